Context: an optimization exercise on an open-source flow, tuned for small area. The choices shown serve that exercise and are no tape-out recipe. In this exercise RTL edits were held to simulation tests only and were not proved equivalent to the original. Order is by start time. A run may have started before the one above it ended, and the first run may already hold edits. Some runs may be left out. An edit can pass the tests and still lose a function that they never use. No driver is modelled on the clock port, so clock power and skew are understated where the tree is cut down; a real chip needs a root buffer or a tree. Power figures rest on the tool's default switching activity, not on a simulated workload.

**design.v**
```verilog
module spi_master (
    input        clk,
    input        rst_n,
    input        start,
    input        hold_cs,          
    input [31:0] data_in,
    output reg   sclk,
    output reg   mosi,
    output reg   cs_n,
    output reg   busy
);
    reg [1:0] state;
    reg [5:0] bit_cnt;
    reg [31:0] shift_reg;
    localparam IDLE     = 2'd0;
    localparam ASSERT   = 2'd1;
    localparam TRANSFER = 2'd2;
    localparam DONE     = 2'd3;
    always @(posedge clk or negedge rst_n) begin
        if (!rst_n) begin
            state     <= IDLE;
            cs_n      <= 1'b1;
            sclk      <= 1'b0;
            mosi      <= 1'b0;
            busy      <= 1'b0;
            bit_cnt   <= 6'd0;
            shift_reg <= 32'd0;
        end else begin
            case (state)
                IDLE: begin
                    if (!hold_cs)
                        cs_n <= 1'b1;   
                    sclk <= 1'b0;
                    busy <= 1'b0;
                    if (start) begin
                        shift_reg <= data_in;
                        bit_cnt   <= 6'd31;
                        state     <= ASSERT;
                    end
                end
                ASSERT: begin
                    cs_n <= 1'b0;
                    busy <= 1'b1;
                    state <= TRANSFER;
                end
                TRANSFER: begin
                    sclk <= ~sclk;
                    if (sclk == 1'b0) begin
                        mosi <= shift_reg[bit_cnt];
                    end else begin
                        if (bit_cnt == 0) begin
                            state <= DONE;
                        end else begin
                            bit_cnt <= bit_cnt - 1;
                        end
                    end
                end
                DONE: begin
                    if (!hold_cs)
                        cs_n <= 1'b1;   
                    busy <= 1'b0;
                    sclk <= 1'b0;
                    state <= IDLE;
                end
            endcase
        end
    end
endmodule
module spi_slave (
    input         clk,
    input         rst_n,
    input         sclk,
    input         cs_n,
    input         mosi,
    output        miso,
    output reg [31:0] data_out,
    output reg        valid,
    output reg        response_ready
);
    reg [5:0] bit_cnt_rx;
    reg [31:0] shift_rx;
    reg [31:0] tx_buffer;
    reg [31:0] shift_tx;
    reg tx_load;
    reg tx_valid;
    reg sclk_d;
    wire sclk_rising  = (sclk == 1'b1 && sclk_d == 1'b0);
    wire sclk_falling = (sclk == 1'b0 && sclk_d == 1'b1);
    always @(posedge clk or negedge rst_n) begin
        if (!rst_n) begin
            shift_rx        <= 32'd0;
            shift_tx        <= 32'd0;
            tx_buffer       <= 32'd0;
            bit_cnt_rx      <= 6'd0;
            data_out        <= 32'd0;
            valid           <= 1'b0;
            response_ready  <= 1'b0;
            tx_load         <= 1'b0;
            tx_valid        <= 1'b0;
            sclk_d          <= 1'b0;
        end else begin
            sclk_d <= sclk;
            valid <= 1'b0;
            response_ready <= 1'b0;
            if (cs_n) begin
                bit_cnt_rx <= 6'd0;
                tx_valid   <= 1'b0;
            end
            if (!cs_n && sclk_rising) begin
                shift_rx <= {shift_rx[30:0], mosi};
                bit_cnt_rx <= bit_cnt_rx + 1;
                if (bit_cnt_rx == 6'd31) begin
                    data_out <= {shift_rx[30:0], mosi};
                    valid    <= 1'b1;
                    tx_buffer <= {shift_rx[30:0], mosi} + 1;
                    tx_load <= 1'b1;
                end else begin
                    tx_load <= 1'b0;
                end
            end else begin
                tx_load <= 1'b0;
            end
            if (tx_load) begin
                shift_tx <= tx_buffer;
                tx_valid <= 1'b1;
                response_ready <= 1'b1;
            end
            if (!cs_n && sclk_falling && tx_valid) begin
                shift_tx <= {shift_tx[30:0], 1'b0};   
            end
        end
    end
    assign miso = shift_tx[31];   
endmodule
module device_a (
    input         clk,
    input         rst_n,
    input  [31:0] in_data,
    input         response_ready,    
    input         miso,              
    output        sclk,
    output        mosi,
    output        cs_n,
    output [31:0] out_data,          
    output        done_B_to_A        
);
    reg [3:0]  state;
    reg        start;
    reg        hold_cs;
    reg [31:0] tx_data;
    wire       busy;
    reg [31:0] rx_shift;
    reg [5:0]  bit_cnt;
    reg        done;
    reg sclk_d;
    wire sclk_rising = (sclk && !sclk_d);
    assign done_B_to_A = done;
    spi_master u_spi_master (
        .clk(clk),
        .rst_n(rst_n),
        .start(start),
        .hold_cs(hold_cs),
        .data_in(tx_data),
        .sclk(sclk),
        .mosi(mosi),
        .cs_n(cs_n),
        .busy(busy)
    );
    localparam IDLE         = 4'd0;
    localparam SEND_PHASE1  = 4'd1;
    localparam WAIT1        = 4'd2;
    localparam WAIT_RESP    = 4'd3;
    localparam LOAD_DUMMY   = 4'd4;
    localparam SEND_PHASE2  = 4'd5;
    localparam RECEIVE      = 4'd6;
    localparam DONE         = 4'd7;
    always @(posedge clk or negedge rst_n) begin
        if (!rst_n) begin
            state     <= IDLE;
            start     <= 1'b0;
            tx_data   <= 32'd0;
            rx_shift  <= 32'd0;
            bit_cnt   <= 6'd0;
            done      <= 1'b0;
            hold_cs   <= 1'b1;
            sclk_d    <= 1'b0;
        end else begin
            start  <= 1'b0;
            done   <= 1'b0;
            sclk_d <= sclk;
            case (state)
                IDLE: begin
                    tx_data <= in_data;
                    hold_cs <= 1'b1;   
                    state   <= SEND_PHASE1;
                end
                SEND_PHASE1: begin
                    start <= 1'b1;
                    state <= WAIT1;
                end
                WAIT1: begin
                    if (!busy)
                        state <= WAIT_RESP;
                end
                WAIT_RESP: begin
                    if (response_ready)
                        state <= LOAD_DUMMY;
                end
                LOAD_DUMMY: begin
                    tx_data <= 32'd0;
                    state   <= SEND_PHASE2;
                end
                SEND_PHASE2: begin
                    start   <= 1'b1;
                    rx_shift <= 32'd0;
                    bit_cnt <= 6'd0;
                    state   <= RECEIVE;
                end
                RECEIVE: begin
                    if (sclk_rising) begin
                        rx_shift <= {rx_shift[30:0], miso};
                        bit_cnt <= bit_cnt + 1;
                        if (bit_cnt == 6'd31) begin
                            done  <= 1'b1;
                            state <= DONE;
                        end
                    end
                end
                DONE: begin
                    state <= IDLE;
                    hold_cs <= 1'b0;   
                end
            endcase
        end
    end
    assign out_data = rx_shift;
endmodule
module device_b (
    input         clk,
    input         rst_n,
    input         sclk,          
    input         cs_n,          
    input         mosi,          
    output        miso,          
    output [31:0] out_data,      
    output        response_ready  
);
    wire [31:0] data_out_wire;
    wire        valid_wire;
    wire        response_ready_wire;
    spi_slave u_spi_slave (
        .clk(clk),
        .rst_n(rst_n),
        .sclk(sclk),
        .cs_n(cs_n),
        .mosi(mosi),
        .miso(miso),
        .data_out(data_out_wire),
        .valid(valid_wire),
        .response_ready(response_ready_wire)
    );
    reg [31:0] data_buf;
    always @(posedge clk or negedge rst_n) begin
        if (!rst_n)
            data_buf <= 32'd0;
        else if (valid_wire)
            data_buf <= data_out_wire;
    end
    assign out_data = data_buf;
    assign response_ready = response_ready_wire;
endmodule
module spi_top (
    input         clk,
    input         rst_n,
    input  [31:0] in_data_A,         
    output [31:0] out_data_B,        
    output [31:0] out_data_A,        
    output        done_A_to_B,       
    output        response_ready,    
    output        done_B_to_A        
);
    wire sclk, mosi, cs_n, miso;
    device_a u_device_a (
        .clk(clk),
        .rst_n(rst_n),
        .in_data(in_data_A),
        .response_ready(response_ready),
        .miso(miso),
        .sclk(sclk),
        .mosi(mosi),
        .cs_n(cs_n),
        .out_data(out_data_A),
        .done_B_to_A(done_B_to_A)
    );
    device_b u_device_b (
        .clk(clk),
        .rst_n(rst_n),
        .sclk(sclk),
        .cs_n(cs_n),
        .mosi(mosi),
        .miso(miso),
        .out_data(out_data_B),
        .response_ready(response_ready)
    );
    assign done_A_to_B = ~cs_n && !mosi;   
endmodule
```
**run.sh**
```bash
#!/bin/bash
# synth_recipe.tcl (not shown) runs the flow's synth.tcl, then flattens the netlist and writes it again
# the make line also repeats each setting of config.mk as NAME=value (left out here)
make -C /OpenROAD-flow-scripts/flow DESIGN_CONFIG=/design/flow/config.mk WORK_HOME=/design/flow/orfs CLKGATE_MAP_FILE= SYNTH_SCRIPT=/design/flow/synth_recipe.tcl finish
```
**config.mk**
```make
export PLATFORM = sky130hd
export DESIGN_NAME = spi_top
export DESIGN_NICKNAME = spi_top
export VERILOG_FILES = /design/flow/design.v
export SDC_FILE = /design/flow/constraint.sdc
export NUM_CORES = 4
export LEC_CHECK = 0
export CAP_MARGIN = 20
export CORE_MARGIN = 2
export CORE_UTILIZATION = 40
export SLEW_MARGIN = 20
```
**constraint.sdc**
```tcl
create_clock -name core_clock -period 5.0 [get_ports {clk}]
set_input_delay 1.0000 -clock core_clock [delete_from_list [all_inputs] [get_ports {clk}]]
set_output_delay 1.0000 -clock core_clock [all_outputs]
set_load 0.01 [all_outputs]
```
==> flow_summary.toml, run 1 <==
[synthesis]
synth_flop_cell = "dfrtp_1"
netlist_top_cells_area = "dfrtp_1 58%, nand2_1 6.1%, mux2_2 5.6%"
netlist.area_leader.share_pct = 58.0
synthTopCellsByCount = "287 x dfrtp_1, 202 x nand2_1, 110 x o21ai_0"
synth_top_area_cell = "dfrtp_1"
ys_types = 64
yosysMostFrequentCell = "dfrtp_1"
syn_area_per_cell_um2 = 10.8
async_flop_share_pct = 100
synth_seq_cells = 289
yosysWarnings = 4
syn-cell-area_um2 = 12400
synth-edff-count = 0
synth_cells = 1148
yosysSeqAreaShare_pct = 58.4

[floorplan]
rows = 64
die_h_um = 180
die_w_um = 180
start_util_pct = 40.6
coreArea_um2 = 30500
io-pin-count = 101
dieArea_um2 = 32400

[layout]
drive_gt1_share_pct = 11.2
n_antenna_cell = 0
nets = 1266
syn_to_final_growth_pct = 18.8

[drt]
ant_nets = 0
drc = 0
routed_wl_um = 24200
viasPerCell = 5.07
num_vias = 8277
first_pass_iters = 4
wl_per_cell_um = 14.8
drt_iter0_drc = 479

[timing]
setup_tns_ps = 0
rsz0062_at_grt = "no"
fmax_mhz = 325
fin_crit_ps = 3080
setup_viol = 0
holdWs_ps = 450
clock_skew_ps = 23.1
finalHoldViolCount = 0
tightest_slew_ps = 1030
slew_violations = 0
relSlewSlack_pct = 31.3
fin_crit_sh_pct = 61.6

[global_routing]
grt_max_degree = 95
grt_pass1_wl_um = 41900
antenna_found_initial = 0
grt_overflow = 0
grt_pass1_vias = 8146
groute.usage.overall_pct = 15.2

[power]
leakage_nw = 6.62
ir_drop_uv = 229
p_per_area_nw_per_um2 = 326

[clock_tree]
cts_max_path_buffers = 3
cts_hold_buf = 0
root_buffer = "clkbuf_16"
h-tree-depth = 1
post_cts_resized = 0
cts_tree = "done"
clock_sinks = 289
cts_setup_buffers = 0
clkTransAtPathRegs_ps = 60
clk_latency_ps = 560
cts_made_buffers = 30

[placed_design]
portBuffers = 100
hpwl_um = 15400
gp_congestion = 0.809

[run]
maxCapViolations = 0

[critical_path]
cp-start-kind = "flip-flop"
worst-r2r-cell-count = 8
crit_path_end_kind = "flip-flop"
crit_fanout = 43
worst-endpoint-arrival_ps = 3570
cp.required_ps = 5490
critical_path_class = "reg -> reg"

[hold_path]
hold_class = "in -> async"

[run_status]
outcome = "finished clean"
==> routing by layer <==
layer	share of wire [%]	global-route usage [%]	routed length, µm	vias up
li1	-	-	-	4130
met1	50	22.4	12100	4006
met2	44	23.5	10700	123
met3	4.1	2.73	980	18
met4	1.2	3.29	298	0
met5	0	0	0	-
==> through the flow <==
step	setup WS (ps)	power, mW	instances	utilization, %	instance area (µm²)
3_5_place_dp	1890	2.58	1579	44.9	13700
5_1_grt	1620	4.99	1633	48.3	14700
2_1_floorplan	2670	2.49	1148	-	12400
3_3_place_gp	1960	2.58	1579	44.9	13700
6_report	1920	4.79	1633	48.3	14700
4_1_cts	1860	4.87	1633	48.2	14700
==> final timing paths <==
kind,from,end,slack (ps)
min reg2reg,u_device_a.bit_cnt[5],u_device_a.bit_cnt[5],470
max reg2reg,u_device_a.u_spi_master.sclk,u_device_b.u_spi_slave.data_out[8],1920
max in group asynchronous,rst_n,u_device_a.u_spi_master.cs_n,3460
min in group core_clock,u_device_a.bit_cnt[5],u_device_a.bit_cnt[5],470
max,u_device_a.u_spi_master.sclk,u_device_b.u_spi_slave.data_out[8],1920
min,rst_n,u_device_b.u_spi_slave.shift_tx[18],450
==> layout by cell type (no fill, tap or decap), drive strengths merged, types with 38 or more instances in the layout <==
master         Yosys  layout
clkdlybuf4s50      0      99
nor2              38      38
inv               52      52
mux2              63      63
o21ai            136     136
dfrtp            287     287
clkbuf            56      46
nand2            202     202
nand3             55      55
mux2i             43      43
==> cells by family after synthesis <==
group	Yosys count	share of synthesized area, %
AOI/OAI and AO/OA	220	10.9
xor gates and xnor gates	18	1.27
buffers and inverters	128	4.02
and+or+nand+nor	364	13.5
muxes	112	10.3
adders and majority gates	17	1.72
DFF	289	58.4
==> critical path, cell delays in order (launching register included) <==
cell and delay (ps):
dfrtp_1 540, nor3b_2 240, buf_4 390, or3b_2 480
buf_4 280, inv_2 590, buf_4 320, nand2_1 80
nand2_1 70
==> cell type report <==
class	instances	area [µm²]
Sequential cell	289	7240
Inverter	52	195
Clock inverter	8	126
Fill cell	2754	15800
Multi-Input combinational cell	731	4670
Tap cell	396	495
Clock buffer	46	881
Timing Repair Buffer	111	1110
==> power breakdown <==
group / leakage (nW) / internal (mW) / switching (mW)
clock: 0.496 / 1.36 / 0.897
combinational: 2.34 / 0.0548 / 0.0788
sequential: 3.78 / 2.37 / 0.0268
==> inputs of run 2 (changes only) <==
==> design.v (replaced) <==
module spi_top (
    input         clk,
    input         rst_n,
    input  [31:0] in_data_A,         
    output [31:0] out_data_B,        
    output [31:0] out_data_A,        
    output        done_A_to_B,       
    output        response_ready,    
    output        done_B_to_A        
);
    reg [7:0]  c;
    reg [31:0] tx;
    reg [31:0] rx;
    reg [31:0] data_b;
    wire wrap    = (c == 8'd139);
    wire ld_tx   = (c == 8'd0) || wrap;
    wire sh_tx   = !c[0] && (((c >= 8'd6) && (c <= 8'd66)) || (c == 8'd74) ||
                             ((c >= 8'd76) && (c <= 8'd136)));
    wire fill    = (c <= 8'd74) ? tx[31] : 1'b1;
    wire ld_b    = (c == 8'd68);
    wire clr_rx  = (c == 8'd71);
    wire sh_rx   = c[0] && (c >= 8'd75) && (c <= 8'd137);
    wire rx_bit  = tx[31] ^ (&tx[30:0]);
    always @(posedge clk or negedge rst_n) begin
        if (!rst_n)
            c <= 8'd0;
        else
            c <= wrap ? 8'd1 : c + 8'd1;
    end
    always @(posedge clk) begin
        if (ld_tx)
            tx <= in_data_A;
        else if (sh_tx)
            tx <= {tx[30:0], fill};
    end
    always @(posedge clk or negedge rst_n) begin
        if (!rst_n)
            data_b <= 32'd0;
        else if (ld_b)
            data_b <= {tx[30:0], tx[31]};
    end
    always @(posedge clk or negedge rst_n) begin
        if (!rst_n)
            rx <= 32'd0;
        else if (clr_rx)
            rx <= 32'd0;
        else if (sh_rx)
            rx <= {rx[30:0], rx_bit};
    end
    wire cs_n = (c <= 8'd3);
    wire mosi = (c >= 8'd5) && (c <= 8'd74) && tx[31];
    assign out_data_B     = data_b;
    assign out_data_A     = rx;
    assign done_A_to_B    = ~cs_n && !mosi;
    assign response_ready = (c == 8'd69);
    assign done_B_to_A    = (c == 8'd138);
endmodule
--- a/config.mk
+++ b/config.mk
@@ -5,6 +5,7 @@
 export SDC_FILE = /design/flow/constraint.sdc
 export NUM_CORES = 4
 export LEC_CHECK = 0
+export ABC_AREA = 1
 export CAP_MARGIN = 20
 export CORE_MARGIN = 2
 export CORE_UTILIZATION = 40
==> run 2 against run 1 <==
Area after synthesis down 61%. Flip-flop and latch count down 185. Die area down 60%. Cell count down 50%. Synthesized cell count down 50%. Critical path depth down 2. First-iteration DRC count down 49%. Hold slack better by 34 ps. Clock-buffer cell count down 37. Highest routed layer unchanged. Global-route usage up 1.9 points.
==> flow_summary.toml, run 2 <==
[synthesis]
synth_top_area_cell = "dfrtp_1"
synth_xor_area_share_pct = 0.547
synth-simple-area-share_pct = 23.5
ys_types = 28
synth_top_family_by_area = "simple AND/OR/NAND/NOR gates"
synth_mux_area_share_pct = 0
yosysMostFrequentCell = "nand2_1"
synth_flop_cell = "dfrtp_1"
yosysSeqAreaShare_pct = 57.5
synth_adder_area_share_pct = 1.30
netlist.area_leader.share_pct = 37.5
netlist_top_cells_area = "dfrtp_1 37%, edfxtp_1 20%, nand2_1 16%"
synth_compound_area_share_pct = 8.02
synthTopCellsByCount = "211 x nand2_1, 78 x inv_1, 72 x dfrtp_1"
async_flop_share_pct = 69.2
synth_cells = 578
synth_seq_cells = 104
syn_area_per_cell_um2 = 8.31
yosysWarnings = 1
synth-edff-count = 32
syn-cell-area_um2 = 4810

[floorplan]
coreArea_um2 = 11900
io-pin-count = 101
start_util_pct = 40.5
dieArea_um2 = 12900
rows = 40
die_w_um = 114
die_h_um = 114

[run]
maxCapViolations = 0

[layout]
layout_commonest_cell = "nand2_1"
final_cell_mix = "211 x nand2_1, 99 x clkdlybuf4s50_1, 78 x inv_1"
n_antenna_cell = 0
drive_gt1_share_pct = 4.31
fillers = 1124
nets = 707
regArea_um2 = 2760
largestRegisters = "data_b x32, rx x32, tx x32"
multi_input_area_um2 = 1610
syn_to_final_growth_pct = 29.8

[clock_tree]
cts_made_buffers = 9
cts_max_path_buffers = 2
h-tree-depth = 3
root_buffer = "clkbuf_16"
cts_tree = "done"
clkTransAtPathRegs_ps = 70
post_cts_resized = 0
cts_setup_buffers = 0
cts_hold_buf = 0
clk_latency_ps = 350
clock_sinks = 104

[global_routing]
grt_overflow = 0
groute.usage.overall_pct = 17.1
grt_max_degree = 73
antenna_found_initial = 0
grt_pass1_vias = 3656
grt_pass1_wl_um = 17500

[drt]
wl_per_cell_um = 12.8
ant_nets = 0
num_vias = 3784
routed_wl_um = 10500
drc = 0
viasPerCell = 4.61
drt_iter0_drc = 244
first_pass_iters = 4

[timing]
slew_violations = 0
fin_crit_sh_pct = 66.7
finalHoldViolCount = 0
clock_skew_ps = 7.44
tightest_slew_ps = 970
setup_viol = 0
relSlewSlack_pct = 35.1
rsz0062_at_grt = "no"
setup_tns_ps = 0
fmax_mhz = 300
fin_crit_ps = 3330

[critical_path]
critical_path_class = "reg -> out"
timing.rr.start = "c[0]"
cp.required_ps = 4000
cp-start-kind = "flip-flop"
startpoint = "c[4]"
worst-endpoint-arrival_ps = 2330
crit_fanout = 5
crit_path_end_kind = "output port"

[run_status]
outcome = "finished clean"

[placed_design]
portBuffers = 100
gp_congestion = 0.816
hpwl_um = 7190

[hold_path]
hold_class = "reg -> reg"
min_from = "data_b[6]"
==> run 2: path summary, 6_finish.rpt <==
| kind | end | slack [ps] | cells after the start |
|---|---|---|---|
| worst min register to register | data_b[6] | 480 | 2 |
| worst min-delay path | data_b[6] | 480 | 2 |
| max in group asynchronous | data_b[8] | 3580 | 1 |
| worst max register to register | tx[25] | 2150 | 9 |
| worst max-delay path | done_A_to_B | 1670 | 6 |
| min in group asynchronous | rx[18] | 790 | 1 |
==> run 2: logic make-up after synthesis <==
| family | Yosys count |
|---|---|
| adders and majority gates | 5 |
| DFF | 104 |
| and+or+nand+nor | 286 |
| AOI/OAI and AO/OA | 76 |
| xor gates and xnor gates | 3 |
| buffers and inverters | 104 |
==> run 2: final cells by class <==
type | count | share of cell area (%)
tap | 147 | 2.95
clock buffer | 9 | 3.61
timing repair buffer | 103 | 16.8
sequential | 104 | 44.3
clock inverter | 7 | 1.74
multi-input combinational | 370 | 25.8
inverter | 80 | 4.83
==> run 2: through the flow <==
| step | std cells | hold WS, ps | utilization (%) | setup WS [ps] | area (µm²) |
|---|---|---|---|---|---|
| after floorplan | 578 | 514 | - | 2700 | 4810 |
| after global placement | 802 | 468 | 49.4 | 2070 | 5860 |
| after detailed placement | 803 | 474 | 49.7 | 2040 | 5890 |
| after CTS | 819 | 491 | 52.5 | 1650 | 6220 |
| after global routing | 820 | 517 | 52.6 | 1430 | 6240 |
| final | 820 | 484 | 52.6 | 1670 | 6240 |
==> run 2: critical path, cell delays in order (launching register included) <==
cell and delay (ps):
dfrtp_1 430, nor2_2 140, nand3_1 220, o21ai_0 280, o21ai_0 160, a21oi_1 190, clkdlybuf4s50_1 560
==> run 2: routing by layer <==
metal	track usage, %	share of wire, %	up-vias
met2	26.9	45	82
met1	23.7	49	1717
met3	3.03	4.1	15
met5	0	0	-
met4	6.91	1.8	0
li1	-	-	1970
Power of run 2 is not shown: the default activity estimate is doubtful for this run.
==> inputs of run 3 (changes only) <==
--- a/config.mk
+++ b/config.mk
@@ -5,7 +5,6 @@
 export SDC_FILE = /design/flow/constraint.sdc
 export NUM_CORES = 4
 export LEC_CHECK = 0
-export ABC_AREA = 1
 export CAP_MARGIN = 20
 export CORE_MARGIN = 2
 export CORE_UTILIZATION = 40
==> run 3 against run 2 <==
Critical path depth did not move. Wire length fell by 8.7%. Global-route usage fell by 1.9 points. Still clean on timing, DRC and antenna. Highest routed layer unchanged. Clock skew rose by 2.2 ps. Largest cell class unchanged.
==> flow_summary.toml, run 3 <==
[placed_design]
placed_cell_area_um2 = 5830
gp_congestion = 0.790
preCtsSetupSlack_ps = 2260
dp_cells = 559
portBuffers = 100
hpwl_um = 6480

[global_routing]
groute.usage.overall_pct = 15.2
grt_pass1_vias = 2840
grt_overflow = 0
antenna_found_initial = 0
grt_pass1_wl_um = 15300
grt_max_degree = 73

[synthesis]
synth_seq_cells = 104
yosysSeqAreaShare_pct = 57.4
syn-cell-area_um2 = 4810
yosysWarnings = 1
syn_area_per_cell_um2 = 14.6
synth_flop_cell = "dfrtp_1"
netlist.area_leader.share_pct = 37.4
async_flop_share_pct = 69.2
ys_types = 41
netlist_top_cells_area = "dfrtp_1 37%, edfxtp_1 20%, mux2_4 8.4%"
yosysMostFrequentCell = "dfrtp_1"
synthTopCellsByCount = "72 x dfrtp_1, 32 x edfxtp_1, 31 x mux2i_1"
synth_cells = 329
synth-edff-count = 32
synth_top_area_cell = "dfrtp_1"

[timing]
fin_crit_sh_pct = 62.6
setup_tns_ps = 0
clock_skew_ps = 9.62
slew_violations = 0
rsz0062_at_grt = "no"
fin_crit_ps = 3130
relSlewSlack_pct = 29.2
tightest_slew_ps = 1060
setup_viol = 0
fin_ws_ps = 1870
fmax_mhz = 319
finalHoldViolCount = 0

[run]
maxCapViolations = 0

[critical_path]
worst-endpoint-arrival_ps = 2130
crit_path_end_kind = "output port"
cp-start-kind = "flip-flop"
cp.required_ps = 4000
timing.rr.start = "c[0]"
crit_fanout = 7
startpoint = "c[0]"
critical_path_class = "reg -> out"

[drt]
first_pass_iters = 4
wl_per_cell_um = 16.7
ant_nets = 0
viasPerCell = 4.96
num_vias = 2850
drt_iter0_drc = 201
routed_wl_um = 9570
drc = 0

[clock_tree]
root_buffer = "clkbuf_16"
cts_made_buffers = 9
cts_tree = "done"
clk_latency_ps = 350
clkTransAtPathRegs_ps = 70
clock_sinks = 104
h-tree-depth = 3
cts_setup_buffers = 0
post_cts_resized = 0
cts_max_path_buffers = 2
cts_hold_buf = 0

[layout]
largestRegisters = "data_b x32, rx x32, tx x32"
layout_commonest_cell = "clkdlybuf4s50_1"
drive_gt1_share_pct = 26.6
nets = 462
n_antenna_cell = 0
final_cell_mix = "99 x clkdlybuf4s50_1, 72 x dfrtp_1, 32 x edfxtp_1"
stdcell_area_um2 = 6110
syn_to_final_growth_pct = 26.9
final_cells = 575
fillers = 1043

[floorplan]
start_util_pct = 40.6
dieArea_um2 = 12900
die_h_um = 114
rows = 40
die_w_um = 114
io-pin-count = 101
coreArea_um2 = 11900

[run_status]
outcome = "finished clean"

[hold_path]
min_from = "data_b[28]"
hold_class = "reg -> reg"
[run 3: cell type report]
type,instances,area (µm²),area share (%)
Clock buffer,9,225,3.69
Tap cell,147,184,3.01
Multi-Input combinational cell,201,1850,30.2
Clock inverter,7,55.1,0.902
Inverter,5,18.8,0.307
Timing Repair Buffer,102,1010,16.6
Sequential cell,104,2760,45.2
[run 3: cell families after synthesis]
logic type	after synthesis	synth area share, %
adder cells (fa/ha/maj)	5	1.30
AO/OA/AOI/OAI	19	2.99
buffers and inverters	24	4.26
flip-flops	104	57.4
AND/OR/NAND/NOR	77	9.65
multiplexers	94	23.3
XOR/XNOR	6	1.09
[run 3: worst paths after layout]
| check | to | slack, ps | cells past startpoint |
|---|---|---|---|
| min reg2reg | data_b[28] | 490 | 1 |
| min in group asynchronous | rx[17] | 780 | 1 |
| max reg2reg | tx[20] | 2500 | 6 |
| min | data_b[28] | 490 | 1 |
| max | done_A_to_B | 1870 | 6 |
| max in group asynchronous | data_b[21] | 3590 | 1 |
[run 3: critical path, stage by stage (launching register included)]
cell and delay, ps:
dfrtp_1 460, inv_1 150, o21ai_0 170, a21o_1 130, a21oi_1 70, a31oi_1 230
clkdlybuf4s50_1 570
[run 3: metrics by stage]
step                util, %  hold WS (ps)
detailed placement     49.1           481
finish                 51.5           490
global route           51.5           519
CTS                    51.5           498
floorplan                 -           484
global placement       49.1           476
[run 3: per-layer routing]
| metal | track usage, % | wire, µm | vias to the layer above |
|---|---|---|---|
| met3 | 3.13 | 343 | 12 |
| met2 | 23.4 | 4590 | 62 |
| met5 | 0 | 0 | - |
| li1 | - | - | 1361 |
| met4 | 5.61 | 154 | 0 |
| met1 | 21.5 | 4480 | 1415 |
Power of run 3 is not shown: the default activity estimate is doubtful for this run.
==> inputs of run 4 (changes only) <==
--- a/design.v
+++ b/design.v
@@ -27,25 +27,32 @@
         else
             c <= wrap ? 8'd1 : c + 8'd1;
     end
-    always @(posedge clk) begin
-        if (ld_tx)
-            tx <= in_data_A;
-        else if (sh_tx)
-            tx <= {tx[30:0], fill};
-    end
+    wire hold_tx = !ld_tx && !sh_tx;
+    wire hold_b  = !ld_b;
+    wire hold_rx = !clr_rx && !sh_rx;
+    wire [31:0] tx_next, b_next, rx_next;
+    genvar i;
+    generate
+        for (i = 0; i < 32; i = i + 1) begin : g_bit
+            sel3 u_tx (.s0(ld_tx), .d0(in_data_A[i]),
+                       .s1(sh_tx), .d1(i == 0 ? fill : tx[(i + 31) % 32]),
+                       .s2(hold_tx), .d2(tx[i]), .y(tx_next[i]));
+            sel2 u_b  (.s0(ld_b), .d0(tx[(i + 31) % 32]),
+                       .s1(hold_b), .d1(data_b[i]), .y(b_next[i]));
+            sel2 u_rx (.s0(sh_rx), .d0(i == 0 ? rx_bit : rx[(i + 31) % 32]),
+                       .s1(hold_rx), .d1(rx[i]), .y(rx_next[i]));
+        end
+    endgenerate
+    always @(posedge clk)
+        tx <= tx_next;
     always @(posedge clk or negedge rst_n) begin
-        if (!rst_n)
+        if (!rst_n) begin
             data_b <= 32'd0;
-        else if (ld_b)
-            data_b <= {tx[30:0], tx[31]};
-    end
-    always @(posedge clk or negedge rst_n) begin
-        if (!rst_n)
-            rx <= 32'd0;
-        else if (clr_rx)
-            rx <= 32'd0;
-        else if (sh_rx)
-            rx <= {rx[30:0], rx_bit};
+            rx     <= 32'd0;
+        end else begin
+            data_b <= b_next;
+            rx     <= rx_next;
+        end
     end
     wire cs_n = (c <= 8'd3);
     wire mosi = (c >= 8'd5) && (c <= 8'd74) && tx[31];
@@ -55,3 +62,18 @@
     assign response_ready = (c == 8'd69);
     assign done_B_to_A    = (c == 8'd138);
 endmodule
+module sel2 (
+    input  s0, d0,
+    input  s1, d1,
+    output y
+);
+    assign y = (s0 & d0) | (s1 & d1);
+endmodule
+module sel3 (
+    input  s0, d0,
+    input  s1, d1,
+    input  s2, d2,
+    output y
+);
+    assign y = (s0 & d0) | (s1 & d1) | (s2 & d2);
+endmodule
--- a/config.mk
+++ b/config.mk
@@ -9,3 +9,4 @@
 export CORE_MARGIN = 2
 export CORE_UTILIZATION = 40
 export SLEW_MARGIN = 20
+export SYNTH_HIERARCHICAL = 1
==> run 4 against run 3 <==
Critical path type unchanged. Clock skew up 6.8 ps. Setup slack lost 24 ps. Design area shrank 12%. Global-route usage up 3.2 points. Fmax shrank 0.75%. Clock-buffer cell count unchanged. Die area fell by 17%. Hold slack gained 13 ps. Via count up 10%. Cell count decreased by 2.1%.
==> flow_summary.toml, run 4 <==
[run_status]
outcome = "finished clean"

[layout]
n_antenna_cell = 0
syn_to_final_growth_pct = 35.2
largestRegisters = "data_b x32, rx x32, tx x32"
drive_gt1_share_pct = 7.67
fin_util_pct = 55.4
nets = 464
layout_commonest_cell = "clkdlybuf4s50_1"
stdcell_area_um2 = 5390
final_cells = 563
fillers = 873
final_cell_mix = "99 x clkdlybuf4s50_1, 72 x dfrtp_1, 64 x a22o_1"

[hold_path]
min_to = "data_b[4]"
whs_path_depth = 1
hold_class = "reg -> reg"
min_from = "data_b[4]"

[timing]
fin_ws_ps = 1850
fin_crit_ps = 3150
slew_violations = 0
relSlewSlack_pct = 34.8
clock_skew_ps = 16.4
setup_tns_ps = 0
fmax_mhz = 317
fin_crit_sh_pct = 63.1
rsz0062_at_grt = "no"
finalHoldViolCount = 0
holdWs_ps = 503
tightest_slew_ps = 972
setup_viol = 0

[floorplan]
io-pin-count = 101
rows = 36
die_w_um = 104
start_util_pct = 41.0
die_h_um = 104
dieArea_um2 = 10800
coreArea_um2 = 9730

[power]
p_per_area_nw_per_um2 = 270
leakage_nw = 2.37
ir_drop_uv = 151
total_power_mw = 1.45

[critical_path]
critical_path_class = "reg -> out"
worst-r2r-cell-count = 6
r2r_setup_slack_ps = 2120
critical_path.top_delay_family = "buffers and inverters"
path_cells = "inv_1 -> ha_1 -> nand2b_1 -> o21ai_0 -> o22a_1 -> clkdlybuf4s50_1"
crit_path_end_kind = "output port"
crit_slowest_cell = "clkdlybuf4s50_1"
timing.rr.start = "c[6]"
worst_path_largest_cell_delay_ps = 530
r2r_end = "data_b[28]"
crit_fanout = 8
worst-endpoint-arrival_ps = 2150
cp.required_ps = 4000
crit_buf_inv = 2
cp-start-kind = "flip-flop"

[synthesis]
async_flop_share_pct = 69.2
ys_types = 37
synth_top_area_cell = "dfrtp_1"
syn_area_per_cell_um2 = 12.8
synth_flop_cell = "dfrtp_1"
syn-cell-area_um2 = 3990
netlist_top_cells_area = "dfrtp_1 45%, dfxtp_1 16%, a22o_1 14%"
netlist.area_leader.share_pct = 45.2
synthTopCellsByCount = "72 x dfrtp_1, 64 x a22o_1, 36 x inv_1"
synth_cells = 311
yosysMostFrequentCell = "dfrtp_1"
yosysWarnings = 7
synth_seq_cells = 104
synth-edff-count = 0
yosysSeqAreaShare_pct = 61.3

[clock_tree]
cts_max_path_buffers = 2
post_cts_resized = 0
cts_hold_buf = 0
cts_made_buffers = 9
clk_latency_ps = 350
cts_setup_buffers = 0
h-tree-depth = 3
clkTransAtPathRegs_ps = 100
cts_tree = "done"
root_buffer = "clkbuf_8"
clock_sinks = 104

[placed_design]
hpwl_um = 6290
portBuffers = 100
gp_congestion = 0.877
dp_cells = 547
preCtsSetupSlack_ps = 2230
placed_cell_area_um2 = 5190

[global_routing]
grt_pass1_vias = 3127
grt_overflow = 0
groute.usage.overall_pct = 18.4
grt_pass1_wl_um = 16100
antenna_found_initial = 0
grt_max_degree = 73

[drt]
first_pass_iters = 7
num_vias = 3143
viasPerCell = 5.58
drt_iter0_drc = 277
wl_per_cell_um = 17.2
routed_wl_um = 9690
ant_nets = 0
drc = 0

[run]
maxCapViolations = 0
-- run 4: power by group --
group	switching, mW	internal (mW)	total, mW	leakage (nW)
clock network	0.292	0.237	0.529	0.104
registers	0.0152	0.851	0.866	1.26
logic	0.0230	0.0345	0.0575	1.01
total	0.330	1.12	1.45	2.37
-- run 4: logic make-up after synthesis --
kind of cell               share of synthesized area [%]
adders and majority gates                           1.57
muxes                                              0.283
DFF                                                 61.3
buffers and inverters                               3.99
xor gates and xnor gates                            1.32
and+or+nand+nor                                     6.15
AOI/OAI and AO/OA                                   25.4
-- run 4: cell type report --
| cell class | count | area, µm² | share of cell area, % |
|---|---|---|---|
| sequential | 104 | 2440 | 45.3 |
| multi-input combinational | 168 | 1400 | 26.0 |
| timing repair buffer | 106 | 1040 | 19.4 |
| tap | 133 | 166 | 3.09 |
| inverter | 36 | 135 | 2.51 |
| clock buffer | 9 | 124 | 2.30 |
| clock inverter | 7 | 76.3 | 1.42 |
-- run 4: how the worst max path moves through the flow --
stage,start,to,slack (ps),cells past startpoint
2_1_floorplan,c[0],tx[0],80,7
3_3_place_gp,c[0],tx[9],2270,10
3_5_place_dp,c[1],done_A_to_B,2230,6
4_1_cts,c[1],done_A_to_B,1820,6
5_1_grt,c[1],done_A_to_B,1630,6
6_report,c[1],done_A_to_B,1850,6
-- run 4: metal layers --
layer	vias to the layer above	GRT usage (%)	part of all wire (%)
met2	111	27.4	45
met1	1566	26.3	48
li1	1459	-	-
met3	7	4.66	6.1
met4	0	5.98	1.0
met5	-	0	0
-- run 4: worst register-to-register path, stage by stage, from the launching register on --
cell and delay, ps:
dfrtp_1 490, nor2b_1 220, and3_1 240, nand2_1 80, buf_4 340, clkinv_1 870, a22o_1 540
-- run 4: per-module statistics from Yosys, one instance, submodules excluded --
module   cells inside  times used  flip-flops and latches
sel2                1          64                       0
spi_top           183           1                     104
sel3                2          32                       0
==> inputs of run 5 (changes only) <==
==> flow/run.sh (new file) <==
#!/bin/bash
# The standard layout, with the smallest buffer on the ports instead of the
# resizer's default pick.
set -euo pipefail
bash standard.sh "BUFFER_PORTS_ARGS=-buffer_cell sky130_fd_sc_hd__buf_1" finish > standard.log 2>&1
==> standard.sh (new file) <==
#!/bin/bash
# synth_recipe.tcl (not shown) runs the flow's synth.tcl, then flattens the netlist and writes it again
# the make line also repeats each setting of config.mk as NAME=value (left out here)
make -C /OpenROAD-flow-scripts/flow DESIGN_CONFIG=/design/flow/config.mk WORK_HOME=/design/flow/orfs CLKGATE_MAP_FILE= SYNTH_SCRIPT=/design/flow/synth_recipe.tcl "${@:-finish}"
removed: run.sh
==> run 5 against run 4 <==
Still clean on timing, DRC and antenna. Sequential power hardly changed. Design area is 12% lower. Global-route usage fell by 0.18 points. Flip-flop and latch count did not move. Via count about the same. Critical endpoint is now done_B_to_A.
==> flow_summary.toml, run 5 <==
[clock_tree]
clkTransAtPathRegs_ps = 90
root_buffer = "clkbuf_8"
cts_tree = "done"
cts_made_buffers = 9
clock_sinks = 104
clk_latency_ps = 360
h-tree-depth = 3
cts_setup_buffers = 0
cts_max_path_buffers = 2
cts_hold_buf = 0
post_cts_resized = 0

[global_routing]
grt_overflow = 0
groute.usage.overall_pct = 18.2
antenna_found_initial = 0
grt_pass1_vias = 3017
grt_pass1_wl_um = 16000
use_met1_pct = 26.4
met3_usage_pct = 4.72
grt_use_met2_pct = 27.2
grt-busiest-layer = "met2"
grt_max_degree = 73

[hold_path]
hold_class = "reg -> reg"
whs_path_depth = 1

[power]
seqPwrFrac_pct = 62.3
power.switching_uw = 336
ir_drop_uv = 169
combinationalPowerShare_pct = 3.0
p_sw_share_pct = 24.2
total_power_mw = 1.39
pwr-share-clk_pct = 34.7
p_per_area_nw_per_um2 = 293
leakage_nw = 2.13
power.internal_mw = 1.06

[critical_path]
endpoint = "done_B_to_A"
crit_fanout = 8
timing.rr.start = "c[0]"
cp-start-kind = "flip-flop"
r2r_setup_slack_ps = 2270
worst-endpoint-arrival_ps = 1890
crit_path_end_kind = "output port"
r2r_end = "tx[16]"
critical_path_class = "reg -> out"
cp.required_ps = 4000
startpoint = "c[6]"
worst-r2r-cell-count = 10

[synthesis]
synth_cells = 311
ys_types = 37
synth-edff-count = 0
synth_xor_area_share_pct = 1.32
synth_top_area_cell = "dfrtp_1"
synth-simple-area-share_pct = 6.15
yosysSeqAreaShare_pct = 61.3
async_flop_share_pct = 69.2
yosysWarnings = 7
synth_mux_area_share_pct = 0.283
netlist.area_leader.share_pct = 45.2
syn_area_per_cell_um2 = 12.8
synth_adder_area_share_pct = 1.57
yosysMostFrequentCell = "dfrtp_1"
synth_seq_cells = 104
synth_top_family_by_area = "compound AO/OA/AOI/OAI gates"
synthTopCellsByCount = "72 x dfrtp_1, 64 x a22o_1, 36 x inv_1"
synth_flop_cell = "dfrtp_1"
synth_compound_area_share_pct = 25.4
netlist_top_cells_area = "dfrtp_1 45%, dfxtp_1 16%, a22o_1 14%"
syn-cell-area_um2 = 3990

[drt]
drt_iter0_drc = 300
drc = 0
viasPerCell = 5.58
routed_wl_um = 9490
num_vias = 3141
first_pass_iters = 6
wl_per_cell_um = 16.9
ant_nets = 0

[timing]
relSlewSlack_pct = 31.5
rsz0062_at_grt = "no"
slew_violations = 0
fmax_mhz = 347
setup_viol = 0
fin_crit_sh_pct = 57.7
finalHoldViolCount = 0
fin_crit_ps = 2890
tightest_slew_ps = 1030
setup_tns_ps = 0
clock_skew_ps = 12.7

[placed_design]
placed_cell_area_um2 = 4580
gp_congestion = 0.858
hpwl_um = 6300
dp_cells = 547
portBuffers = 100

[floorplan]
io-pin-count = 101
die_h_um = 104
coreArea_um2 = 9730
start_util_pct = 41.0
dieArea_um2 = 10800
rows = 36
die_w_um = 104

[run_status]
outcome = "finished clean"

[layout]
final_cell_mix = "99 x buf_1, 72 x dfrtp_1, 64 x a22o_1"
nets = 464
layout_commonest_cell = "buf_1"
stdcell_area_um2 = 4750
syn_to_final_growth_pct = 19.3
final_cells = 563
largestRegisters = "data_b x32, rx x32, tx x32"
n_antenna_cell = 0
drive_gt1_share_pct = 7.44

[run]
maxCapViolations = 0
-- run 5: cell counts after synthesis --
No cell type changed its count.
-- run 5: power groups by stage --
stage / sequential, mW / combinational (mW) / clock (mW)
2_1_floorplan: 0.878 / 0.0170 / 0
3_3_place_gp: 0.884 / 0.0421 / 0
3_5_place_dp: 0.884 / 0.0430 / 0
4_1_cts: 0.866 / 0.0432 / 0.504
5_1_grt: 0.869 / 0.0488 / 0.539
6_report: 0.866 / 0.0417 / 0.483
-- run 5: area by class of cell --
type | count | area [µm²]
multi-input combinational | 168 | 1400
fill | 948 | 4970
timing repair buffer | 106 | 432
tap | 133 | 166
sequential | 104 | 2440
clock inverter | 7 | 55.1
inverter | 36 | 135
clock buffer | 9 | 124
-- run 5: per-layer routing --
layer / share of wire [%] / vias to the layer above
met3: 6.8 / 4
li1: - / 1455
met1: 47 / 1564
met4: 0.39 / 0
met2: 46 / 118
met5: 0 / -
-- run 5: worst min-delay path by stage --
stage	startpoint	endpoint	slack, ps
6_report	data_b[1]	data_b[1]	510
5_1_grt	data_b[12]	data_b[12]	520
4_1_cts	data_b[1]	data_b[1]	510
3_5_place_dp	data_b[22]	data_b[22]	480
3_3_place_gp	rx[31]	rx[31]	480
2_1_floorplan	tx[17]	tx[18]	480
-- run 5: through the flow --
step                util (%)  setup WS (ps)  hold slack, ps
finish                  48.9           2110             508
global route            48.9           1960             520
CTS                     48.9           2100             505
detailed placement      47.0           2300             479
global placement        46.9           2190             477
floorplan                  -           77.1             480
-- run 5: cells by family (layout without fill, tap and decap cells) --
kind of cell | count (synthesis) | in the layout
muxes | 1 | 1
DFF | 104 | 104
and+or+nand+nor | 41 | 41
AOI/OAI and AO/OA | 115 | 115
buffers and inverters | 39 | 158
xor gates and xnor gates | 6 | 6
adders and majority gates | 5 | 5
-- run 5: critical path, cell delays in order (launching register included) --
cell,delay [ps]
dfrtp_1,500
nor4b_2,510
and2b_1,200
and3_1,160
buf_1,150
-- run 5: per-module statistics from Yosys (local to each module, per instance) --
module | flops+latches | times used | area, µm²
spi_top | 104 | 1 | 2980
sel2 | 0 | 64 | 8.76
sel3 | 0 | 32 | 13.8
==> inputs of run 6 (changes only) <==
--- a/config.mk
+++ b/config.mk
@@ -7,6 +7,8 @@
 export LEC_CHECK = 0
 export CAP_MARGIN = 20
 export CORE_MARGIN = 2
-export CORE_UTILIZATION = 40
+export CORE_UTILIZATION = 60
+export CTS_BUF_LIST = sky130_fd_sc_hd__clkbuf_4 sky130_fd_sc_hd__clkbuf_8
+export CTS_CLUSTER_SIZE = 10
 export SLEW_MARGIN = 20
 export SYNTH_HIERARCHICAL = 1
==> run 6 against run 5 <==
Still clean on timing, DRC and antenna. Register-to-register slack worse by 50 ps. Core utilization is 25 points higher. Die area shrank 32%. Global-route usage up 6.6 points. Combinational power shrank 2%. Design area decreased by 0.45%. Sequential power about the same. Area after synthesis unchanged. Clock-buffer cell count up 2. Hold slack lost 8.5 ps. Via count rose by 1.3%. Largest cell class unchanged.
==> flow_summary.toml, run 6 <==
[drt]
drc = 0
first_pass_iters = 10
wl_per_cell_um = 17.9
viasPerCell = 6.29
num_vias = 3182
routed_wl_um = 9060
ant_nets = 0
drt_iter0_drc = 382

[hold_path]
min_to = "data_b[3]"
hold_class = "reg -> reg"
min_from = "data_b[3]"
whs_path_depth = 1

[synthesis]
synth-edff-count = 0
synth_adder_area_share_pct = 1.57
synth_mux_area_share_pct = 0.283
netlist.area_leader.share_pct = 45.2
synth_cells = 311
synth_xor_area_share_pct = 1.32
syn_area_per_cell_um2 = 12.8
syn-cell-area_um2 = 3990
yosysWarnings = 7
yosysMostFrequentCell = "dfrtp_1"
netlist_top_cells_area = "dfrtp_1 45%, dfxtp_1 16%, a22o_1 14%"
synth_top_family_by_area = "compound AO/OA/AOI/OAI gates"
synth_flop_cell = "dfrtp_1"
synth_compound_area_share_pct = 25.4
synth-simple-area-share_pct = 6.15
synthTopCellsByCount = "72 x dfrtp_1, 64 x a22o_1, 36 x inv_1"
synth_top_area_cell = "dfrtp_1"
ys_types = 37
async_flop_share_pct = 69.2
synth_seq_cells = 104
yosysSeqAreaShare_pct = 61.3

[critical_path]
crit_buf_inv = 1
path_cells = "nor4b_2 -> and2b_1 -> and3_1 -> buf_1"
critical_path.top_delay_family = "simple AND/OR/NAND/NOR gates"
worst_path_largest_cell_delay_ps = 490
cp-start-kind = "flip-flop"
worst-r2r-cell-count = 9
crit_path_end_kind = "output port"
cp.required_ps = 4000
r2r_setup_slack_ps = 2220
r2r_end = "rx[8]"
crit_slowest_cell = "dfrtp_1"
critical_path_class = "reg -> out"
crit_fanout = 8
worst-endpoint-arrival_ps = 1860
timing.rr.start = "c[0]"

[timing]
setup_viol = 0
fmax_mhz = 350
fin_crit_sh_pct = 57.1
fin_crit_ps = 2860
slew_violations = 0
finalHoldViolCount = 0
holdWs_ps = 499
relSlewSlack_pct = 31.9
tightest_slew_ps = 1020
setup_tns_ps = 0
rsz0062_at_grt = "no"
clock_skew_ps = 10.9

[layout]
layout_commonest_cell = "buf_1"
n_antenna_cell = 0
drive_gt1_share_pct = 7.93
syn_to_final_growth_pct = 18.8
nets = 463
final_cell_mix = "99 x buf_1, 72 x dfrtp_1, 64 x a22o_1"
largestRegisters = "data_b x32, rx x32, tx x32"

[global_routing]
grt_max_degree = 44
grt_pass1_vias = 2775
grt_pass1_wl_um = 14300
grt_overflow = 0
groute.usage.overall_pct = 24.8
antenna_found_initial = 0

[clock_tree]
clkTransAtPathRegs_ps = 100
cts_made_buffers = 9
cts_max_path_buffers = 2
root_buffer = "clkbuf_8"
cts_hold_buf = 0
h-tree-depth = 3
post_cts_resized = 0
cts_setup_buffers = 0
clock_sinks = 104
clk_latency_ps = 360
cts_tree = "done"

[placed_design]
hpwl_um = 5860
gp_congestion = 0.921
portBuffers = 100

[floorplan]
io-pin-count = 101
rows = 29
die_h_um = 85.5
coreArea_um2 = 6390
die_w_um = 85.5
start_util_pct = 62.4
dieArea_um2 = 7310

[run_status]
outcome = "finished clean"

[power]
leakage_nw = 2.16
p_per_area_nw_per_um2 = 317
ir_drop_uv = 297

[run]
maxCapViolations = 0
==> run 6: worst max-delay path by stage <==
stage	start	to	slack, ps	depth (start not counted)
finish	c[6]	done_B_to_A	2140	4
CTS	c[0]	data_b[26]	1860	5
detailed placement	c[0]	data_b[21]	1870	5
global placement	c[6]	data_b[12]	1960	5
global route	c[6]	data_b[11]	2020	5
floorplan	c[0]	tx[0]	80	7
==> run 6: report_power, final <==
part           switching [mW]  internal, mW  leakage, nW  total (mW)
clock network           0.282         0.313        0.120       0.595
registers              0.0159         0.850         1.26       0.866
logic                  0.0228        0.0181        0.780      0.0409
==> run 6: cells by family (layout without fill, tap and decap cells) <==
group / count (synthesis) / after routing
muxes: 1 / 1
and+or+nand+nor: 41 / 41
DFF: 104 / 104
xor gates and xnor gates: 6 / 6
buffers and inverters: 39 / 157
adders and majority gates: 5 / 5
AOI/OAI and AO/OA: 115 / 115
==> run 6: metal layers <==
layer  track usage [%]  part of all wire, %  up-vias
li1                  -                    -     1458
met1              39.3                   46     1565
met2              34.7                   46      150
met4              6.93                 0.78        0
met3              5.29                  7.4        9
met5                 0                    0        -
==> run 6: cell type report <==
cell class | instances | area (µm²)
clock buffer | 11 | 151
clock inverter | 5 | 86.3
fill | 482 | 1650
inverter | 36 | 135
multi-input combinational | 168 | 1410
sequential | 104 | 2440
tap | 77 | 96.3
timing repair buffer | 105 | 414
==> run 6: stage by stage <==
stage,std cells,util [%],cell area (µm²),total power [mW],setup slack [ps]
final,506,74.1,4730,1.50,2140
after global routing,506,74.1,4730,1.55,2020
after CTS,506,74.1,4730,1.51,1860
after detailed placement,490,70.4,4490,0.924,1870
after global placement,490,70.3,4490,0.923,1960
after floorplan,311,-,3990,0.895,77.1
==> run 6: worst register-to-register path: stages, from the launching register on <==
cell and delay [ps]:
dfrtp_1 520, inv_1 160, ha_1 240, o21ba_2 190
o21ai_0 190, a21oi_2 80, buf_4 250, a21oi_2 580
buf_4 350, a22o_1 170
==> run 6: Yosys stat by module (local to each module, per instance) <==
module   times used  area [µm²]  cells inside
sel3             32        13.8             2
spi_top           1        2980           183
sel2             64        8.76             1
==> inputs of run 7 (changes only) <==
--- a/design.v
+++ b/design.v
@@ -8,25 +8,34 @@
     output        response_ready,    
     output        done_B_to_A        
 );
-    reg [7:0]  c;
+    reg [6:0]  p;
+    reg        t;
     reg [31:0] tx;
     reg [31:0] rx;
     reg [31:0] data_b;
-    wire wrap    = (c == 8'd139);
-    wire ld_tx   = (c == 8'd0) || wrap;
-    wire sh_tx   = !c[0] && (((c >= 8'd6) && (c <= 8'd66)) || (c == 8'd74) ||
-                             ((c >= 8'd76) && (c <= 8'd136)));
-    wire fill    = (c <= 8'd74) ? tx[31] : 1'b1;
-    wire ld_b    = (c == 8'd68);
-    wire clr_rx  = (c == 8'd71);
-    wire sh_rx   = c[0] && (c >= 8'd75) && (c <= 8'd137);
+    wire wrap = (p == 7'd69);
+    always @(posedge clk or negedge rst_n) begin
+        if (!rst_n) begin
+            p <= 7'd69;
+            t <= 1'b1;
+        end else if (wrap) begin
+            p <= 7'd0;
+            t <= 1'b0;
+        end else begin
+            p <= p + {6'd0, t};
+            t <= !t;
+        end
+    end
+    wire p1      = (p >= 7'd2) && (p <= 7'd33);     
+    wire mid     = (p >= 7'd34) && (p <= 7'd36);    
+    wire p2      = (p >= 7'd37) && (p <= 7'd68);    
+    wire ld_tx   = wrap;
+    wire sh_tx   = t && (p1 || p2);
+    wire fill    = p2 ? 1'b1 : tx[31];
+    wire ld_b    = t && (p == 7'd33);
+    wire clr_rx  = !t && (p == 7'd35);
+    wire sh_rx   = !t && p2;
     wire rx_bit  = tx[31] ^ (&tx[30:0]);
-    always @(posedge clk or negedge rst_n) begin
-        if (!rst_n)
-            c <= 8'd0;
-        else
-            c <= wrap ? 8'd1 : c + 8'd1;
-    end
     wire hold_tx = !ld_tx && !sh_tx;
     wire hold_b  = !ld_b;
     wire hold_rx = !clr_rx && !sh_rx;
@@ -54,13 +63,13 @@
             rx     <= rx_next;
         end
     end
-    wire cs_n = (c <= 8'd3);
-    wire mosi = (c >= 8'd5) && (c <= 8'd74) && tx[31];
+    wire cs_n = (p == 7'd0) || (p == 7'd1 && !t) || (wrap && t);
+    wire mosi = (p1 && tx[31]) || (mid && tx[0]);
     assign out_data_B     = data_b;
     assign out_data_A     = rx;
     assign done_A_to_B    = ~cs_n && !mosi;
-    assign response_ready = (c == 8'd69);
-    assign done_B_to_A    = (c == 8'd138);
+    assign response_ready = !t && (p == 7'd34);
+    assign done_B_to_A    = t && (p == 7'd68);
 endmodule
 module sel2 (
     input  s0, d0,
--- a/config.mk
+++ b/config.mk
@@ -7,8 +7,6 @@
 export LEC_CHECK = 0
 export CAP_MARGIN = 20
 export CORE_MARGIN = 2
-export CORE_UTILIZATION = 60
-export CTS_BUF_LIST = sky130_fd_sc_hd__clkbuf_4 sky130_fd_sc_hd__clkbuf_8
-export CTS_CLUSTER_SIZE = 10
+export CORE_UTILIZATION = 40
 export SLEW_MARGIN = 20
 export SYNTH_HIERARCHICAL = 1
==> run 7 against run 6 <==
Still clean. Critical path depth rose by 1. Clock skew grew 4.6 ps. Non-clock buffer count unchanged. Setup slack got worse by 180 ps. Largest cell class unchanged. Largest power group unchanged. Highest routed layer unchanged.
==> flow_summary.toml, run 7 <==
[run_status]
outcome = "finished clean"

[power]
pwr-share-clk_pct = 37.7
ir_drop_uv = 135
p_per_area_nw_per_um2 = 294
power.switching_uw = 319
leakage_nw = 2.20
seqPwrFrac_pct = 60.5
p_sw_share_pct = 23.0
combinationalPowerShare_pct = 1.8
power.internal_mw = 1.07

[critical_path]
crit_fanout = 9
cp.required_ps = 4000
startpoint = "p[1]"
worst-r2r-cell-count = 8
worst-endpoint-arrival_ps = 2030
cp-start-kind = "flip-flop"
critical_path_class = "reg -> out"
timing.rr.start = "p[1]"
crit_path_end_kind = "output port"

[floorplan]
io-pin-count = 101
start_util_pct = 40.6
dieArea_um2 = 10600
die_h_um = 103
die_w_um = 103
rows = 36
coreArea_um2 = 9640

[clock_tree]
cts_setup_buffers = 0
clk_latency_ps = 360
cts_max_path_buffers = 2
root_buffer = "clkbuf_8"
clock_sinks = 104
cts_hold_buf = 0
post_cts_resized = 0
cts_made_buffers = 9
cts_tree = "done"
clkTransAtPathRegs_ps = 110
h-tree-depth = 3

[global_routing]
grt_pass1_wl_um = 14800
grt_pass1_vias = 2972
grt_overflow = 0
antenna_found_initial = 0
groute.usage.overall_pct = 17.7
grt_max_degree = 73

[layout]
syn_to_final_growth_pct = 20.4
final_cell_mix = "99 x buf_1, 68 x dfrtp_1, 64 x a22o_1"
drive_gt1_share_pct = 7.88
nets = 450
n_antenna_cell = 0
fin_util_pct = 48.9
largestRegisters = "data_b x32, rx x32, tx x32"
layout_commonest_cell = "buf_1"

[synthesis]
synth_seq_cells = 104
netlist.area_leader.share_pct = 43.5
yosysWarnings = 7
synth_top_area_cell = "dfrtp_1"
synth_cells = 301
async_flop_share_pct = 69.2
ys_types = 37
synthTopCellsByCount = "68 x dfrtp_1, 64 x a22o_1, 34 x inv_1"
syn_area_per_cell_um2 = 13.0
syn-cell-area_um2 = 3920
yosysSeqAreaShare_pct = 62.5
synth-edff-count = 0
synth_flop_cell = "dfrtp_1"
yosysMostFrequentCell = "dfrtp_1"
netlist_top_cells_area = "dfrtp_1 43%, dfxtp_1 16%, a22o_1 14%"

[timing]
holdWs_ps = 503
fin_crit_sh_pct = 60.7
slew_violations = 0
rsz0062_at_grt = "no"
fin_crit_ps = 3030
setup_tns_ps = 0
setup_viol = 0
relSlewSlack_pct = 37.1
finalHoldViolCount = 0
fmax_mhz = 330
clock_skew_ps = 15.5
tightest_slew_ps = 943

[drt]
drt_iter0_drc = 241
wl_per_cell_um = 16.5
drc = 0
viasPerCell = 5.56
routed_wl_um = 9090
first_pass_iters = 7
num_vias = 3070
ant_nets = 0

[hold_path]
whs_path_depth = 1
hold_class = "reg -> reg"
min_from = "data_b[19]"

[placed_design]
gp_congestion = 0.879
portBuffers = 100
hpwl_um = 5850

[run]
maxCapViolations = 0
## run 7: changes by cell type in the layout (fill, tap and decap cells not counted), moves of 3 or more
cell,delta
dfstp_2,+4
o21ai_0,-3
nand2_1,+4
ha_1,-3
dfrtp_1,-4
## run 7: power by group through the flow
stage | clock network [mW] | registers, mW | logic (mW)
3_3_place_gp | 0 | 0.854 | 0.0230
6_report | 0.522 | 0.837 | 0.0251
3_5_place_dp | 0 | 0.854 | 0.0234
5_1_grt | 0.571 | 0.837 | 0.0287
4_1_cts | 0.534 | 0.837 | 0.0236
2_1_floorplan | 0 | 0.854 | 0.000318
## run 7: final timing paths
path,endpoint,slack [ps]
worst max-delay path,done_A_to_B,1970
worst min-delay path,data_b[19],500
worst max register to register,tx[25],2240
worst min register to register,data_b[19],500
max in group asynchronous,p[6],3820
min in group asynchronous,data_b[5],570
## run 7: worst max-delay path, stage by stage (launching register included)
cell and delay, ps:
dfrtp_1 470, or4_4 600, xnor2_1 150, o32ai_1 230, a21oi_1 90, buf_1 140
## run 7: per-stage QoR
stage | cell area, µm² | total power [mW] | cells | setup slack, ps
2_1_floorplan | 3920 | 0.854 | 301 | 1810
3_3_place_gp | 4460 | 0.877 | 534 | 2130
3_5_place_dp | 4480 | 0.877 | 535 | 2250
4_1_cts | 4680 | 1.39 | 551 | 1950
5_1_grt | 4710 | 1.44 | 552 | 1850
6_report | 4710 | 1.38 | 552 | 1970
## run 7: kinds of logic after synthesis
group,Yosys count,share of synthesized area (%)
flip-flops,104,62.5
AND/OR/NAND/NOR,44,6.78
buffers and inverters,38,3.96
adder cells (fa/ha/maj),2,0.639
AO/OA/AOI/OAI,106,24.5
XOR/XNOR,7,1.57
## run 7: per-layer routing
layer,global-route usage [%],vias up,part of all wire (%)
met1,25.7,1533,48
met3,4.47,15,6.2
met5,0,-,0
li1,-,1420,-
met2,26.0,102,44
met4,5.67,0,1.6
## run 7: Yosys stat by module (local to each module, per instance)
module / flip-flops and latches / cells inside / area (µm²)
sel3: 0 / 2 / 13.8
spi_top: 104 / 173 / 2910
sel2: 0 / 1 / 8.76
## run 7: layout make-up
type | count | area (µm²)
fillers | 938 | 4930
flip-flops and latches | 104 | 2450
multi-input cells | 159 | 1320
repair buffers | 105 | 444
well taps | 133 | 166
clock buffers | 11 | 153
inverters | 35 | 131
clock inverters | 5 | 47.5
==> inputs of run 8 (changes only) <==
--- a/config.mk
+++ b/config.mk
@@ -7,6 +7,9 @@
 export LEC_CHECK = 0
 export CAP_MARGIN = 20
 export CORE_MARGIN = 2
-export CORE_UTILIZATION = 40
+export CORE_UTILIZATION = 65
+export CTS_BUF_LIST = sky130_fd_sc_hd__clkbuf_8
+export CTS_CLUSTER_DIAMETER = 60
+export CTS_CLUSTER_SIZE = 26
 export SLEW_MARGIN = 20
 export SYNTH_HIERARCHICAL = 1
==> run 8 against run 7 <==
Still clean. First-iteration DRC count rose by 57%. Setup slack got worse by 16 ps. Area after synthesis did not move. Non-clock buffer count fell by 1. Critical path type unchanged. Critical endpoint unchanged. Highest routed layer unchanged.
==> flow_summary.toml, run 8 <==
[layout]
layout_commonest_cell = "buf_1"
stdcell_area_um2 = 4630
syn_to_final_growth_pct = 18.2
nets = 449
largestRegisters = "data_b x32, rx x32, tx x32"
final_cell_mix = "99 x buf_1, 68 x dfrtp_1, 64 x a22o_1"
n_antenna_cell = 0
drive_gt1_share_pct = 7.89

[synthesis]
yosysSeqAreaShare_pct = 62.5
synth_seq_cells = 104
async_flop_share_pct = 69.2
synth_flop_cell = "dfrtp_1"
ys_types = 37
yosysWarnings = 7
synth-edff-count = 0
yosysMostFrequentCell = "dfrtp_1"
synth_top_area_cell = "dfrtp_1"
netlist.area_leader.share_pct = 43.5
syn-cell-area_um2 = 3920
synthTopCellsByCount = "68 x dfrtp_1, 64 x a22o_1, 34 x inv_1"
synth_cells = 301
syn_area_per_cell_um2 = 13.0
netlist_top_cells_area = "dfrtp_1 43%, dfxtp_1 16%, a22o_1 14%"

[floorplan]
die_w_um = 81.6
start_util_pct = 66.5
rows = 28
die_h_um = 81.6
io-pin-count = 101
coreArea_um2 = 5890
dieArea_um2 = 6660

[placed_design]
portBuffers = 100
placed_cell_area_um2 = 4410
hpwl_um = 5610
preCtsSetupSlack_ps = 2360
gp_congestion = 0.898

[run]
maxCapViolations = 0

[global_routing]
grt_pass1_wl_um = 13900
grt_max_degree = 73
antenna_found_initial = 0
grt_pass1_vias = 2885
groute.usage.overall_pct = 27.7
grt_overflow = 0

[timing]
finalHoldViolCount = 0
clock_skew_ps = 6.85
slew_violations = 0
setup_tns_ps = 0
fin_crit_ps = 3050
relSlewSlack_pct = 35.3
fin_ws_ps = 1950
rsz0062_at_grt = "no"
fmax_mhz = 328
setup_viol = 0
fin_crit_sh_pct = 61.0
tightest_slew_ps = 971

[clock_tree]
root_buffer = "clkbuf_8"
post_cts_resized = 0
cts_tree = "done"
cts_hold_buf = 0
cts_setup_buffers = 0
clk_latency_ps = 370
h-tree-depth = 3
cts_made_buffers = 9
cts_max_path_buffers = 2
clock_sinks = 104
clkTransAtPathRegs_ps = 90

[drt]
viasPerCell = 6.24
ant_nets = 0
first_pass_iters = 7
drt_iter0_drc = 378
drc = 0
num_vias = 3077
wl_per_cell_um = 18.1
routed_wl_um = 8910

[run_status]
outcome = "finished clean"

[critical_path]
crit_buf_inv = 1
cp-start-kind = "flip-flop"
timing.rr.start = "p[1]"
crit_path_end_kind = "output port"
r2r_setup_slack_ps = 2310
endpoint = "done_A_to_B"
cp.required_ps = 4000
worst_path_largest_cell_delay_ps = 600
path_cells = "or4_4 -> xnor2_1 -> o32ai_1 -> a21oi_1 -> buf_1"
crit_slowest_cell = "or4_4"
critical_path_class = "reg -> out"
worst-r2r-cell-count = 8
r2r_end = "tx[16]"
startpoint = "p[1]"
path_depth = 5
crit_fanout = 9
worst-endpoint-arrival_ps = 2050
critical_path.top_delay_family = "simple AND/OR/NAND/NOR gates"

[hold_path]
hold_class = "reg -> reg"
## run 8: cell types whose count changed in the layout (fill, tap and decap cells not counted), sizes merged
cell | before | now
bufinv | 0 | 1
buf | 104 | 103
inv | 37 | 36
clkinvlp | 0 | 2
clkinv | 3 | 1
## run 8: area by class of cell
class | instances | area [µm²]
Clock buffer | 11 | 151
Clock inverter | 5 | 62.6
Fill cell | 393 | 1260
Inverter | 35 | 131
Multi-Input combinational cell | 159 | 1320
Sequential cell | 104 | 2450
Tap cell | 75 | 93.8
Timing Repair Buffer | 104 | 417
## run 8: worst min path at each step
stage                from  depth (start not counted)         end  slack, ps
2_1_floorplan      tx[17]                          2      tx[18]        480
3_3_place_gp    data_b[1]                          1   data_b[1]        480
3_5_place_dp       rx[31]                          1      rx[31]        480
4_1_cts            rx[31]                          1      rx[31]        510
5_1_grt        data_b[20]                          1  data_b[20]        510
6_report       data_b[20]                          1  data_b[20]        500
## run 8: per-stage QoR
step / hold WS (ps) / instances / utilization, %
2_1_floorplan: 480 / 301 / -
3_3_place_gp: 479 / 476 / 74.6
3_5_place_dp: 478 / 477 / 74.9
4_1_cts: 506 / 493 / 78.5
5_1_grt: 515 / 493 / 78.6
6_report: 501 / 493 / 78.6
## run 8: modules after synthesis, one instance, submodules excluded
| module | flip-flops and latches | cells inside |
|---|---|---|
| sel2 | 0 | 1 |
| sel3 | 0 | 2 |
| spi_top | 104 | 173 |
## run 8: cells by family after synthesis
group	Yosys count	share of synthesized area, %
flip-flops	104	62.5
XOR/XNOR	7	1.57
buffers and inverters	38	3.96
adder cells (fa/ha/maj)	2	0.639
AND/OR/NAND/NOR	44	6.78
AO/OA/AOI/OAI	106	24.5
## run 8: per-layer routing
metal	wire, µm	GRT usage (%)	share of wire [%]
met5	0	0	0
met4	126	10.0	1.4
met3	639	7.14	7.2
met2	4250	43.0	48
met1	3890	37.9	44
Power of run 8 is not shown: the default activity estimate is doubtful for this run.
==> inputs of run 9 (changes only) <==
--- a/config.mk
+++ b/config.mk
@@ -8,8 +8,8 @@
 export CAP_MARGIN = 20
 export CORE_MARGIN = 2
 export CORE_UTILIZATION = 65
-export CTS_BUF_LIST = sky130_fd_sc_hd__clkbuf_8
-export CTS_CLUSTER_DIAMETER = 60
-export CTS_CLUSTER_SIZE = 26
+export CTS_BUF_LIST = sky130_fd_sc_hd__clkbuf_16
+export CTS_CLUSTER_DIAMETER = 100
+export CTS_CLUSTER_SIZE = 50
 export SLEW_MARGIN = 20
 export SYNTH_HIERARCHICAL = 1
==> run 9 against run 8 <==
Still clean. Setup slack better by 48 ps. Flip-flop and latch count stayed put. Sequential share of layout area down 1.2 points. First-iteration DRC count is 4.0% lower. Non-clock buffer count is 1 higher. Design area increased by 2.2%. Critical path depth unchanged. Cell count up 0.20%. Wire length increased by 2.3%. Via count up 2.0%. Critical endpoint unchanged.
==> flow_summary.toml, run 9 <==
[critical_path]
r2r_setup_slack_ps = 2290
cp.required_ps = 4000
worst-r2r-cell-count = 8
crit_path_end_kind = "output port"
worst-endpoint-arrival_ps = 2000
timing.rr.start = "p[1]"
cp-start-kind = "flip-flop"
crit_fanout = 9
r2r_end = "tx[20]"
critical_path_class = "reg -> out"

[timing]
fin_crit_ps = 3000
tightest_slew_ps = 962
slew_violations = 0
setup_viol = 0
setup_tns_ps = 0
fin_crit_sh_pct = 60.1
relSlewSlack_pct = 35.9
finalHoldViolCount = 0
rsz0062_at_grt = "no"
fmax_mhz = 333
holdWs_ps = 495
clock_skew_ps = 7.94

[layout]
drive_gt1_share_pct = 7.64
n_antenna_cell = 0
syn_to_final_growth_pct = 20.8
layout_commonest_cell = "buf_1"
largestRegisters = "data_b x32, rx x32, tx x32"
nets = 450
fillers = 371
final_cell_mix = "99 x buf_1, 68 x dfrtp_1, 64 x a22o_1"

[run_status]
outcome = "finished clean"

[floorplan]
die_h_um = 81.6
io-pin-count = 101
start_util_pct = 66.5
rows = 28
coreArea_um2 = 5890
die_w_um = 81.6
dieArea_um2 = 6660

[placed_design]
portBuffers = 100
hpwl_um = 5610
gp_congestion = 0.898

[power]
total_power_mw = 1.53
ir_drop_uv = 303
leakage_nw = 2.23
p_per_area_nw_per_um2 = 323

[synthesis]
syn-cell-area_um2 = 3920
yosysSeqAreaShare_pct = 62.5
synth_cells = 301
netlist_top_cells_area = "dfrtp_1 43%, dfxtp_1 16%, a22o_1 14%"
ys_types = 37
synth_seq_cells = 104
netlist.area_leader.share_pct = 43.5
yosysMostFrequentCell = "dfrtp_1"
yosysWarnings = 7
async_flop_share_pct = 69.2
synthTopCellsByCount = "68 x dfrtp_1, 64 x a22o_1, 34 x inv_1"
syn_area_per_cell_um2 = 13.0
synth_top_area_cell = "dfrtp_1"
synth_flop_cell = "dfrtp_1"
synth-edff-count = 0

[drt]
wl_per_cell_um = 18.4
num_vias = 3138
first_pass_iters = 8
viasPerCell = 6.35
ant_nets = 0
drc = 0
drt_iter0_drc = 363
routed_wl_um = 9110

[global_routing]
grt_overflow = 0
grt_pass1_wl_um = 14000
grt_max_degree = 73
antenna_found_initial = 0
grt_pass1_vias = 2892
groute.usage.overall_pct = 27.6

[clock_tree]
clock_sinks = 104
root_buffer = "clkbuf_16"
cts_setup_buffers = 0
clk_latency_ps = 340
cts_max_path_buffers = 2
cts_tree = "done"
cts_made_buffers = 9
clkTransAtPathRegs_ps = 60
cts_hold_buf = 0
post_cts_resized = 0
h-tree-depth = 3

[hold_path]
whs_path_depth = 1
min_to = "data_b[20]"
hold_class = "reg -> reg"
min_from = "data_b[20]"

[run]
maxCapViolations = 0
## run 9: through the flow
step | area, µm² | std cells | util (%) | setup WS, ps
global placement | 4390 | 476 | 74.6 | 2140
global route | 4730 | 494 | 80.4 | 1910
floorplan | 3920 | 301 | - | 1810
finish | 4730 | 494 | 80.4 | 2000
detailed placement | 4410 | 477 | 74.9 | 2360
CTS | 4700 | 493 | 79.8 | 1990
## run 9: per-module statistics from Yosys (local to each module, per instance)
module,flops+latches,cells inside
spi_top,104,173
sel2,0,1
sel3,0,2
## run 9: logic make-up (layout without fill, tap and decap cells)
kind of cell,Yosys count,count (layout),share of synthesized area [%]
buf+inv,38,156,3.96
xor+xnor,7,7,1.57
simple gates,44,44,6.78
compound gates,106,106,24.5
flops,104,104,62.5
fa+ha+maj,2,2,0.639
## run 9: where the power goes
part           internal [mW]  total (mW)  switching (mW)
clock network          0.367       0.667           0.300
logic                0.00857      0.0245          0.0160
registers              0.837       0.837               0
## run 9: area by class of cell
| class | count | area [µm²] | share of cell area [%] |
|---|---|---|---|
| flip-flops and latches | 104 | 2450 | 51.7 |
| multi-input cells | 159 | 1320 | 28.0 |
| repair buffers | 105 | 444 | 9.39 |
| clock buffers | 10 | 250 | 5.29 |
| inverters | 35 | 131 | 2.78 |
| well taps | 75 | 93.8 | 1.98 |
| clock inverters | 6 | 40.0 | 0.847 |
## run 9: how the worst max path moves through the flow
stage               startpoint     endpoint  slack, ps  depth (start not counted)
CTS                       p[1]  done_A_to_B       1990                          5
global placement          p[1]       tx[23]       2140                          7
detailed placement        p[1]       tx[18]       2360                          8
floorplan                 p[6]        tx[0]       1810                          7
global route              p[1]  done_A_to_B       1910                          5
finish                    p[1]  done_A_to_B       2000                          5
## run 9: critical path, cell delays in order, from the launching register on
cell     delay, ps
dfrtp_1        460
or4_4          600
xnor2_1        150
o32ai_1        250
a21oi_1         70
buf_1          140
## run 9: layer usage
layer,GRT usage (%),vias up,share of wire (%)
li1,-,1425,-
met1,38.4,1563,42
met2,44.2,144,50
met3,6.37,6,7.3
met4,7.50,0,0.74
met5,0,-,0
==> inputs of run 10 (changes only) <==
==> flow/run.sh (replaced) <==
#!/bin/bash
# The standard layout, with:
# - the smallest buffer on the ports instead of the resizer's default pick;
# - a clock tree of clkbuf_4 leaves under a clkbuf_8 root.
set -euo pipefail
bash standard.sh \
  "BUFFER_PORTS_ARGS=-buffer_cell sky130_fd_sc_hd__buf_1" \
  "CTS_ARGS=-sink_clustering_enable -repair_clock_nets -buf_list sky130_fd_sc_hd__clkbuf_4 -root_buf sky130_fd_sc_hd__clkbuf_8" \
  finish > standard.log 2>&1
--- a/config.mk
+++ b/config.mk
@@ -8,8 +8,5 @@
 export CAP_MARGIN = 20
 export CORE_MARGIN = 2
 export CORE_UTILIZATION = 65
-export CTS_BUF_LIST = sky130_fd_sc_hd__clkbuf_16
-export CTS_CLUSTER_DIAMETER = 100
-export CTS_CLUSTER_SIZE = 50
 export SLEW_MARGIN = 20
 export SYNTH_HIERARCHICAL = 1
==> run 10 against run 9 <==
Still clean. Hold slack improved by 7.5 ps. Flip-flop and latch count stayed put. Clock-buffer cell count down 1. Cell count is 0.20% lower. Die area is the same. Via count fell by 0.83%. Area after synthesis stayed put. Core utilization shrank 2.1 points. Fmax fell by 1.5%. First-iteration DRC count is the same. Synthesized cell count is the same. Clock skew about the same. Highest routed layer unchanged.
==> flow_summary.toml, run 10 <==
[drt]
drc = 0
ant_nets = 0
first_pass_iters = 8
routed_wl_um = 8830
wl_per_cell_um = 17.9
num_vias = 3112
viasPerCell = 6.31
drt_iter0_drc = 363

[synthesis]
netlist.area_leader.share_pct = 43.5
yosysMostFrequentCell = "dfrtp_1"
synth_flop_cell = "dfrtp_1"
synth_cells = 301
yosysSeqAreaShare_pct = 62.5
syn_area_per_cell_um2 = 13.0
syn-cell-area_um2 = 3920
synth-edff-count = 0
synthTopCellsByCount = "68 x dfrtp_1, 64 x a22o_1, 34 x inv_1"
ys_types = 37
yosysWarnings = 7
synth_top_area_cell = "dfrtp_1"
async_flop_share_pct = 69.2
synth_seq_cells = 104
netlist_top_cells_area = "dfrtp_1 43%, dfxtp_1 16%, a22o_1 14%"

[layout]
largestRegisters = "data_b x32, rx x32, tx x32"
final_cells = 493
fillers = 399
n_antenna_cell = 0
drive_gt1_share_pct = 7.42
syn_to_final_growth_pct = 17.6
nets = 449
layout_commonest_cell = "buf_1"
final_cell_mix = "99 x buf_1, 68 x dfrtp_1, 64 x a22o_1"

[clock_tree]
clkTransAtPathRegs_ps = 90
cts_tree = "done"
clock_sinks = 104
cts_max_path_buffers = 2
cts_made_buffers = 9
root_buffer = "clkbuf_8"
cts_hold_buf = 0
h-tree-depth = 3
cts_setup_buffers = 0
post_cts_resized = 0
clk_latency_ps = 380

[critical_path]
crit_path_end_kind = "output port"
critical_path_class = "reg -> out"
crit_fanout = 9
worst-endpoint-arrival_ps = 2050
worst_path_largest_cell_delay_ps = 600
cp-start-kind = "flip-flop"
path_cells = "or4_4 -> xnor2_1 -> o32ai_1 -> a21oi_1 -> buf_1"
cp.required_ps = 4000
crit_slowest_cell = "or4_4"
worst-r2r-cell-count = 8

[floorplan]
io-pin-count = 101
die_h_um = 81.6
start_util_pct = 66.5
rows = 28
dieArea_um2 = 6660
die_w_um = 81.6
coreArea_um2 = 5890

[timing]
finalHoldViolCount = 0
relSlewSlack_pct = 36.3
fmax_mhz = 328
fin_crit_ps = 3050
setup_viol = 0
setup_tns_ps = 0
clock_skew_ps = 7.91
fin_crit_sh_pct = 61.0
rsz0062_at_grt = "no"
slew_violations = 0
tightest_slew_ps = 956

[global_routing]
grt_pass1_wl_um = 13800
grt_overflow = 0
antenna_found_initial = 0
groute.usage.overall_pct = 27.5
grt_pass1_vias = 2862
grt_max_degree = 73

[placed_design]
dp_cells = 477
portBuffers = 100
hpwl_um = 5610
gp_congestion = 0.898

[hold_path]
hold_class = "reg -> reg"
whs_path_depth = 1

[run]
maxCapViolations = 0

[run_status]
outcome = "finished clean"
run 10: cell types whose count changed in the layout (fill, tap and decap cells not counted):
cell / previous run / this run
clkbuf_8: 0 / 9
clkbuf_16: 10 / 0
buf_16: 1 / 0
bufinv_16: 0 / 1
run 10: kinds of logic after synthesis:
| kind of cell | count (synthesis) | share of synthesized area (%) |
|---|---|---|
| AND/OR/NAND/NOR | 44 | 6.78 |
| buffers and inverters | 38 | 3.96 |
| AO/OA/AOI/OAI | 106 | 24.5 |
| adder cells (fa/ha/maj) | 2 | 0.639 |
| XOR/XNOR | 7 | 1.57 |
| flip-flops | 104 | 62.5 |
run 10: path summary, 6_finish.rpt:
| path | start | to | slack [ps] |
|---|---|---|---|
| max | p[1] | done_A_to_B | 1950 |
| min | rx[31] | rx[31] | 500 |
| max reg2reg | p[1] | tx[18] | 2300 |
| min reg2reg | rx[31] | rx[31] | 500 |
| max in group asynchronous | rst_n | rx[11] | 3600 |
| min in group asynchronous | rst_n | p[5] | 810 |
run 10: Yosys stat by module (local to each module, per instance):
module,copies in the design,cells,flip-flops and latches
sel3,32,2,0
sel2,64,1,0
spi_top,1,173,104
run 10: layout make-up:
cell class | instances | area, µm² | area share [%]
clock buffers | 9 | 124 | 2.69
inverters | 35 | 131 | 2.85
multi-input cells | 159 | 1320 | 28.7
clock inverters | 7 | 70.1 | 1.52
flip-flops and latches | 104 | 2450 | 53.1
repair buffers | 104 | 417 | 9.05
well taps | 75 | 93.8 | 2.04
run 10: worst max-delay path, delay by kind of cell, from the launching register on:
kind,cells,cell delay [ps]
AOI/OAI and AO/OA,2,320
xor gates and xnor gates,1,150
and+or+nand+nor,1,600
DFF,1,470
buffers and inverters,1,140
run 10: through the flow:
stage / worst slack, ps / hold WS (ps) / utilization [%] / area [µm²]
after floorplan: 1810 / 480 / - / 3920
after global placement: 2140 / 479 / 74.6 / 4390
after detailed placement: 2360 / 478 / 74.9 / 4410
after CTS: 1940 / 506 / 78.2 / 4600
after global routing: 1850 / 515 / 78.3 / 4610
final: 1950 / 502 / 78.3 / 4610
run 10: metal layers:
layer	global-route usage (%)	vias up	part of all wire [%]
li1	-	1421	-
met1	37.7	1539	43
met2	42.5	144	49
met3	9.12	8	7.3
met4	7.50	0	1.1
met5	0	-	0
Power of run 10 is not shown: the default activity estimate is doubtful for this run.
==> inputs of run 11 (changes only) <==
==> flow/run.sh (replaced) <==
#!/bin/bash
# The standard layout, with:
# - the smallest buffer on the ports instead of the resizer's default pick;
# - a clock tree of clkbuf_4 leaves under a clkbuf_8 root;
# - ABC's buffers removed before placement, and cells on paths with slack
#   downsized after global routing.
set -euo pipefail
bash standard.sh \
  "BUFFER_PORTS_ARGS=-buffer_cell sky130_fd_sc_hd__buf_1" \
  "CTS_ARGS=-sink_clustering_enable -repair_clock_nets -buf_list sky130_fd_sc_hd__clkbuf_4 -root_buf sky130_fd_sc_hd__clkbuf_8" \
  "REMOVE_ABC_BUFFERS=1" \
  "RECOVER_POWER=100" \
  finish > standard.log 2>&1
==> run 11 against run 10 <==
The layout now fails its checks (max-capacitance violations, max-slew violations). Global-route usage down 0.063 points. Cell count unchanged. Flip-flop and latch count unchanged. Design area down 0.33%. Highest routed layer unchanged.
==> flow_summary.toml, run 11 <==
[run_status]
outcome = "complete, but fails checks"
checkFailReasons = "max-capacitance violations, max-slew violations"

[global_routing]
grt_pass1_wl_um = 13800
antenna_found_initial = 0
groute.usage.overall_pct = 27.5
grt_overflow = 0
grt_pass1_vias = 2803
grt_max_degree = 46

[drt]
drc = 0
wl_per_cell_um = 18.0
viasPerCell = 6.34
ant_nets = 0
num_vias = 3126
drt_iter0_drc = 285
routed_wl_um = 8900
first_pass_iters = 8

[synthesis]
synth_cells = 301
synth_flop_cell = "dfrtp_1"
synth_seq_cells = 104
synth_top_area_cell = "dfrtp_1"
syn_area_per_cell_um2 = 13.0
yosysMostFrequentCell = "dfrtp_1"
ys_types = 37
syn-cell-area_um2 = 3920
async_flop_share_pct = 69.2
netlist.area_leader.share_pct = 43.5
synthTopCellsByCount = "68 x dfrtp_1, 64 x a22o_1, 34 x inv_1"
yosysSeqAreaShare_pct = 62.5
synth-edff-count = 0
yosysWarnings = 7
netlist_top_cells_area = "dfrtp_1 43%, dfxtp_1 16%, a22o_1 14%"

[clock_tree]
cts_hold_buf = 0
cts_tree = "done"
root_buffer = "clkbuf_8"
post_cts_resized = 0
clkTransAtPathRegs_ps = 100
clock_sinks = 104
cts_made_buffers = 9
cts_max_path_buffers = 2
cts_setup_buffers = 0
h-tree-depth = 3
clk_latency_ps = 370

[timing]
fin_crit_sh_pct = 73.4
setup_tns_ps = 0
fmax_mhz = 272
tightest_slew_ps = 2370
slew_violations = 84
fin_crit_ps = 3670
relSlewSlack_pct = -58.3
rsz0062_at_grt = "no"
setup_viol = 0
finalHoldViolCount = 0
holdWs_ps = 504
clock_skew_ps = 10.3

[critical_path]
r2r_setup_slack_ps = 1330
critical_path_class = "reg -> reg"
startpoint = "p[6]"
r2r_end = "data_b[6]"
cp-start-kind = "flip-flop"
timing.rr.start = "p[6]"
critical_path.top_delay_family = "buffers and inverters"
crit_slowest_cell = "clkbuf_1"
worst-r2r-cell-count = 6
worst_path_largest_cell_delay_ps = 1060
path_cells = "nor3_1 -> nand2_1 -> or4_1 -> clkbuf_1 -> inv_1 -> a22o_1"
crit_fanout = 33
worst-endpoint-arrival_ps = 3920
crit_buf_inv = 2
cp.required_ps = 5250
crit_path_end_kind = "flip-flop"

[layout]
final_cell_mix = "99 x buf_1, 68 x dfrtp_1, 64 x a22o_1"
n_antenna_cell = 0
nets = 449
syn_to_final_growth_pct = 17.3
fin_util_pct = 78.0
largestRegisters = "data_b x32, rx x32, tx x32"
layout_commonest_cell = "buf_1"
drive_gt1_share_pct = 5.74

[power]
pwr-share-clk_pct = 38.1
ir_drop_uv = 288
leakage_nw = 2.17
combinationalPowerShare_pct = 1.6
p_per_area_nw_per_um2 = 303
power.switching_uw = 308
seqPwrFrac_pct = 60.2
total_power_mw = 1.39
p_sw_share_pct = 22.2
power.internal_mw = 1.08

[floorplan]
die_w_um = 81.6
coreArea_um2 = 5890
dieArea_um2 = 6660
start_util_pct = 66.5
io-pin-count = 101
die_h_um = 81.6
rows = 28

[placed_design]
hpwl_um = 5770
portBuffers = 100
gp_congestion = 0.865

[run]
maxCapViolations = 2

[hold_path]
hold_class = "reg -> reg"
whs_path_depth = 1
min_to = "data_b[10]"
min_from = "data_b[10]"
## run 11: worst reg2reg max path: stages (launching register included)
cell and delay, ps:
dfstp_1 730, nor3_1 140, nand2_1 110, or4_1 120
clkbuf_1 1060, inv_1 930, a22o_1 480
## run 11: layer usage
metal | vias up | global-route usage, % | wire (µm)
met4 | 0 | 5.50 | 53
met2 | 161 | 43.0 | 4340
met1 | 1539 | 38.5 | 3740
met5 | - | 0 | 0
li1 | 1420 | - | -
met3 | 6 | 8.35 | 766
## run 11: stage by stage
stage / setup WS, ps / area (µm²) / cells
floorplan: 1840 / 3890 / 298
global placement: 2130 / 4400 / 477
detailed placement: 2380 / 4400 / 477
CTS: 1960 / 4610 / 493
global route: 1020 / 4590 / 493
finish: 1330 / 4590 / 493
## run 11: modules after synthesis, one instance, submodules excluded
module,flip-flops and latches,copies in the design
sel2,0,64
sel3,0,32
spi_top,104,1
## run 11: worst max path at each step
| stage | endpoint | slack [ps] | depth (start not counted) |
|---|---|---|---|
| 5_1_grt | data_b[7] | 1020 | 6 |
| 3_5_place_dp | done_A_to_B | 2380 | 5 |
| 3_3_place_gp | tx[22] | 2130 | 7 |
| 4_1_cts | done_A_to_B | 1960 | 5 |
| 6_report | data_b[6] | 1330 | 6 |
| 2_1_floorplan | tx[0] | 1840 | 6 |
## run 11: cells by family after synthesis
kind of cell,Yosys count,synth area share (%)
fa+ha+maj,2,0.639
flops,104,62.5
buf+inv,38,3.96
xor+xnor,7,1.57
compound gates,106,24.5
simple gates,44,6.78
## run 11: power groups by stage
| stage | combinational, mW | clock [mW] | sequential, mW |
|---|---|---|---|
| floorplan | 0.000318 | 0 | 0.854 |
| global placement | 0.0231 | 0 | 0.854 |
| detailed placement | 0.0233 | 0 | 0.854 |
| CTS | 0.0235 | 0.541 | 0.837 |
| global route | 0.0262 | 0.577 | 0.837 |
| finish | 0.0226 | 0.530 | 0.837 |
## run 11: area by class of cell
class / count / area [µm²]
flip-flops and latches: 104 / 2450
multi-input cells: 159 / 1320
fillers: 381 / 1290
repair buffers: 104 / 398
inverters: 35 / 131
clock buffers: 9 / 124
well taps: 75 / 93.8
clock inverters: 7 / 80.1
==> inputs of run 12 (changes only) <==
==> design.v (replaced) <==
module spi_top (
    input         clk,
    input         rst_n,
    input  [31:0] in_data_A,         
    output [31:0] out_data_B,        
    output [31:0] out_data_A,        
    output        done_A_to_B,       
    output        response_ready,    
    output        done_B_to_A        
);
    reg [1:0]  ph;
    reg [5:0]  n;
    reg [31:0] tx;
    reg [31:0] rx;
    reg [31:0] data_b;
    wire [1:0] ph_next;
    wire [5:0] n_next;
    wire ld_tx, sh_tx, hold_tx, fill, ld_b, hold_b, sh_rx, hold_rx, rx_bit;
    wire dab, rr, dba;
    ctl u_ctl (.ph(ph), .n(n), .tx(tx),
               .ph_next(ph_next), .n_next(n_next),
               .ld_tx(ld_tx), .sh_tx(sh_tx), .hold_tx(hold_tx), .fill(fill),
               .ld_b(ld_b), .hold_b(hold_b), .sh_rx(sh_rx), .hold_rx(hold_rx),
               .rx_bit(rx_bit),
               .done_A_to_B(dab), .response_ready(rr), .done_B_to_A(dba));
    always @(posedge clk or negedge rst_n) begin
        if (!rst_n) begin
            ph <= 2'd0;
            n  <= 6'd59;
        end else begin
            ph <= ph_next;
            n  <= n_next;
        end
    end
    wire [31:0] tx_next, b_next, rx_next;
    genvar i;
    generate
        for (i = 0; i < 32; i = i + 1) begin : g_bit
            sel3 u_tx (.s0(ld_tx), .d0(in_data_A[i]),
                       .s1(sh_tx), .d1(i == 0 ? fill : tx[(i + 31) % 32]),
                       .s2(hold_tx), .d2(tx[i]), .y(tx_next[i]));
            sel2 u_b  (.s0(ld_b), .d0(tx[(i + 31) % 32]),
                       .s1(hold_b), .d1(data_b[i]), .y(b_next[i]));
            sel2 u_rx (.s0(sh_rx), .d0(i == 0 ? rx_bit : rx[(i + 31) % 32]),
                       .s1(hold_rx), .d1(rx[i]), .y(rx_next[i]));
        end
    endgenerate
    always @(posedge clk)
        tx <= tx_next;
    always @(posedge clk or negedge rst_n) begin
        if (!rst_n) begin
            data_b <= 32'd0;
            rx     <= 32'd0;
        end else begin
            data_b <= b_next;
            rx     <= rx_next;
        end
    end
    assign out_data_B     = data_b;
    assign out_data_A     = rx;
    assign done_A_to_B    = dab;
    assign response_ready = rr;
    assign done_B_to_A    = dba;
endmodule
module sel2 (
    input  s0, d0,
    input  s1, d1,
    output y
);
    assign y = (s0 & d0) | (s1 & d1);
endmodule
module sel3 (
    input  s0, d0,
    input  s1, d1,
    input  s2, d2,
    output y
);
    assign y = (s0 & d0) | (s1 & d1) | (s2 & d2);
endmodule
module ctl (ph, n, tx, ph_next, n_next, ld_tx, sh_tx, hold_tx, hold_b, hold_rx, rx_bit, fill, ld_b, sh_rx, done_A_to_B, response_ready, done_B_to_A);
  input [1:0] ph;
  wire [1:0] ph;
  input [5:0] n;
  wire [5:0] n;
  input [31:0] tx;
  wire [31:0] tx;
  output [1:0] ph_next;
  wire [1:0] ph_next;
  output [5:0] n_next;
  wire [5:0] n_next;
  output ld_tx;
  wire ld_tx;
  output sh_tx;
  wire sh_tx;
  output hold_tx;
  wire hold_tx;
  output hold_b;
  wire hold_b;
  output hold_rx;
  wire hold_rx;
  output rx_bit;
  wire rx_bit;
  output fill;
  wire fill;
  output ld_b;
  wire ld_b;
  output sh_rx;
  wire sh_rx;
  output done_A_to_B;
  wire done_A_to_B;
  output response_ready;
  wire response_ready;
  output done_B_to_A;
  wire done_B_to_A;
  wire _000_;
  wire _001_;
  wire _002_;
  wire _003_;
  wire _004_;
  wire _005_;
  wire _006_;
  wire _007_;
  wire _008_;
  wire _009_;
  wire _010_;
  wire _011_;
  wire _012_;
  wire _013_;
  wire _014_;
  wire _015_;
  wire _016_;
  wire _017_;
  wire _018_;
  wire _019_;
  wire _020_;
  wire _021_;
  wire _022_;
  wire _023_;
  wire _024_;
  wire _025_;
  wire _026_;
  wire _027_;
  wire _028_;
  wire _029_;
  wire _030_;
  wire _031_;
  wire _032_;
  wire _033_;
  wire _034_;
  wire _035_;
  wire _036_;
  wire _037_;
  wire _038_;
  wire _039_;
  wire _040_;
  wire _041_;
  wire _042_;
  hm_inv_1 g0 (.A(n[0]), .Y(_015_));
  hm_inv_1 g1 (.A(n[1]), .Y(_016_));
  hm_nor2_1 g2 (.A(_015_), .B(_016_), .Y(_017_));
  hm_and3_1 g3 (.A(n[2]), .B(_017_), .C(n[3]), .X(_018_));
  hm_and3_1 g4 (.A(n[4]), .B(_018_), .C(n[5]), .X(_019_));
  hm_inv_1 g5 (.A(ph[1]), .Y(_020_));
  hm_inv_1 g6 (.A(ph[0]), .Y(_021_));
  hm_nor2_1 g7 (.A(_020_), .B(_021_), .Y(_022_));
  hm_inv_1 g8 (.A(_022_), .Y(_023_));
  hm_o22ai_1 g9 (.A1(n[2]), .A2(_023_), .B1(n[1]), .B2(_023_), .Y(_024_));
  hm_or2_1 g10 (.A(_020_), .B(_024_), .X(_025_));
  hm_o21a_1 g11 (.A1(ph[0]), .A2(_019_), .B1(_025_), .X(ph_next[0]));
  hm_and2_1 g12 (.A(n[4]), .B(_018_), .X(_026_));
  hm_nor2_1 g13 (.A(n[4]), .B(_018_), .Y(_027_));
  hm_inv_1 g14 (.A(n[2]), .Y(_028_));
  hm_nor2_1 g15 (.A(_028_), .B(n[4]), .Y(_029_));
  hm_nor2_1 g16 (.A(n[3]), .B(n[5]), .Y(_030_));
  hm_nand4_1 g17 (.A(ph[1]), .B(_021_), .C(_029_), .D(_030_), .Y(_031_));
  hm_or3_1 g18 (.A(n[0]), .B(_016_), .C(_031_), .X(_032_));
  hm_o21ai_1 g19 (.A1(_026_), .A2(_027_), .B1(_032_), .Y(n_next[4]));
  hm_nand2_1 g20 (.A(n[2]), .B(_017_), .Y(_033_));
  hm_inv_1 g21 (.A(_033_), .Y(_034_));
  hm_nor2_1 g22 (.A(n[3]), .B(_034_), .Y(_035_));
  hm_o21ai_1 g23 (.A1(_018_), .A2(_035_), .B1(_032_), .Y(n_next[3]));
  hm_nor2_1 g24 (.A(n[2]), .B(_017_), .Y(_036_));
  hm_nor2_1 g25 (.A(_034_), .B(_036_), .Y(n_next[2]));
  hm_inv_1 g26 (.A(_032_), .Y(_037_));
  hm_nor2_1 g27 (.A(n[0]), .B(n[1]), .Y(_038_));
  hm_or3_1 g28 (.A(_037_), .B(_038_), .C(_017_), .X(_039_));
  hm_inv_1 g29 (.A(_039_), .Y(n_next[1]));
  hm_nor2_1 g30 (.A(n[0]), .B(_037_), .Y(n_next[0]));
  hm_nor2_1 g31 (.A(ph[1]), .B(ph[0]), .Y(_040_));
  hm_inv_1 g32 (.A(_040_), .Y(_041_));
  hm_o21ai_1 g33 (.A1(n[2]), .A2(_041_), .B1(_032_), .Y(ld_tx));
  hm_and3_1 g34 (.A(_023_), .B(_041_), .C(n[0]), .X(sh_tx));
  hm_nor2_1 g35 (.A(ld_tx), .B(sh_tx), .Y(hold_tx));
  hm_nor2_1 g36 (.A(_031_), .B(_039_), .Y(done_B_to_A));
  hm_and3_1 g37 (.A(_028_), .B(_022_), .C(_038_), .X(response_ready));
  hm_nor2_1 g38 (.A(ph[1]), .B(_021_), .Y(_042_));
  hm_a222oi_1 g39 (.A1(tx[31]), .A2(_042_), .B1(_033_), .B2(_040_), .C1(tx[0]), .C2(_024_), .Y(done_A_to_B));
  hm_inv_1 g40 (.A(hold_tx), .Y(_000_));
  hm_nor2_1 g41 (.A(_025_), .B(_000_), .Y(sh_rx));
  hm_inv_1 g42 (.A(tx[31]), .Y(_001_));
  hm_nand4_1 g43 (.A(tx[21]), .B(tx[20]), .C(tx[23]), .D(tx[22]), .Y(_002_));
  hm_nand4_1 g44 (.A(tx[17]), .B(tx[16]), .C(tx[19]), .D(tx[18]), .Y(_003_));
  hm_nand3_1 g45 (.A(tx[29]), .B(tx[28]), .C(tx[30]), .Y(_004_));
  hm_nand4_1 g46 (.A(tx[25]), .B(tx[24]), .C(tx[27]), .D(tx[26]), .Y(_005_));
  hm_or4_1 g47 (.A(_002_), .B(_003_), .C(_004_), .D(_005_), .X(_006_));
  hm_nand4_1 g48 (.A(tx[5]), .B(tx[4]), .C(tx[7]), .D(tx[6]), .Y(_007_));
  hm_nand4_1 g49 (.A(tx[0]), .B(tx[1]), .C(tx[3]), .D(tx[2]), .Y(_008_));
  hm_nand4_1 g50 (.A(tx[13]), .B(tx[12]), .C(tx[15]), .D(tx[14]), .Y(_009_));
  hm_nand4_1 g51 (.A(tx[9]), .B(tx[8]), .C(tx[11]), .D(tx[10]), .Y(_010_));
  hm_or4_1 g52 (.A(_007_), .B(_008_), .C(_009_), .D(_010_), .X(_011_));
  hm_nor2_1 g53 (.A(_006_), .B(_011_), .Y(_012_));
  hm_nand2_1 g54 (.A(_001_), .B(_012_), .Y(_013_));
  hm_o21ai_1 g55 (.A1(_001_), .A2(_012_), .B1(_013_), .Y(rx_bit));
  hm_nand2_1 g56 (.A(_019_), .B(_042_), .Y(hold_b));
  hm_inv_1 g57 (.A(hold_b), .Y(ld_b));
  hm_a31oi_1 g58 (.A1(_015_), .A2(n[1]), .A3(_022_), .B1(sh_rx), .Y(hold_rx));
  hm_o21ai_1 g59 (.A1(_020_), .A2(ph[0]), .B1(_001_), .Y(fill));
  hm_o21ai_1 g60 (.A1(_020_), .A2(_037_), .B1(hold_b), .Y(ph_next[1]));
  hm_nor2_1 g61 (.A(n[5]), .B(_026_), .Y(_014_));
  hm_o21ai_1 g62 (.A1(_019_), .A2(_014_), .B1(_032_), .Y(n_next[5]));
endmodule
module hm_a222oi_1 (input A1, A2, B1, B2, C1, C2, output Y);
  assign Y = (~A1&~B1&~C1) | (~A1&~B1&~C2) | (~A1&~B2&~C1) | (~A2&~B1&~C1) | (~A1&~B2&~C2) | (~A2&~B1&~C2) | (~A2&~B2&~C1) | (~A2&~B2&~C2);
endmodule
module hm_a31oi_1 (input A1, A2, A3, B1, output Y);
  assign Y = (~A1&~B1) | (~A2&~B1) | (~A3&~B1);
endmodule
module hm_and2_1 (input A, B, output X);
  assign X = (A&B);
endmodule
module hm_and3_1 (input A, B, C, output X);
  assign X = (A&B&C);
endmodule
module hm_inv_1 (input A, output Y);
  assign Y = (~A);
endmodule
module hm_nand2_1 (input A, B, output Y);
  assign Y = (~A) | (~B);
endmodule
module hm_nand3_1 (input A, B, C, output Y);
  assign Y = (~A) | (~B) | (~C);
endmodule
module hm_nand4_1 (input A, B, C, D, output Y);
  assign Y = (~A) | (~B) | (~C) | (~D);
endmodule
module hm_nor2_1 (input A, B, output Y);
  assign Y = (~A&~B);
endmodule
module hm_o21a_1 (input A1, A2, B1, output X);
  assign X = (A1&B1) | (A2&B1);
endmodule
module hm_o21ai_1 (input A1, A2, B1, output Y);
  assign Y = (~A1&~A2) | (~B1);
endmodule
module hm_o22ai_1 (input A1, A2, B1, B2, output Y);
  assign Y = (~B1&~B2) | (~A1&~A2);
endmodule
module hm_or2_1 (input A, B, output X);
  assign X = (A) | (B);
endmodule
module hm_or3_1 (input A, B, C, output X);
  assign X = (A) | (B) | (C);
endmodule
module hm_or4_1 (input A, B, C, D, output X);
  assign X = (A) | (B) | (C) | (D);
endmodule
==> flow/run.sh (replaced) <==
#!/bin/bash
# The standard layout, with the smallest buffer on the ports instead of the
# resizer's default pick, and a clock tree without dummy loads.
set -euo pipefail
bash standard.sh \
  "BUFFER_PORTS_ARGS=-buffer_cell sky130_fd_sc_hd__buf_1" \
  "CTS_ARGS=-sink_clustering_enable -repair_clock_nets -dont_use_dummy_load" \
  finish > standard.log 2>&1
==> run 12 against run 11 <==
Now clean on timing, DRC and antenna. Sequential share of layout area increased by 2.3 points. Combinational power grew 84%. Register-to-register slack improved by 770 ps. Non-clock buffer count is the same. Fmax up 21%. Cell count decreased by 2.6%. Critical endpoint is now done_B_to_A. Largest cell class unchanged. Highest routed layer unchanged.
==> flow_summary.toml, run 12 <==
[critical_path]
endpoint = "done_B_to_A"
worst-r2r-cell-count = 7
crit_path_end_kind = "output port"
crit_slowest_cell = "dfstp_2"
worst_path_largest_cell_delay_ps = 550
r2r_end = "data_b[25]"
startpoint = "n[5]"
cp-start-kind = "flip-flop"
cp.required_ps = 4000
timing.rr.start = "n[1]"
critical_path.top_delay_family = "simple AND/OR/NAND/NOR gates"
r2r_setup_slack_ps = 2100
crit_buf_inv = 2
worst-endpoint-arrival_ps = 2040
crit_fanout = 5
critical_path_class = "reg -> out"
path_cells = "nor2_1 -> nand4_1 -> or3_1 -> inv_1 -> or3_1 -> nor2_1 -> buf_1"
path_depth = 7

[clock_tree]
post_cts_resized = 0
cts_tree = "done"
cts_hold_buf = 0
h-tree-depth = 3
cts_made_buffers = 9
cts_max_path_buffers = 2
clock_sinks = 104
cts_setup_buffers = 0
clk_latency_ps = 360
clkTransAtPathRegs_ps = 80
root_buffer = "clkbuf_8"

[floorplan]
io-pin-count = 101
die_h_um = 80.0
start_util_pct = 67.8
coreArea_um2 = 5540
rows = 27
die_w_um = 80.0
dieArea_um2 = 6410

[timing]
finalHoldViolCount = 0
tightest_slew_ps = 965
rsz0062_at_grt = "no"
relSlewSlack_pct = 35.6
setup_tns_ps = 0
fin_crit_sh_pct = 60.8
setup_viol = 0
clock_skew_ps = 34.6
fmax_mhz = 329
fin_crit_ps = 3040
slew_violations = 0

[power]
p_sw_share_pct = 21.0
leakage_nw = 2.07
seqPwrFrac_pct = 66.3
ir_drop_uv = 186
combinationalPowerShare_pct = 3.2
power.internal_mw = 1.03
power.switching_uw = 274
pwr-share-clk_pct = 30.5
p_per_area_nw_per_um2 = 297

[global_routing]
grt_overflow = 0
grt_max_degree = 73
grt_pass1_vias = 2785
grt_pass1_wl_um = 13000
groute.usage.overall_pct = 26.6
antenna_found_initial = 0

[synthesis]
ys_types = 19
synth_seq_cells = 104
synthTopCellsByCount = "67 x dfrtp_1, 64 x a22o_1, 45 x inv_1"
synth_top_area_cell = "dfrtp_1"
netlist_top_cells_area = "dfrtp_1 45%, dfxtp_1 17%, a22o_1 15%"
synth_cells = 295
yosysWarnings = 7
netlist.area_leader.share_pct = 44.6
syn-cell-area_um2 = 3760
synth_flop_cell = "dfrtp_1"
yosysMostFrequentCell = "dfrtp_1"
yosysSeqAreaShare_pct = 65.1
async_flop_share_pct = 69.2
syn_area_per_cell_um2 = 12.7
synth-edff-count = 0

[drt]
routed_wl_um = 8300
first_pass_iters = 6
ant_nets = 0
wl_per_cell_um = 17.3
drc = 0
viasPerCell = 6.28
drt_iter0_drc = 351
num_vias = 3014

[placed_design]
hpwl_um = 5450
portBuffers = 100
placed_cell_area_um2 = 4270
gp_congestion = 0.882

[layout]
nets = 444
stdcell_area_um2 = 4400
n_antenna_cell = 0
layout_commonest_cell = "buf_1"
final_cell_mix = "99 x buf_1, 67 x dfrtp_1, 64 x a22o_1"
drive_gt1_share_pct = 6.13
largestRegisters = "data_b x32, rx x32, tx x32"
syn_to_final_growth_pct = 17.1
fin_util_pct = 79.4

[hold_path]
min_from = "data_b[0]"
hold_class = "reg -> reg"

[run_status]
outcome = "finished clean"

[run]
maxCapViolations = 0
-- run 12: cell type report --
class	instances	area, µm²
clock buffers	9	124
well taps	72	90.1
flip-flops and latches	104	2450
inverters	45	169
repair buffers	104	409
fillers	367	1140
multi-input cells	146	1160
-- run 12: worst reg2reg max path: cells and delay by family (launching register included) --
| kind | cells | cell delay, ps |
|---|---|---|
| AOI/OAI and AO/OA | 1 | 280 |
| and+or+nand+nor | 4 | 1050 |
| buffers and inverters | 2 | 930 |
| DFF | 1 | 570 |
-- run 12: worst min path at each step --
stage                 end  slack (ps)  depth (start not counted)
3_5_place_dp    data_b[0]         480                          1
3_3_place_gp       rx[31]         480                          1
4_1_cts         data_b[0]         500                          1
5_1_grt        data_b[20]         520                          1
2_1_floorplan        n[0]         470                          1
6_report        data_b[0]         500                          1
-- run 12: stage by stage --
stage / power (mW) / std cells / setup slack (ps) / hold slack [ps]
finish: 1.31 / 480 / 1960 / 500
global placement: 0.922 / 471 / 1800 / 476
CTS: 1.32 / 480 / 1680 / 503
floorplan: 0.897 / 295 / 115 / 472
detailed placement: 0.925 / 471 / 1690 / 481
global route: 1.35 / 480 / 1860 / 523
-- run 12: cells by family (layout without fill, tap and decap cells) --
logic type / after synthesis / after routing / synth area share [%]
and+or+nand+nor: 39 / 39 / 5.19
buffers and inverters: 45 / 158 / 4.49
AOI/OAI and AO/OA: 107 / 107 / 25.2
DFF: 104 / 104 / 65.1
-- run 12: layer usage --
metal / vias up / track usage (%) / part of all wire [%]
li1: 1376 / - / -
met1: 1480 / 35.8 / 43
met2: 140 / 41.7 / 48
met3: 18 / 6.11 / 7.2
met4: 0 / 11.4 / 2.0
met5: - / 0 / 0
-- run 12: Yosys stat by module, one instance, submodules excluded, a selection --
module,copies in the design,flops+latches,cells
hm_a222oi_1,1,0,1
sel2,64,0,1
hm_or2_1,1,0,1
hm_nand4_1,8,0,1
hm_or3_1,2,0,1
hm_and3_1,4,0,1
hm_inv_1,13,0,1
-- run 12: power groups by stage --
stage / clock network (mW) / logic (mW) / registers [mW]
2_1_floorplan: 0 / 0.0182 / 0.878
3_3_place_gp: 0 / 0.0402 / 0.882
3_5_place_dp: 0 / 0.0420 / 0.882
4_1_cts: 0.408 / 0.0422 / 0.865
5_1_grt: 0.433 / 0.0477 / 0.868
6_report: 0.399 / 0.0416 / 0.866
==> inputs of run 13 (changes only) <==
--- a/config.mk
+++ b/config.mk
@@ -7,6 +7,6 @@
 export LEC_CHECK = 0
 export CAP_MARGIN = 20
 export CORE_MARGIN = 2
-export CORE_UTILIZATION = 65
+export CORE_UTILIZATION = 50
 export SLEW_MARGIN = 20
 export SYNTH_HIERARCHICAL = 1
==> run 13 against run 12 <==
Fmax shrank 1.1%. Power grew 0.55%. Sequential power is essentially flat. Sequential share of layout area shrank 0.81 points. Register-to-register slack lost 170 ps. Synthesized cell count is the same. Global-route usage shrank 5.8 points. Clock power grew 2%. Critical path type is now reg -> reg. Critical endpoint is now rx[22]. Largest cell class unchanged. Largest power group unchanged.
==> flow_summary.toml, run 13 <==
[synthesis]
ys_types = 19
yosysMostFrequentCell = "dfrtp_1"
synth-edff-count = 0
yosysSeqAreaShare_pct = 65.1
synth_flop_cell = "dfrtp_1"
syn-cell-area_um2 = 3760
netlist.area_leader.share_pct = 44.6
syn_area_per_cell_um2 = 12.7
synth_seq_cells = 104
yosysWarnings = 7
netlist_top_cells_area = "dfrtp_1 45%, dfxtp_1 17%, a22o_1 15%"
synth_top_area_cell = "dfrtp_1"
synthTopCellsByCount = "67 x dfrtp_1, 64 x a22o_1, 45 x inv_1"
synth_cells = 295
async_flop_share_pct = 69.2

[clock_tree]
cts_hold_buf = 0
clock_sinks = 104
post_cts_resized = 0
cts_made_buffers = 9
cts_setup_buffers = 0
h-tree-depth = 3
cts_tree = "done"
clkTransAtPathRegs_ps = 80
root_buffer = "clkbuf_8"
cts_max_path_buffers = 2
clk_latency_ps = 350

[power]
ir_drop_uv = 151
total_power_mw = 1.31
leakage_nw = 2.09
p_per_area_nw_per_um2 = 294

[global_routing]
grt_pass1_wl_um = 13800
antenna_found_initial = 0
grt_pass1_vias = 2811
grt_overflow = 0
groute.usage.overall_pct = 20.8
grt_max_degree = 73

[floorplan]
io-pin-count = 101
start_util_pct = 51.8
rows = 31
dieArea_um2 = 8230
coreArea_um2 = 7250
die_w_um = 90.7
die_h_um = 90.7

[timing]
rsz0062_at_grt = "no"
finalHoldViolCount = 0
fmax_mhz = 325
holdWs_ps = 499
relSlewSlack_pct = 26.1
clock_skew_ps = 27.2
setup_viol = 0
fin_crit_ps = 3070
tightest_slew_ps = 1110
fin_crit_sh_pct = 61.4
setup_tns_ps = 0
slew_violations = 0

[run]
maxCapViolations = 0

[placed_design]
portBuffers = 100
gp_congestion = 0.890
hpwl_um = 5360
dp_cells = 500

[drt]
drt_iter0_drc = 326
drc = 0
num_vias = 2960
ant_nets = 0
wl_per_cell_um = 16.7
routed_wl_um = 8530
first_pass_iters = 8
viasPerCell = 5.80

[critical_path]
cp.required_ps = 5260
crit_fanout = 33
critical_path.most_common_cell = "buf_4"
cp-start-kind = "flip-flop"
crit_slowest_cell = "a31oi_2"
crit_path_end_kind = "flip-flop"
critical_path_class = "reg -> reg"
worst_path_largest_cell_delay_ps = 550
critical_path.top_delay_family = "buffers and inverters"
path_cells = "inv_1 -> nor2_1 -> nand4_1 -> or3_1 -> o21ai_2 -> buf_4 -> nor2_2 -> inv_1 -> nor2_2 -> buf_4 -> a31oi_2 -> buf_4 -> a22o_1"
worst-endpoint-arrival_ps = 3340
crit_buf_inv = 5

[layout]
n_antenna_cell = 0
final_cells = 510
nets = 447
regArea_um2 = 2450
largestRegisters = "data_b x32, rx x32, tx x32"
final_cell_mix = "99 x buf_1, 67 x dfrtp_1, 64 x a22o_1"
syn_to_final_growth_pct = 18.8
fillers = 654
layout_commonest_cell = "buf_1"
multi_input_area_um2 = 1160
fin_util_pct = 61.6
drive_gt1_share_pct = 6.33

[run_status]
outcome = "finished clean"

[hold_path]
hold_class = "reg -> reg"
==> run 13: cell families (layout without fill, tap and decap cells) <==
kind of cell           Yosys count  in the layout  synth area share, %
DFF                            104            104                 65.1
buffers and inverters           45            161                 4.49
and+or+nand+nor                 39             39                 5.19
AOI/OAI and AO/OA              107            107                 25.2
==> run 13: metal layers <==
metal,track usage (%),routed length (µm),vias up
met3,4.34,609,6
met5,0,0,-
met4,7.82,72,0
met1,30.4,4000,1442
li1,-,-,1388
met2,30.7,3850,124
==> run 13: worst register-to-register path, delay by kind of cell (launching register included) <==
family | cells | cell delay, ps
AO/OA/AOI/OAI | 3 | 790
AND/OR/NAND/NOR | 5 | 720
buffers and inverters | 5 | 1050
flip-flops | 1 | 440
==> run 13: final cells by class <==
cell class / count / area share, %
Clock buffer: 9 / 2.77
Inverter: 45 / 3.78
Multi-Input combinational cell: 146 / 25.9
Sequential cell: 104 / 54.8
Tap cell: 99 / 2.77
Timing Repair Buffer: 107 / 9.95
==> run 13: report_power, final <==
part	switching, mW	internal [mW]	total, mW
Combinational	0.0223	0.0208	0.0431
Sequential	0.0147	0.851	0.865
Clock	0.242	0.162	0.405
Total	0.279	1.03	1.31
==> run 13: final timing paths <==
path	from	cells past startpoint	slack [ps]	endpoint
min in group asynchronous	rst_n	1	640	data_b[6]
worst min-delay path	data_b[2]	1	500	data_b[2]
worst max register to register	n[2]	13	1930	rx[22]
max in group asynchronous	rst_n	2	3700	n[1]
worst max-delay path	n[2]	13	1930	rx[22]
worst min register to register	data_b[2]	1	500	data_b[2]
==> run 13: metrics by stage <==
step,area [µm²],worst slack (ps)
finish,4470,1930
detailed placement,4320,1980
floorplan,3760,115
global route,4470,1640
global placement,4320,2050
CTS,4450,1940
==> run 13: per-module statistics from Yosys (local to each module, per instance), a selection <==
module / flops+latches / times used
hm_nand3_1: 0 / 1
sel3: 0 / 32
hm_o21a_1: 0 / 1
spi_top: 104 / 1
hm_a222oi_1: 0 / 1
hm_and2_1: 0 / 1
hm_nor2_1: 0 / 17
hm_or2_1: 0 / 1
hm_nand4_1: 0 / 8
hm_o22ai_1: 0 / 1
hm_o21ai_1: 0 / 7
hm_nand2_1: 0 / 3
==> inputs of run 14 (changes only) <==
--- a/config.mk
+++ b/config.mk
@@ -7,6 +7,6 @@
 export LEC_CHECK = 0
 export CAP_MARGIN = 20
 export CORE_MARGIN = 2
-export CORE_UTILIZATION = 50
+export CORE_UTILIZATION = 80
 export SLEW_MARGIN = 20
 export SYNTH_HIERARCHICAL = 1
==> run 14 against run 13 <==
The flow now stops in global placement (3_3_place_gp). Area after synthesis unchanged. Synthesized cell count is the same.
==> flow_summary.toml, run 14 <==
[synthesis]
synthTopCellsByCount = "67 x dfrtp_1, 64 x a22o_1, 45 x inv_1"
synth_top_area_cell = "dfrtp_1"
syn_area_per_cell_um2 = 12.7
syn-cell-area_um2 = 3760
synth-edff-count = 0
synth_seq_cells = 104
synth_flop_cell = "dfrtp_1"
ys_types = 19
netlist_top_cells_area = "dfrtp_1 45%, dfxtp_1 17%, a22o_1 15%"
async_flop_share_pct = 69.2
yosysSeqAreaShare_pct = 65.1
yosysMostFrequentCell = "dfrtp_1"
netlist.area_leader.share_pct = 44.6
yosysWarnings = 7
synth_cells = 295

[placed_design]
portBuffers = 100

[run_status]
lastStage = "global placement (3_3_place_gp)"
outcome = "stopped before the end"
first-error = "[ERROR GPL-0301] Utilization 100.403 % exceeds 100%."

[floorplan]
io-pin-count = 101
die_h_um = 72.5
die_w_um = 72.5
start_util_pct = 84.6
rows = 24
-- run 14: cell counts after synthesis --
Identical to the previous run, type by type.
-- run 14: cell families after synthesis --
group | count (synthesis) | synth area share [%]
compound gates | 107 | 25.2
buf+inv | 45 | 4.49
flops | 104 | 65.1
simple gates | 39 | 5.19
-- run 14: per-module statistics from Yosys, one instance, submodules excluded, excerpt --
module | cells inside | times used | flops+latches
hm_a222oi_1 | 1 | 1 | 0
hm_a31oi_1 | 1 | 1 | 0
hm_and2_1 | 1 | 1 | 0
hm_nand4_1 | 1 | 8 | 0
hm_nor2_1 | 1 | 17 | 0
hm_o21ai_1 | 1 | 7 | 0
hm_o22ai_1 | 1 | 1 | 0
hm_or2_1 | 1 | 1 | 0
sel2 | 1 | 64 | 0
spi_top | 104 | 1 | 104
==> inputs of run 15 (changes only) <==
==> flow/run.sh (replaced) <==
#!/bin/bash
# The standard layout, with:
# - the smallest buffer on the ports instead of the resizer's default pick;
# - a clock tree without dummy loads, whose leaves flow/merge_leaves.tcl then
#   merges pairwise into clkbuf_16s (CTS stops its H-tree at 15 sinks a leaf).
set -euo pipefail
bash standard.sh \
  "BUFFER_PORTS_ARGS=-buffer_cell sky130_fd_sc_hd__buf_1" \
  "CTS_ARGS=-sink_clustering_enable -repair_clock_nets -dont_use_dummy_load -root_buf sky130_fd_sc_hd__clkbuf_4" \
  "POST_CTS_TCL=$PWD/flow/merge_leaves.tcl" \
  finish > standard.log 2>&1
==> flow/merge_leaves.tcl (new file) <==
# Post-CTS: halve the number of clock leaf buffers. TritonCTS stops its H-tree at
# 15 sinks per leaf; for this design two neighbouring leaves fit one clkbuf_16.
# Each leaf buffer is paired with its nearest unpaired neighbour, the pair's
# sinks moved onto one buffer, the other buffer removed, and the kept buffer
# sized up. The leaves stay on the same root, one level down, so every sink
# keeps the same number of buffers on its clock path.
proc clk_leaf_merge { } {
  set block [ord::get_db_block]
  set clknet [$block findNet clk]
  set roots {}
  foreach it [$clknet getITerms] { if {[$it isInputSignal]} { lappend roots [$it getInst] } }
  if {[llength $roots] != 1} { puts "merge: [llength $roots] roots, skipped"; return }
  set root [lindex $roots 0]
  set rootnet [[$root findITerm X] getNet]
  set leaves {}
  foreach it [$rootnet getITerms] {
    if {[$it isInputSignal]} {
      set inst [$it getInst]
      if {![string match *clkbuf* [[$inst getMaster] getName]]} { puts "merge: root drives [[$inst getMaster] getName], skipped"; return }
      lappend leaves $inst
    }
  }
  puts "merge: [llength $leaves] leaves"
  set left $leaves
  while {[llength $left] >= 2} {
    set a [lindex $left 0]
    set left [lrange $left 1 end]
    lassign [$a getLocation] ax ay
    set best -1; set bd 1e18
    for {set i 0} {$i < [llength $left]} {incr i} {
      lassign [[lindex $left $i] getLocation] bx by
      set d [expr {abs($ax-$bx) + abs($ay-$by)}]
      if {$d < $bd} { set bd $d; set best $i }
    }
    set b [lindex $left $best]
    set left [lreplace $left $best $best]
    set na [[$a findITerm X] getNet]
    set nb [[$b findITerm X] getNet]
    foreach it [$nb getITerms] {
      if {[$it isInputSignal]} { $it disconnect; $it connect $na }
    }
    # move the kept buffer to the middle of the pair
    lassign [$b getLocation] bx by
    $a setLocation [expr {($ax+$bx)/2}] [expr {($ay+$by)/2}]
    [$b findITerm A] disconnect
    odb::dbInst_destroy $b
    odb::dbNet_destroy $nb
    replace_cell [get_cells [$a getName]] sky130_fd_sc_hd__clkbuf_16
  }
}
clk_leaf_merge
detailed_placement
estimate_parasitics -placement
--- a/config.mk
+++ b/config.mk
@@ -7,6 +7,6 @@
 export LEC_CHECK = 0
 export CAP_MARGIN = 20
 export CORE_MARGIN = 2
-export CORE_UTILIZATION = 80
+export CORE_UTILIZATION = 65
 export SLEW_MARGIN = 20
 export SYNTH_HIERARCHICAL = 1
==> run 15 against run 14 <==
Now clean on timing, DRC and antenna. Synthesized cell count stayed put. Area after synthesis unchanged.
==> flow_summary.toml, run 15 <==
[placed_design]
placed_cell_area_um2 = 4270
portBuffers = 100
hpwl_um = 5450
gp_congestion = 0.882
preCtsSetupSlack_ps = 1690
dp_cells = 471

[timing]
setup_viol = 0
tightest_slew_ps = 971
clock_skew_ps = 22.9
setup_tns_ps = 0
fmax_mhz = 324
holdWs_ps = 496
finalHoldViolCount = 0
rsz0062_at_grt = "no"
fin_crit_ps = 3080
relSlewSlack_pct = 35.2
fin_ws_ps = 1920
fin_crit_sh_pct = 61.7
slew_violations = 0

[drt]
num_vias = 2921
routed_wl_um = 8150
viasPerCell = 6.12
ant_nets = 0
drc = 0
drt_iter0_drc = 286
wl_per_cell_um = 17.1
first_pass_iters = 6

[layout]
syn_to_final_growth_pct = 17.0
fillers = 360
largestRegisters = "data_b x32, rx x32, tx x32"
drive_gt1_share_pct = 5.19
multi_input_area_um2 = 1160
final_cell_mix = "99 x buf_1, 67 x dfrtp_1, 64 x a22o_1"
layout_commonest_cell = "buf_1"
n_antenna_cell = 0
regArea_um2 = 2450
final_cells = 477
stdcell_area_um2 = 4400
nets = 441

[synthesis]
synth_cells = 295
yosysWarnings = 7
synth_flop_cell = "dfrtp_1"
syn_area_per_cell_um2 = 12.7
netlist_top_cells_area = "dfrtp_1 45%, dfxtp_1 17%, a22o_1 15%"
synth_top_area_cell = "dfrtp_1"
async_flop_share_pct = 69.2
ys_types = 19
synthTopCellsByCount = "67 x dfrtp_1, 64 x a22o_1, 45 x inv_1"
yosysMostFrequentCell = "dfrtp_1"
synth_seq_cells = 104
synth-edff-count = 0
netlist.area_leader.share_pct = 44.6
yosysSeqAreaShare_pct = 65.1
syn-cell-area_um2 = 3760

[clock_tree]
clkTransAtPathRegs_ps = 90
clock_sinks = 104
clk_latency_ps = 410

[critical_path]
timing.rr.start = "n[1]"
r2r_end = "data_b[25]"
cp.required_ps = 4000
crit_fanout = 5
critical_path_class = "reg -> out"
cp-start-kind = "flip-flop"
r2r_setup_slack_ps = 2090
worst-endpoint-arrival_ps = 2080
worst-r2r-cell-count = 8
crit_path_end_kind = "output port"

[hold_path]
whs_path_depth = 1
hold_class = "reg -> reg"
min_from = "data_b[0]"
min_to = "data_b[0]"

[global_routing]
antenna_found_initial = 0
groute.usage.overall_pct = 26.0
grt_max_degree = 73
grt_pass1_wl_um = 12900
grt_overflow = 0
grt_pass1_vias = 2755

[floorplan]
die_w_um = 80.0
die_h_um = 80.0
rows = 27
dieArea_um2 = 6410
coreArea_um2 = 5540
io-pin-count = 101
start_util_pct = 67.8

[power]
leakage_nw = 2.07
p_per_area_nw_per_um2 = 293
ir_drop_uv = 291

[run_status]
outcome = "finished clean"

[run]
maxCapViolations = 0
-- run 15: worst max path at each step --
stage	start	to	slack (ps)
2_1_floorplan	n[4]	rx[0]	110
3_3_place_gp	n[1]	data_b[24]	1800
3_5_place_dp	n[1]	data_b[25]	1690
5_1_grt	n[5]	done_B_to_A	1800
6_report	n[5]	done_B_to_A	1920
-- run 15: metrics by stage --
stage          utilization (%)  power, mW
6_report                  79.4       1.29
5_1_grt                   79.4       1.33
3_5_place_dp              77.1      0.925
3_3_place_gp              77.1      0.922
2_1_floorplan                -      0.897
-- run 15: logic make-up after synthesis --
| kind of cell | share of synthesized area [%] |
|---|---|
| flops | 65.1 |
| buf+inv | 4.49 |
| compound gates | 25.2 |
| simple gates | 5.19 |
-- run 15: Yosys stat by module, one instance, submodules excluded, a selection --
| module | flops+latches | cells |
|---|---|---|
| sel2 | 0 | 1 |
| hm_a222oi_1 | 0 | 1 |
| hm_and3_1 | 0 | 1 |
| hm_or2_1 | 0 | 1 |
| hm_o22ai_1 | 0 | 1 |
| hm_inv_1 | 0 | 1 |
| hm_and2_1 | 0 | 1 |
| hm_or4_1 | 0 | 1 |
| hm_o21a_1 | 0 | 1 |
| hm_nand2_1 | 0 | 1 |
| hm_nand4_1 | 0 | 1 |
| hm_o21ai_1 | 0 | 1 |
| hm_nand3_1 | 0 | 1 |
| sel3 | 0 | 2 |
| hm_or3_1 | 0 | 1 |
-- run 15: cell type report --
cell class | instances | share of cell area, %
clock buffer | 5 | 2.45
sequential | 104 | 55.7
inverter | 45 | 3.84
multi-input combinational | 146 | 26.3
tap | 72 | 2.05
timing repair buffer | 105 | 9.65
-- run 15: power by group --
group | internal, mW | leakage, nW | switching, mW
logic | 0.0192 | 0.756 | 0.0224
registers | 0.851 | 1.26 | 0.0149
clock network | 0.153 | 0.0539 | 0.228
total | 1.02 | 2.07 | 0.265
-- run 15: worst max-delay path, stage by stage (launching register included) --
cell and delay [ps]:
dfstp_2 550, nor2_1 50, nand4_1 110, or3_1 220, inv_1 110, or3_1 380, nor2_1 110, buf_1 150
-- run 15: metal layers --
metal	global-route usage, %	share of wire, %
met1	35.9	43
met2	42.1	49
met3	4.75	7.1
met4	8.47	1.2
met5	0	0
==> inputs of run 16 (changes only) <==
==> design.v (replaced) <==
module spi_top (
    input         clk,
    input         rst_n,
    input  [31:0] in_data_A,         
    output [31:0] out_data_B,        
    output [31:0] out_data_A,        
    output        done_A_to_B,       
    output        response_ready,    
    output        done_B_to_A        
);
    reg [1:0]  ph;
    reg [5:0]  n;
    reg [31:0] tx;
    reg [31:0] rx;
    reg [31:0] data_b;
    wire [1:0] ph_next;
    wire [5:0] n_next;
    wire ld_tx, sh_tx, hold_tx, fill, ld_b, hold_b, sh_rx, hold_rx, rx_bit;
    wire dab, rr, dba;
    ctl u_ctl (.ph(ph), .n(n), .tx(tx),
               .ph_next(ph_next), .n_next(n_next),
               .ld_tx(ld_tx), .sh_tx(sh_tx), .hold_tx(hold_tx), .fill(fill),
               .ld_b(ld_b), .hold_b(hold_b), .sh_rx(sh_rx), .hold_rx(hold_rx),
               .rx_bit(rx_bit),
               .done_A_to_B(dab), .response_ready(rr), .done_B_to_A(dba));
    always @(posedge clk or negedge rst_n) begin
        if (!rst_n) begin
            ph <= 2'd0;
            n  <= 6'd0;
        end else begin
            ph <= ph_next;
            n  <= n_next;
        end
    end
    wire [31:0] tx_next, b_next, rx_next;
    genvar i;
    generate
        for (i = 0; i < 32; i = i + 1) begin : g_bit
            sel3 u_tx (.s0(ld_tx), .d0(in_data_A[i]),
                       .s1(sh_tx), .d1(i == 0 ? fill : tx[(i + 31) % 32]),
                       .s2(hold_tx), .d2(tx[i]), .y(tx_next[i]));
            sel2 u_b  (.s0(ld_b), .d0(tx[(i + 31) % 32]),
                       .s1(hold_b), .d1(data_b[i]), .y(b_next[i]));
            sel2 u_rx (.s0(sh_rx), .d0(i == 0 ? rx_bit : rx[(i + 31) % 32]),
                       .s1(hold_rx), .d1(rx[i]), .y(rx_next[i]));
        end
    endgenerate
    always @(posedge clk)
        tx <= tx_next;
    always @(posedge clk or negedge rst_n) begin
        if (!rst_n) begin
            data_b <= 32'd0;
            rx     <= 32'd0;
        end else begin
            data_b <= b_next;
            rx     <= rx_next;
        end
    end
    assign out_data_B     = data_b;
    assign out_data_A     = rx;
    assign done_A_to_B    = dab;
    assign response_ready = rr;
    assign done_B_to_A    = dba;
endmodule
module sel2 (
    input  s0, d0,
    input  s1, d1,
    output y
);
    assign y = (s0 & d0) | (s1 & d1);
endmodule
module sel3 (
    input  s0, d0,
    input  s1, d1,
    input  s2, d2,
    output y
);
    assign y = (s0 & d0) | (s1 & d1) | (s2 & d2);
endmodule
module ctl (ph, n, tx, ph_next, n_next, ld_tx, sh_tx, hold_tx, hold_b, hold_rx, rx_bit, fill, ld_b, sh_rx, done_A_to_B, response_ready, done_B_to_A);
  input [1:0] ph;
  wire [1:0] ph;
  input [5:0] n;
  wire [5:0] n;
  input [31:0] tx;
  wire [31:0] tx;
  output [1:0] ph_next;
  wire [1:0] ph_next;
  output [5:0] n_next;
  wire [5:0] n_next;
  output ld_tx;
  wire ld_tx;
  output sh_tx;
  wire sh_tx;
  output hold_tx;
  wire hold_tx;
  output hold_b;
  wire hold_b;
  output hold_rx;
  wire hold_rx;
  output rx_bit;
  wire rx_bit;
  output fill;
  wire fill;
  output ld_b;
  wire ld_b;
  output sh_rx;
  wire sh_rx;
  output done_A_to_B;
  wire done_A_to_B;
  output response_ready;
  wire response_ready;
  output done_B_to_A;
  wire done_B_to_A;
  wire _00_;
  wire _01_;
  wire _02_;
  wire _03_;
  wire _04_;
  wire _05_;
  wire _06_;
  wire _07_;
  wire _08_;
  wire _09_;
  wire _10_;
  wire _11_;
  wire _12_;
  wire _13_;
  wire _14_;
  wire _15_;
  wire _16_;
  wire _17_;
  wire _18_;
  wire _19_;
  wire _20_;
  wire _21_;
  wire _22_;
  wire _23_;
  wire _24_;
  wire _25_;
  wire _26_;
  wire _27_;
  wire _28_;
  wire _29_;
  wire _30_;
  wire _31_;
  wire _32_;
  wire _33_;
  wire _34_;
  wire _35_;
  wire _36_;
  wire _37_;
  wire _38_;
  wire _39_;
  hm_inv_1 g0 (.A(n[3]), .Y(_12_));
  hm_nor2_1 g1 (.A(n[5]), .B(n[4]), .Y(_13_));
  hm_inv_1 g2 (.A(n[1]), .Y(_14_));
  hm_and3_1 g3 (.A(n[2]), .B(_14_), .C(ph[0]), .X(_15_));
  hm_inv_1 g4 (.A(ph[1]), .Y(_16_));
  hm_nand2_1 g5 (.A(_16_), .B(ph[0]), .Y(_17_));
  hm_o21a_1 g6 (.A1(_16_), .A2(ph[0]), .B1(_17_), .X(_18_));
  hm_nor2_1 g7 (.A(n[0]), .B(_18_), .Y(sh_tx));
  hm_nand4_1 g8 (.A(_12_), .B(_13_), .C(_15_), .D(sh_tx), .Y(hold_b));
  hm_inv_1 g9 (.A(hold_b), .Y(ld_b));
  hm_and2_1 g10 (.A(n[1]), .B(n[0]), .X(_19_));
  hm_nand3_1 g11 (.A(ph[1]), .B(n[3]), .C(_19_), .Y(_20_));
  hm_o21ai_1 g12 (.A1(_16_), .A2(ph[0]), .B1(_20_), .Y(_21_));
  hm_nor2_1 g13 (.A(n[2]), .B(ph[0]), .Y(_22_));
  hm_nor2_1 g14 (.A(_21_), .B(_22_), .Y(ph_next[0]));
  hm_nand2_1 g15 (.A(_13_), .B(_22_), .Y(_23_));
  hm_nor2_1 g16 (.A(_20_), .B(_23_), .Y(_24_));
  hm_nand2_1 g17 (.A(n[2]), .B(_19_), .Y(_25_));
  hm_o21ai_1 g18 (.A1(n[2]), .A2(_19_), .B1(_25_), .Y(_26_));
  hm_nor2_1 g19 (.A(_24_), .B(_26_), .Y(n_next[2]));
  hm_nor2_1 g20 (.A(_12_), .B(_25_), .Y(_27_));
  hm_nand2_1 g21 (.A(n[4]), .B(_27_), .Y(_28_));
  hm_o21a_1 g22 (.A1(n[4]), .A2(_27_), .B1(_28_), .X(n_next[4]));
  hm_nor2_1 g23 (.A(n[1]), .B(n[0]), .Y(_29_));
  hm_nor2_1 g24 (.A(_19_), .B(_29_), .Y(n_next[1]));
  hm_nand2_1 g25 (.A(n[5]), .B(_28_), .Y(_30_));
  hm_o21ai_1 g26 (.A1(n[5]), .A2(_28_), .B1(_30_), .Y(n_next[5]));
  hm_and3_1 g27 (.A(ph[1]), .B(_15_), .C(n[0]), .X(response_ready));
  hm_inv_1 g28 (.A(tx[31]), .Y(_31_));
  hm_and2_1 g29 (.A(_16_), .B(_22_), .X(_32_));
  hm_and2_1 g30 (.A(ph[1]), .B(tx[0]), .X(_33_));
  hm_nor2_1 g31 (.A(_32_), .B(_33_), .Y(_34_));
  hm_o22a_1 g32 (.A1(_31_), .A2(_17_), .B1(_21_), .B2(_34_), .X(done_A_to_B));
  hm_inv_1 g33 (.A(_24_), .Y(_35_));
  hm_and3_1 g34 (.A(n[0]), .B(_35_), .C(_21_), .X(sh_rx));
  hm_nand4_1 g35 (.A(tx[21]), .B(tx[20]), .C(tx[23]), .D(tx[22]), .Y(_36_));
  hm_nand4_1 g36 (.A(tx[17]), .B(tx[16]), .C(tx[19]), .D(tx[18]), .Y(_37_));
  hm_nand3_1 g37 (.A(tx[29]), .B(tx[28]), .C(tx[30]), .Y(_38_));
  hm_nand4_1 g38 (.A(tx[25]), .B(tx[24]), .C(tx[27]), .D(tx[26]), .Y(_39_));
  hm_or4_1 g39 (.A(_36_), .B(_37_), .C(_38_), .D(_39_), .X(_00_));
  hm_nand4_1 g40 (.A(tx[5]), .B(tx[4]), .C(tx[7]), .D(tx[6]), .Y(_01_));
  hm_nand4_1 g41 (.A(tx[0]), .B(tx[1]), .C(tx[3]), .D(tx[2]), .Y(_02_));
  hm_nand4_1 g42 (.A(tx[13]), .B(tx[12]), .C(tx[15]), .D(tx[14]), .Y(_03_));
  hm_nand4_1 g43 (.A(tx[9]), .B(tx[8]), .C(tx[11]), .D(tx[10]), .Y(_04_));
  hm_or4_1 g44 (.A(_01_), .B(_02_), .C(_03_), .D(_04_), .X(_05_));
  hm_nor2_1 g45 (.A(_00_), .B(_05_), .Y(_06_));
  hm_nand2_1 g46 (.A(_31_), .B(_06_), .Y(_07_));
  hm_o21ai_1 g47 (.A1(_31_), .A2(_06_), .B1(_07_), .Y(rx_bit));
  hm_o21ai_1 g48 (.A1(_16_), .A2(ph[0]), .B1(_31_), .Y(fill));
  hm_nand2_1 g49 (.A(_29_), .B(_32_), .Y(_08_));
  hm_nand2_1 g50 (.A(_35_), .B(_08_), .Y(ld_tx));
  hm_a31oi_1 g51 (.A1(n[2]), .A2(_19_), .A3(ph[1]), .B1(sh_rx), .Y(hold_rx));
  hm_o21ai_1 g52 (.A1(_16_), .A2(_24_), .B1(hold_b), .Y(ph_next[1]));
  hm_nand2_1 g53 (.A(_12_), .B(_25_), .Y(_09_));
  hm_nand2_1 g54 (.A(_35_), .B(_09_), .Y(_10_));
  hm_nor2_1 g55 (.A(_27_), .B(_10_), .Y(n_next[3]));
  hm_nand2_1 g56 (.A(n[0]), .B(_35_), .Y(n_next[0]));
  hm_nor2_1 g57 (.A(sh_tx), .B(ld_tx), .Y(hold_tx));
  hm_or4_1 g58 (.A(_16_), .B(_12_), .C(_14_), .D(n[0]), .X(_11_));
  hm_nor2_1 g59 (.A(_23_), .B(_11_), .Y(done_B_to_A));
endmodule
module hm_a31oi_1 (input A1, A2, A3, B1, output Y);
  assign Y = (~A1&~B1) | (~A2&~B1) | (~A3&~B1);
endmodule
module hm_and2_1 (input A, B, output X);
  assign X = (A&B);
endmodule
module hm_and3_1 (input A, B, C, output X);
  assign X = (A&B&C);
endmodule
module hm_inv_1 (input A, output Y);
  assign Y = (~A);
endmodule
module hm_nand2_1 (input A, B, output Y);
  assign Y = (~A) | (~B);
endmodule
module hm_nand3_1 (input A, B, C, output Y);
  assign Y = (~A) | (~B) | (~C);
endmodule
module hm_nand4_1 (input A, B, C, D, output Y);
  assign Y = (~A) | (~B) | (~C) | (~D);
endmodule
module hm_nor2_1 (input A, B, output Y);
  assign Y = (~A&~B);
endmodule
module hm_o21a_1 (input A1, A2, B1, output X);
  assign X = (A1&B1) | (A2&B1);
endmodule
module hm_o21ai_1 (input A1, A2, B1, output Y);
  assign Y = (~A1&~A2) | (~B1);
endmodule
module hm_o22a_1 (input A1, A2, B1, B2, output X);
  assign X = (A1&B1) | (A2&B1) | (A1&B2) | (A2&B2);
endmodule
module hm_or4_1 (input A, B, C, D, output X);
  assign X = (A) | (B) | (C) | (D);
endmodule
==> run 16 against run 15 <==
Power grew 0.29%. Design area shrank 0.85%. Cell count shrank 1.0%. Sequential power is essentially flat. Setup slack gained 300 ps. Critical endpoint is now rx[30]. Largest power group unchanged.
==> flow_summary.toml, run 16 <==
[run_status]
outcome = "finished clean"

[placed_design]
portBuffers = 100
gp_congestion = 0.905
hpwl_um = 5570
preCtsSetupSlack_ps = 1790

[drt]
viasPerCell = 6.36
drt_iter0_drc = 310
num_vias = 3001
ant_nets = 0
routed_wl_um = 8530
wl_per_cell_um = 18.1
drc = 0
first_pass_iters = 7

[synthesis]
synthTopCellsByCount = "72 x dfrtp_1, 64 x a22o_1, 38 x inv_1"
syn-cell-area_um2 = 3740
netlist.area_leader.share_pct = 48.2
async_flop_share_pct = 69.2
ys_types = 16
synth-simple-area-share_pct = 5.72
synth_mux_area_share_pct = 0
yosysWarnings = 7
synth_seq_cells = 104
synth_adder_area_share_pct = 0
synth_compound_area_share_pct = 25.2
synth-edff-count = 0
synth_flop_cell = "dfrtp_1"
synth_top_area_cell = "dfrtp_1"
syn_area_per_cell_um2 = 12.8
yosysMostFrequentCell = "dfrtp_1"
synth_cells = 292
synth_top_family_by_area = "compound AO/OA/AOI/OAI gates"
yosysSeqAreaShare_pct = 65.3
synth_xor_area_share_pct = 0
netlist_top_cells_area = "dfrtp_1 48%, dfxtp_1 17%, a22o_1 15%"

[global_routing]
grt_max_degree = 73
groute.usage.overall_pct = 26.8
grt_overflow = 0
antenna_found_initial = 0
grt_pass1_vias = 2747
grt_pass1_wl_um = 13200

[run]
maxCapViolations = 0

[critical_path]
crit_fanout = 33
critical_path_class = "reg -> reg"
cp.required_ps = 5350
worst-endpoint-arrival_ps = 3140
worst-r2r-cell-count = 8
crit_path_end_kind = "flip-flop"
cp-start-kind = "flip-flop"

[timing]
fmax_mhz = 359
finalHoldViolCount = 0
holdWs_ps = 484
fin_ws_ps = 2220
tightest_slew_ps = 1050
setup_viol = 0
fin_crit_sh_pct = 55.7
slew_violations = 0
rsz0062_at_grt = "no"
clock_skew_ps = 17.1
relSlewSlack_pct = 30.1
fin_crit_ps = 2780
setup_tns_ps = 0

[power]
ir_drop_uv = 197
power.switching_uw = 271
p_sw_share_pct = 21.0
pwr-share-clk_pct = 29.8
p_per_area_nw_per_um2 = 296
power.internal_mw = 1.02
combinationalPowerShare_pct = 3.2
leakage_nw = 2.02
seqPwrFrac_pct = 67.0

[layout]
n_antenna_cell = 0
nets = 436
final_cell_mix = "99 x buf_1, 72 x dfrtp_1, 64 x a22o_1"
layout_commonest_cell = "buf_1"
syn_to_final_growth_pct = 16.6
drive_gt1_share_pct = 3.50
fillers = 392
largestRegisters = "data_b x32, rx x32, tx x32"

[floorplan]
start_util_pct = 67.5
die_w_um = 79.9
rows = 27
io-pin-count = 101
die_h_um = 79.9
coreArea_um2 = 5540
dieArea_um2 = 6380

[clock_tree]
clock_sinks = 104
clk_latency_ps = 420
clkTransAtPathRegs_ps = 90

[hold_path]
hold_class = "reg -> reg"
whs_path_depth = 1
run 16: cell types whose count changed after synthesis, moves of 2 or more:
cell	previous run	this run
dfstp_2	5	0
inv_1	45	38
or3_1	2	0
dfrtp_1	67	72
nor2_1	17	14
nand2_1	3	11
and2_1	1	3
run 16: per-module statistics from Yosys (local to each module, per instance), excerpt:
| module | cell area (µm²) | times used | cells inside | flip-flops and latches |
|---|---|---|---|---|
| spi_top | 2440 | 1 | 104 | 104 |
| hm_o21ai_1 | 5.00 | 6 | 1 | 0 |
| hm_and3_1 | 6.26 | 3 | 1 | 0 |
| hm_o21a_1 | 7.51 | 2 | 1 | 0 |
| hm_nand2_1 | 3.75 | 11 | 1 | 0 |
| hm_o22a_1 | 8.76 | 1 | 1 | 0 |
| hm_or4_1 | 7.51 | 3 | 1 | 0 |
| hm_inv_1 | 3.75 | 6 | 1 | 0 |
| hm_a31oi_1 | 6.26 | 1 | 1 | 0 |
| hm_and2_1 | 6.26 | 3 | 1 | 0 |
| hm_nand3_1 | 5.00 | 2 | 1 | 0 |
run 16: metal layers:
layer | track usage [%] | vias to the layer above | part of all wire, %
li1 | - | 1370 | -
met1 | 36.6 | 1481 | 42
met2 | 44.3 | 136 | 49
met3 | 5.20 | 14 | 7.1
met4 | 7.29 | 0 | 1.5
met5 | 0 | - | 0
run 16: power groups by stage:
stage	sequential, mW	combinational (mW)	clock (mW)
floorplan	0.878	0.0167	0
global placement	0.882	0.0398	0
detailed placement	0.883	0.0412	0
global route	0.868	0.0472	0.416
finish	0.866	0.0410	0.385
run 16: critical path, cell delays in order (launching register included):
cell     delay, ps
dfrtp_1        450
and2_1         260
nand3_1        130
nor2_1         230
inv_1          140
and3_2         410
a31oi_2        600
buf_4          340
a22o_1         170
run 16: final timing paths:
path                        from  slack (ps)          to
max                         n[0]        2220      rx[30]
min                         n[5]         480        n[5]
max reg2reg                 n[0]        2220      rx[30]
min reg2reg                 n[5]         480        n[5]
max in group asynchronous  rst_n        3640  data_b[22]
min in group asynchronous  rst_n         750      rx[28]
run 16: cell type report:
cell class	instances	area [µm²]	share of cell area (%)
timing repair buffer	103	402	9.21
clock buffer	5	108	2.47
multi-input combinational	150	1170	27.0
inverter	38	143	3.27
sequential	104	2440	56.0
tap	72	90.1	2.07
run 16: cell families after synthesis:
group	count (synthesis)
AND/OR/NAND/NOR	44
AO/OA/AOI/OAI	106
flip-flops	104
buffers and inverters	38
run 16: through the flow:
| stage | utilization [%] | power [mW] | area (µm²) | cells |
|---|---|---|---|---|
| after global routing | 78.7 | 1.33 | 4360 | 472 |
| after global placement | 76.6 | 0.922 | 4240 | 467 |
| after detailed placement | 76.6 | 0.924 | 4240 | 467 |
| after floorplan | - | 0.895 | 3740 | 292 |
| final | 78.7 | 1.29 | 4360 | 472 |
==> inputs of run 17 (changes only) <==
--- a/config.mk
+++ b/config.mk
@@ -7,6 +7,6 @@
 export LEC_CHECK = 0
 export CAP_MARGIN = 20
 export CORE_MARGIN = 2
-export CORE_UTILIZATION = 65
+export CORE_UTILIZATION = 70
 export SLEW_MARGIN = 20
 export SYNTH_HIERARCHICAL = 1
==> run 17 against run 16 <==
Non-clock buffer count unchanged. Combinational power barely moved. Core utilization up 6.1 points. First-iteration DRC count rose by 20%. Cell count fell by 0.42%. Sequential share of layout area about the same. Hold slack lost 6.4 ps. Still clean on timing, DRC and antenna. Clock power is 1% higher. Global-route usage up 3.7 points. Via count up 3.2%. Design area is essentially flat. Sequential power hardly changed.
==> flow_summary.toml, run 17 <==
[power]
power.switching_uw = 275
ir_drop_uv = 255
power.internal_mw = 1.02
pwr-share-clk_pct = 30.0
leakage_nw = 2.02
combinationalPowerShare_pct = 3.2
p_per_area_nw_per_um2 = 298
total_power_mw = 1.30
seqPwrFrac_pct = 66.8
p_sw_share_pct = 21.2

[critical_path]
cp.required_ps = 5360
worst_path_largest_cell_delay_ps = 590
critical_path.top_delay_family = "simple AND/OR/NAND/NOR gates"
r2r_end = "rx[17]"
path_cells = "and2_1 -> nand3_1 -> nor2_1 -> inv_1 -> and3_2 -> a31oi_2 -> buf_4 -> a22o_1"
crit_fanout = 33
critical_path_class = "reg -> reg"
worst-r2r-cell-count = 8
r2r_setup_slack_ps = 2170
cp-start-kind = "flip-flop"
timing.rr.start = "n[0]"
crit_buf_inv = 2
worst-endpoint-arrival_ps = 3190
crit_path_end_kind = "flip-flop"
crit_slowest_cell = "a31oi_2"

[synthesis]
syn_area_per_cell_um2 = 12.8
synth-edff-count = 0
synth_xor_area_share_pct = 0
synth_flop_cell = "dfrtp_1"
synth_adder_area_share_pct = 0
synth_top_family_by_area = "compound AO/OA/AOI/OAI gates"
synth_top_area_cell = "dfrtp_1"
async_flop_share_pct = 69.2
synth_cells = 292
synthTopCellsByCount = "72 x dfrtp_1, 64 x a22o_1, 38 x inv_1"
synth_compound_area_share_pct = 25.2
netlist.area_leader.share_pct = 48.2
yosysSeqAreaShare_pct = 65.3
synth_mux_area_share_pct = 0
synth-simple-area-share_pct = 5.72
yosysWarnings = 7
yosysMostFrequentCell = "dfrtp_1"
ys_types = 16
syn-cell-area_um2 = 3740
synth_seq_cells = 104
netlist_top_cells_area = "dfrtp_1 48%, dfxtp_1 17%, a22o_1 15%"

[timing]
finalHoldViolCount = 0
setup_viol = 0
fin_crit_ps = 2830
slew_violations = 0
holdWs_ps = 477
setup_tns_ps = 0
clock_skew_ps = 10.3
fmax_mhz = 353
fin_ws_ps = 2170
rsz0062_at_grt = "no"
relSlewSlack_pct = 32.9
fin_crit_sh_pct = 56.6
tightest_slew_ps = 1010

[layout]
fillers = 284
fin_util_pct = 84.8
regArea_um2 = 2440
final_cells = 470
stdcell_area_um2 = 4360
syn_to_final_growth_pct = 16.5
n_antenna_cell = 0
multi_input_area_um2 = 1170
nets = 436
largestRegisters = "data_b x32, rx x32, tx x32"
final_cell_mix = "99 x buf_1, 72 x dfrtp_1, 64 x a22o_1"
layout_commonest_cell = "buf_1"
drive_gt1_share_pct = 3.50

[hold_path]
min_from = "n[5]"
min_to = "n[5]"
whs_path_depth = 1
hold_class = "reg -> reg"

[global_routing]
grt_pass1_wl_um = 14400
grt_overflow = 0
grt_max_degree = 73
groute.usage.overall_pct = 30.5
antenna_found_initial = 0
grt_pass1_vias = 2899

[drt]
first_pass_iters = 7
wl_met3_um = 711
wl_per_cell_um = 18.8
top_layer = "met4"
num_vias = 3098
met2_wirelength_um = 4470
wl_met1_um = 3520
drc = 0
ant_nets = 0
viasPerCell = 6.59
routed_wl_um = 8840
drt_iter0_drc = 373

[floorplan]
start_util_pct = 72.8
die_w_um = 77.1
coreArea_um2 = 5140
dieArea_um2 = 5940
io-pin-count = 101
die_h_um = 77.1
rows = 26

[placed_design]
gp_congestion = 0.912
placed_cell_area_um2 = 4240
portBuffers = 100
hpwl_um = 5870
dp_cells = 465
preCtsSetupSlack_ps = 1760

[clock_tree]
clk_latency_ps = 420
clock_sinks = 104
clkTransAtPathRegs_ps = 100

[run]
maxCapViolations = 0

[run_status]
outcome = "finished clean"
## run 17: logic make-up after synthesis
| kind of cell | Yosys count |
|---|---|
| buffers and inverters | 38 |
| AOI/OAI and AO/OA | 106 |
| DFF | 104 |
| and+or+nand+nor | 44 |
## run 17: Yosys stat by module, one instance, submodules excluded, excerpt
| module | area, µm² | cells inside |
|---|---|---|
| sel2 | 8.76 | 1 |
| hm_o21a_1 | 7.51 | 1 |
| hm_o22a_1 | 8.76 | 1 |
| hm_o21ai_1 | 5.00 | 1 |
| hm_nand4_1 | 6.26 | 1 |
| sel3 | 13.8 | 2 |
| hm_a31oi_1 | 6.26 | 1 |
| hm_and3_1 | 6.26 | 1 |
| hm_or4_1 | 7.51 | 1 |
| spi_top | 2440 | 104 |
| hm_inv_1 | 3.75 | 1 |
| hm_and2_1 | 6.26 | 1 |
| hm_nand2_1 | 3.75 | 1 |
| hm_nand3_1 | 5.00 | 1 |
| hm_nor2_1 | 3.75 | 1 |
## run 17: metal layers
metal  track usage [%]  vias to the layer above
li1                  -                     1371
met1              42.0                     1534
met2              50.2                      175
met3              5.41                       18
met4              9.64                        0
met5                 0                        -
## run 17: how the worst max path moves through the flow
stage / start / end / slack (ps) / cells after the start
after global placement: n[0] / tx[10] / 2030 / 8
final: n[0] / rx[17] / 2170 / 8
after global routing: n[0] / rx[26] / 2010 / 8
after floorplan: ph[1] / data_b[0] / 1020 / 7
after detailed placement: n[0] / tx[12] / 1760 / 8
## run 17: layout make-up
| class | instances | share of cell area, % |
|---|---|---|
| tap | 70 | 2.01 |
| clock buffer | 5 | 2.47 |
| multi-input combinational | 150 | 27.0 |
| sequential | 104 | 56.1 |
| timing repair buffer | 103 | 9.22 |
| inverter | 38 | 3.27 |
## run 17: worst register-to-register path: cells and delay by family (launching register included)
kind	cells	cell delay, ps
buf+inv	2	500
compound gates	2	770
simple gates	4	1050
flops	1	460
## run 17: power by group through the flow
stage	Sequential [mW]	Combinational, mW	Clock (mW)
finish	0.866	0.0412	0.389
global route	0.868	0.0474	0.425
detailed placement	0.883	0.0417	0
global placement	0.882	0.0396	0
floorplan	0.878	0.0167	0
==> inputs of run 18 (changes only) <==
==> design.v (replaced) <==
module spi_top (
    input         clk,
    input         rst_n,
    input  [31:0] in_data_A,         
    output [31:0] out_data_B,        
    output [31:0] out_data_A,        
    output        done_A_to_B,       
    output        response_ready,    
    output        done_B_to_A        
);
    reg [1:0]  ph;
    reg [5:0]  n;
    reg [31:0] tx;
    reg [31:0] rx;
    reg [31:0] data_b;
    wire [1:0] ph_next;
    wire [5:0] n_next;
    wire ld_tx, sh_tx, hold_tx, fill, ld_b, hold_b, sh_rx, hold_rx, rx_bit;
    wire dab, rr, dba;
    ctl u_ctl (.ph(ph), .n(n), .tx(tx),
               .ph_next(ph_next), .n_next(n_next),
               .ld_tx(ld_tx), .sh_tx(sh_tx), .hold_tx(hold_tx), .fill(fill),
               .ld_b(ld_b), .hold_b(hold_b), .sh_rx(sh_rx), .hold_rx(hold_rx),
               .rx_bit(rx_bit),
               .done_A_to_B(dab), .response_ready(rr), .done_B_to_A(dba));
    always @(posedge clk or negedge rst_n) begin
        if (!rst_n) begin
            ph <= 2'd0;
            n  <= 6'd0;
        end else begin
            ph <= ph_next;
            n  <= n_next;
        end
    end
    wire [31:0] tx_next, b_next, rx_next;
    genvar i;
    generate
        for (i = 0; i < 32; i = i + 1) begin : g_bit
            sel3 u_tx (.s0(ld_tx), .d0(in_data_A[i]),
                       .s1(sh_tx), .d1(i == 0 ? fill : tx[(i + 31) % 32]),
                       .s2(hold_tx), .d2(tx[i]), .y(tx_next[i]));
            sel2 u_b  (.s0(ld_b), .d0(tx[(i + 31) % 32]),
                       .s1(hold_b), .d1(data_b[i]), .y(b_next[i]));
            sel2 u_rx (.s0(sh_rx), .d0(i == 0 ? rx_bit : rx[(i + 31) % 32]),
                       .s1(hold_rx), .d1(rx[i]), .y(rx_next[i]));
        end
    endgenerate
    always @(posedge clk)
        tx <= tx_next;
    always @(posedge clk or negedge rst_n) begin
        if (!rst_n) begin
            data_b <= 32'd0;
            rx     <= 32'd0;
        end else begin
            data_b <= b_next;
            rx     <= rx_next;
        end
    end
    assign out_data_B     = data_b;
    assign out_data_A     = rx;
    assign done_A_to_B    = dab;
    assign response_ready = rr;
    assign done_B_to_A    = dba;
endmodule
module sel2 (
    input  s0, d0,
    input  s1, d1,
    output y
);
    assign y = (s0 & d0) | (s1 & d1);
endmodule
module sel3 (
    input  s0, d0,
    input  s1, d1,
    input  s2, d2,
    output y
);
    assign y = (s0 & d0) | (s1 & d1) | (s2 & d2);
endmodule
module ctl (ph, n, tx, ph_next, n_next, ld_tx, sh_tx, hold_tx, hold_b, hold_rx, rx_bit, fill, ld_b, sh_rx, done_A_to_B, response_ready, done_B_to_A);
  input [1:0] ph;
  wire [1:0] ph;
  input [5:0] n;
  wire [5:0] n;
  input [31:0] tx;
  wire [31:0] tx;
  output [1:0] ph_next;
  wire [1:0] ph_next;
  output [5:0] n_next;
  wire [5:0] n_next;
  output ld_tx;
  wire ld_tx;
  output sh_tx;
  wire sh_tx;
  output hold_tx;
  wire hold_tx;
  output hold_b;
  wire hold_b;
  output hold_rx;
  wire hold_rx;
  output rx_bit;
  wire rx_bit;
  output fill;
  wire fill;
  output ld_b;
  wire ld_b;
  output sh_rx;
  wire sh_rx;
  output done_A_to_B;
  wire done_A_to_B;
  output response_ready;
  wire response_ready;
  output done_B_to_A;
  wire done_B_to_A;
  wire _00_;
  wire _01_;
  wire _02_;
  wire _03_;
  wire _04_;
  wire _05_;
  wire _06_;
  wire _07_;
  wire _08_;
  wire _09_;
  wire _10_;
  wire _11_;
  wire _12_;
  wire _13_;
  wire _14_;
  wire _15_;
  wire _16_;
  wire _17_;
  wire _18_;
  wire _19_;
  wire _20_;
  wire _21_;
  wire _22_;
  wire _23_;
  wire _24_;
  wire _25_;
  wire _26_;
  wire _27_;
  wire _28_;
  wire _29_;
  wire _30_;
  wire _31_;
  wire _32_;
  wire _33_;
  wire _34_;
  wire _35_;
  wire _36_;
  hm_inv_1 g0 (.A(n[5]), .Y(_08_));
  hm_inv_1 g1 (.A(n[4]), .Y(_09_));
  hm_nand2_1 g2 (.A(_08_), .B(_09_), .Y(_10_));
  hm_inv_1 g3 (.A(n[1]), .Y(_11_));
  hm_nand3_1 g4 (.A(n[2]), .B(_11_), .C(ph[0]), .Y(_12_));
  hm_nor2b_1 g5 (.A(ph[1]), .B_N(ph[0]), .Y(_13_));
  hm_inv_1 g6 (.A(ph[1]), .Y(_14_));
  hm_nor2_1 g7 (.A(_14_), .B(ph[0]), .Y(_15_));
  hm_inv_1 g8 (.A(n[0]), .Y(_16_));
  hm_o21ai_1 g9 (.A1(_13_), .A2(_15_), .B1(_16_), .Y(_17_));
  hm_nor4_1 g10 (.A(n[3]), .B(_10_), .C(_12_), .D(_17_), .Y(ld_b));
  hm_nand3_1 g11 (.A(ph[1]), .B(n[3]), .C(n[1]), .Y(_18_));
  hm_o22ai_1 g12 (.A1(_14_), .A2(ph[0]), .B1(_16_), .B2(_18_), .Y(_19_));
  hm_nor2_1 g13 (.A(n[2]), .B(ph[0]), .Y(_20_));
  hm_nor2_1 g14 (.A(_19_), .B(_20_), .Y(ph_next[0]));
  hm_nand3_1 g15 (.A(_08_), .B(_09_), .C(_20_), .Y(_21_));
  hm_nor3_1 g16 (.A(_16_), .B(_18_), .C(_21_), .Y(_22_));
  hm_nor2_1 g17 (.A(_11_), .B(_16_), .Y(_23_));
  hm_nor2_1 g18 (.A(n[2]), .B(_23_), .Y(_24_));
  hm_and3_1 g19 (.A(n[1]), .B(n[0]), .C(n[2]), .X(_25_));
  hm_nor3_1 g20 (.A(_22_), .B(_24_), .C(_25_), .Y(n_next[2]));
  hm_nand2_1 g21 (.A(n[3]), .B(_25_), .Y(_26_));
  hm_nor2_1 g22 (.A(_09_), .B(_26_), .Y(_27_));
  hm_a21oi_1 g23 (.A1(_09_), .A2(_26_), .B1(_27_), .Y(n_next[4]));
  hm_a21oi_1 g24 (.A1(_11_), .A2(_16_), .B1(_23_), .Y(n_next[1]));
  hm_nand2_1 g25 (.A(_08_), .B(_27_), .Y(_28_));
  hm_o21ai_1 g26 (.A1(_08_), .A2(_27_), .B1(_28_), .Y(n_next[5]));
  hm_nor3_1 g27 (.A(_14_), .B(_12_), .C(_16_), .Y(response_ready));
  hm_nor3_1 g28 (.A(n[2]), .B(ph[0]), .C(ph[1]), .Y(_29_));
  hm_a21oi_1 g29 (.A1(ph[1]), .A2(tx[0]), .B1(_29_), .Y(_30_));
  hm_nor2_1 g30 (.A(_19_), .B(_30_), .Y(_31_));
  hm_a21oi_1 g31 (.A1(tx[31]), .A2(_13_), .B1(_31_), .Y(done_A_to_B));
  hm_or2_1 g32 (.A(_16_), .B(_22_), .X(n_next[0]));
  hm_nor2b_1 g33 (.A(n_next[0]), .B_N(_19_), .Y(sh_rx));
  hm_nand4_1 g34 (.A(tx[21]), .B(tx[22]), .C(tx[16]), .D(tx[19]), .Y(_32_));
  hm_nand3_1 g35 (.A(tx[25]), .B(tx[26]), .C(tx[28]), .Y(_33_));
  hm_nand4_1 g36 (.A(tx[4]), .B(tx[7]), .C(tx[0]), .D(tx[2]), .Y(_34_));
  hm_nand4_1 g37 (.A(tx[13]), .B(tx[14]), .C(tx[8]), .D(tx[11]), .Y(_35_));
  hm_nor4_1 g38 (.A(_32_), .B(_33_), .C(_34_), .D(_35_), .Y(_36_));
  hm_nand4_1 g39 (.A(tx[20]), .B(tx[23]), .C(tx[17]), .D(tx[18]), .Y(_00_));
  hm_nand4_1 g40 (.A(tx[29]), .B(tx[30]), .C(tx[24]), .D(tx[27]), .Y(_01_));
  hm_nand4_1 g41 (.A(tx[5]), .B(tx[6]), .C(tx[1]), .D(tx[3]), .Y(_02_));
  hm_nand4_1 g42 (.A(tx[12]), .B(tx[15]), .C(tx[9]), .D(tx[10]), .Y(_03_));
  hm_nor4_1 g43 (.A(_00_), .B(_01_), .C(_02_), .D(_03_), .Y(_04_));
  hm_nand2_1 g44 (.A(_36_), .B(_04_), .Y(_05_));
  hm_nand2_1 g45 (.A(tx[31]), .B(_05_), .Y(_06_));
  hm_o21ai_1 g46 (.A1(tx[31]), .A2(_05_), .B1(_06_), .Y(rx_bit));
  hm_or2_1 g47 (.A(tx[31]), .B(_15_), .X(fill));
  hm_inv_1 g48 (.A(_17_), .Y(sh_tx));
  hm_a31o_1 g49 (.A1(_11_), .A2(_16_), .A3(_29_), .B1(_22_), .X(ld_tx));
  hm_a21oi_1 g50 (.A1(ph[1]), .A2(_25_), .B1(sh_rx), .Y(hold_rx));
  hm_inv_1 g51 (.A(ld_b), .Y(hold_b));
  hm_o21ai_1 g52 (.A1(_14_), .A2(_22_), .B1(hold_b), .Y(ph_next[1]));
  hm_o21ai_1 g53 (.A1(n[3]), .A2(_25_), .B1(_26_), .Y(_07_));
  hm_nor2_1 g54 (.A(_22_), .B(_07_), .Y(n_next[3]));
  hm_nor2_1 g55 (.A(sh_tx), .B(ld_tx), .Y(hold_tx));
  hm_nor3_1 g56 (.A(n[0]), .B(_21_), .C(_18_), .Y(done_B_to_A));
endmodule
module hm_a21oi_1 (input A1, A2, B1, output Y);
  assign Y = (~A1&~B1) | (~A2&~B1);
endmodule
module hm_a31o_1 (input A1, A2, A3, B1, output X);
  assign X = (A1&A2&A3) | (B1);
endmodule
module hm_and3_1 (input A, B, C, output X);
  assign X = (A&B&C);
endmodule
module hm_inv_1 (input A, output Y);
  assign Y = (~A);
endmodule
module hm_nand2_1 (input A, B, output Y);
  assign Y = (~A) | (~B);
endmodule
module hm_nand3_1 (input A, B, C, output Y);
  assign Y = (~A) | (~B) | (~C);
endmodule
module hm_nand4_1 (input A, B, C, D, output Y);
  assign Y = (~A) | (~B) | (~C) | (~D);
endmodule
module hm_nor2_1 (input A, B, output Y);
  assign Y = (~A&~B);
endmodule
module hm_nor2b_1 (input A, B_N, output Y);
  assign Y = (~A&B_N);
endmodule
module hm_nor3_1 (input A, B, C, output Y);
  assign Y = (~A&~B&~C);
endmodule
module hm_nor4_1 (input A, B, C, D, output Y);
  assign Y = (~A&~B&~C&~D);
endmodule
module hm_o21ai_1 (input A1, A2, B1, output Y);
  assign Y = (~A1&~A2) | (~B1);
endmodule
module hm_o22ai_1 (input A1, A2, B1, B2, output Y);
  assign Y = (~B1&~B2) | (~A1&~A2);
endmodule
module hm_or2_1 (input A, B, output X);
  assign X = (A) | (B);
endmodule
==> flow/run.sh (replaced) <==
#!/bin/bash
# The standard layout, with:
# - the smallest buffer on the ports instead of the resizer's default pick;
# - a clock tree without dummy loads, whose leaves flow/merge_leaves.tcl then
#   merges pairwise into clkbuf_16s (CTS stops its H-tree at 15 sinks a leaf);
# - ABC told that a cell output drives 1 fF, not 5, so it keeps the one-cell
#   modules of rtl/spi_top.v at drive strength 1 (sizing is left to the
#   resizer, which sees the real loads).
set -euo pipefail
bash standard.sh \
  "BUFFER_PORTS_ARGS=-buffer_cell sky130_fd_sc_hd__buf_1" \
  "CTS_ARGS=-sink_clustering_enable -repair_clock_nets -dont_use_dummy_load -root_buf sky130_fd_sc_hd__clkbuf_4" \
  "POST_CTS_TCL=$PWD/flow/merge_leaves.tcl" \
  "ABC_LOAD_IN_FF=1" \
  finish > standard.log 2>&1
--- a/config.mk
+++ b/config.mk
@@ -7,6 +7,6 @@
 export LEC_CHECK = 0
 export CAP_MARGIN = 20
 export CORE_MARGIN = 2
-export CORE_UTILIZATION = 70
+export CORE_UTILIZATION = 65
 export SLEW_MARGIN = 20
 export SYNTH_HIERARCHICAL = 1
==> run 18 against run 17 <==
Fmax up 0.46%. Design area increased by 0.78%. Sequential power about the same. Wire length shrank 3.2%. Largest power group unchanged. Critical path depth did not move. Synthesized cell count is 1.0% lower. Critical path type unchanged. Via count shrank 3.2%. Core utilization shrank 5.0 points. Non-clock buffer count increased by 2. First-iteration DRC count down 12%. Hold slack worse by 17 ps. Setup slack better by 13 ps.
==> flow_summary.toml, run 18 <==
[layout]
final_cell_mix = "99 x buf_1, 72 x dfrtp_1, 64 x a22o_1"
nets = 435
n_antenna_cell = 0
drive_gt1_share_pct = 3.76
largestRegisters = "data_b x32, rx x32, tx x32"
layout_commonest_cell = "buf_1"
syn_to_final_growth_pct = 17.8

[global_routing]
met3_usage_pct = 6.00
antenna_found_initial = 0
grt_overflow = 0
grt_use_met2_pct = 44.3
grt_max_degree = 73
grt_pass1_wl_um = 13800
groute.usage.overall_pct = 28.3
grt_pass1_vias = 2789
use_met1_pct = 40.0
grt-busiest-layer = "met2"

[timing]
relSlewSlack_pct = 29.1
fin_ws_ps = 2180
rsz0062_at_grt = "no"
tightest_slew_ps = 1060
slew_violations = 0
finalHoldViolCount = 0
setup_tns_ps = 0
fin_crit_sh_pct = 56.4
fin_crit_ps = 2820
fmax_mhz = 355
setup_viol = 0
clock_skew_ps = 13.1

[floorplan]
die_h_um = 79.7
io-pin-count = 101
die_w_um = 79.7
rows = 27
coreArea_um2 = 5510
start_util_pct = 67.7
dieArea_um2 = 6350

[clock_tree]
clkTransAtPathRegs_ps = 100
clock_sinks = 104
clk_latency_ps = 430

[synthesis]
netlist.area_leader.share_pct = 48.4
yosysWarnings = 7
synth-edff-count = 0
synth_cells = 289
synth_xor_area_share_pct = 0
synth-simple-area-share_pct = 5.14
netlist_top_cells_area = "dfrtp_1 48%, dfxtp_1 17%, a22o_1 15%"
syn_area_per_cell_um2 = 12.9
synth_mux_area_share_pct = 0
ys_types = 18
syn-cell-area_um2 = 3730
synth_top_area_cell = "dfrtp_1"
yosysSeqAreaShare_pct = 65.5
synth_flop_cell = "dfrtp_1"
synthTopCellsByCount = "72 x dfrtp_1, 64 x a22o_1, 39 x inv_1"
async_flop_share_pct = 69.2
synth_top_family_by_area = "compound AO/OA/AOI/OAI gates"
synth_seq_cells = 104
yosysMostFrequentCell = "dfrtp_1"
synth_adder_area_share_pct = 0
synth_compound_area_share_pct = 25.4

[drt]
ant_nets = 0
viasPerCell = 6.37
drc = 0
first_pass_iters = 6
wl_per_cell_um = 18.2
drt_iter0_drc = 330
num_vias = 3000
routed_wl_um = 8550

[placed_design]
hpwl_um = 5660
preCtsSetupSlack_ps = 2260
gp_congestion = 0.795
portBuffers = 100

[hold_path]
hold_class = "in -> async"

[critical_path]
cp-start-kind = "flip-flop"
crit_fanout = 33
worst-endpoint-arrival_ps = 3130
cp.required_ps = 5320
crit_path_end_kind = "flip-flop"
critical_path_class = "reg -> reg"

[power]
p_per_area_nw_per_um2 = 294
ir_drop_uv = 325
total_power_mw = 1.29
leakage_nw = 2.02

[run]
maxCapViolations = 0

[run_status]
outcome = "finished clean"
==> run 18: changes by cell type after synthesis, sizes merged, moves of 3 or more <==
cell / delta
nor3: +5
and2: -3
nand2: -6
or4: -3
nor2: -5
a21oi: +5
nor4: +3
==> run 18: stage by stage <==
stage	cells	utilization, %	instance area [µm²]	hold WS (ps)
final	471	79.7	4390	460
after global routing	471	79.7	4390	471
after detailed placement	465	77.3	4260	479
after global placement	464	76.9	4230	477
after floorplan	289	-	3730	480
==> run 18: logic make-up after synthesis <==
| group | count (synthesis) |
|---|---|
| buf+inv | 39 |
| compound gates | 108 |
| flops | 104 |
| simple gates | 38 |
==> run 18: layout make-up <==
cell class / count / area, µm²
sequential: 104 / 2440
multi-input combinational: 146 / 1160
fill: 371 / 1120
timing repair buffer: 105 / 444
inverter: 39 / 146
clock buffer: 5 / 108
tap: 72 / 90.1
==> run 18: power by group <==
| group | total [mW] | internal, mW | switching, mW |
|---|---|---|---|
| Combinational | 0.0434 | 0.0198 | 0.0237 |
| Sequential | 0.866 | 0.851 | 0.0156 |
| Clock | 0.383 | 0.153 | 0.230 |
| Total | 1.29 | 1.02 | 0.269 |
==> run 18: worst max-delay path, stage by stage, from the launching register on <==
cell and delay [ps]:
dfrtp_1 480, inv_1 130, nor2_1 150, o21ai_1 120, inv_1 780, nor2_2 300, buf_4 310, a222oi_1 340
inv_1 90
==> run 18: worst paths after layout <==
| path | slack, ps | end | cells past startpoint | startpoint |
|---|---|---|---|---|
| worst max-delay path | 2180 | tx[18] | 8 | ph[1] |
| worst min-delay path | 460 | data_b[12] | 1 | rst_n |
| worst max register to register | 2180 | tx[18] | 8 | ph[1] |
| worst min register to register | 510 | data_b[10] | 1 | data_b[10] |
| max in group asynchronous | 4000 | rx[2] | 2 | rst_n |
| min in group core_clock | 510 | data_b[10] | 1 | data_b[10] |
==> run 18: metal layers <==
layer,part of all wire (%),up-vias
met4,1.2,0
met5,0,-
met3,7.2,8
li1,-,1365
met1,43,1504
met2,48,123
==> run 18: modules after synthesis, one instance, submodules excluded, excerpt <==
module      flops+latches  cells inside  cell area, µm²
hm_a31o_1               0             1            8.76
hm_nor2_1               0             1            3.75
hm_or2_1                0             1            6.26
hm_o22ai_1              0             1            6.26
sel3                    0             2            13.8
hm_nand4_1              0             1            6.26
hm_and3_1               0             1            6.26
hm_nand2_1              0             1            3.75
hm_nor3_1               0             1            5.00
hm_o21ai_1              0             1            5.00
hm_inv_1                0             1            3.75
hm_nor4_1               0             1            6.26
==> inputs of run 19 (changes only) <==
==> design.v: back to that of run 16 <==
==> flow/run.sh (replaced) <==
#!/bin/bash
# The standard layout, with:
# - the smallest buffer on the ports instead of the resizer's default pick;
# - a clock tree without dummy loads, whose leaves flow/merge_leaves.tcl then
#   merges pairwise into four clkbuf_16s (CTS stops its H-tree at 15 sinks a
#   leaf), driven straight from the clock port.
set -euo pipefail
bash standard.sh \
  "BUFFER_PORTS_ARGS=-buffer_cell sky130_fd_sc_hd__buf_1" \
  "CTS_ARGS=-sink_clustering_enable -repair_clock_nets -dont_use_dummy_load -root_buf sky130_fd_sc_hd__clkbuf_4" \
  "POST_CTS_TCL=$PWD/flow/merge_leaves.tcl" \
  finish > standard.log 2>&1
--- a/flow/merge_leaves.tcl
+++ b/flow/merge_leaves.tcl
@@ -48,6 +48,24 @@
     replace_cell [get_cells [$a getName]] sky130_fd_sc_hd__clkbuf_16
   }
 }
+proc clk_root_drop { } {
+  set block [ord::get_db_block]
+  set clknet [$block findNet clk]
+  set roots {}
+  foreach it [$clknet getITerms] { if {[$it isInputSignal]} { lappend roots [$it getInst] } }
+  if {[llength $roots] != 1} { return }
+  set root [lindex $roots 0]
+  set rootnet [[$root findITerm X] getNet]
+  set loads {}
+  foreach it [$rootnet getITerms] { if {[$it isInputSignal]} { lappend loads $it } }
+  if {[llength $loads] > 4} { puts "drop: [llength $loads] leaves, root kept"; return }
+  foreach it $loads { $it disconnect; $it connect $clknet }
+  [$root findITerm A] disconnect
+  odb::dbInst_destroy $root
+  odb::dbNet_destroy $rootnet
+  puts "drop: root removed, clk drives [llength $loads] leaves"
+}
 clk_leaf_merge
+clk_root_drop
 detailed_placement
 estimate_parasitics -placement
==> run 19 against run 18 <==
Synthesized cell count rose by 1.0%. Sequential power barely moved. Hold slack improved by 23 ps. Flip-flop and latch count did not move. Die area rose by 0.35%. Register-to-register slack improved by 40 ps. Design area fell by 0.88%. Setup slack improved by 43 ps. Area after synthesis rose by 0.37%. Combinational power fell by 5.8%. Critical endpoint is now rx[30]. Largest power group unchanged.
==> flow_summary.toml, run 19 <==
[run_status]
outcome = "finished clean"

[timing]
finalHoldViolCount = 0
slew_violations = 0
fin_crit_ps = 2780
fin_crit_sh_pct = 55.5
rsz0062_at_grt = "no"
clock_skew_ps = 17.7
setup_tns_ps = 0
tightest_slew_ps = 1040
setup_viol = 0
relSlewSlack_pct = 30.7
fmax_mhz = 360

[critical_path]
crit_fanout = 33
path_cells = "and2_1 -> nand3_1 -> nor2_1 -> inv_1 -> and3_2 -> a31oi_2 -> buf_4 -> a22o_1"
cp-start-kind = "flip-flop"
crit_path_end_kind = "flip-flop"
critical_path_class = "reg -> reg"
cp.required_ps = 5090
crit_buf_inv = 2
worst_path_largest_cell_delay_ps = 610
crit_slowest_cell = "a31oi_2"
worst-endpoint-arrival_ps = 2870
critical_path.top_delay_family = "simple AND/OR/NAND/NOR gates"

[placed_design]
placed_cell_area_um2 = 4240
dp_cells = 467
hpwl_um = 5570
gp_congestion = 0.905
portBuffers = 100

[synthesis]
async_flop_share_pct = 69.2
synth_top_area_cell = "dfrtp_1"
synthTopCellsByCount = "72 x dfrtp_1, 64 x a22o_1, 38 x inv_1"
synth_flop_cell = "dfrtp_1"
syn-cell-area_um2 = 3740
ys_types = 16
synth_cells = 292
syn_area_per_cell_um2 = 12.8
netlist.area_leader.share_pct = 48.2
netlist_top_cells_area = "dfrtp_1 48%, dfxtp_1 17%, a22o_1 15%"
yosysMostFrequentCell = "dfrtp_1"
yosysWarnings = 7
synth_seq_cells = 104
synth-edff-count = 0
yosysSeqAreaShare_pct = 65.3

[power]
leakage_nw = 2.01
ir_drop_uv = 196
p_per_area_nw_per_um2 = 288

[floorplan]
rows = 27
die_h_um = 79.9
io-pin-count = 101
start_util_pct = 67.5
dieArea_um2 = 6380
coreArea_um2 = 5540
die_w_um = 79.9

[global_routing]
grt_overflow = 0
grt_max_degree = 73
antenna_found_initial = 0
grt_pass1_vias = 2752
groute.usage.overall_pct = 26.5
grt_pass1_wl_um = 13100

[layout]
syn_to_final_growth_pct = 16.4
nets = 435
layout_commonest_cell = "buf_1"
largestRegisters = "data_b x32, rx x32, tx x32"
stdcell_area_um2 = 4350
drive_gt1_share_pct = 3.26
fin_util_pct = 78.5
n_antenna_cell = 0
final_cells = 471
final_cell_mix = "99 x buf_1, 72 x dfrtp_1, 64 x a22o_1"

[drt]
routed_wl_um = 8460
first_pass_iters = 5
wl_per_cell_um = 18.0
drt_iter0_drc = 365
ant_nets = 0
viasPerCell = 6.36
num_vias = 2994
drc = 0

[clock_tree]
clock_sinks = 104
clk_latency_ps = 160
clkTransAtPathRegs_ps = 90

[run]
maxCapViolations = 0

[hold_path]
hold_class = "reg -> reg"
==> run 19: kinds of logic (layout without fill, tap and decap cells) <==
logic type	Yosys count	count (layout)	share of synthesized area [%]
flops	104	104	65.3
compound gates	106	106	25.2
simple gates	44	44	5.72
buf+inv	38	145	3.81
==> run 19: final timing paths <==
check / depth (start not counted) / startpoint / to / slack, ps
min reg2reg: 1 / n[5] / n[5] / 480
min in group asynchronous: 1 / rst_n / rx[29] / 1000
max in group asynchronous: 1 / rst_n / data_b[22] / 3400
max reg2reg: 8 / n[0] / rx[30] / 2220
max: 8 / n[0] / rx[30] / 2220
min: 1 / n[5] / n[5] / 480
==> run 19: layout make-up <==
type                       count  area [µm²]
inverter                      38         143
multi-input combinational    150        1170
fill                         392        1190
sequential                   104        2440
timing repair buffer         103         402
clock buffer                   4         100
tap                           72        90.1
==> run 19: modules after synthesis (local to each module, per instance), a selection <==
module	copies in the design	cells	cell area, µm²
hm_o22a_1	1	1	8.76
hm_inv_1	6	1	3.75
hm_or4_1	3	1	7.51
spi_top	1	104	2440
hm_a31oi_1	1	1	6.26
hm_and3_1	3	1	6.26
sel3	32	2	13.8
hm_o21ai_1	6	1	5.00
hm_nand4_1	8	1	6.26
hm_and2_1	3	1	6.26
hm_nor2_1	14	1	3.75
==> run 19: metal layers <==
layer,global-route usage [%],up-vias,share of wire (%)
li1,-,1373,-
met1,36.4,1468,42
met2,43.8,141,49
met3,4.75,12,7.4
met4,7.29,0,1.4
met5,0,-,0
==> run 19: worst register-to-register path, stage by stage (launching register included) <==
cell and delay (ps):
dfrtp_1 450, and2_1 250, nand3_1 120, nor2_1 210
inv_1 140, and3_2 400, a31oi_2 610, buf_4 340
a22o_1 180
==> run 19: through the flow <==
step	total power [mW]	setup slack (ps)	hold WS, ps
floorplan	0.895	1020	438
global placement	0.922	2030	453
detailed placement	0.924	1790	460
global route	1.29	2010	502
finish	1.25	2220	484
==> run 19: report_power, final <==
| part | leakage [nW] | internal (mW) | total, mW | switching [mW] |
|---|---|---|---|---|
| Combinational | 0.705 | 0.0175 | 0.0409 | 0.0234 |
| Clock | 0.0493 | 0.147 | 0.345 | 0.198 |
| Sequential | 1.26 | 0.851 | 0.866 | 0.0150 |
| Total | 2.01 | 1.02 | 1.25 | 0.236 |
==> inputs of run 20 (changes only) <==
--- a/config.mk
+++ b/config.mk
@@ -5,8 +5,8 @@
 export SDC_FILE = /design/flow/constraint.sdc
 export NUM_CORES = 4
 export LEC_CHECK = 0
-export CAP_MARGIN = 20
+export CAP_MARGIN = 10
 export CORE_MARGIN = 2
 export CORE_UTILIZATION = 65
-export SLEW_MARGIN = 20
+export SLEW_MARGIN = 10
 export SYNTH_HIERARCHICAL = 1
==> run 20 against run 19 <==
Still clean on timing, DRC and antenna. Design area hardly changed. Clock skew fell by 0.61 ps. Core utilization is 0.068 points lower. Cell count is the same. Highest routed layer unchanged. Setup slack lost 270 ps. Combinational power barely moved. Synthesized cell count unchanged. Clock power about the same. Die area stayed put.
==> flow_summary.toml, run 20 <==
[synthesis]
netlist_top_cells_area = "dfrtp_1 48%, dfxtp_1 17%, a22o_1 15%"
syn-cell-area_um2 = 3740
synth-simple-area-share_pct = 5.72
synth_mux_area_share_pct = 0
synth_seq_cells = 104
async_flop_share_pct = 69.2
synth_xor_area_share_pct = 0
yosysWarnings = 7
synth_compound_area_share_pct = 25.2
yosysMostFrequentCell = "dfrtp_1"
synth_top_family_by_area = "compound AO/OA/AOI/OAI gates"
synth-edff-count = 0
netlist.area_leader.share_pct = 48.2
synthTopCellsByCount = "72 x dfrtp_1, 64 x a22o_1, 38 x inv_1"
syn_area_per_cell_um2 = 12.8
synth_adder_area_share_pct = 0
synth_top_area_cell = "dfrtp_1"
yosysSeqAreaShare_pct = 65.3
synth_flop_cell = "dfrtp_1"
ys_types = 16
synth_cells = 292

[drt]
drc = 0
first_pass_iters = 5
num_vias = 2976
wl_per_cell_um = 18.0
drt_iter0_drc = 392
viasPerCell = 6.32
routed_wl_um = 8470
ant_nets = 0

[timing]
setup_viol = 0
fin_crit_ps = 3040
relSlewSlack_pct = 22.0
fin_crit_sh_pct = 60.8
clock_skew_ps = 17.1
tightest_slew_ps = 1170
fmax_mhz = 329
finalHoldViolCount = 0
setup_tns_ps = 0
rsz0062_at_grt = "no"
slew_violations = 0

[floorplan]
die_w_um = 79.9
die_h_um = 79.9
dieArea_um2 = 6380
rows = 27
start_util_pct = 67.5
coreArea_um2 = 5540
io-pin-count = 101

[clock_tree]
clkTransAtPathRegs_ps = 90
clock_sinks = 104
clk_latency_ps = 160

[run]
maxCapViolations = 0

[power]
leakage_nw = 2.01
ir_drop_uv = 197
p_sw_share_pct = 19.1
seqPwrFrac_pct = 69.0
combinationalPowerShare_pct = 3.3
p_per_area_nw_per_um2 = 289
power.internal_mw = 1.02
pwr-share-clk_pct = 27.7
power.switching_uw = 239

[critical_path]
worst_path_largest_cell_delay_ps = 830
critical_path.most_common_cell = "inv_1"
cp.required_ps = 5040
worst-endpoint-arrival_ps = 3080
timing.rr.start = "n[0]"
crit_path_end_kind = "flip-flop"
path_cells = "and2_1 -> nand3_1 -> nor2_1 -> inv_1 -> nand2_1 -> nor2_4 -> a222oi_1 -> inv_1"
cp-start-kind = "flip-flop"
crit_fanout = 33
critical_path_class = "reg -> reg"
crit_slowest_cell = "nand2_1"
startpoint = "n[0]"

[global_routing]
grt_overflow = 0
grt_pass1_vias = 2752
antenna_found_initial = 0
grt_pass1_wl_um = 13100
groute.usage.overall_pct = 26.5
grt_max_degree = 73

[layout]
largestRegisters = "data_b x32, rx x32, tx x32"
drive_gt1_share_pct = 2.76
nets = 435
final_cell_mix = "99 x buf_1, 72 x dfrtp_1, 64 x a22o_1"
syn_to_final_growth_pct = 16.3
final_cells = 471
n_antenna_cell = 0
fillers = 391
layout_commonest_cell = "buf_1"
stdcell_area_um2 = 4350

[run_status]
outcome = "finished clean"

[hold_path]
hold_class = "reg -> reg"
min_from = "n[5]"

[placed_design]
dp_cells = 467
portBuffers = 100
placed_cell_area_um2 = 4240
gp_congestion = 0.905
hpwl_um = 5570
run 20: final cells by class:
cell class / count / area, µm² / share of cell area [%]
timing repair buffer: 103 / 402 / 9.24
multi-input combinational: 150 / 1170 / 26.9
sequential: 104 / 2440 / 56.2
tap: 72 / 90.1 / 2.07
clock buffer: 4 / 100 / 2.30
inverter: 38 / 143 / 3.28
run 20: Yosys stat by module (local to each module, per instance), a selection:
module | cells | flip-flops and latches
hm_a31oi_1 | 1 | 0
hm_and2_1 | 1 | 0
hm_and3_1 | 1 | 0
hm_inv_1 | 1 | 0
hm_nand2_1 | 1 | 0
hm_nand3_1 | 1 | 0
hm_nand4_1 | 1 | 0
hm_nor2_1 | 1 | 0
hm_o21a_1 | 1 | 0
hm_o21ai_1 | 1 | 0
hm_o22a_1 | 1 | 0
hm_or4_1 | 1 | 0
sel2 | 1 | 0
sel3 | 2 | 0
spi_top | 104 | 104
run 20: worst paths after layout:
kind / endpoint / slack [ps] / cells after the start
max: tx[22] / 1960 / 8
min: n[5] / 480 / 1
max reg2reg: tx[22] / 1960 / 8
min reg2reg: n[5] / 480 / 1
max in group asynchronous: rx[26] / 3400 / 1
min in group asynchronous: rx[29] / 1000 / 1
run 20: cells by family after synthesis:
| logic type | after synthesis |
|---|---|
| DFF | 104 |
| and+or+nand+nor | 44 |
| AOI/OAI and AO/OA | 106 |
| buffers and inverters | 38 |
run 20: per-stage QoR:
step                utilization, %  power (mW)  setup WS [ps]  hold slack [ps]
floorplan                        -       0.895           1020              438
global placement              76.6       0.922           2030              453
detailed placement            76.6       0.924           1790              460
global route                  78.5        1.29           1730              502
finish                        78.5        1.25           1960              484
run 20: metal layers:
layer	global-route usage [%]	part of all wire (%)	vias to the layer above
li1	-	-	1370
met4	7.29	1.1	0
met5	0	0	-
met2	43.8	50	131
met3	4.75	6.8	10
met1	36.4	43	1465
run 20: worst max-delay path, delay by kind of cell, from the launching register on:
family,cells,cell delay (ps)
DFF,1,450
and+or+nand+nor,5,1760
AOI/OAI and AO/OA,1,480
buffers and inverters,2,210
run 20: power by group through the flow:
stage | Clock [mW] | Combinational [mW] | Sequential [mW]
after floorplan | 0 | 0.0167 | 0.878
after global placement | 0 | 0.0398 | 0.882
after detailed placement | 0 | 0.0412 | 0.883
after global routing | 0.377 | 0.0472 | 0.868
final | 0.348 | 0.0410 | 0.866
==> inputs of run 21 (changes only) <==
--- a/config.mk
+++ b/config.mk
@@ -5,8 +5,8 @@
 export SDC_FILE = /design/flow/constraint.sdc
 export NUM_CORES = 4
 export LEC_CHECK = 0
-export CAP_MARGIN = 10
+export CAP_MARGIN = 0
 export CORE_MARGIN = 2
 export CORE_UTILIZATION = 65
-export SLEW_MARGIN = 10
+export SLEW_MARGIN = 0
 export SYNTH_HIERARCHICAL = 1
==> run 21 against run 20 <==
Still clean on timing, DRC and antenna. Clock-buffer cell count is the same. Register-to-register slack lost 310 ps. Flip-flop and latch count is the same. Setup slack lost 310 ps. Cell count is the same. Critical path type unchanged. Largest cell class unchanged. Largest power group unchanged. Highest routed layer unchanged.
==> flow_summary.toml, run 21 <==
[critical_path]
critical_path.most_common_cell = "inv_1"
cp.required_ps = 5100
critical_path_class = "reg -> reg"
cp-start-kind = "flip-flop"
worst_path_largest_cell_delay_ps = 1270
crit_fanout = 33
crit_path_end_kind = "flip-flop"
path_cells = "and2_1 -> nand3_1 -> nor2_1 -> inv_1 -> nand2_1 -> nor2_2 -> a222oi_1 -> inv_1"
crit_slowest_cell = "nor2_2"
worst-endpoint-arrival_ps = 3450

[global_routing]
groute.usage.overall_pct = 26.5
grt_pass1_vias = 2752
grt_max_degree = 73
antenna_found_initial = 0
grt_pass1_wl_um = 13100
grt_overflow = 0

[timing]
fin_crit_ps = 3350
rsz0062_at_grt = "no"
finalHoldViolCount = 0
relSlewSlack_pct = 13.7
clock_skew_ps = 17.8
fmax_mhz = 298
fin_crit_sh_pct = 67.0
tightest_slew_ps = 1290
slew_violations = 0
setup_viol = 0
setup_tns_ps = 0

[power]
p_per_area_nw_per_um2 = 289
leakage_nw = 2.01
ir_drop_uv = 196

[drt]
drt_iter0_drc = 386
first_pass_iters = 5
wl_per_cell_um = 18.1
routed_wl_um = 8510
num_vias = 2997
viasPerCell = 6.36
ant_nets = 0
drc = 0

[synthesis]
netlist_top_cells_area = "dfrtp_1 48%, dfxtp_1 17%, a22o_1 15%"
yosysWarnings = 7
async_flop_share_pct = 69.2
synth_seq_cells = 104
synth-edff-count = 0
synth_flop_cell = "dfrtp_1"
synthTopCellsByCount = "72 x dfrtp_1, 64 x a22o_1, 38 x inv_1"
synth_top_area_cell = "dfrtp_1"
ys_types = 16
netlist.area_leader.share_pct = 48.2
syn_area_per_cell_um2 = 12.8
syn-cell-area_um2 = 3740
synth_cells = 292
yosysMostFrequentCell = "dfrtp_1"
yosysSeqAreaShare_pct = 65.3

[placed_design]
gp_congestion = 0.905
hpwl_um = 5570
portBuffers = 100
placed_cell_area_um2 = 4240

[clock_tree]
clkTransAtPathRegs_ps = 90
clk_latency_ps = 170
clock_sinks = 104

[floorplan]
coreArea_um2 = 5540
start_util_pct = 67.5
io-pin-count = 101
die_w_um = 79.9
die_h_um = 79.9
rows = 27
dieArea_um2 = 6380

[layout]
nets = 435
n_antenna_cell = 0
drive_gt1_share_pct = 2.76
stdcell_area_um2 = 4340
final_cell_mix = "99 x buf_1, 72 x dfrtp_1, 64 x a22o_1"
syn_to_final_growth_pct = 16.1
layout_commonest_cell = "buf_1"
largestRegisters = "data_b x32, rx x32, tx x32"
fin_util_pct = 78.4

[hold_path]
hold_class = "reg -> reg"

[run]
maxCapViolations = 0

[run_status]
outcome = "finished clean"
-- run 21: cell counts after synthesis --
No cell type changed its count.
-- run 21: critical path, delay by kind of cell (launching register included) --
| family | cells | cell delay, ps |
|---|---|---|
| AOI/OAI and AO/OA | 1 | 270 |
| and+or+nand+nor | 5 | 2340 |
| buffers and inverters | 2 | 220 |
| DFF | 1 | 450 |
-- run 21: layer usage --
| metal | routed length, µm | GRT usage (%) | up-vias |
|---|---|---|---|
| met2 | 4170 | 43.8 | 146 |
| met4 | 120 | 7.29 | 0 |
| met5 | 0 | 0 | - |
| met3 | 601 | 4.75 | 17 |
| met1 | 3620 | 36.4 | 1469 |
| li1 | - | - | 1365 |
-- run 21: power by group --
part / internal [mW] / switching [mW]
Clock: 0.147 / 0.199
Combinational: 0.0176 / 0.0236
Sequential: 0.851 / 0.0151
Total: 1.02 / 0.238
-- run 21: logic make-up after synthesis --
logic type	count (synthesis)	share of synthesized area, %
AOI/OAI and AO/OA	106	25.2
DFF	104	65.3
and+or+nand+nor	44	5.72
buffers and inverters	38	3.81
-- run 21: metrics by stage --
stage / power (mW) / std cells / worst slack, ps / hold slack (ps)
2_1_floorplan: 0.895 / 292 / 1020 / 438
3_3_place_gp: 0.922 / 467 / 2030 / 453
3_5_place_dp: 0.924 / 467 / 1790 / 460
5_1_grt: 1.29 / 471 / 1390 / 502
6_report: 1.25 / 471 / 1650 / 484
-- run 21: path summary, 6_finish.rpt --
path,slack [ps],startpoint,to,depth (start not counted)
setup / recovery,1650,n[0],tx[22],8
hold / removal,480,n[5],n[5],1
setup reg to reg,1650,n[0],tx[22],8
hold reg to reg,480,n[5],n[5],1
max in group asynchronous,3400,rst_n,rx[26],1
min in group asynchronous,1010,rst_n,rx[29],1
-- run 21: layout make-up --
type	count	area (µm²)
well taps	72	90.1
flip-flops and latches	104	2440
clock buffers	4	100
multi-input cells	150	1170
fillers	391	1200
repair buffers	103	402
inverters	38	143
-- run 21: Yosys stat by module, one instance, submodules excluded, a selection --
module / flip-flops and latches / cells / copies in the design
hm_a31oi_1: 0 / 1 / 1
hm_o21a_1: 0 / 1 / 2
hm_nor2_1: 0 / 1 / 14
sel2: 0 / 1 / 64
hm_and3_1: 0 / 1 / 3
hm_nand3_1: 0 / 1 / 2
sel3: 0 / 2 / 32
hm_inv_1: 0 / 1 / 6
hm_o21ai_1: 0 / 1 / 6
hm_and2_1: 0 / 1 / 3
hm_o22a_1: 0 / 1 / 1
spi_top: 104 / 104 / 1
hm_or4_1: 0 / 1 / 3
hm_nand2_1: 0 / 1 / 11
==> inputs of run 22 (changes only) <==
==> design.v: back to that of run 18 <==
--- a/flow/run.sh
+++ b/flow/run.sh
@@ -9,4 +9,5 @@
   "BUFFER_PORTS_ARGS=-buffer_cell sky130_fd_sc_hd__buf_1" \
   "CTS_ARGS=-sink_clustering_enable -repair_clock_nets -dont_use_dummy_load -root_buf sky130_fd_sc_hd__clkbuf_4" \
   "POST_CTS_TCL=$PWD/flow/merge_leaves.tcl" \
+  "ABC_LOAD_IN_FF=1" \
   finish > standard.log 2>&1
==> run 22 against run 21 <==
Still clean on timing, DRC and antenna. Critical path depth is 1 lower. Cell count is 0.64% lower. Combinational power is 2% lower. Register-to-register slack better by 380 ps. Wire length is 0.62% higher. Non-clock buffer count stayed put. Largest power group unchanged.
==> flow_summary.toml, run 22 <==
[placed_design]
gp_congestion = 0.795
hpwl_um = 5620
portBuffers = 100
dp_cells = 464

[critical_path]
crit_fanout = 33
cp.required_ps = 5090
worst_path_largest_cell_delay_ps = 1010
cp-start-kind = "flip-flop"
path_cells = "nor2_1 -> nand3_1 -> nor3_1 -> or2_0 -> nor2b_2 -> a21oi_2 -> a22o_1"
critical_path_class = "reg -> reg"
worst-r2r-cell-count = 7
critical_path.top_delay_family = "compound AO/OA/AOI/OAI gates"
r2r_setup_slack_ps = 2030
path_depth = 7
crit_buf_inv = 0
worst-endpoint-arrival_ps = 3060
crit_slowest_cell = "a21oi_2"
crit_path_end_kind = "flip-flop"

[floorplan]
io-pin-count = 101
dieArea_um2 = 6350
start_util_pct = 67.7
rows = 27
die_h_um = 79.7
die_w_um = 79.7
coreArea_um2 = 5510

[synthesis]
synth_seq_cells = 104
synth_top_area_cell = "dfrtp_1"
synth_cells = 289
synth-edff-count = 0
yosysSeqAreaShare_pct = 65.5
netlist_top_cells_area = "dfrtp_1 48%, dfxtp_1 17%, a22o_1 15%"
syn_area_per_cell_um2 = 12.9
ys_types = 18
netlist.area_leader.share_pct = 48.4
syn-cell-area_um2 = 3730
yosysMostFrequentCell = "dfrtp_1"
async_flop_share_pct = 69.2
synth_flop_cell = "dfrtp_1"
synthTopCellsByCount = "72 x dfrtp_1, 64 x a22o_1, 39 x inv_1"
yosysWarnings = 7

[timing]
finalHoldViolCount = 0
fin_crit_ps = 2970
setup_tns_ps = 0
fmax_mhz = 336
relSlewSlack_pct = 13.2
setup_viol = 0
fin_crit_sh_pct = 59.5
clock_skew_ps = 15.5
tightest_slew_ps = 1300
slew_violations = 0
rsz0062_at_grt = "no"

[clock_tree]
clock_sinks = 104
clkTransAtPathRegs_ps = 90
clk_latency_ps = 160

[global_routing]
grt_use_met2_pct = 45.5
groute.usage.overall_pct = 27.4
use_met1_pct = 39.2
grt_max_degree = 73
grt_overflow = 0
met3_usage_pct = 4.75
grt-busiest-layer = "met2"
grt_pass1_wl_um = 13600
grt_pass1_vias = 2775
antenna_found_initial = 0

[hold_path]
whs_path_depth = 1
hold_class = "reg -> reg"

[layout]
multi_input_area_um2 = 1150
layout_commonest_cell = "buf_1"
fillers = 379
largestRegisters = "data_b x32, rx x32, tx x32"
n_antenna_cell = 0
final_cell_mix = "99 x buf_1, 72 x dfrtp_1, 64 x a22o_1"
nets = 432
final_cells = 468
syn_to_final_growth_pct = 16.3
drive_gt1_share_pct = 3.03
regArea_um2 = 2440

[drt]
ant_nets = 0
first_pass_iters = 6
viasPerCell = 6.45
drc = 0
routed_wl_um = 8560
num_vias = 3019
drt_iter0_drc = 367
wl_per_cell_um = 18.3

[power]
p_per_area_nw_per_um2 = 289
leakage_nw = 1.99
ir_drop_uv = 239
total_power_mw = 1.25

[run_status]
outcome = "finished clean"

[run]
maxCapViolations = 0
-- run 22: changes by cell type in the layout (fill, tap and decap cells not counted), sizes merged, moves of 3 or more --
cell | previous run | this run
a21oi | 0 | 5
and2 | 3 | 0
nand2 | 11 | 5
nor2 | 14 | 9
nor3 | 0 | 5
nor4 | 0 | 3
or4 | 3 | 0
-- run 22: final cells by class --
type / count / area share [%]
well taps: 72 / 2.08
flip-flops and latches: 104 / 56.4
multi-input cells: 146 / 26.6
inverters: 39 / 3.38
clock buffers: 4 / 2.31
repair buffers: 103 / 9.27
-- run 22: layer usage --
layer / wire length, µm / part of all wire (%) / up-vias
li1: - / - / 1358
met1: 3550 / 41 / 1513
met2: 4350 / 51 / 141
met3: 622 / 7.3 / 7
met4: 45 / 0.53 / 0
met5: 0 / 0 / -
-- run 22: cell families (layout without fill, tap and decap cells) --
group	count (synthesis)	count (layout)	share of synthesized area [%]
AO/OA/AOI/OAI	108	108	25.4
flip-flops	104	104	65.5
buffers and inverters	39	146	3.93
AND/OR/NAND/NOR	38	38	5.14
-- run 22: power by group --
group | switching, mW | internal [mW] | leakage [nW]
registers | 0.0157 | 0.851 | 1.26
logic | 0.0229 | 0.0175 | 0.685
clock network | 0.196 | 0.147 | 0.0493
-- run 22: path summary, 6_finish.rpt --
| kind | endpoint | start |
|---|---|---|
| setup / recovery | rx[1] | ph[0] |
| max in group asynchronous | data_b[22] | rst_n |
| hold / removal | data_b[5] | data_b[5] |
| setup reg to reg | rx[1] | ph[0] |
| hold reg to reg | data_b[5] | data_b[5] |
| min in group asynchronous | n[2] | rst_n |
-- run 22: worst reg2reg max path, cell delays in order, from the launching register on --
cell     delay (ps)
dfrtp_1         450
nor2_1          160
nand3_1         120
nor3_1          410
or2_0           240
nor2b_2         240
a21oi_2        1010
a22o_1          280
-- run 22: stage by stage --
stage | utilization (%) | hold slack [ps] | setup WS (ps) | cell area, µm²
6_report | 78.7 | 502 | 2030 | 4330
3_5_place_dp | 76.9 | 478 | 2100 | 4230
3_3_place_gp | 76.9 | 477 | 2240 | 4230
5_1_grt | 78.7 | 518 | 1730 | 4330
2_1_floorplan | - | 480 | 138 | 3730
-- run 22: modules after synthesis (local to each module, per instance), excerpt --
module	cells	times used
hm_nand3_1	1	4
spi_top	104	1
hm_nor3_1	1	5
hm_nor2b_1	1	2
hm_or2_1	1	2
hm_and3_1	1	1
hm_o22ai_1	1	1
hm_nand2_1	1	5
hm_o21ai_1	1	5
sel3	2	32
hm_nand4_1	1	7
hm_a31o_1	1	1
sel2	1	64
hm_nor2_1	1	9
hm_a21oi_1	1	5
==> inputs of run 23 (changes only) <==
--- a/flow/run.sh
+++ b/flow/run.sh
@@ -3,7 +3,10 @@
 # - the smallest buffer on the ports instead of the resizer's default pick;
 # - a clock tree without dummy loads, whose leaves flow/merge_leaves.tcl then
 #   merges pairwise into four clkbuf_16s (CTS stops its H-tree at 15 sinks a
-#   leaf), driven straight from the clock port.
+#   leaf), driven straight from the clock port;
+# - ABC told that a cell output drives 1 fF, not 5, so it keeps the one-cell
+#   modules of rtl/spi_top.v at drive strength 1 (sizing is left to the
+#   resizer, which sees the real loads).
 set -euo pipefail
 bash standard.sh \
   "BUFFER_PORTS_ARGS=-buffer_cell sky130_fd_sc_hd__buf_1" \
==> run 23 against run 22 <==
Largest power group unchanged. Global-route usage stayed put. Sequential share of layout area stayed put. Critical path depth stayed put. Hold slack stayed put. Design area stayed put. Still clean on timing, DRC and antenna.
==> flow_summary.toml, run 23 <==
[critical_path]
critical_path.top_delay_family = "compound AO/OA/AOI/OAI gates"
cp.required_ps = 5090
crit_fanout = 33
crit_path_end_kind = "flip-flop"
worst_path_largest_cell_delay_ps = 1010
worst-endpoint-arrival_ps = 3060
crit_buf_inv = 0
cp-start-kind = "flip-flop"
path_cells = "nor2_1 -> nand3_1 -> nor3_1 -> or2_0 -> nor2b_2 -> a21oi_2 -> a22o_1"
crit_slowest_cell = "a21oi_2"
critical_path_class = "reg -> reg"
startpoint = "ph[0]"
timing.rr.start = "ph[0]"

[timing]
rsz0062_at_grt = "no"
fin_ws_ps = 2030
slew_violations = 0
finalHoldViolCount = 0
fin_crit_sh_pct = 59.5
holdWs_ps = 502
setup_tns_ps = 0
tightest_slew_ps = 1300
clock_skew_ps = 15.5
fmax_mhz = 336
fin_crit_ps = 2970
relSlewSlack_pct = 13.2
setup_viol = 0

[synthesis]
synth_adder_area_share_pct = 0
synth_xor_area_share_pct = 0
netlist_top_cells_area = "dfrtp_1 48%, dfxtp_1 17%, a22o_1 15%"
async_flop_share_pct = 69.2
yosysSeqAreaShare_pct = 65.5
synth_seq_cells = 104
synth_cells = 289
yosysMostFrequentCell = "dfrtp_1"
synth_flop_cell = "dfrtp_1"
synth_top_family_by_area = "compound AO/OA/AOI/OAI gates"
synth_compound_area_share_pct = 25.4
synth_top_area_cell = "dfrtp_1"
yosysWarnings = 7
ys_types = 18
synthTopCellsByCount = "72 x dfrtp_1, 64 x a22o_1, 39 x inv_1"
synth-edff-count = 0
synth-simple-area-share_pct = 5.14
syn_area_per_cell_um2 = 12.9
synth_mux_area_share_pct = 0
netlist.area_leader.share_pct = 48.4
syn-cell-area_um2 = 3730

[power]
leakage_nw = 1.99
p_per_area_nw_per_um2 = 289
total_power_mw = 1.25
ir_drop_uv = 239

[layout]
fillers = 379
final_cells = 468
stdcell_area_um2 = 4330
largestRegisters = "data_b x32, rx x32, tx x32"
drive_gt1_share_pct = 3.03
n_antenna_cell = 0
layout_commonest_cell = "buf_1"
final_cell_mix = "99 x buf_1, 72 x dfrtp_1, 64 x a22o_1"
nets = 432
syn_to_final_growth_pct = 16.3
fin_util_pct = 78.7

[placed_design]
hpwl_um = 5620
dp_cells = 464
placed_cell_area_um2 = 4230
portBuffers = 100
gp_congestion = 0.795
preCtsSetupSlack_ps = 2100

[run]
maxCapViolations = 0

[clock_tree]
clock_sinks = 104
clkTransAtPathRegs_ps = 90
clk_latency_ps = 160

[run_status]
outcome = "finished clean"

[floorplan]
dieArea_um2 = 6350
io-pin-count = 101
rows = 27
die_h_um = 79.7
start_util_pct = 67.7
coreArea_um2 = 5510
die_w_um = 79.7

[global_routing]
grt_overflow = 0
grt_pass1_wl_um = 13600
grt_pass1_vias = 2775
groute.usage.overall_pct = 27.4
antenna_found_initial = 0
grt_max_degree = 73

[drt]
viasPerCell = 6.45
routed_wl_um = 8560
num_vias = 3019
drt_iter0_drc = 367
ant_nets = 0
first_pass_iters = 6
drc = 0
wl_per_cell_um = 18.3

[hold_path]
min_from = "data_b[5]"
hold_class = "reg -> reg"
run 23: cell counts after synthesis:
Identical to the previous run, type by type.
run 23: cells by family (layout without fill, tap and decap cells):
family          Yosys count  after routing
compound gates          108            108
flops                   104            104
simple gates             38             38
buf+inv                  39            146
run 23: worst paths after layout:
check                        endpoint  slack (ps)  depth (start not counted)
max                             rx[1]        2030                          7
min                         data_b[5]         500                          1
max reg2reg                     rx[1]        2030                          7
min reg2reg                 data_b[5]         500                          1
max in group asynchronous  data_b[22]        3390                          1
min in group asynchronous        n[2]        1010                          1
run 23: per-layer routing:
metal  routed length (µm)  global-route usage [%]  vias to the layer above  share of wire (%)
li1                     -                       -                     1358                  -
met1                 3550                    39.2                     1513                 41
met2                 4350                    45.5                      141                 51
met3                  622                    4.75                        7                7.3
met4                   45                    3.79                        0               0.53
met5                    0                       0                        -                  0
run 23: final cells by class:
cell class                      instances  area (µm²)  share of cell area (%)
Clock buffer                            4         100                    2.31
Sequential cell                       104        2440                    56.4
Inverter                               39         146                    3.38
Tap cell                               72        90.1                    2.08
Multi-Input combinational cell        146        1150                    26.6
Timing Repair Buffer                  103         402                    9.27
run 23: worst register-to-register path: cells and delay by family, from the launching register on:
family | cells | cell delay [ps]
compound gates | 2 | 1290
simple gates | 5 | 1170
flops | 1 | 450
run 23: Yosys stat by module, one instance, submodules excluded, a selection:
module | cells | cell area [µm²]
hm_and3_1 | 1 | 6.26
hm_a21oi_1 | 1 | 5.00
hm_nor4_1 | 1 | 6.26
hm_or2_1 | 1 | 6.26
sel2 | 1 | 8.76
hm_nand4_1 | 1 | 6.26
hm_nand3_1 | 1 | 5.00
hm_nor2b_1 | 1 | 6.26
hm_o21ai_1 | 1 | 5.00
hm_nor3_1 | 1 | 5.00
spi_top | 104 | 2440
hm_a31o_1 | 1 | 8.76
run 23: power breakdown:
| group | internal (mW) | switching [mW] |
|---|---|---|
| Sequential | 0.851 | 0.0157 |
| Clock | 0.147 | 0.196 |
| Combinational | 0.0175 | 0.0229 |
==> inputs of run 24 (changes only) <==
--- a/design.v
+++ b/design.v
@@ -146,72 +146,72 @@
   wire _31_;
   wire _32_;
   wire _33_;
-  wire _34_;
-  wire _35_;
-  wire _36_;
-  hm_inv_1 g0 (.A(n[5]), .Y(_08_));
-  hm_inv_1 g1 (.A(n[4]), .Y(_09_));
-  hm_nand2_1 g2 (.A(_08_), .B(_09_), .Y(_10_));
-  hm_inv_1 g3 (.A(n[1]), .Y(_11_));
-  hm_nand3_1 g4 (.A(n[2]), .B(_11_), .C(ph[0]), .Y(_12_));
-  hm_nor2b_1 g5 (.A(ph[1]), .B_N(ph[0]), .Y(_13_));
-  hm_inv_1 g6 (.A(ph[1]), .Y(_14_));
-  hm_nor2_1 g7 (.A(_14_), .B(ph[0]), .Y(_15_));
-  hm_inv_1 g8 (.A(n[0]), .Y(_16_));
-  hm_o21ai_1 g9 (.A1(_13_), .A2(_15_), .B1(_16_), .Y(_17_));
-  hm_nor4_1 g10 (.A(n[3]), .B(_10_), .C(_12_), .D(_17_), .Y(ld_b));
-  hm_nand3_1 g11 (.A(ph[1]), .B(n[3]), .C(n[1]), .Y(_18_));
-  hm_o22ai_1 g12 (.A1(_14_), .A2(ph[0]), .B1(_16_), .B2(_18_), .Y(_19_));
-  hm_nor2_1 g13 (.A(n[2]), .B(ph[0]), .Y(_20_));
-  hm_nor2_1 g14 (.A(_19_), .B(_20_), .Y(ph_next[0]));
-  hm_nand3_1 g15 (.A(_08_), .B(_09_), .C(_20_), .Y(_21_));
-  hm_nor3_1 g16 (.A(_16_), .B(_18_), .C(_21_), .Y(_22_));
-  hm_nor2_1 g17 (.A(_11_), .B(_16_), .Y(_23_));
-  hm_nor2_1 g18 (.A(n[2]), .B(_23_), .Y(_24_));
-  hm_and3_1 g19 (.A(n[1]), .B(n[0]), .C(n[2]), .X(_25_));
-  hm_nor3_1 g20 (.A(_22_), .B(_24_), .C(_25_), .Y(n_next[2]));
-  hm_nand2_1 g21 (.A(n[3]), .B(_25_), .Y(_26_));
-  hm_nor2_1 g22 (.A(_09_), .B(_26_), .Y(_27_));
-  hm_a21oi_1 g23 (.A1(_09_), .A2(_26_), .B1(_27_), .Y(n_next[4]));
-  hm_a21oi_1 g24 (.A1(_11_), .A2(_16_), .B1(_23_), .Y(n_next[1]));
-  hm_nand2_1 g25 (.A(_08_), .B(_27_), .Y(_28_));
-  hm_o21ai_1 g26 (.A1(_08_), .A2(_27_), .B1(_28_), .Y(n_next[5]));
-  hm_nor3_1 g27 (.A(_14_), .B(_12_), .C(_16_), .Y(response_ready));
-  hm_nor3_1 g28 (.A(n[2]), .B(ph[0]), .C(ph[1]), .Y(_29_));
-  hm_a21oi_1 g29 (.A1(ph[1]), .A2(tx[0]), .B1(_29_), .Y(_30_));
-  hm_nor2_1 g30 (.A(_19_), .B(_30_), .Y(_31_));
-  hm_a21oi_1 g31 (.A1(tx[31]), .A2(_13_), .B1(_31_), .Y(done_A_to_B));
-  hm_or2_1 g32 (.A(_16_), .B(_22_), .X(n_next[0]));
-  hm_nor2b_1 g33 (.A(n_next[0]), .B_N(_19_), .Y(sh_rx));
-  hm_nand4_1 g34 (.A(tx[21]), .B(tx[22]), .C(tx[16]), .D(tx[19]), .Y(_32_));
-  hm_nand3_1 g35 (.A(tx[25]), .B(tx[26]), .C(tx[28]), .Y(_33_));
-  hm_nand4_1 g36 (.A(tx[4]), .B(tx[7]), .C(tx[0]), .D(tx[2]), .Y(_34_));
-  hm_nand4_1 g37 (.A(tx[13]), .B(tx[14]), .C(tx[8]), .D(tx[11]), .Y(_35_));
-  hm_nor4_1 g38 (.A(_32_), .B(_33_), .C(_34_), .D(_35_), .Y(_36_));
-  hm_nand4_1 g39 (.A(tx[20]), .B(tx[23]), .C(tx[17]), .D(tx[18]), .Y(_00_));
-  hm_nand4_1 g40 (.A(tx[29]), .B(tx[30]), .C(tx[24]), .D(tx[27]), .Y(_01_));
-  hm_nand4_1 g41 (.A(tx[5]), .B(tx[6]), .C(tx[1]), .D(tx[3]), .Y(_02_));
-  hm_nand4_1 g42 (.A(tx[12]), .B(tx[15]), .C(tx[9]), .D(tx[10]), .Y(_03_));
-  hm_nor4_1 g43 (.A(_00_), .B(_01_), .C(_02_), .D(_03_), .Y(_04_));
-  hm_nand2_1 g44 (.A(_36_), .B(_04_), .Y(_05_));
-  hm_nand2_1 g45 (.A(tx[31]), .B(_05_), .Y(_06_));
-  hm_o21ai_1 g46 (.A1(tx[31]), .A2(_05_), .B1(_06_), .Y(rx_bit));
-  hm_or2_1 g47 (.A(tx[31]), .B(_15_), .X(fill));
-  hm_inv_1 g48 (.A(_17_), .Y(sh_tx));
-  hm_a31o_1 g49 (.A1(_11_), .A2(_16_), .A3(_29_), .B1(_22_), .X(ld_tx));
-  hm_a21oi_1 g50 (.A1(ph[1]), .A2(_25_), .B1(sh_rx), .Y(hold_rx));
-  hm_inv_1 g51 (.A(ld_b), .Y(hold_b));
-  hm_o21ai_1 g52 (.A1(_14_), .A2(_22_), .B1(hold_b), .Y(ph_next[1]));
-  hm_o21ai_1 g53 (.A1(n[3]), .A2(_25_), .B1(_26_), .Y(_07_));
-  hm_nor2_1 g54 (.A(_22_), .B(_07_), .Y(n_next[3]));
-  hm_nor2_1 g55 (.A(sh_tx), .B(ld_tx), .Y(hold_tx));
-  hm_nor3_1 g56 (.A(n[0]), .B(_21_), .C(_18_), .Y(done_B_to_A));
+  hm_inv_1 g0 (.A(n[2]), .Y(_05_));
+  hm_nand2_1 g1 (.A(n[1]), .B(n[0]), .Y(_06_));
+  hm_nor2_1 g2 (.A(_05_), .B(_06_), .Y(_07_));
+  hm_inv_1 g3 (.A(n[0]), .Y(_08_));
+  hm_inv_1 g4 (.A(ph[1]), .Y(_09_));
+  hm_inv_1 g5 (.A(ph[0]), .Y(_10_));
+  hm_nor2_1 g6 (.A(_09_), .B(_10_), .Y(_11_));
+  hm_or2_1 g7 (.A(n[5]), .B(n[4]), .X(_12_));
+  hm_nor2_1 g8 (.A(n[2]), .B(_12_), .Y(_13_));
+  hm_nand4_1 g9 (.A(n[1]), .B(n[3]), .C(_11_), .D(_13_), .Y(_14_));
+  hm_nor2_1 g10 (.A(_08_), .B(_14_), .Y(_15_));
+  hm_a211oi_1 g11 (.A1(_05_), .A2(_06_), .B1(_07_), .C1(_15_), .Y(n_next[2]));
+  hm_inv_1 g12 (.A(n[4]), .Y(_16_));
+  hm_and3_1 g13 (.A(n[1]), .B(n[0]), .C(n[3]), .X(_17_));
+  hm_nand2_1 g14 (.A(n[2]), .B(_17_), .Y(_18_));
+  hm_nor2_1 g15 (.A(_16_), .B(_18_), .Y(_19_));
+  hm_a21oi_1 g16 (.A1(_16_), .A2(_18_), .B1(_19_), .Y(n_next[4]));
+  hm_nor2_1 g17 (.A(n[1]), .B(n[0]), .Y(_20_));
+  hm_a21oi_1 g18 (.A1(n[1]), .A2(n[0]), .B1(_20_), .Y(n_next[1]));
+  hm_nor2_1 g19 (.A(n[5]), .B(_19_), .Y(_21_));
+  hm_a21oi_1 g20 (.A1(n[5]), .A2(_19_), .B1(_21_), .Y(n_next[5]));
+  hm_nand3_1 g21 (.A(_09_), .B(ph[0]), .C(n[2]), .Y(_22_));
+  hm_nor3_1 g22 (.A(_08_), .B(_22_), .C(n[1]), .Y(response_ready));
+  hm_nor3_1 g23 (.A(ph[1]), .B(_10_), .C(_17_), .Y(_23_));
+  hm_nor2_1 g24 (.A(_09_), .B(ph[0]), .Y(_24_));
+  hm_nor3_1 g25 (.A(n[2]), .B(ph[0]), .C(ph[1]), .Y(_25_));
+  hm_a221oi_1 g26 (.A1(tx[0]), .A2(_23_), .B1(tx[31]), .B2(_24_), .C1(_25_), .Y(done_A_to_B));
+  hm_nor3_1 g27 (.A(_05_), .B(n[3]), .C(_12_), .Y(_26_));
+  hm_nand3_1 g28 (.A(_20_), .B(_24_), .C(_26_), .Y(hold_b));
+  hm_inv_1 g29 (.A(hold_b), .Y(ld_b));
+  hm_nor4_1 g30 (.A(_23_), .B(ld_b), .C(_15_), .D(_25_), .Y(ph_next[1]));
+  hm_and3_1 g31 (.A(n[0]), .B(ph[0]), .C(ph_next[1]), .X(sh_rx));
+  hm_nand4_1 g32 (.A(tx[21]), .B(tx[20]), .C(tx[23]), .D(tx[22]), .Y(_27_));
+  hm_nand4_1 g33 (.A(tx[17]), .B(tx[16]), .C(tx[19]), .D(tx[18]), .Y(_28_));
+  hm_nand4_1 g34 (.A(tx[25]), .B(tx[24]), .C(tx[27]), .D(tx[26]), .Y(_29_));
+  hm_nand4b_1 g35 (.A_N(_29_), .B(tx[28]), .C(tx[30]), .D(tx[29]), .Y(_30_));
+  hm_nand4_1 g36 (.A(tx[5]), .B(tx[4]), .C(tx[7]), .D(tx[6]), .Y(_31_));
+  hm_nand4_1 g37 (.A(tx[0]), .B(tx[1]), .C(tx[3]), .D(tx[2]), .Y(_32_));
+  hm_nand4_1 g38 (.A(tx[13]), .B(tx[12]), .C(tx[15]), .D(tx[14]), .Y(_33_));
+  hm_nand4_1 g39 (.A(tx[9]), .B(tx[8]), .C(tx[11]), .D(tx[10]), .Y(_00_));
+  hm_or4_1 g40 (.A(_31_), .B(_32_), .C(_33_), .D(_00_), .X(_01_));
+  hm_nor4_1 g41 (.A(_27_), .B(_28_), .C(_30_), .D(_01_), .Y(_02_));
+  hm_xor2_1 g42 (.A(tx[31]), .B(_02_), .X(rx_bit));
+  hm_or2_1 g43 (.A(tx[31]), .B(_11_), .X(fill));
+  hm_nor2_1 g44 (.A(n[0]), .B(_09_), .Y(sh_tx));
+  hm_a21o_1 g45 (.A1(_20_), .A2(_25_), .B1(_15_), .X(ld_tx));
+  hm_nor2_1 g46 (.A(_06_), .B(_22_), .Y(_03_));
+  hm_nor2_1 g47 (.A(sh_rx), .B(_03_), .Y(hold_rx));
+  hm_a21oi_1 g48 (.A1(_10_), .A2(hold_b), .B1(_15_), .Y(ph_next[0]));
+  hm_o21ai_1 g49 (.A1(n[3]), .A2(_07_), .B1(_18_), .Y(_04_));
+  hm_nor2_1 g50 (.A(_15_), .B(_04_), .Y(n_next[3]));
+  hm_nand2_1 g51 (.A(n[0]), .B(_14_), .Y(n_next[0]));
+  hm_nor2_1 g52 (.A(sh_tx), .B(ld_tx), .Y(hold_tx));
+  hm_nor2_1 g53 (.A(n[0]), .B(_14_), .Y(done_B_to_A));
+endmodule
+module hm_a211oi_1 (input A1, A2, B1, C1, output Y);
+  assign Y = (~A1&~B1&~C1) | (~A2&~B1&~C1);
+endmodule
+module hm_a21o_1 (input A1, A2, B1, output X);
+  assign X = (A1&A2) | (B1);
 endmodule
 module hm_a21oi_1 (input A1, A2, B1, output Y);
   assign Y = (~A1&~B1) | (~A2&~B1);
 endmodule
-module hm_a31o_1 (input A1, A2, A3, B1, output X);
-  assign X = (A1&A2&A3) | (B1);
+module hm_a221oi_1 (input A1, A2, B1, B2, C1, output Y);
+  assign Y = (~A1&~B1&~C1) | (~A1&~B2&~C1) | (~A2&~B1&~C1) | (~A2&~B2&~C1);
 endmodule
 module hm_and3_1 (input A, B, C, output X);
   assign X = (A&B&C);
@@ -228,12 +228,12 @@
 module hm_nand4_1 (input A, B, C, D, output Y);
   assign Y = (~A) | (~B) | (~C) | (~D);
 endmodule
+module hm_nand4b_1 (input A_N, B, C, D, output Y);
+  assign Y = (A_N) | (~B) | (~C) | (~D);
+endmodule
 module hm_nor2_1 (input A, B, output Y);
   assign Y = (~A&~B);
 endmodule
-module hm_nor2b_1 (input A, B_N, output Y);
-  assign Y = (~A&B_N);
-endmodule
 module hm_nor3_1 (input A, B, C, output Y);
   assign Y = (~A&~B&~C);
 endmodule
@@ -243,9 +243,12 @@
 module hm_o21ai_1 (input A1, A2, B1, output Y);
   assign Y = (~A1&~A2) | (~B1);
 endmodule
-module hm_o22ai_1 (input A1, A2, B1, B2, output Y);
-  assign Y = (~B1&~B2) | (~A1&~A2);
-endmodule
 module hm_or2_1 (input A, B, output X);
   assign X = (A) | (B);
 endmodule
+module hm_or4_1 (input A, B, C, D, output X);
+  assign X = (A) | (B) | (C) | (D);
+endmodule
+module hm_xor2_1 (input A, B, output X);
+  assign X = (A&~B) | (~A&B);
+endmodule
==> run 24 against run 23 <==
Register-to-register slack got worse by 430 ps. First-iteration DRC count fell by 12%. Critical path depth rose by 2. Critical endpoint is now rx[22]. Hold slack got worse by 16 ps. Area after synthesis fell by 0.13%. Wire length fell by 0.85%. Largest power group unchanged. Clock skew fell by 3.6 ps. Power rose by 0.30%. Global-route usage fell by 0.83 points. Non-clock buffer count did not move.
==> flow_summary.toml, run 24 <==
[floorplan]
die_w_um = 79.7
rows = 27
dieArea_um2 = 6350
coreArea_um2 = 5510
die_h_um = 79.7
io-pin-count = 101
start_util_pct = 67.6

[timing]
setup_viol = 0
setup_tns_ps = 0
tightest_slew_ps = 1310
fmax_mhz = 294
relSlewSlack_pct = 12.6
fin_crit_sh_pct = 68.1
finalHoldViolCount = 0
clock_skew_ps = 11.9
fin_crit_ps = 3400
rsz0062_at_grt = "no"
fin_ws_ps = 1600
slew_violations = 0

[drt]
wl_met1_um = 3620
drt_iter0_drc = 322
first_pass_iters = 7
viasPerCell = 6.39
routed_wl_um = 8490
top_layer = "met4"
wl_per_cell_um = 18.3
wl_met3_um = 596
num_vias = 2970
ant_nets = 0
met2_wirelength_um = 4200
drc = 0

[synthesis]
yosysSeqAreaShare_pct = 65.6
async_flop_share_pct = 69.2
synth-edff-count = 0
yosysWarnings = 7
synth_seq_cells = 104
ys_types = 21
netlist.area_leader.share_pct = 48.4
synth_flop_cell = "dfrtp_1"
synthTopCellsByCount = "72 x dfrtp_1, 64 x a22o_1, 38 x inv_1"
syn-cell-area_um2 = 3720
netlist_top_cells_area = "dfrtp_1 48%, dfxtp_1 17%, a22o_1 15%"
yosysMostFrequentCell = "dfrtp_1"
synth_cells = 286
syn_area_per_cell_um2 = 13.0
synth_top_area_cell = "dfrtp_1"

[placed_design]
hpwl_um = 5440
placed_cell_area_um2 = 4220
portBuffers = 100
preCtsSetupSlack_ps = 1670
gp_congestion = 0.771

[clock_tree]
clk_latency_ps = 160
clock_sinks = 104
clkTransAtPathRegs_ps = 90

[power]
seqPwrFrac_pct = 69.0
p_per_area_nw_per_um2 = 290
leakage_nw = 2.02
pwr-share-clk_pct = 27.7
combinationalPowerShare_pct = 3.2
ir_drop_uv = 293
total_power_mw = 1.25
power.switching_uw = 239
p_sw_share_pct = 19.0
power.internal_mw = 1.02

[global_routing]
grt_overflow = 0
antenna_found_initial = 0
grt_pass1_wl_um = 13200
grt_max_degree = 73
grt_pass1_vias = 2659
groute.usage.overall_pct = 26.6

[layout]
drive_gt1_share_pct = 2.80
final_cell_mix = "99 x buf_1, 72 x dfrtp_1, 64 x a22o_1"
syn_to_final_growth_pct = 16.1
largestRegisters = "data_b x32, rx x32, tx x32"
fillers = 382
stdcell_area_um2 = 4320
n_antenna_cell = 0
layout_commonest_cell = "buf_1"
nets = 429

[critical_path]
worst-endpoint-arrival_ps = 3440
crit_fanout = 34
cp-start-kind = "flip-flop"
crit_path_end_kind = "flip-flop"
r2r_setup_slack_ps = 1600
critical_path_class = "reg -> reg"
cp.required_ps = 5040

[run]
maxCapViolations = 0

[run_status]
outcome = "finished clean"

[hold_path]
hold_class = "reg -> reg"
run 24: layer usage:
layer,up-vias,track usage [%]
met5,-,0
met4,0,5.52
met3,7,4.07
met2,125,42.3
met1,1488,39.3
li1,1350,-
run 24: final timing paths:
path	endpoint	cells after the start	startpoint
min reg2reg	n[5]	1	n[5]
max reg2reg	rx[22]	9	n[5]
min	n[5]	1	n[5]
max in group asynchronous	data_b[21]	1	rst_n
min in group asynchronous	n[5]	1	rst_n
max	rx[22]	9	n[5]
run 24: per-stage QoR:
stage,util (%),instances,hold WS (ps)
floorplan,-,286,432
global placement,76.6,461,450
detailed placement,76.6,461,472
global route,78.5,465,517
finish,78.5,465,485
run 24: final cells by class:
type	count	area, µm²	share of cell area (%)
Timing Repair Buffer	103	402	9.30
Inverter	38	143	3.30
Clock buffer	4	100	2.32
Multi-Input combinational cell	144	1140	26.5
Tap cell	72	90.1	2.09
Sequential cell	104	2440	56.5
run 24: power groups by stage:
stage / sequential (mW) / combinational (mW) / clock, mW
floorplan: 0.878 / 0.0163 / 0
global placement: 0.882 / 0.0394 / 0
detailed placement: 0.883 / 0.0407 / 0
global route: 0.868 / 0.0466 / 0.379
finish: 0.866 / 0.0404 / 0.348
run 24: logic make-up after synthesis:
kind of cell	after synthesis	share of synthesized area (%)
AND/OR/NAND/NOR	39	5.31
AO/OA/AOI/OAI	104	25.0
flip-flops	104	65.6
XOR/XNOR	1	0.235
buffers and inverters	38	3.83
run 24: critical path: stages (launching register included):
cell and delay (ps):
dfrtp_1 380, or2_0 180, nor3_1 80, nand3_1 90, buf_4 340, inv_1 100
nor4_1 330, and3_1 960, nor2_2 470, a22o_1 350
run 24: Yosys stat by module (local to each module, per instance), a selection:
module	times used	flops+latches	area, µm²	cells inside
hm_a211oi_1	1	0	7.51	1
hm_a21o_1	1	0	7.51	1
hm_inv_1	6	0	3.75	1
hm_nor3_1	4	0	5.00	1
hm_o21ai_1	1	0	5.00	1
hm_or4_1	1	0	7.51	1
hm_xor2_1	1	0	8.76	1
sel2	64	0	8.76	1
spi_top	1	104	2440	104

[re-timing with driven ports]
How much do the figures lean on ideal ports? The routed layouts below were timed once more, with nothing changed but the port constraints. Step 1 sets driving cells, clkbuf_16 on the clock port and buf_2 on the other inputs (assumed; they add their load-dependent delay and slew). Step 2 adds t to the input delays and takes it off the output delays; t is the mean of the earliest and latest rising clock arrival at the registers after step 1. Input paths then give back, and output paths get back, about the clock's delay inside the block. Slacks: ideal / step 1 / step 2; pairs: ideal / step 1.
| run | t, ns | setup WS [ns] | worst data-port slew with drivers (ns) |
|---|---|---|---|
| run 1 | 0.601 | 1.920 / 1.920 / 1.920 | 0.05 |
| run 2 | 0.384 | 1.666 / 1.625 / 2.009 | 0.04 |
| run 3 | 0.383 | 1.869 / 1.829 / 2.212 | 0.03 |
| run 4 | 0.380 | 1.846 / 1.810 / 2.117 | 0.06 |
| run 5 | 0.389 | 2.114 / 2.082 / 2.268 | 0.07 |
| run 6 | 0.389 | 2.143 / 2.113 / 2.223 | 0.06 |
| run 7 | 0.385 | 1.966 / 1.934 / 2.237 | 0.05 |
| run 8 | 0.401 | 1.950 / 1.919 / 2.311 | 0.04 |
| run 9 | 0.369 | 1.997 / 1.961 / 2.294 | 0.04 |
| run 10 | 0.403 | 1.951 / 1.919 / 2.298 | 0.04 |
| run 11 | 0.391 | 1.328 / 1.328 / 1.328 | 0.05 |
| run 12 | 0.370 | 1.962 / 1.931 / 2.102 | 0.04 |
| run 13 | 0.367 | 1.928 / 1.928 / 1.928 | 0.05 |
| run 15 | 0.428 | 1.917 / 1.889 / 2.094 | 0.04 |
| run 16 | 0.438 | 2.215 / 2.194 / 2.215 | 0.04 |
| run 17 | 0.443 | 2.169 / 2.156 / 2.169 | 0.04 |
| run 18 | 0.452 | 2.182 / 2.182 / 2.182 | 0.05 |
| run 19 | 0.227 | 2.225 / 2.224 / 2.224 | 0.04 |
| run 20 | 0.228 | 1.958 / 1.958 / 1.958 | 0.04 |
| run 21 | 0.228 | 1.649 / 1.649 / 1.649 | 0.04 |
| run 22 | 0.229 | 2.026 / 2.026 / 2.026 | 0.05 |
| run 23 | 0.229 | 2.026 / 2.026 / 2.026 | 0.05 |
| run 24 | 0.225 | 1.597 / 1.597 / 1.597 | 0.04 |
For run 19, which loses most, drivers alone change the setup slack by -0.001 ns; drivers and shift together by -0.001 ns.
